Source: an optimization exercise on an open RTL-to-GDS flow (aim: small area). Production flows keep margins and buffers that such runs may drop.
At most, simulation tests tie the RTL to the original design; equivalence was not proved.
Order is by start time. A run may have started before the one above it ended, and the first run may already hold edits.
The series may have gaps, and a smaller design here may also do less where the tests do not look.
Function not checked in runs 5 and 6: the RTL went through the layout flow alone.

## run.sh

```bash
#!/bin/bash
# synth_recipe.tcl (not shown) runs the flow's synth.tcl, then flattens the netlist and writes it again
# the make line also repeats each setting of config.mk as NAME=value (left out here)
make -C /OpenROAD-flow-scripts/flow DESIGN_CONFIG=/design/flow/config.mk WORK_HOME=/design/flow/orfs CLKGATE_MAP_FILE= SYNTH_SCRIPT=/design/flow/synth_recipe.tcl finish
```

## config.mk

```make
export PLATFORM = sky130hd
export DESIGN_NAME = top
export DESIGN_NICKNAME = top
export VERILOG_FILES = /design/flow/design.v
export SDC_FILE = /design/flow/constraint.sdc
export NUM_CORES = 4
export LEC_CHECK = 0
export CAP_MARGIN = 20
export CORE_MARGIN = 2
export CORE_UTILIZATION = 40
export SLEW_MARGIN = 20
```

## constraint.sdc

```tcl
create_clock -name core_clock -period 80.0 [get_ports {clk}]
set_input_delay 16.0000 -clock core_clock [delete_from_list [all_inputs] [get_ports {clk}]]
set_output_delay 16.0000 -clock core_clock [all_outputs]
set_load 0.01 [all_outputs]
```

## design.v

```verilog
module low_pass_filter
    #(parameter DATA_WIDTH = 16)
    (
        input rstn,
        input en,
        input clk,
        input signed [DATA_WIDTH - 1 : 0] xin,
        output signed [DATA_WIDTH - 1 : 0] yout
    );
    parameter NB_OF_X_REG = 13;
    parameter NB_OF_Y_REG = 2;  
    integer i;
    reg signed [DATA_WIDTH - 1 : 0] xn [NB_OF_X_REG - 1 : 0];
    reg signed [DATA_WIDTH - 1 : 0] yn [NB_OF_Y_REG - 1 : 0];
    wire signed [2 * DATA_WIDTH - 1 : 0] y;
    wire [DATA_WIDTH - 1 : 0] xn0 = xn[0];
    wire [DATA_WIDTH - 1 : 0] xn1 = xn[1];
    wire [DATA_WIDTH - 1 : 0] xn2 = xn[2];
    wire [DATA_WIDTH - 1 : 0] xn3 = xn[3];
    wire [DATA_WIDTH - 1 : 0] xn4 = xn[4];
    wire [DATA_WIDTH - 1 : 0] xn5 = xn[5];
    wire [DATA_WIDTH - 1 : 0] xn6 = xn[6];
    wire [DATA_WIDTH - 1 : 0] xn7 = xn[7];
    wire [DATA_WIDTH - 1 : 0] xn8 = xn[8];
    wire [DATA_WIDTH - 1 : 0] xn9 = xn[9];
    wire [DATA_WIDTH - 1 : 0] xn10 = xn[10];
    wire [DATA_WIDTH - 1 : 0] xn11 = xn[11];
    wire [DATA_WIDTH - 1 : 0] xn12 = xn[12];
    wire [DATA_WIDTH - 1 : 0] yn0 = yn[0];
    wire [DATA_WIDTH - 1 : 0] yn1 = yn[1];
    always @(posedge clk or negedge rstn)
    begin
        if (!rstn)
        begin
            for (i = 0; i < NB_OF_X_REG; i++)
                xn[i] <= 0;
            for (i = 0; i < NB_OF_Y_REG; i++)
                yn[i] <= 0;
        end
        else
            if (rstn && en)
            begin
                for (i = 0; i < NB_OF_X_REG - 1; i++)
                    xn[i + 1] <= xn[i];
                for (i = 0; i < NB_OF_Y_REG - 1; i++)
                    yn[i + 1] <= yn[i];
                xn[0] <= xin;
                yn[0] <= y[DATA_WIDTH - 1 + 5 : 5]; 
            end 
    end
    assign y = (2 * yn[0]) - yn[1] + xn[0] - (2 * xn[5]) + xn[11];
    assign yout = (rstn & en) ? y[DATA_WIDTH - 1 + 3 : 3] : {DATA_WIDTH{1'b0}};
endmodule
module high_pass_filter
    #(parameter DATA_WIDTH = 16)
    (
        input rstn,
        input en,
        input clk,
        input signed [DATA_WIDTH - 1 : 0] xin,
        output signed [DATA_WIDTH - 1 : 0] yout
    );
    parameter NB_OF_X_REG = 33;
    parameter NB_OF_Y_REG = 1;  
    integer i;
    reg signed [DATA_WIDTH - 1 : 0] xn [NB_OF_X_REG - 1 : 0];
    reg signed [DATA_WIDTH - 1 : 0] yn [NB_OF_Y_REG - 1 : 0];
    wire signed [2 * DATA_WIDTH - 1 : 0] y;
    wire [DATA_WIDTH - 1 : 0] xn0 = xn[0];
    wire [DATA_WIDTH - 1 : 0] xn1 = xn[1];
    wire [DATA_WIDTH - 1 : 0] xn2 = xn[2];
    wire [DATA_WIDTH - 1 : 0] xn3 = xn[3];
    wire [DATA_WIDTH - 1 : 0] xn4 = xn[4];
    wire [DATA_WIDTH - 1 : 0] xn5 = xn[5];
    wire [DATA_WIDTH - 1 : 0] xn6 = xn[6];
    wire [DATA_WIDTH - 1 : 0] xn7 = xn[7];
    wire [DATA_WIDTH - 1 : 0] xn8 = xn[8];
    wire [DATA_WIDTH - 1 : 0] xn9 = xn[9];
    wire [DATA_WIDTH - 1 : 0] xn10 = xn[10];
    wire [DATA_WIDTH - 1 : 0] xn11 = xn[11];
    wire [DATA_WIDTH - 1 : 0] xn12 = xn[12];
    wire [DATA_WIDTH - 1 : 0] xn13 = xn[13];
    wire [DATA_WIDTH - 1 : 0] xn14 = xn[14];
    wire [DATA_WIDTH - 1 : 0] xn15 = xn[15];
    wire [DATA_WIDTH - 1 : 0] xn16 = xn[16];
    wire [DATA_WIDTH - 1 : 0] xn17 = xn[17];
    wire [DATA_WIDTH - 1 : 0] xn18 = xn[18];
    wire [DATA_WIDTH - 1 : 0] xn19 = xn[19];
    wire [DATA_WIDTH - 1 : 0] xn20 = xn[20];
    wire [DATA_WIDTH - 1 : 0] xn21 = xn[21];
    wire [DATA_WIDTH - 1 : 0] xn22 = xn[22];
    wire [DATA_WIDTH - 1 : 0] xn23 = xn[23];
    wire [DATA_WIDTH - 1 : 0] xn24 = xn[24];
    wire [DATA_WIDTH - 1 : 0] xn25 = xn[25];
    wire [DATA_WIDTH - 1 : 0] xn26 = xn[26];
    wire [DATA_WIDTH - 1 : 0] xn27 = xn[27];
    wire [DATA_WIDTH - 1 : 0] xn28 = xn[28];
    wire [DATA_WIDTH - 1 : 0] xn29 = xn[29];
    wire [DATA_WIDTH - 1 : 0] xn30 = xn[30];
    wire [DATA_WIDTH - 1 : 0] xn31 = xn[31];
    wire [DATA_WIDTH - 1 : 0] xn32 = xn[32];
    wire [DATA_WIDTH - 1 : 0] yn0 = yn[0];
    always @(posedge clk or negedge rstn)
    begin
        if (!rstn)
        begin
            for (i = 0; i < NB_OF_X_REG; i++)
                xn[i] <= 0;
            for (i = 0; i < NB_OF_Y_REG; i++)
                yn[i] <= 0;
        end
        else
            if (rstn && en)
            begin
                for (i = 0; i < NB_OF_X_REG - 1; i++)
                    xn[i + 1] <= xn[i];
                for (i = 0; i < NB_OF_Y_REG - 1; i++)
                    yn[i + 1] <= yn[i];
                xn[0] <= xin;
                yn[0] <= y[DATA_WIDTH - 1 + 5 : 5];
            end 
    end
    assign y = (32 * xn[15]) - yn[0] - xn[0] + xn[31];
    assign yout = (rstn & en) ? y[DATA_WIDTH - 1 + 5 : 5] : {DATA_WIDTH{1'b0}};
endmodule
module derivative
    #(parameter DATA_WIDTH = 16)
    (
        input rstn,
        input en,
        input clk,
        input signed [DATA_WIDTH - 1 : 0] xin,
        output signed [DATA_WIDTH - 1 : 0] yout
    );
    parameter NB_OF_X_REG = 2;
    integer i;
    reg signed [DATA_WIDTH - 1 : 0] xn [NB_OF_X_REG - 1 : 0];
    wire signed [DATA_WIDTH - 1 : 0] yn;
    wire [DATA_WIDTH - 1 : 0] xn0 = xn[0];
    wire [DATA_WIDTH - 1 : 0] xn1 = xn[1];
    always @(posedge clk or negedge rstn)
    begin
        if (!rstn)
        begin
            for (i = 0; i < NB_OF_X_REG; i++)
                xn[i] <= 0;
        end
        else
            if (rstn && en)
            begin
                for (i = 0; i < NB_OF_X_REG - 1; i++)
                    xn[i + 1] <= xn[i];
                xn[0] <= xin;
            end 
    end
    assign yn = xn[0] - xn[1];
    assign yout = (rstn & en) ? yn : {DATA_WIDTH{1'b0}};
endmodule
module squared
    #(parameter DATA_WIDTH = 16)
    (
        input rstn,
        input en,
        input clk,
        input signed [DATA_WIDTH - 1 : 0] xin,
        output signed [DATA_WIDTH - 1 : 0] yout
    );
    integer i;
    reg signed [2 * DATA_WIDTH - 1 : 0] mul;
    always @(posedge clk or negedge rstn)
    begin
        if (!rstn)
            mul <= 0;
        else
            if (rstn  && en)
                mul <= xin * xin;
    end
    assign yout = (rstn & en) ? mul[DATA_WIDTH - 1 : 0] : {DATA_WIDTH{1'b0}};
endmodule
module integration
    #(parameter DATA_WIDTH = 16)
    (
        input rstn,
        input en,
        input clk,
        input [DATA_WIDTH - 1 : 0] xin,
        output [DATA_WIDTH - 1 : 0] yout
    );
    parameter WINDOW_SIZE = 30;
    reg signed [DATA_WIDTH - 1 : 0] xn [WINDOW_SIZE - 1 : 0];
    reg signed [2 * DATA_WIDTH - 1 : 0] sum;
    reg signed [2 * DATA_WIDTH - 1 : 0] s;
    integer i;
    wire [DATA_WIDTH - 1 : 0] xn0 = xn[0];
    wire [DATA_WIDTH - 1 : 0] xn1 = xn[1];
    wire [DATA_WIDTH - 1 : 0] xn2 = xn[2];
    wire [DATA_WIDTH - 1 : 0] xn3 = xn[3];
    wire [DATA_WIDTH - 1 : 0] xn4 = xn[4];
    wire [DATA_WIDTH - 1 : 0] xn5 = xn[5];
    wire [DATA_WIDTH - 1 : 0] xn6 = xn[6];
    wire [DATA_WIDTH - 1 : 0] xn7 = xn[7];
    wire [DATA_WIDTH - 1 : 0] xn8 = xn[8];
    wire [DATA_WIDTH - 1 : 0] xn9 = xn[9];
    wire [DATA_WIDTH - 1 : 0] xn10 = xn[10];
    wire [DATA_WIDTH - 1 : 0] xn11 = xn[11];
    wire [DATA_WIDTH - 1 : 0] xn12 = xn[12];
    wire [DATA_WIDTH - 1 : 0] xn13 = xn[13];
    wire [DATA_WIDTH - 1 : 0] xn14 = xn[14];
    wire [DATA_WIDTH - 1 : 0] xn15 = xn[15];
    wire [DATA_WIDTH - 1 : 0] xn16 = xn[16];
    wire [DATA_WIDTH - 1 : 0] xn17 = xn[17];
    wire [DATA_WIDTH - 1 : 0] xn18 = xn[18];
    wire [DATA_WIDTH - 1 : 0] xn19 = xn[19];
    wire [DATA_WIDTH - 1 : 0] xn20 = xn[20];
    wire [DATA_WIDTH - 1 : 0] xn21 = xn[21];
    wire [DATA_WIDTH - 1 : 0] xn22 = xn[22];
    wire [DATA_WIDTH - 1 : 0] xn23 = xn[23];
    wire [DATA_WIDTH - 1 : 0] xn24 = xn[24];
    wire [DATA_WIDTH - 1 : 0] xn25 = xn[25];
    wire [DATA_WIDTH - 1 : 0] xn26 = xn[26];
    wire [DATA_WIDTH - 1 : 0] xn27 = xn[27];
    wire [DATA_WIDTH - 1 : 0] xn28 = xn[28];
    wire [DATA_WIDTH - 1 : 0] xn29 = xn[29];
    always @(posedge clk or negedge rstn)
    begin
      if (!rstn)
      begin
        for (i = 0; i < WINDOW_SIZE; i++)
          xn[i] <= 0;
        sum <= 0;
      end
      else if (rstn && en)
      begin
        xn[0] <= xin;
        for (i = 0; i < WINDOW_SIZE; i++)
          xn[i + 1] <= xn[i];
        s = xin;
        for (i = 0; i < WINDOW_SIZE - 1; i++)
          s = s + xn[i];
        sum <= s / WINDOW_SIZE;
      end
    end
    assign yout = (rstn && en) ? sum[DATA_WIDTH - 1 : 0] : {DATA_WIDTH{1'b0}};
endmodule
module slope
  #(parameter DATA_WIDTH = 16)
  (
    input rstn,
    input en,
    input clk,
    input signed [DATA_WIDTH - 1 : 0] xin,
    output [DATA_WIDTH - 1 : 0] last_slope,
    output [DATA_WIDTH - 1 : 0] yout
  );
  parameter NB_OF_REGS = 10;
  reg [DATA_WIDTH - 1 : 0] sr [NB_OF_REGS - 1 : 0];
  reg [DATA_WIDTH - 1 : 0] max;
  reg [DATA_WIDTH - 1 : 0] result [1 : 0];
  integer i;
  always @(posedge clk or negedge rstn)
  begin
    if(!rstn)
    begin
      max = 0;
      for (i = 0; i <NB_OF_REGS; i++)
        sr[i] <= 0;
      for (i = 0; i < 2; i++)
        result[i] <= 0;
    end
    else if (rstn && en)
    begin
      sr[0] <= xin;
      for (i = 0; i < NB_OF_REGS - 1; i++)
        sr[i + 1] <= sr[i];
      max = xin;
      for (i = 0; i < NB_OF_REGS - 2; i++)
        if (sr[i] > max )
          max = sr[i];
      result[0] <= max;
      result[1] <= result[0];
    end
  end
  assign last_slope = (rstn && en) ? result[0] : {DATA_WIDTH{1'b0}};  
  assign yout = (rstn && en) ? result[0] : {DATA_WIDTH{1'b0}};
endmodule
module shift_register
  #(
    parameter DATA_WIDTH = 16,
    parameter NB_OF_REGS = 3
  )
  (
    input rstn,
    input en,
    input clk,
    input signed [DATA_WIDTH - 1 : 0] xin,
    output signed [DATA_WIDTH - 1 : 0] yout
  );
  reg signed [DATA_WIDTH - 1 : 0] sr [NB_OF_REGS - 1 : 0];
  integer i;
  always @(posedge clk or negedge rstn)
  begin
    if (!rstn)
    begin
      for (i = 0; i < NB_OF_REGS; i++)
        sr[i] <= 0;
    end
    else if (rstn && en)
    begin
      sr[0] <= xin;
      for (i = 0; i < NB_OF_REGS - 1; i++)
        sr[i + 1] <= sr[i];
    end
  end
  assign yout = (rstn && en) ? sr[NB_OF_REGS - 1] : {DATA_WIDTH{1'b0}};
endmodule
module peak_detector
  #(parameter DATA_WIDTH = 16)
  (
    input rstn,
    input en,
    input clk,
    input signed [DATA_WIDTH - 1 : 0] xin,
    input timer_activation,
    output signed [DATA_WIDTH - 1: 0] yout,
    output flag
  );
  parameter NB_OF_REGS = 3;
  reg signed [DATA_WIDTH - 1 : 0] sr [NB_OF_REGS - 1 : 0];
  reg signed [DATA_WIDTH - 1 : 0] peak;
  reg state;
  integer i;
  wire signed [DATA_WIDTH - 1 : 0] sr0 = sr[0];
  wire signed [DATA_WIDTH - 1 : 0] sr1 = sr[1];
  wire signed [DATA_WIDTH - 1 : 0] sr2 = sr[2];
  always @(posedge clk or negedge rstn)
  begin
    if (!rstn)
    begin
      for (i = 0; i < NB_OF_REGS; i++)
        sr[i] <= 0;
      peak <= 0;
      state <= 0;
    end
    else if (rstn && en)
    begin
      sr[0] <= xin;
      for (i= 0; i < NB_OF_REGS - 1; i++)
        sr[i + 1] <= sr[i];
      if (sr[1] > sr[2] && sr[1] >= sr[0])
      begin
        if (timer_activation == 0)
        begin
          peak <= sr[1];
          state <= 1;
        end
        else
        begin
          if (sr[1] > peak)
          begin
            peak <= sr[1];
            state <= 1;
          end
        end
      end
      else
        state <= 0;
    end
  end
  assign yout = (rstn && en) ? peak : {DATA_WIDTH{1'b0}};
  assign flag = (rstn && en) ? (state ? 1 : 0) : 0;
endmodule
module special_counter
  #(
    parameter PERIOD = 200
  )
  (
    input rstn,
    input en,
    input clk,
    input start,
    output reg flag,
    output active
  );
  reg signed [31 : 0] counter;
  always @(posedge clk or negedge rstn)
  begin
    if (!rstn)
    begin
      counter <= 0;
      flag <= 0;
    end
    else if (start)
    begin
      counter <= 1;
      flag <= 0;
    end
    else if (rstn && en)
    begin
      if (counter == 0)
        flag <= 0;
      else if (counter == PERIOD)
      begin
        counter <= 0;
        flag <= 1;
      end
      else  
        counter <= counter + 1;
    end
  end
  assign active = (rstn && en) ? ((counter != 0) ? 1 : 0) : 0;
endmodule
module special_counter_2
  #(
    parameter DATA_WIDTH = 16,
    parameter PERIOD = 16'hFFFF
  )
  (
    input rstn,
    input en,
    input clk,
    input start,
    input load,
    input [DATA_WIDTH - 1 : 0] value,
    output [DATA_WIDTH - 1 : 0] counter_val
  );
  reg signed [31 : 0] counter;
  always @(posedge clk or negedge rstn)
  begin
    if (!rstn)
    begin
      counter <= 0;
    end
    else if (start)
    begin
      counter <= 1;
    end
    else if (load)
    begin
      counter <= value;
    end
    else if (rstn && en)
    begin
      if (counter == PERIOD)
        counter <= 0;
      else  
        counter <= counter + 1;
    end
  end
  assign counter_val = (rstn && en) ? counter : {DATA_WIDTH{1'b0}};
endmodule
module control_unit
  #(
    parameter DATA_WIDTH = 16,
    parameter PT360MS = 350
  )
  (
    input rstn,
    input en,
    input clk,
    input signed [DATA_WIDTH - 1 : 0] peak_i,
    input signed [DATA_WIDTH - 1 : 0] peak_f,
    input signed [DATA_WIDTH - 1 : 0] thri_1,
    input signed [DATA_WIDTH - 1 : 0] thri_2,
    input signed [DATA_WIDTH - 1 : 0] thrf_1,
    input signed [DATA_WIDTH - 1 : 0] thrf_2,
    input signed [DATA_WIDTH - 1 : 0] rrmiss,
    input peak_i_flag,
    input peak_f_validation,
    input s200ms_flag,
    input s360ms_flag,
    input [DATA_WIDTH - 1 : 0] slope,
    input [DATA_WIDTH - 1 : 0] last_slope,
    input [DATA_WIDTH - 1 : 0] rr_interval,
    input timer_2s_update_flag,
    output reg timer_2s_trigger,
    output reg signed [DATA_WIDTH - 1 : 0] peak_i_max,
    output reg signed [DATA_WIDTH - 1 : 0] peak_i_mean,
    output reg signed [DATA_WIDTH - 1 : 0] peak_f_max,
    output reg signed [DATA_WIDTH - 1 : 0] peak_f_mean,
    output reg init_thrs,
    output reg load,
    output reg [DATA_WIDTH - 1 : 0] preset_value,
    output reg signed [DATA_WIDTH - 1 : 0] peak_i_sb,
    output reg signed [DATA_WIDTH - 1 : 0] peak_f_sb,
    output reg npu,
    output reg spu,
    output reg rru,
    output reg search_back,
    output reg t_wave
  );
  parameter STATE_START_UP          = 2'd0;
  parameter STATE_LEARNING_PHASE_1  = 2'd1;
  parameter STATE_LEARNING_PHASE_2  = 2'd2;
  parameter STATE_DETECTION         = 2'd3;
  reg [1 : 0] state;
  reg [1 : 0] rr_counter;
  reg [DATA_WIDTH - 1 : 0] last_rr_interval;
  reg signed [DATA_WIDTH - 1 : 0] peak_f_best;
  always @(posedge clk or negedge rstn)
  begin
    if (!rstn)
    begin
      init_thrs <= 0;
      load <= 0;
      preset_value <= 0;
      npu <= 0;
      spu <= 0;
      rru <= 0;
      search_back <= 0;
      t_wave <= 0;
      state <= STATE_START_UP;
      timer_2s_trigger <= 0;
      rr_counter <= 0;
      peak_i_max <= 0;
      peak_i_mean <= 0;
      peak_f_max <= 0;
      peak_f_mean <= 0;
      last_rr_interval <= 0;
      peak_f_best <= 0;
      peak_i_sb <= 0;
      peak_f_sb <= 0;
    end
    else if (rstn && en)
    begin
        if (peak_f_validation == 1)
          peak_f_best <= peak_f;
        case(state)
          STATE_START_UP:
          begin
            if (s200ms_flag == 1)
            begin
              peak_i_max <= peak_i;
              peak_i_mean <= peak_i;
              peak_f_max <= peak_f_best;
              peak_f_mean <= peak_f_best;
              state <= STATE_LEARNING_PHASE_1;
              timer_2s_trigger <= 1;
              rr_counter <= 0;
            end
          end
          STATE_LEARNING_PHASE_1:
          begin
            timer_2s_trigger <= 0;
            if (s200ms_flag == 1)
            begin
              if (peak_i > peak_i_max)
                  peak_i_max <= peak_i;
              if (peak_f_best > peak_f_max)
                  peak_f_max <= peak_f_best;
              peak_i_mean <= (peak_i_mean + peak_i) >> 1;
              peak_f_mean <= (peak_f_mean + peak_f_best) >> 1;
            end
            if (timer_2s_update_flag == 1)
            begin
              init_thrs <= 1;
              state <= STATE_LEARNING_PHASE_2;
            end
          end
          STATE_LEARNING_PHASE_2:
          begin
            init_thrs <= 0;
            if (s200ms_flag == 1)
            begin
              if (peak_i > thri_1 && peak_f_best > thrf_1)
              begin
                spu <= 1;
              end
              else
              begin
                npu <= 1;
                load <= 1;
              end
              rr_counter <= rr_counter + 1;
            end
            else
            begin
              if (spu == 1)
                spu <= 0;
              if (npu == 1)
                npu <= 0;
              if (load == 1)
                load <= 0;
            end
            if (rr_counter == 2)
            begin
              rr_counter <= 0;
              state <= STATE_DETECTION;
            end
          end
          STATE_DETECTION:
          begin
            if (s200ms_flag == 1)
            begin
              if (peak_i >= thri_1 && peak_f_best >= thrf_1)
              begin
                if (s200ms_flag == 1 && s360ms_flag == 0)
                begin
                  if (slope < last_slope / 2)
                  begin
                    npu <= 1;
                    spu <= 0;
                    rru <= 0;
                    t_wave <= 1;  
                  end
                  else
                  begin
                    npu <= 0;
                    spu <= 1;
                    rru <= 1;
                    search_back <= 0;
                    peak_i_sb <= 0;
                    peak_f_sb <= 0;
                  end
                end
                else if (s200ms_flag == 0 && s360ms_flag == 1)
                begin
                  npu <= 0;
                  spu <= 1;
                  rru <= 1;
                  search_back <= 0;
                end
              end
              else
              begin
                npu <= 1;
                spu <= 0;
                rru <= 0;
                if (peak_i > peak_i_sb && rr_interval >= PT360MS)
                begin
                  search_back <= 1;  
                  last_rr_interval <= rr_interval;
                  peak_i_sb <= peak_i;
                  peak_f_sb <= peak_f_best;
                end
              end
            end
            else
            begin
              if (spu == 1)
                spu <= 0;
              if (npu == 1)
                npu <= 0;
              if (rru == 1)
                rru <= 0;
              if (search_back == 1)
                search_back <= 0;
              if (t_wave == 1)
                t_wave <= 0;
              if (load == 1)
                load <= 0;
            end
            if (rr_interval > rrmiss)
            begin
              if (peak_i_sb >= thri_2 && peak_f_sb >= thrf_2)
              begin
                npu <= 0;
                spu <= 1;
                rru <= 1;
                load <= 1;
                preset_value <= last_rr_interval;
                peak_i_sb <= 0;
                peak_f_sb <= 0;
              end
            end
          end
        endcase
        if (load == 1)
          load <= 0;
    end
  end
endmodule
module correct_threshould
  #(parameter DATA_WIDTH = 16)
  (
    input rstn,
    input en,
    input clk,
    input signed [DATA_WIDTH - 1 : 0] peak_i,
    input signed [DATA_WIDTH - 1 : 0] peak_f,
    input signed [DATA_WIDTH - 1 : 0] peak_i_sb,
    input signed [DATA_WIDTH - 1 : 0] peak_f_sb,
    input signed [DATA_WIDTH - 1 : 0] peak_i_max,
    input signed [DATA_WIDTH - 1 : 0] peak_i_mean,
    input signed [DATA_WIDTH - 1 : 0] peak_f_max,
    input signed [DATA_WIDTH - 1 : 0] peak_f_mean,
    input init,
    input peak_selector,
    input npu,
    input spu,
    input flag,
    output reg signed [DATA_WIDTH - 1 : 0] thri_1,
    output reg signed [DATA_WIDTH - 1 : 0] thri_2,
    output reg signed [DATA_WIDTH - 1 : 0] thrf_1,
    output reg signed [DATA_WIDTH - 1 : 0] thrf_2,
    output reg qrs
  );
  reg signed [DATA_WIDTH - 1 : 0] peak_i_selected;
  reg signed [DATA_WIDTH - 1 : 0] peak_f_selected;
  reg signed [DATA_WIDTH - 1: 0] npk_i;
  reg signed [DATA_WIDTH - 1: 0] spk_i;
  reg signed [DATA_WIDTH - 1: 0] npk_f;
  reg signed [DATA_WIDTH - 1: 0] spk_f;
  integer t;
  reg signed [DATA_WIDTH - 1 : 0] thi1;
  reg signed [DATA_WIDTH - 1 : 0] thi2;
  reg signed [DATA_WIDTH - 1 : 0] thf1;
  reg signed [DATA_WIDTH - 1 : 0] thf2;
  reg signed [DATA_WIDTH - 1 : 0] d;
  always @(posedge clk or negedge rstn)
  begin
    if (!rstn)
    begin
      peak_i_selected = 0;
      peak_f_selected = 0;
      npk_i = 0;
      spk_i = 0;
      npk_f = 0;
      spk_f = 0;
      thi1 = 0;
      thi2 = 0;
      thf1 = 0;
      thf2 = 0;
      thri_1 <= 0;
      thri_2 <= 0;
      thrf_1 <= 0;
      thrf_2 <= 0;
      qrs <= 0;
    end
    else if (rstn && en)
    begin
      if (peak_selector == 1)
      begin
        peak_i_selected = peak_i_sb;
        peak_f_selected = peak_f_sb;
      end
      else
      begin
        peak_i_selected = peak_i;
        peak_f_selected = peak_f;
      end
      if (qrs == 1)
        qrs <= 0;
      if (init == 1)
      begin
        spk_i = (peak_i_max >> 1);
        npk_i = (peak_i_mean >> 3);
        thi1 = npk_i + ((spk_i - npk_i) >> 2);
        thi2 = thi1 >> 1;
        spk_f = (peak_f_max >> 1);
        npk_f = (peak_f_mean >> 3);
        thf1 = npk_f + ((spk_f - npk_f) >> 2);
        thf2 = thf1 >> 1;
      end
      if (npu == 1)
      begin
        t = peak_i_selected + 7 * npk_i;
        npk_i = (t >= 0) ? ((t + 4) >>> 3) : -((4 - t) >>> 3);
        t = peak_f_selected + 7 * npk_f;
        npk_f = (t >= 0) ? ((t + 4) >>> 3) : -((4 - t) >>> 3);
      end
      if (spu == 1)
      begin
        t = peak_i_selected + 7 * spk_i;
        spk_i = (t >= 0) ? ((t + 4) >>> 3) : -((4 - t) >>> 3);
        t = peak_f_selected + 7 * spk_f;
        spk_f = (t >= 0) ? ((t + 4) >>> 3) : -((4 - t) >>> 3);
        qrs <= 1;
      end
      if (spu == 1 || npu == 1)
      begin
        d = spk_i - npk_i;
        t = 4 * npk_i + d;
        thi1 = (t >= 0) ? ((t + 2) >>> 2) : -((2 - t) >>> 2);
        t = thi1;
        thi2 = (t >= 0) ? ((t + 1) >>> 1) : -((1 - t) >>> 1);
        d = spk_f - npk_f;
        t = 4 * npk_f + d;
        thf1 = (t >= 0) ? ((t + 2) >>> 2) : -((2 - t) >>> 2);
        t = thf1;
        thf2 = (t >= 0) ? ((t + 1) >>> 1) : -((1 - t) >>> 1);
      end
      if (flag == 1)
      begin
        thi1 = thi1 / 2;
        thf1 = thf1 / 2;
      end
      thri_1 <= thi1;
      thri_2 <= thi2;
      thrf_1 <= thf1;
      thrf_2 <= thf2;
    end
  end
endmodule
module rr_update
  #(parameter DATA_WIDTH = 16)
  (
    input rstn,
    input en,
    input clk,
    input rru,
    input signed [DATA_WIDTH - 1 : 0] rr_interval,
    output reg signed [DATA_WIDTH - 1 : 0] rrmiss,
    output reg regular
  );
  parameter PT1000MS = 200;
  parameter RR92PERCENT = 184;
  parameter RR116PERCENT = 232;
  parameter RR166PERCENT = 332;
  parameter REGULAR_HR = 0;
  parameter IRREGULAR_HR = 1;
  parameter NB_OF_REGS = 8;
  reg signed [DATA_WIDTH - 1 : 0] sr1 [NB_OF_REGS - 1 : 0];
  reg signed [DATA_WIDTH - 1 : 0] sr2 [NB_OF_REGS - 1 : 0];
  reg signed [2 * DATA_WIDTH - 1 : 0] rravg1;
  reg signed [2 * DATA_WIDTH - 1 : 0] rravg2;
  reg signed [DATA_WIDTH - 1 : 0] rrlow;
  reg signed [DATA_WIDTH - 1 : 0] rrhigh;
  integer i;
  integer t;
  reg signed [DATA_WIDTH - 1 : 0] rrmiss_v;
  reg regular_v;
  wire signed [DATA_WIDTH - 1 : 0] sr1_0 = sr1[0];
  wire signed [DATA_WIDTH - 1 : 0] sr1_1 = sr1[1];
  wire signed [DATA_WIDTH - 1 : 0] sr1_2 = sr1[2];
  wire signed [DATA_WIDTH - 1 : 0] sr1_3 = sr1[3];
  wire signed [DATA_WIDTH - 1 : 0] sr1_4 = sr1[4];
  wire signed [DATA_WIDTH - 1 : 0] sr1_5 = sr1[5];
  wire signed [DATA_WIDTH - 1 : 0] sr1_6 = sr1[6];
  wire signed [DATA_WIDTH - 1 : 0] sr1_7 = sr1[7];
  wire signed [DATA_WIDTH - 1 : 0] sr2_0 = sr2[0];
  wire signed [DATA_WIDTH - 1 : 0] sr2_1 = sr2[1];
  wire signed [DATA_WIDTH - 1 : 0] sr2_2 = sr2[2];
  wire signed [DATA_WIDTH - 1 : 0] sr2_3 = sr2[3];
  wire signed [DATA_WIDTH - 1 : 0] sr2_4 = sr2[4];
  wire signed [DATA_WIDTH - 1 : 0] sr2_5 = sr2[5];
  wire signed [DATA_WIDTH - 1 : 0] sr2_6 = sr2[6];
  wire signed [DATA_WIDTH - 1 : 0] sr2_7 = sr2[7];
  always @(posedge clk or negedge rstn)
  begin
    if(!rstn)
    begin
      for (i = 0; i < NB_OF_REGS; i++)
      begin
        sr1[i] <= PT1000MS;
        sr2[i] <= PT1000MS;
      end
      rravg1 = PT1000MS << 3;
      rravg2 = PT1000MS << 3;
      regular_v = REGULAR_HR;
      rrlow = RR92PERCENT;
      rrhigh = RR116PERCENT;
      rrmiss_v = RR166PERCENT;
      rrmiss <= RR166PERCENT;
      regular <= REGULAR_HR;
    end
    else if (rstn && en)
    begin
      if (rru == 1)
      begin
        sr1[0] <= rr_interval;
        for ( i = 0; i < NB_OF_REGS - 1; i++)
          sr1[i + 1] <= sr1[i];
        rravg1 = rr_interval;
        for (i = 1; i < NB_OF_REGS - 2; i++)
          rravg1 = rravg1 + sr1[i];
        rravg1 = rravg1 / NB_OF_REGS;
        if (rr_interval >= rrlow && rr_interval <= rrhigh)
        begin
          sr2[0] <= rr_interval;
          for ( i = 0; i < NB_OF_REGS - 2; i++)
            sr2[i + 1] <= sr2[i];
          rravg2 = rr_interval;
          for (i = 1; i < NB_OF_REGS - 2; i++)
            rravg2 = rravg2 + sr2[i];
          rravg2 = rravg2 / NB_OF_REGS;
          t = 92 * rravg1;
          rrlow = (t >= 0) ? ((t + 50) / 100) : -((50 - t) / 100);
          t = 116 * rravg1;
          rrhigh = (t >= 0) ? ((t + 50) / 100) : -((50 - t) / 100);
          t = 166 * rravg2;
          rrmiss_v = (t >= 0) ? ((t + 50) / 100) : -((50 - t) / 100);
          regular_v = REGULAR_HR;
        end
        else
        begin
          t = 166 * rravg1;
          rrmiss_v = (t >= 0) ? ((t + 50) / 100) : -((50 - t) / 100);
          regular_v = IRREGULAR_HR;
        end
      end
      else
      begin
        regular_v = REGULAR_HR;
      end
      rrmiss <= rrmiss_v;
      regular <= regular_v;
    end
  end
endmodule
module top
    #(parameter DATA_WIDTH = 16)
    (
        input clk,
        input rstn,
        input en,
        input [DATA_WIDTH - 1 : 0] xin,
        output y
    );
    parameter PT150MS = 30;
    parameter PT200MS = 40;
    parameter PT160MS = 32;
    parameter PT360MS = 72;
    parameter PT1000MS = 200;
    parameter PT2000MS = 400;
    parameter PT4000MS = 800;
    wire signed [DATA_WIDTH - 1 : 0] lpf_out;
    wire signed [DATA_WIDTH - 1 : 0] hpf_out;
    wire signed [DATA_WIDTH - 1 : 0] sr_out;
    wire signed [DATA_WIDTH - 1 : 0] deriv_out;
    wire signed [DATA_WIDTH - 1 : 0] squared_out;
     wire signed [DATA_WIDTH - 1 : 0] sr_out_2;
    wire signed [DATA_WIDTH - 1 : 0] integral_out;
    wire [DATA_WIDTH - 1 : 0] slope_out;
    wire [DATA_WIDTH - 1 : 0] last_slope;
    wire signed [DATA_WIDTH - 1 : 0] peak_i;
    wire signed [DATA_WIDTH - 1 : 0] peak_i_max;
    wire signed [DATA_WIDTH - 1 : 0] peak_i_mean;
    wire sc200_start;
    wire sc200_activation;
    wire sc200_flag;
    wire sc200_f_activation;
    wire sc200_f_flag;
    wire timer_360ms_update_flag;
    wire timer_360ms_activation;  
    wire timer_2s_update_flag;
    wire timer_2s_trigger;
    wire timer_2s_activation;
    wire init_thrs;
    wire signed [DATA_WIDTH - 1 : 0] peak_f;
    wire signed [DATA_WIDTH - 1 : 0] peak_f_max;
    wire signed [DATA_WIDTH - 1 : 0] peak_f_mean;
    wire peak_f_flag;
    wire [DATA_WIDTH - 1 : 0] rr_interval;
    wire qrs;
    wire signed [DATA_WIDTH - 1 : 0] rrmiss;
    wire signed [DATA_WIDTH - 1 : 0] thri_1;
    wire signed [DATA_WIDTH - 1 : 0] thrf_1;
    wire signed [DATA_WIDTH - 1 : 0] thri_2;
    wire signed [DATA_WIDTH - 1 : 0] thrf_2;
    wire npu;
    wire spu;
    wire rru;
    wire search_back;
    wire t_wave;
    wire load;
    wire [DATA_WIDTH - 1 : 0] preset_value;
    wire signed [DATA_WIDTH - 1 : 0] peak_i_sb;
    wire signed [DATA_WIDTH - 1 : 0] peak_f_sb;
    wire regular;
    low_pass_filter 
    #(
      .DATA_WIDTH(DATA_WIDTH)
    )
    LPF
    (
      .rstn(rstn),
      .en(en),
      .clk(clk),
      .xin(xin),
      .yout(lpf_out)
    );
    high_pass_filter
    #(
      .DATA_WIDTH(DATA_WIDTH)
    )
    HPF
    (
      .rstn(rstn),
      .en(en),
      .clk(clk),
      .xin(lpf_out),
      .yout(hpf_out)
    );
    shift_register
    #(
      .DATA_WIDTH(DATA_WIDTH),
      .NB_OF_REGS(3)
    )
    SR_1
    (
      .rstn(rstn),
      .en(en),
      .clk(clk),
      .xin(hpf_out),
      .yout(sr_out)
    );
    derivative
    #(
      .DATA_WIDTH(DATA_WIDTH)
    )
    DERIV
    (
      .rstn(rstn),
      .en(en),
      .clk(clk),
      .xin(hpf_out),
      .yout(deriv_out)
    );
    squared
    #(
      .DATA_WIDTH(DATA_WIDTH)
    )
    SQR
    (
      .rstn(rstn),
      .en(en),
      .clk(clk),
      .xin(deriv_out),
      .yout(squared_out)
    );
    shift_register
    #(
      .DATA_WIDTH(DATA_WIDTH),
      .NB_OF_REGS(1)
    )
    SR_2
    (
      .rstn(rstn),
      .en(en),
      .clk(clk),
      .xin(squared_out),
      .yout(sr_out_2)
    );
    integration
    #(
      .DATA_WIDTH(DATA_WIDTH)
    )
    MWI
    (
      .rstn(rstn),
      .en(en),
      .clk(clk),
      .xin(squared_out),
      .yout(integral_out)
    );
    slope
    #(
      .DATA_WIDTH(DATA_WIDTH)
    )
    SL
    (
      .rstn(rstn),
      .en(en),
      .clk(clk),
      .xin(sr_out_2),
      .last_slope(last_slope),
      .yout(slope_out)
    );
    peak_detector
    #(
      .DATA_WIDTH(DATA_WIDTH)
    )
    PDF
    (
      .rstn(rstn),
      .en(en),
      .clk(clk),
      .xin(sr_out),
      .timer_activation(sc200_f_activation),
      .yout(peak_f),
      .flag(peak_f_flag)
    );
    special_counter
    #(
      .PERIOD(PT200MS)
    )
    SC_200ms_f
    (
      .rstn(rstn),
      .en(en),
      .clk(clk),
      .start(peak_f_flag),
      .flag(sc200_f_flag),
      .active(sc200_f_activation)
    );
    peak_detector
    #(
      .DATA_WIDTH(DATA_WIDTH)
    )
    PDI
    (
      .rstn(rstn),
      .en(en),
      .clk(clk),
      .xin(integral_out),
      .timer_activation(sc200_activation),
      .yout(peak_i),
      .flag(sc200_start)
    );
    special_counter
    #(
      .PERIOD(PT200MS)
    )
    SC_200ms
    (
      .rstn(rstn),
      .en(en),
      .clk(clk),
      .start(sc200_start),
      .flag(sc200_flag),
      .active(sc200_activation)
    );
    control_unit
    #(
      .DATA_WIDTH(DATA_WIDTH),
      .PT360MS(PT360MS)
    )
    CU_1
    (
      .rstn(rstn),
      .en(en),
      .clk(clk),
      .peak_i(peak_i),
      .peak_f(peak_f),
      .thri_1(thri_1),
      .thri_2(thri_2),
      .thrf_1(thrf_1),
      .thrf_2(thrf_2),
      .rrmiss(rrmiss),
      .peak_i_flag(sc200_start),
      .peak_f_validation(sc200_f_flag),
      .s200ms_flag(sc200_flag),
      .s360ms_flag(timer_360ms_update_flag),
      .slope(slope_out),
      .last_slope(last_slope),
      .rr_interval(rr_interval),
      .timer_2s_update_flag(timer_2s_update_flag),
      .timer_2s_trigger(timer_2s_trigger),
      .peak_i_max(peak_i_max),
      .peak_i_mean(peak_i_mean),
      .peak_f_max(peak_f_max),
      .peak_f_mean(peak_f_mean),
      .init_thrs(init_thrs),
      .load(load),
      .preset_value(preset_value),
      .peak_i_sb(peak_i_sb),
      .peak_f_sb(peak_f_sb),
      .npu(npu),
      .spu(spu),
      .rru(rru),
      .search_back(search_back),
      .t_wave(t_wave)
    );
    special_counter
    #(
      .PERIOD(PT2000MS)
    )
    SC_2000s
    (
      .rstn(rstn),
      .en(en),
      .clk(clk),
      .start(timer_2s_trigger),
      .flag(timer_2s_update_flag),
      .active(timer_2s_activation)
    );
    special_counter
    #(
      .PERIOD(PT160MS)
    )
    SC_360ms
    (
      .rstn(rstn),
      .en(en),
      .clk(clk),
      .start(sc200_flag),
      .flag(timer_360ms_update_flag),
      .active(timer_360ms_activation)
    );
    special_counter_2
    #(
      .DATA_WIDTH(DATA_WIDTH),
      .PERIOD(16'hFFFF)
    )
    SC2_count_rr_interval
    (
      .rstn(rstn),
      .en(en),
      .clk(clk),
      .start(spu),
      .load(load),
      .value(preset_value),
      .counter_val(rr_interval)
    );
  correct_threshould
  #(
    .DATA_WIDTH(DATA_WIDTH)
  )
  UP
  (
    .rstn(rstn),
    .en(en),
    .clk(clk),
    .peak_i(peak_i),
    .peak_f(peak_f),
    .peak_i_sb(peak_i_sb),
    .peak_f_sb(peak_f_sb),
    .peak_i_max(peak_i_max),
    .peak_i_mean(peak_i_mean),
    .peak_f_max(peak_f_max),
    .peak_f_mean(peak_f_mean),
    .init(init_thrs),
    .peak_selector(load),
    .npu(npu),
    .spu(spu),
    .flag(regular),
    .thri_1(thri_1),
    .thri_2(thri_2),
    .thrf_1(thrf_1),
    .thrf_2(thrf_2),
    .qrs(qrs)
  );
  rr_update
  #(
    .DATA_WIDTH(DATA_WIDTH)
  )
  rr_u
  (
    .rstn(rstn),
    .en(en),
    .clk(clk),
    .rru(rru),
    .rr_interval(rr_interval),
    .rrmiss(rrmiss),
    .regular(regular)
  );
  assign y = (rstn | en) ? (load | spu) : 0;
endmodule
```

==> qor.csv, run 1 <==
metric,value,unit
outcome,timing/DRC/antenna clean,
Slowest cell on crit path,a21oi_1,
GPL Wtd Cong,0.933,
final wirelength,617000,um
Hold WC Path Type,flip-flop to flip-flop,
# H-tree levels,5,
CP Max Fanout,31,
Ys Warns,29,
die width,757,um
Finished Cell Area,243000,um2
Worst Skew,0.0863,ns
Tmin final,54.04,ns
cts bufs inserted,275,
most frequent cells in the layout,"nand2_1 (5568), inv_1 (2503), dfrtp_1 (2204)",
Core Area,565000,um2
Post-CTS Hold Fix Bufs,0,
largest net degree at the start of global routing,231,
maxcap violations,0,
Pins Over Slew Limit,0,
Main synth FF type,dfrtp_1,
via/cell ratio,5.55,
Worst Tran Pin Value,1.28,ns
Crit path largest cell delay,0.82,ns
first-pass GRT wire length,1020000,um
Synth async-reset ratio,100,%
post-synthesis register bit count,2256,
CTS max path bufs,4,
Final Cycle Share,67.5,%
share of cells above drive strength 1,6.83,%
global route hottest layer,met2,
routed len/inst,17.5,um
"Clk pin slew, worst setup/hold paths",0.06,ns
Critical Path Most Common Cell,a21oi_1,
f_max,0.0185,GHz
Worst Path Arrival,54.75,ns
CTS root buffer,clkbuf_16,
routed vias,196000,
RSZ-0062 raised after global routing,false,
Ports,20,
"commonest non-fill, non-tap cell in the layout",nand2_1,
clk sinks,2256,
fin nets,29900,
post-synthesis cell count,28100,
M3 GR Usage,1.62,%
total iterations of the first detailed-routing run,6,
Area growth syn-to-layout,7.17,%
hpwl dp,471000,um
initial antenna violation count,4,
Setup crit start kind,input pin,
crit path kind,input pin to flip-flop,
DRC violations left,0,
Cell variety after synth,210,
Crit. End Element,flip-flop,
die area,573000,um2
Syn Area/Cell,8.07,um2
Iteration-0 DRC Markers,15600,
I/O Buffers,19,
register area share after synthesis,24.9,%
vias in the first global route,189000,
cell area after placement,234000,um2
Core Rows,276,
CP required,80.71,ns
total track usage,21.0,%
TNS Setup,0,ns
met1 Use GR,31.2,%
final hold vios,0,
max_slew headroom,13.8,%
Worst-Skew Late Latency,0.93,ns
initial core utilization,40.2,%
Syn Std Cell Area,227000,um2
post_cts resized,0,
Post-synth EDFFs,0,
Die Y,757,um
"Remaining Overflow, GRT",0,
met2 Use GR,33.5,%
postcts setup bufs,0,
Setup-failing EPs final,0,
post-route ant nets,0,
CTS tree,built,
## final timing paths
| check | startpoint | to | slack (ns) | cells past startpoint |
|---|---|---|---|---|
| setup / recovery | rstn | rr_u.rrlow[14] | 25.96 | 130 |
| hold / removal | HPF.xn[25][5] | HPF.xn[26][5] | 0.45 | 2 |
| setup reg to reg | SC2_count_rr_interval.counter[1] | rr_u.rrlow[14] | 40.88 | 130 |
| hold reg to reg | HPF.xn[25][5] | HPF.xn[26][5] | 0.45 | 2 |
| max in group asynchronous | rstn | SC_200ms_f.counter[16] | 60.34 | 7 |
| min in group asynchronous | rstn | PDI.peak[15] | 15.01 | 1 |
## per-layer routing
| metal | up-vias | part of all wire (%) |
|---|---|---|
| met5 | - | 0 |
| met4 | 0 | 2.0 |
| met2 | 4282 | 45 |
| met1 | 94800 | 49 |
| li1 | 96400 | - |
| met3 | 661 | 4.2 |
## per-stage QoR
stage,utilization (%),cells,hold slack [ns],setup slack (ns)
after floorplan,-,28100,0.432,32.64
after global placement,41.4,34800,0.443,25.78
after detailed placement,41.4,34800,0.445,26.07
after CTS,43.0,35300,0.450,26.84
after global routing,43.0,35300,0.469,23.22
final,43.0,35300,0.447,25.96
## cell families (layout without fill, tap and decap cells)
group,count (synthesis),in the layout,synth area share (%)
AO/OA/AOI/OAI,6829,6829,20.6
XOR/XNOR,1990,1990,7.89
flip-flops,2256,2256,24.9
adder cells (fa/ha/maj),2386,2386,16.5
multiplexers,533,533,2.51
other,1,6,0.00165
buffers and inverters,3580,3270,6.34
AND/OR/NAND/NOR,10600,10600,21.3
## sequential cells by signal, summed over array words and instances, names as in the netlist, 32 cells and up
name and count:
rr_u.sr1 96, SC_360ms.counter 32, SC_200ms.counter 32, SC2_count_rr_interval.counter 32, SC_2000s.counter 32, DERIV.xn 32, HPF.xn 512, PDF.sr 48
PDI.sr 48, MWI.xn 464, LPF.yn 32, SC_200ms_f.counter 32, SL.sr 128, rr_u.sr2 96, LPF.xn 192
## worst max-delay path: cells and delay by family
kind / cells / cell delay [ns]
multiplexers: 3 / 1.17
AO/OA/AOI/OAI: 58 / 17.73
adder cells (fa/ha/maj): 18 / 6.81
XOR/XNOR: 8 / 3.18
buffers and inverters: 10 / 1.59
AND/OR/NAND/NOR: 33 / 8.15
## final cells by class
type | count | area (um2)
fillers | 56800 | 322000
flip-flops and latches | 2256 | 56500
repair buffers | 263 | 2120
well taps | 7506 | 9390
clock inverters | 100 | 1330
diodes | 4 | 10.0
inverters | 2514 | 9440
multi-input cells | 22300 | 156000
clock buffers | 393 | 7960
## Yosys cell counts, drive strengths merged, types with 79 or more instances
cell	instances	area, um2
o22ai	126	865
a21oi	1492	7740
nand2	5588	21000
and2	240	1550
o211ai	273	2170
nor2b	166	1050
nor4	217	1610
o21bai	193	1470
nor2	1641	6260
clkbuf	840	3540
or2	158	991
nor3	571	3040
or3	191	1250
xor2	580	5120
a211o	94	840
a21o	320	2440
a31oi	256	1770
o21ai	1970	10100
o21a	202	1530
nand3	595	3060
ha	1267	15900
mux2i	321	3280
nand4	283	1800
a21boi	83	657
nand2b	202	1260
a211oi	301	2450
maj3	88	886
fa	1031	20600
or4	86	693
a22oi	80	634
mux2	212	2400
xnor2	1394	12400
inv	2510	9420
and3	300	1910
nor3b	79	608
buf	223	1360
dfrtp	2208	55300
o31ai	174	1490
Power of run 1 is not shown: default switching activity piles up to over one toggle a cycle in this logic, so the estimate is an artifact.
==> run 2: changes to the inputs <==
==> design.v (replaced) <==
module top
  (
    input clk,
    input rstn,
    input en,
    input [15 : 0] xin,
    output y
  );
  integer i;
  function [23 : 0] add24;
    input [23 : 0] a;
    input [23 : 0] b;
    input ci;
    integer k;
    reg c;
    begin
      c = ci;
      for (k = 0; k < 24; k = k + 1)
      begin
        add24[k] = a[k] ^ b[k] ^ c;
        c = (a[k] & b[k]) | (c & (a[k] ^ b[k]));
      end
    end
  endfunction
  function geu16;
    input [15 : 0] a;
    input [15 : 0] b;
    integer k;
    reg c;
    begin
      c = 1'b1;
      for (k = 0; k < 16; k = k + 1)
        c = (a[k] & ~b[k]) | (c & (a[k] | ~b[k]));
      geu16 = c;
    end
  endfunction
  function ges16;
    input [15 : 0] a;
    input [15 : 0] b;
    begin
      ges16 = geu16({~a[15], a[14 : 0]}, {~b[15], b[14 : 0]});
    end
  endfunction
  function [23 : 0] sx16;
    input [15 : 0] a;
    begin
      sx16 = {{8{a[15]}}, a};
    end
  endfunction
  reg [5 : 0] vcnt;
  wire vld1 = |vcnt;
  wire vld6 = vcnt[5] | vcnt[4] | vcnt[3] | (vcnt[2] & vcnt[1]);
  wire vld12 = vcnt[5] | vcnt[4] | (vcnt[3] & vcnt[2]);
  wire vld16 = vcnt[5] | vcnt[4];
  wire vld29 = vcnt[5] | (vcnt[4] & vcnt[3] & vcnt[2] & (vcnt[1] | vcnt[0]));
  wire vld32 = vcnt[5];
  reg [15 : 0] lx [0 : 11];
  reg [15 : 0] ly0, ly1;
  wire [15 : 0] lx0 = vld1 ? lx[0] : 16'd0;
  wire [15 : 0] lx5 = vld6 ? lx[5] : 16'd0;
  wire [15 : 0] lx11 = vld12 ? lx[11] : 16'd0;
  wire [23 : 0] yl_a = add24({sx16(ly0), 1'b0}, ~sx16(ly1), 1'b1);
  wire [23 : 0] yl_b = add24(yl_a, sx16(lx0), 1'b0);
  wire [23 : 0] yl_c = add24(yl_b, ~{sx16(lx5), 1'b0}, 1'b1);
  wire [23 : 0] yl = add24(yl_c, sx16(lx11), 1'b0);
  reg [15 : 0] hx [1 : 31];
  reg [1 : 0] hx0_lo;
  wire [15 : 0] hx0 = {ly0[13 : 0], hx0_lo};
  wire [15 : 0] hx15 = vld16 ? hx[15] : 16'd0;
  wire [15 : 0] hx31 = vld32 ? hx[31] : 16'd0;
  reg [15 : 0] hy0;       
  wire [23 : 0] hz_a = add24(sx16(hx31), ~sx16(hy0), 1'b1);
  wire [23 : 0] hz = add24(hz_a, ~sx16(hx0), 1'b1);
  wire [23 : 0] hpf_w = add24({8'd0, hx15}, {8'd0, hz[20 : 5]}, 1'b0);
  wire [15 : 0] hpf_out = hpf_w[15 : 0];
  reg [15 : 0] s1, s2, p0, p1, p2;
  wire [23 : 0] dv_w = add24({8'd0, s1}, ~{8'd0, s2}, 1'b1);
  wire [14 : 0] e = dv_w[14 : 0];
  reg [23 : 0] sq_acc;
  reg [23 : 0] sq_row;
  integer si, sj;
  always @*
  begin
    sq_acc = 24'd0;
    for (si = 0; si < 8; si = si + 1)
      sq_acc[2 * si] = e[si];
    for (si = 0; si < 7; si = si + 1)
    begin
      sq_row = 24'd0;
      for (sj = si + 1; sj < 15; sj = sj + 1)
        if (si + sj + 1 < 16)
          sq_row[si + sj + 1] = e[si] & e[sj];
      sq_acc = add24(sq_acc, sq_row, 1'b0);
    end
  end
  wire [15 : 0] sq = sq_acc[15 : 0];
  wire [14 : 0] sq_c = {sq[15 : 2], sq[0]};    
  reg [14 : 0] ix [0 : 28];
  reg [20 : 0] racc;
  wire [15 : 0] ix28 = vld29 ? {ix[28][14 : 1], 1'b0, ix[28][0]} : 16'd0;
  wire [23 : 0] u0 = add24({3'd0, racc}, {8'd0, sq}, 1'b0);
  wire [4 : 0] w_hi = ix28[15] ? (sq[15] ? 5'h00 : 5'h1f) : (sq[15] ? 5'h01 : 5'h00);
  wire [23 : 0] racc_nx = add24(u0, ~{3'd0, w_hi, ix28}, 1'b1);
  wire sneg = ~(u0[20] | (&u0[19 : 16]));
  wire [23 : 0] u1 = add24(u0, sneg ? 24'd29 : 24'd0, 1'b0);
  reg [19 : 0] q15;
  reg [3 : 0] r15;
  reg [4 : 0] x15;
  integer di;
  always @*
  begin
    r15 = 4'd0;
    for (di = 20; di >= 1; di = di - 1)
    begin
      x15 = {r15, u1[di]};
      q15[di - 1] = x15[4] | (&x15[3 : 0]);
      if (q15[di - 1])
        r15 = x15[3 : 0] + 4'd1;
      else
        r15 = x15[3 : 0];
    end
  end
  wire [15 : 0] mwi = q15[15 : 0] ^ 16'h8000;
  reg [15 : 0] isum;
  reg [15 : 0] a0, a1, a2, peak_i;
  reg st_i;
  reg [15 : 0] peak_f;
  reg st_f;
  reg [5 : 0] c200i, c200f;
  reg fl200i, fl200f;
  reg [8 : 0] c2s;
  reg fl2s;
  reg [5 : 0] c160;
  reg fl160;
  reg [15 : 0] rrc;
  reg init_thrs, load, npu, spu, rru;
  reg [15 : 0] preset_value;
  reg [1 : 0] state;
  reg timer_2s_trigger;
  reg [1 : 0] rr_counter;
  reg [15 : 0] last_rr_interval;
  reg [15 : 0] peak_f_best, peak_i_sb, peak_f_sb;
  reg [15 : 0] spk_i, npk_i, spk_f, npk_f;
  reg [15 : 0] thri_1, thri_2, thrf_1, thrf_2;
  reg [15 : 0] sr1 [0 : 5];
  reg [15 : 0] sr2 [0 : 5];
  reg [15 : 0] avg_lim;    
  reg [15 : 0] avg_miss;   
  reg regular;
  wire [15 : 0] rr_interval = rrc;
  always @(posedge clk)
  begin
    if (en)
    begin
      lx[0] <= xin;
      for (i = 1; i < 12; i = i + 1)
        lx[i] <= lx[i - 1];
      hx[1] <= hx0;
      for (i = 2; i < 32; i = i + 1)
        hx[i] <= hx[i - 1];
      ix[0] <= sq_c;
      for (i = 1; i < 29; i = i + 1)
        ix[i] <= ix[i - 1];
    end
  end
  always @(posedge clk or negedge rstn)
  begin
    if (!rstn)
    begin
      vcnt <= 0;
      ly0 <= 0;
      ly1 <= 0;
      hx0_lo <= 0;
      hy0 <= 0;
      s1 <= 0;
      s2 <= 0;
      p0 <= 0;
      p1 <= 0;
      p2 <= 0;
      racc <= 21'h0F0000;
      isum <= 0;
      a0 <= 0;
      a1 <= 0;
      a2 <= 0;
    end
    else if (en)
    begin
      if (!vcnt[5])
        vcnt <= add24({18'd0, vcnt}, 24'd0, 1'b1);
      ly0 <= yl[20 : 5];
      ly1 <= ly0;
      hx0_lo <= yl[4 : 3];
      hy0 <= hpf_out;
      s1 <= hy0;
      s2 <= s1;
      p0 <= s2;
      p1 <= p0;
      p2 <= p1;
      racc <= racc_nx[20 : 0];
      isum <= mwi;
      a0 <= isum;
      a1 <= a0;
      a2 <= a1;
    end
  end
  wire a1_gt_a2 = ~ges16(a2, a1);
  wire a1_ge_a0 = ges16(a1, a0);
  wire a1_gt_pk = ~ges16(peak_i, a1);
  wire p1_gt_p2 = ~ges16(p2, p1);
  wire p1_ge_p0 = ges16(p1, p0);
  wire p1_gt_pk = ~ges16(peak_f, p1);
  always @(posedge clk or negedge rstn)
  begin
    if (!rstn)
    begin
      peak_i <= 0;
      st_i <= 0;
      peak_f <= 0;
      st_f <= 0;
    end
    else if (en)
    begin
      if (a1_gt_a2 && a1_ge_a0)
      begin
        if (c200i == 0 || a1_gt_pk)
        begin
          peak_i <= a1;
          st_i <= 1;
        end
      end
      else
        st_i <= 0;
      if (p1_gt_p2 && p1_ge_p0)
      begin
        if (c200f == 0 || p1_gt_pk)
        begin
          peak_f <= p1;
          st_f <= 1;
        end
      end
      else
        st_f <= 0;
    end
  end
  wire [23 : 0] c200i_inc = add24({18'd0, c200i}, 24'd0, 1'b1);
  wire [23 : 0] c200f_inc = add24({18'd0, c200f}, 24'd0, 1'b1);
  wire [23 : 0] c2s_inc = add24({15'd0, c2s}, 24'd0, 1'b1);
  wire [23 : 0] c160_inc = add24({18'd0, c160}, 24'd0, 1'b1);
  wire [23 : 0] rrc_inc = add24({8'd0, rrc}, 24'd0, 1'b1);
  always @(posedge clk or negedge rstn)
  begin
    if (!rstn)
    begin
      c200i <= 0;
      fl200i <= 0;
      c200f <= 0;
      fl200f <= 0;
      c2s <= 0;
      fl2s <= 0;
      c160 <= 0;
      fl160 <= 0;
      rrc <= 0;
    end
    else
    begin
      if (en && st_i)
      begin
        c200i <= 1;
        fl200i <= 0;
      end
      else if (en)
      begin
        if (c200i == 0)
          fl200i <= 0;
        else if (c200i == 40)
        begin
          c200i <= 0;
          fl200i <= 1;
        end
        else
          c200i <= c200i_inc[5 : 0];
      end
      if (en && st_f)
      begin
        c200f <= 1;
        fl200f <= 0;
      end
      else if (en)
      begin
        if (c200f == 0)
          fl200f <= 0;
        else if (c200f == 40)
        begin
          c200f <= 0;
          fl200f <= 1;
        end
        else
          c200f <= c200f_inc[5 : 0];
      end
      if (timer_2s_trigger)
      begin
        c2s <= 1;
        fl2s <= 0;
      end
      else if (en)
      begin
        if (c2s == 0)
          fl2s <= 0;
        else if (c2s == 400)
        begin
          c2s <= 0;
          fl2s <= 1;
        end
        else
          c2s <= c2s_inc[8 : 0];
      end
      if (fl200i)
      begin
        c160 <= 1;
        fl160 <= 0;
      end
      else if (en)
      begin
        if (c160 == 0)
          fl160 <= 0;
        else if (c160 == 32)
        begin
          c160 <= 0;
          fl160 <= 1;
        end
        else
          c160 <= c160_inc[5 : 0];
      end
      if (spu)
        rrc <= 1;
      else if (load)
        rrc <= preset_value;
      else if (en)
        rrc <= rrc_inc[15 : 0];
    end
  end
  function [17 : 0] div25;
    input [15 : 0] a;
    reg [23 : 0] n;
    reg [4 : 0] r;
    reg [5 : 0] x;
    reg [12 : 0] q;
    integer k;
    begin
      n = {a[15], a[15], a[15], a[15], a[15], a[15], a, 2'b00};
      n = add24(n, 24'd102400, 1'b0);
      r = 5'd0;
      for (k = 17; k >= 0; k = k - 1)
      begin
        x = {r, n[k]};
        if (k < 13)
          q[k] = (x >= 6'd25);
        if (x >= 6'd25)
          r = x - 6'd25;
        else
          r = x[4 : 0];
      end
      div25 = {q, r};
    end
  endfunction
  wire [17 : 0] dl = div25(avg_lim);
  wire [12 : 0] ql = dl[17 : 5];      
  wire [4 : 0] rl = dl[4 : 0];
  wire [17 : 0] dm = div25(avg_miss);
  wire [12 : 0] qm = dm[17 : 5];
  wire [4 : 0] rm = dm[4 : 0];
  wire [23 : 0] qsl = {{12{~ql[12]}}, ql[11 : 0]};
  wire [23 : 0] qsm = {{12{~qm[12]}}, qm[11 : 0]};
  wire [23 : 0] rrhigh_w = add24(sx16(avg_lim), qsl, rl >= 5'd13);
  wire [23 : 0] ql_p1 = add24(qsl, 24'd0, 1'b1);
  wire [23 : 0] rrlow_w = add24(sx16(avg_lim), ~{ql_p1[23], ql_p1[23 : 1]}, 1'b1);
  wire bonus_m = avg_miss[0] ? (avg_miss[15] ? (rm != 5'd0) : 1'b1) : (rm >= 5'd13);
  wire [23 : 0] rm_a = add24(sx16(avg_miss), {{9{avg_miss[15]}}, avg_miss[15 : 1]}, bonus_m);
  wire [23 : 0] rrmiss_w = add24(rm_a, qsm, 1'b0);
  wire [15 : 0] rrlow = rrlow_w[15 : 0];
  wire [15 : 0] rrhigh = rrhigh_w[15 : 0];
  wire [15 : 0] rrmiss = rrmiss_w[15 : 0];
  wire s200ms_flag = fl200i;
  wire s360ms_flag = fl160;
  wire pi_gt_t1 = ~ges16(thri_1, peak_i);
  wire pi_ge_t1 = ges16(peak_i, thri_1);
  wire pf_gt_t1 = ~ges16(thrf_1, peak_f_best);
  wire pf_ge_t1 = ges16(peak_f_best, thrf_1);
  wire pi_gt_max = ~ges16(spk_i, peak_i);
  wire pf_gt_max = ~ges16(spk_f, peak_f_best);
  wire pi_gt_sb = ~ges16(peak_i_sb, peak_i);
  wire rr_ge_72 = (|rrc[15 : 7]) | (rrc[6] & (rrc[5] | rrc[4] | rrc[3]));
  wire rr_gt_miss = ~geu16(rrmiss, rrc);
  wire sbi_ge_t2 = ges16(peak_i_sb, thri_2);
  wire sbf_ge_t2 = ges16(peak_f_sb, thrf_2);
  wire [23 : 0] mean_i = add24({8'd0, npk_i}, {8'd0, peak_i}, 1'b0);
  wire [23 : 0] mean_f = add24({8'd0, npk_f}, {8'd0, peak_f_best}, 1'b0);
  always @(posedge clk or negedge rstn)
  begin
    if (!rstn)
    begin
      init_thrs <= 0;
      load <= 0;
      preset_value <= 0;
      npu <= 0;
      spu <= 0;
      rru <= 0;
      state <= 0;
      timer_2s_trigger <= 0;
      rr_counter <= 0;
      last_rr_interval <= 0;
      peak_f_best <= 0;
      peak_i_sb <= 0;
      peak_f_sb <= 0;
    end
    else if (en)
    begin
      if (fl200f == 1)
        peak_f_best <= peak_f;
      case (state)
        2'd0:
        begin
          if (s200ms_flag == 1)
          begin
            state <= 2'd1;
            timer_2s_trigger <= 1;
            rr_counter <= 0;
          end
        end
        2'd1:
        begin
          timer_2s_trigger <= 0;
          if (fl2s == 1)
          begin
            init_thrs <= 1;
            state <= 2'd2;
          end
        end
        2'd2:
        begin
          init_thrs <= 0;
          if (s200ms_flag == 1)
          begin
            if (pi_gt_t1 && pf_gt_t1)
              spu <= 1;
            else
            begin
              npu <= 1;
              load <= 1;
            end
            rr_counter <= rr_counter + 1;
          end
          else
          begin
            spu <= 0;
            npu <= 0;
            load <= 0;
          end
          if (rr_counter == 2)
          begin
            rr_counter <= 0;
            state <= 2'd3;
          end
        end
        2'd3:
        begin
          if (s200ms_flag == 1)
          begin
            if (pi_ge_t1 && pf_ge_t1)
            begin
              if (s360ms_flag == 0)
              begin
                npu <= 0;
                spu <= 1;
                rru <= 1;
                peak_i_sb <= 0;
                peak_f_sb <= 0;
              end
            end
            else
            begin
              npu <= 1;
              spu <= 0;
              rru <= 0;
              if (pi_gt_sb && rr_ge_72)
              begin
                last_rr_interval <= rr_interval;
                peak_i_sb <= peak_i;
                peak_f_sb <= peak_f_best;
              end
            end
          end
          else
          begin
            spu <= 0;
            npu <= 0;
            rru <= 0;
            load <= 0;
          end
          if (rr_gt_miss)
          begin
            if (sbi_ge_t2 && sbf_ge_t2)
            begin
              npu <= 0;
              spu <= 1;
              rru <= 1;
              load <= 1;
              preset_value <= last_rr_interval;
              peak_i_sb <= 0;
              peak_f_sb <= 0;
            end
          end
        end
      endcase
      if (load == 1)
        load <= 0;
    end
  end
  wire [15 : 0] sel_i = load ? peak_i_sb : peak_i;
  wire [15 : 0] sel_f = load ? peak_f_sb : peak_f;
  function [15 : 0] upd8;
    input [15 : 0] p;
    input [15 : 0] k;
    reg [23 : 0] w;
    reg [23 : 0] b;
    reg c;
    begin
      w = add24(sx16(p), ~sx16(k), 1'b1);                  
      b = add24({{3{w[23]}}, w[23 : 3]}, sx16(k), 1'b0);    
      c = b[16] ? (w[2] & (w[1] | w[0])) : w[2];
      b = add24(b, 24'd0, c);
      upd8 = b[15 : 0];
    end
  endfunction
  wire [15 : 0] base_i = spu ? spk_i : npk_i;
  wire [15 : 0] base_f = spu ? spk_f : npk_f;
  wire [15 : 0] new_i = upd8(sel_i, base_i);
  wire [15 : 0] new_f = upd8(sel_f, base_f);
  wire [15 : 0] nspk_i = init_thrs ? (spk_i >> 1) : (spu ? new_i : spk_i);
  wire [15 : 0] nnpk_i = init_thrs ? (npk_i >> 3) : (npu ? new_i : npk_i);
  wire [15 : 0] nspk_f = init_thrs ? (spk_f >> 1) : (spu ? new_f : spk_f);
  wire [15 : 0] nnpk_f = init_thrs ? (npk_f >> 3) : (npu ? new_f : npk_f);
  function [31 : 0] thr;
    input [15 : 0] s;
    input [15 : 0] n;
    input init;
    reg [23 : 0] d;
    reg [23 : 0] a;
    reg [23 : 0] t1;
    reg [23 : 0] t2;
    reg c;
    begin
      d = add24({8'd0, s}, ~{8'd0, n}, 1'b1);
      a = add24(sx16(n), {{10{init ? 1'b0 : d[15]}}, d[15 : 2]}, 1'b0);
      c = a[16] ? (d[1] & d[0]) : d[1];
      t1 = add24(a, 24'd0, init ? 1'b0 : c);
      if (init)
        t2 = {9'd0, t1[15 : 1]};
      else
        t2 = add24({8'd0, t1[15], t1[15 : 1]}, 24'd0, t1[0] & ~t1[15]);
      thr = {t2[15 : 0], t1[15 : 0]};
    end
  endfunction
  function [15 : 0] half_t;
    input [15 : 0] t;
    reg [23 : 0] u;
    begin
      u = add24({8'd0, t[15], t[15 : 1]}, 24'd0, t[0] & t[15]);
      half_t = u[15 : 0];
    end
  endfunction
  wire [31 : 0] thr_i = thr(nspk_i, nnpk_i, init_thrs);
  wire [31 : 0] thr_f = thr(nspk_f, nnpk_f, init_thrs);
  wire upd = init_thrs | spu | npu;
  wire [15 : 0] thi1_p = upd ? thr_i[15 : 0] : thri_1;
  wire [15 : 0] thf1_p = upd ? thr_f[15 : 0] : thrf_1;
  wire [15 : 0] nthi1 = regular ? half_t(thi1_p) : thi1_p;
  wire [15 : 0] nthf1 = regular ? half_t(thf1_p) : thf1_p;
  always @(posedge clk or negedge rstn)
  begin
    if (!rstn)
    begin
      npk_i <= 0;
      spk_i <= 0;
      npk_f <= 0;
      spk_f <= 0;
      thri_1 <= 0;
      thri_2 <= 0;
      thrf_1 <= 0;
      thrf_2 <= 0;
    end
    else if (en)
    begin
      if (!state[1])
      begin
        if (s200ms_flag)
        begin
          if (!state[0])
          begin
            spk_i <= peak_i;
            npk_i <= peak_i;
            spk_f <= peak_f_best;
            npk_f <= peak_f_best;
          end
          else
          begin
            if (pi_gt_max)
              spk_i <= peak_i;
            if (pf_gt_max)
              spk_f <= peak_f_best;
            npk_i <= {1'b0, mean_i[15 : 1]};
            npk_f <= {1'b0, mean_f[15 : 1]};
          end
        end
      end
      else
      begin
        npk_i <= nnpk_i;
        spk_i <= nspk_i;
        npk_f <= nnpk_f;
        spk_f <= nspk_f;
      end
      thri_1 <= nthi1;
      thri_2 <= upd ? thr_i[31 : 16] : thri_2;
      thrf_1 <= nthf1;
      thrf_2 <= upd ? thr_f[31 : 16] : thrf_2;
    end
  end
  wire [23 : 0] sum1_a = add24(sx16(rrc), sx16(sr1[1]), 1'b0);
  wire [23 : 0] sum1_b = add24(sum1_a, sx16(sr1[2]), 1'b0);
  wire [23 : 0] sum1_c = add24(sum1_b, sx16(sr1[3]), 1'b0);
  wire [23 : 0] sum1_d = add24(sum1_c, sx16(sr1[4]), 1'b0);
  wire [23 : 0] sum1 = add24(sum1_d, sx16(sr1[5]), 1'b0);
  wire [23 : 0] sum2_a = add24(sx16(rrc), sx16(sr2[1]), 1'b0);
  wire [23 : 0] sum2_b = add24(sum2_a, sx16(sr2[2]), 1'b0);
  wire [23 : 0] sum2_c = add24(sum2_b, sx16(sr2[3]), 1'b0);
  wire [23 : 0] sum2_d = add24(sum2_c, sx16(sr2[4]), 1'b0);
  wire [23 : 0] sum2 = add24(sum2_d, sx16(sr2[5]), 1'b0);
  wire [23 : 0] avg1_w = add24({{3{sum1[23]}}, sum1[23 : 3]}, 24'd0, sum1[18] & (sum1[2 : 0] != 3'd0));
  wire [23 : 0] avg2_w = add24({{3{sum2[23]}}, sum2[23 : 3]}, 24'd0, sum2[18] & (sum2[2 : 0] != 3'd0));
  wire [15 : 0] avg1 = avg1_w[15 : 0];
  wire [15 : 0] avg2 = avg2_w[15 : 0];
  wire in_range = ges16(rrc, rrlow) && ges16(rrhigh, rrc);
  always @(posedge clk or negedge rstn)
  begin
    if (!rstn)
    begin
      for (i = 0; i < 6; i = i + 1)
      begin
        sr1[i] <= 200;
        sr2[i] <= 200;
      end
      avg_lim <= 200;
      avg_miss <= 200;
      regular <= 0;
    end
    else if (en)
    begin
      if (rru)
      begin
        sr1[0] <= rrc;
        for (i = 1; i < 6; i = i + 1)
          sr1[i] <= sr1[i - 1];
        if (in_range)
        begin
          sr2[0] <= rrc;
          for (i = 1; i < 6; i = i + 1)
            sr2[i] <= sr2[i - 1];
          avg_lim <= avg1;
          avg_miss <= avg2;
        end
        else
          avg_miss <= avg1;
        regular <= !in_range;
      end
      else
        regular <= 0;
    end
  end
  assign y = (rstn | en) ? (load | spu) : 1'b0;
endmodule
--- a/config.mk
+++ b/config.mk
@@ -7,5 +7,6 @@
 export LEC_CHECK = 0
+export ABC_AREA = 1
 export CAP_MARGIN = 20
 export CORE_MARGIN = 2
-export CORE_UTILIZATION = 40
+export CORE_UTILIZATION = 65
 export SLEW_MARGIN = 20
==> run 2 against run 1 <==
Compared with the run above: first-iteration DRC count shrank 70%; hold slack worse by 0.057 ns; setup slack better by 21 ns.
==> qor.csv, run 2 <==
metric,value,unit,change
M3 GR Usage,3.75,%,was 1.62%
Crit. End Element,primary output,,was flip-flop
first-pass GRT wire length,315000,um,was 1020000 um
most frequent cells in the layout,"nand2_1 (1576), edfxtp_1 (1123), inv_1 (1080)",,"was nand2_1 (5568), inv_1 (2503), dfrtp_1 (2204)"
Setup WS post-layout,46.60,ns,was 25.96 ns
RSZ-0062 raised after global routing,false,,unchanged
Synth async-reset ratio,39.9,%,was 100%
Main synth FF type,edfxtp_1,,was dfrtp_1
post-route ant nets,0,,unchanged
largest registers,"hx x496, ix x435, lx x192",,"was HPF.xn x512, MWI.xn x464, LPF.xn x192"
Worst Path Arrival,17.40,ns,was 54.75 ns
cts bufs inserted,183,,was 275
routed len/inst,19.1,um,was 17.5 um
DRC violations left,0,,unchanged
register area share after synthesis,55.7,%,was 24.9%
total track usage,27.3,%,was 21.0%
post-synthesis register bit count,1868,,was 2256
post-synth top area cell,edfxtp_1,,was dfrtp_1
Core Rows,139,,was 276
Largest register FFs,496,,was 512
Hold Path Depth,0,,was 2
Critical Path Most Common Cell,nor2_1,,was a21oi_1
CP Max Fanout,73,,was 31
CP top delay family,buffers and inverters,,was compound AO/OA/AOI/OAI gates
Cell variety after synth,75,,was 210
# H-tree levels,4,,was 5
GPL Wtd Cong,0.924,,was 0.933
Syn Std Cell Area,94200,um2,was 227000 um2
global route hottest layer,met2,,unchanged
share of Yosys cell area claimed by the top area cell type,35.8,%,was 24.4%
"commonest non-fill, non-tap cell in the layout",nand2_1,,unchanged
top-count cell post-synth,nand2_1,,unchanged
"worst slack, placed",46.60,ns,was 26.07 ns
Crit path largest cell delay,0.60,ns,was 0.82 ns
Post-CTS Hold Fix Bufs,0,,unchanged
met1 Use GR,37.8,%,was 31.2%
f_max,0.0299,GHz,was 0.0185 GHz
outcome,timing/DRC/antenna clean,,unchanged
Final Util,71.5,%,was 43.0%
hold endpoint,hx[25][3],,was HPF.xn[26][5]
Core Area,144000,um2,was 565000 um2
CP cell instances,buf_16 -> nor2_1 -> nor2_1 -> clkdlybuf4s50_1,,
CTS max path bufs,3,,was 4
total iterations of the first detailed-routing run,6,,unchanged
Syn Area/Cell,11.5,um2,was 8.07 um2
final hold vios,0,,unchanged
vias in the first global route,58300,,was 189k
Worst Tran Pin Value,1.08,ns,was 1.28 ns
crit path kind,input pin to primary output,,was input pin to flip-flop
CTS root buffer,clkbuf_16,,unchanged
Slowest cell on crit path,clkdlybuf4s50_1,,was a21oi_1
hpwl dp,133000,um,was 471000 um
die area,148000,um2,was 573000 um2
commonest cells in the netlist,"nand2_1 (1579), edfxtp_1 (1123), inv_1 (1084)",,"was nand2_1 (5570), inv_1 (2503), dfrtp_1 (2208)"
fin nets,9136,,was 29.9k
max_slew headroom,27.2,%,was 13.8%
via/cell ratio,5.67,,was 5.55
Post-synth EDFFs,1123,,was 0
Worst-Skew Late Latency,0.84,ns,was 0.93 ns
I/O Buffers,19,,unchanged
Tmin final,33.40,ns,was 54.04 ns
Reg with most FFs,hx,,was HPF.xn
Die Y,385,um,was 757 um
Critical R2R Launch,s1[0],,was SC2_count_rr_interval.counter[1]
largest net degree at the start of global routing,171,,was 231
R2R setup slack,52.04,ns,was 40.88 ns
clk sinks,1868,,was 2256
TNS Setup,0,ns,unchanged
"Clk pin slew, worst setup/hold paths",0.06,ns,about the same
die width,385,um,was 757 um
Setup-failing EPs final,0,,unchanged
Iteration-0 DRC Markers,4658,,was 15.6k
Hold WC Path Type,flip-flop to flip-flop,,unchanged
Ys Warns,6,,was 29
Inst Count DP,9897,,was 34.8k
Ports,20,,unchanged
post-synthesis cell count,8160,,was 28.1k
met2 Use GR,44.5,%,was 33.5%
crit path buf inv count,2,,was 10
fillers,10000,,was 56.8k
CTS tree,built,,unchanged
final cell count without fillers,10200,,was 35.3k
Area contributors post-synth,"edfxtp_1 (36%), dfrtp_1 (19%), fa_1 (12%)",,"was dfrtp_1 (24%), nand2_1 (9.2%), fa_1 (9.1%)"
postcts setup bufs,0,,unchanged
Crit Reg-Reg Endpoint,isum[0],,was rr_u.rrlow[14]
initial antenna violation count,1,,was 4
Setup crit start kind,input pin,,unchanged
post_cts resized,0,,unchanged
Area growth syn-to-layout,9.01,%,was 7.17%
final wirelength,196000,um,was 617000 um
routed vias,58000,,was 196k
maxcap violations,0,,unchanged
Hold Crit Start,hx[24][3],,was HPF.xn[25][5]
Worst path depth,4,,was 130
Worst Skew,0.0586,ns,was 0.0863 ns
cells on worst reg2reg path,154,,was 130
initial core utilization,65.6,%,was 40.2%
Pins Over Slew Limit,0,,unchanged
Final Cycle Share,41.7,%,was 67.5%
CP required,64.00,ns,was 80.71 ns
share of cells above drive strength 1,8.73,%,was 6.83%
"Remaining Overflow, GRT",0,,unchanged
n_diodes,0,,was 4
run 2: cell types whose count changed after synthesis, moves of 305 or more:
cell | before | now
fa_1 | 1031 | 584
nor3_1 | 541 | 15
ha_1 | 1267 | 354
xnor2_1 | 1370 | 40
edfxtp_1 | 0 | 1123
inv_1 | 2503 | 1084
o21ai_0 | 1769 | 808
nand2_1 | 5570 | 1579
nor2_1 | 1615 | 219
clkbuf_1 | 799 | 232
mux2i_1 | 305 | 0
a21oi_1 | 1439 | 136
dfrtp_1 | 2208 | 699
xor2_1 | 574 | 59
run 2: cell families (layout without fill, tap and decap cells):
| group | count (synthesis) | in the layout | share of synthesized area (%) |
|---|---|---|---|
| multiplexers | 2 | 2 | 0.0239 |
| flip-flops | 1868 | 1868 | 55.7 |
| AND/OR/NAND/NOR | 2424 | 2424 | 11.6 |
| adder cells (fa/ha/maj) | 940 | 940 | 17.1 |
| AO/OA/AOI/OAI | 1431 | 1431 | 8.83 |
| buffers and inverters | 1387 | 1566 | 5.56 |
| XOR/XNOR | 108 | 108 | 1.15 |
run 2: layout make-up:
class | instances | area [um2] | share of cell area, %
Sequential cell | 1868 | 52400 | 51.1
Multi-Input combinational cell | 4905 | 36600 | 35.6
Clock buffer | 242 | 5040 | 4.91
Inverter | 1131 | 4260 | 4.15
Tap cell | 1903 | 2380 | 2.32
Clock inverter | 103 | 1180 | 1.15
Timing Repair Buffer | 90 | 787 | 0.767
run 2: how the worst max path moves through the flow:
| stage | slack, ns | start | to |
|---|---|---|---|
| after floorplan | 47.23 | en | y |
| after global placement | 46.61 | en | y |
| after detailed placement | 46.60 | en | y |
| after CTS | 46.60 | en | y |
| after global routing | 46.55 | en | y |
| final | 46.60 | en | y |
run 2: metal layers:
layer | up-vias | routed length, um | part of all wire [%]
li1 | 27400 | - | -
met1 | 28800 | 84600 | 43
met2 | 1461 | 94900 | 48
met3 | 356 | 9440 | 4.8
met4 | 0 | 6840 | 3.5
met5 | - | 0 | 0
run 2: metrics by stage:
step | hold slack (ns) | area, um2
final | 0.390 | 103000
after global routing | 0.396 | 103000
after CTS | 0.390 | 103000
after detailed placement | 0.405 | 96400
after global placement | 0.400 | 96400
after floorplan | 0.400 | 94200
run 2: worst register-to-register path, delay by kind of cell (launching register included):
kind                       cells  cell delay [ns]
adders and majority gates     61            17.85
and+or+nand+nor               71             7.32
buffers and inverters         21             1.51
AOI/OAI and AO/OA              1             0.78
DFF                            1             0.36
Power of run 2 is left out for the same reason.
==> run 3: changes to the inputs <==
--- a/config.mk
+++ b/config.mk
@@ -11,2 +11,3 @@
 export CORE_UTILIZATION = 65
+export CTS_BUF_LIST = sky130_fd_sc_hd__clkbuf_8
 export SLEW_MARGIN = 20
==> run 3 against run 2 <==
Compared with the run above: non-clock buffer count is the same; clock skew up 0.055 ns; area after synthesis stayed put; critical path type unchanged; still clean on timing, DRC and antenna.
==> qor.csv, run 3 <==
metric,value,unit,change
outcome,timing/DRC/antenna clean,,unchanged
Synth async-reset ratio,39.9,%,unchanged
cts bufs inserted,318,,was 183
Syn Area/Cell,11.5,um2,unchanged
post-synthesis cell count,8160,,unchanged
Area growth syn-to-layout,8.66,%,was 9.01%
post_cts resized,0,,unchanged
Setup-failing EPs final,0,,unchanged
final hold vios,0,,unchanged
Ports,20,,unchanged
maxcap violations,0,,unchanged
Core Rows,139,,unchanged
Core Area,144000,um2,unchanged
Setup crit start kind,input pin,,unchanged
crit path kind,input pin to primary output,,unchanged
Main synth FF type,edfxtp_1,,unchanged
RSZ-0062 raised after global routing,false,,unchanged
Largest register FFs,496,,unchanged
share of cells above drive strength 1,9.83,%,was 8.73%
Synth Area in Compound Gates,8.83,%,unchanged
Syn Std Cell Area,94200,um2,unchanged
Pins Over Slew Limit,0,,unchanged
Worst-Skew Late Latency,1.03,ns,was 0.84 ns
Iteration-0 DRC Markers,4312,,was 4658
Hold WC Path Type,flip-flop to flip-flop,,unchanged
post-synthesis register bit count,1868,,unchanged
commonest cells in the netlist,"nand2_1 (1579), edfxtp_1 (1123), inv_1 (1084)",,unchanged
vias in the first global route,59000,,was 58.3k
f_max,0.0300,GHz,was 0.0299 GHz
largest net degree at the start of global routing,171,,unchanged
CTS tree,built,,unchanged
TNS Setup,0,ns,unchanged
Cell variety after synth,75,,unchanged
post-route ant nets,0,,unchanged
Area contributors post-synth,"edfxtp_1 (36%), dfrtp_1 (19%), fa_1 (12%)",,unchanged
total track usage,26.8,%,was 27.3%
final wirelength,193000,um,was 196000 um
Post-Synth XOR/XNOR Area,1.15,%,unchanged
post-synthesis mux area share,0.0239,%,unchanged
Reg with most FFs,hx,,unchanged
Worst Path Arrival,17.35,ns,was 17.40 ns
postcts setup bufs,0,,unchanged
# H-tree levels,5,,was 4
GPL Wtd Cong,0.924,,unchanged
Post-synth EDFFs,1123,,unchanged
largest family of logic cells by synthesized area,adder cells,,unchanged
Worst Tran Pin Value,1.08,ns,about the same
DRC violations left,0,,unchanged
Die Y,385,um,unchanged
Post-CTS Hold Fix Bufs,0,,unchanged
fin nets,9271,,was 9136
Ys Warns,6,,unchanged
CP Max Fanout,73,,unchanged
most frequent cells in the layout,"nand2_1 (1576), inv_1 (1208), edfxtp_1 (1123)",,"was nand2_1 (1576), edfxtp_1 (1123), inv_1 (1080)"
CTS max path bufs,4,,was 3
I/O Buffers,19,,unchanged
clk sinks,1868,,unchanged
fillers,10200,,was 10.0k
post-synth top area cell,edfxtp_1,,unchanged
"Clk pin slew, worst setup/hold paths",0.06,ns,about the same
initial core utilization,65.6,%,unchanged
die area,148000,um2,unchanged
multi-input logic area,36600,um2,unchanged
hpwl dp,133000,um,unchanged
register area share after synthesis,55.7,%,unchanged
total iterations of the first detailed-routing run,8,,was 6
share of Yosys cell area claimed by the top area cell type,35.8,%,unchanged
max_slew headroom,28.3,%,was 27.2%
Tmin final,33.35,ns,was 33.40 ns
largest registers,"hx x496, ix x435, lx x192",,unchanged
via/cell ratio,5.60,,was 5.67
Crit. End Element,primary output,,unchanged
Worst Skew,0.114,ns,was 0.0586 ns
Register Area,52400,um2,unchanged
routed vias,58500,,was 58.0k
top-count cell post-synth,nand2_1,,unchanged
first-pass GRT wire length,311000,um,was 315000 um
"Remaining Overflow, GRT",0,,unchanged
die width,385,um,unchanged
CTS root buffer,clkbuf_8,,was clkbuf_16
"commonest non-fill, non-tap cell in the layout",nand2_1,,unchanged
simple-gate share of the synthesized area,11.6,%,unchanged
Final Cycle Share,41.7,%,about the same
CP required,64.00,ns,about the same
Synth Area in Adders,17.1,%,unchanged
routed len/inst,18.5,um,was 19.1 um
initial antenna violation count,5,,was 1
-- run 3: layout make-up --
type	instances	area share [%]
antenna	4	0.00978
clock buffer	346	4.65
clock inverter	204	1.09
inverter	1131	4.16
multi-input combinational	4905	35.7
sequential	1868	51.2
tap	1903	2.33
timing repair buffer	90	0.769
-- run 3: final timing paths --
| path | startpoint | end | slack (ns) | depth (start not counted) |
|---|---|---|---|---|
| max | en | y | 46.65 | 4 |
| min | ix[8][8] | ix[9][8] | 0.33 | 0 |
| max reg2reg | s1[0] | isum[0] | 52.06 | 152 |
| min reg2reg | ix[8][8] | ix[9][8] | 0.33 | 0 |
| max in group asynchronous | rstn | ly1[6] | 62.95 | 3 |
| min in group asynchronous | rstn | npk_i[1] | 14.93 | 1 |
-- run 3: layer usage --
metal | vias to the layer above | global-route usage (%) | share of wire (%)
met5 | - | 0 | 0
met4 | 0 | 11.0 | 3.8
met3 | 432 | 4.35 | 5.1
met2 | 1540 | 43.0 | 48
met1 | 28800 | 37.0 | 43
li1 | 27700 | - | -
-- run 3: worst max-delay path: stages --
cell and delay, ns:
buf_16 0.26, nor2_1 0.12, nor2_1 0.25, clkdlybuf4s50_1 0.59
-- run 3: cell families after synthesis --
logic type,after synthesis
AOI/OAI and AO/OA,1431
muxes,2
adders and majority gates,940
xor gates and xnor gates,108
buffers and inverters,1387
DFF,1868
and+or+nand+nor,2424
-- run 3: through the flow --
step           worst slack, ns  utilization (%)  area (um2)  instances  hold slack (ns)
2_1_floorplan            47.23                -       94200       8160            0.400
3_3_place_gp             46.61             67.1       96400       9897            0.400
3_5_place_dp             46.60             67.1       96400       9897            0.405
4_1_cts                  46.60             71.2      102000      10400            0.305
5_1_grt                  46.56             71.2      102000      10500            0.328
6_report                 46.65             71.2      102000      10500            0.326
Power of run 3 is left out for the same reason.
==> run 4: changes to the inputs <==
--- a/config.mk
+++ b/config.mk
@@ -11,3 +11,3 @@
 export CORE_UTILIZATION = 65
-export CTS_BUF_LIST = sky130_fd_sc_hd__clkbuf_8
+export CTS_BUF_LIST = sky130_fd_sc_hd__clkbuf_4
 export SLEW_MARGIN = 20
==> run 4 against run 3 <==
Compared with the run above: non-clock buffer count did not move; clock-buffer cell count rose by 402; wire length rose by 0.56%; largest cell class unchanged; first-iteration DRC count rose by 5.0%; sequential share of layout area fell by 0.13 points; critical path depth did not move; cell area rose by 0.25%; register-to-register slack improved by 0.06 ns; critical endpoint unchanged; final cell count rose by 3.0%; via count rose by 2.0%; area after synthesis did not move.
==> qor.csv, run 4 <==
metric,value,unit,change
outcome,timing/DRC/antenna clean,,unchanged
Area contributors post-synth,"edfxtp_1 (36%), dfrtp_1 (19%), fa_1 (12%)",,unchanged
postcts setup bufs,0,,unchanged
largest net degree at the start of global routing,171,,unchanged
total track usage,27.0,%,was 26.8%
total iterations of the first detailed-routing run,8,,unchanged
Crit path largest cell delay,0.59,ns,about the same
Setup-failing EPs final,0,,unchanged
cts bufs inserted,475,,was 318
Slowest cell on crit path,clkdlybuf4s50_1,,unchanged
Critical Path Most Common Cell,nor2_1,,unchanged
max_slew headroom,29.4,%,was 28.3%
clk sinks,1868,,unchanged
Crit Reg-Reg Endpoint,isum[0],,unchanged
Crit. End Element,primary output,,unchanged
CP top delay family,buffers and inverters,,unchanged
Worst Skew,0.150,ns,was 0.114 ns
Worst Path Arrival,17.35,ns,about the same
die width,385,um,unchanged
initial core utilization,65.6,%,unchanged
Setup crit start kind,input pin,,unchanged
via/cell ratio,5.54,,was 5.60
final wirelength,194000,um,was 193000 um
CTS root buffer,clkbuf_4,,was clkbuf_8
post-route ant nets,0,,unchanged
Largest register FFs,496,,unchanged
Main synth FF type,edfxtp_1,,unchanged
Hold WC Path Type,flip-flop to flip-flop,,unchanged
Tmin final,33.35,ns,about the same
Worst-Skew Late Latency,1.31,ns,was 1.03 ns
register area share after synthesis,55.7,%,unchanged
CP required,64.00,ns,about the same
Post-CTS Hold Fix Bufs,0,,unchanged
CTS max path bufs,4,,unchanged
routed len/inst,18.0,um,was 18.5 um
# H-tree levels,5,,unchanged
Synth async-reset ratio,39.9,%,unchanged
Die Y,385,um,unchanged
R2R setup slack,52.12,ns,was 52.06 ns
Syn Std Cell Area,94200,um2,unchanged
CP cell instances,buf_16 -> nor2_1 -> nor2_1 -> clkdlybuf4s50_1,,unchanged
Setup WS post-layout,46.65,ns,about the same
TNS Setup,0,ns,unchanged
CP Max Fanout,73,,unchanged
crit path kind,input pin to primary output,,unchanged
post-synthesis register bit count,1868,,unchanged
post_cts resized,0,,unchanged
share of Yosys cell area claimed by the top area cell type,35.8,%,unchanged
Area growth syn-to-layout,8.93,%,was 8.66%
"worst slack, placed",46.60,ns,unchanged
Post-synth EDFFs,1123,,unchanged
RSZ-0062 raised after global routing,false,,unchanged
Core Rows,139,,unchanged
Iteration-0 DRC Markers,4529,,was 4312
Finished Cell Area,103000,um2,was 102000 um2
"Clk pin slew, worst setup/hold paths",0.07,ns,was 0.06 ns
post-synthesis cell count,8160,,unchanged
crit path buf inv count,2,,unchanged
CTS tree,built,,unchanged
Hold Crit Start,ix[8][8],,unchanged
routed vias,59700,,was 58.5k
"commonest non-fill, non-tap cell in the layout",nand2_1,,unchanged
final hold slack,0.322,ns,was 0.326 ns
Critical R2R Launch,s1[0],,unchanged
final hold vios,0,,unchanged
share of cells above drive strength 1,13.7,%,was 9.83%
maxcap violations,0,,unchanged
cell area after placement,96400,um2,unchanged
cells on worst reg2reg path,154,,was 152
hold endpoint,ix[9][8],,unchanged
commonest cells in the netlist,"nand2_1 (1579), edfxtp_1 (1123), inv_1 (1084)",,unchanged
post-synth top area cell,edfxtp_1,,unchanged
top-count cell post-synth,nand2_1,,unchanged
hpwl dp,133000,um,unchanged
Pins Over Slew Limit,0,,unchanged
initial antenna violation count,5,,unchanged
most frequent cells in the layout,"nand2_1 (1576), edfxtp_1 (1123), inv_1 (1080)",,"was nand2_1 (1576), inv_1 (1208), edfxtp_1 (1123)"
largest registers,"hx x496, ix x435, lx x192",,unchanged
Core Area,144000,um2,unchanged
Syn Area/Cell,11.5,um2,unchanged
Worst Tran Pin Value,1.06,ns,was 1.08 ns
die area,148000,um2,unchanged
f_max,0.0300,GHz,about the same
Reg with most FFs,hx,,unchanged
vias in the first global route,60500,,was 59.0k
GPL Wtd Cong,0.924,,unchanged
Hold Path Depth,0,,unchanged
Cell variety after synth,75,,unchanged
Ys Warns,6,,unchanged
fin nets,9428,,was 9271
Final Cycle Share,41.7,%,about the same
first-pass GRT wire length,314000,um,was 311000 um
Ports,20,,unchanged
I/O Buffers,19,,unchanged
DRC violations left,0,,unchanged
"Remaining Overflow, GRT",0,,unchanged
run 4: cell counts after synthesis:
Identical to the previous run, type by type.
run 4: layout make-up:
cell class	instances	area (um2)
Antenna cell	7	17.5
Sequential cell	1868	52400
Multi-Input combinational cell	4905	36600
Tap cell	1903	2380
Timing Repair Buffer	90	787
Clock inverter	114	518
Inverter	1131	4260
Fill cell	10400	41100
Clock buffer	748	5620
run 4: cell families after synthesis:
family          count (synthesis)  share of synthesized area, %
compound gates               1431                          8.83
xor+xnor                      108                          1.15
fa+ha+maj                     940                          17.1
buf+inv                      1387                          5.56
flops                        1868                          55.7
mux                             2                        0.0239
simple gates                 2424                          11.6
run 4: worst max path at each step:
stage / slack (ns) / from / endpoint / cells after the start
finish: 46.65 / en / y / 4
global route: 46.56 / en / y / 4
CTS: 46.61 / en / y / 4
detailed placement: 46.60 / en / y / 4
global placement: 46.61 / en / y / 4
floorplan: 47.23 / en / y / 5
run 4: worst register-to-register path: cells and delay by family, from the launching register on:
kind                       cells  cell delay (ns)
buffers and inverters         21             1.51
and+or+nand+nor               71             7.31
DFF                            1             0.36
adders and majority gates     61            17.85
AOI/OAI and AO/OA              1             0.76
run 4: metal layers:
| layer | GRT usage, % | wire length [um] | vias to the layer above |
|---|---|---|---|
| li1 | - | - | 28400 |
| met1 | 36.9 | 84100 | 29200 |
| met2 | 43.2 | 92600 | 1644 |
| met3 | 4.49 | 10200 | 449 |
| met4 | 11.7 | 7190 | 2 |
| met5 | 0 | 13 | - |
run 4: through the flow:
stage	util, %	cells
after floorplan	-	8160
after global placement	67.1	9897
after detailed placement	67.1	9897
after CTS	71.4	10800
after global routing	71.4	10800
final	71.4	10800
Power of run 4 is left out for the same reason.
==> run 5: changes to the inputs <==
--- a/design.v
+++ b/design.v
@@ -57,3 +57,5 @@
   reg [15 : 0] lx [0 : 11];
-  reg [15 : 0] ly0, ly1;
+  reg [15 : 0] ly0_r, ly1_r;
+  wire [15 : 0] ly0 = vld1 ? ly0_r : 16'd0;
+  wire [15 : 0] ly1 = vld1 ? ly1_r : 16'd0;
   wire [15 : 0] lx0 = vld1 ? lx[0] : 16'd0;
@@ -61,8 +63,9 @@
   wire [15 : 0] lx11 = vld12 ? lx[11] : 16'd0;
-  wire [23 : 0] yl_a = add24({sx16(ly0), 1'b0}, ~sx16(ly1), 1'b1);
-  wire [23 : 0] yl_b = add24(yl_a, sx16(lx0), 1'b0);
-  wire [23 : 0] yl_c = add24(yl_b, ~{sx16(lx5), 1'b0}, 1'b1);
-  wire [23 : 0] yl = add24(yl_c, sx16(lx11), 1'b0);
+  wire [23 : 0] yl_a = add24({sx16(ly0), 1'b0}, sx16(lx0), 1'b0);
+  wire [23 : 0] yl_b = add24(yl_a, sx16(lx11), 1'b0);
+  wire [23 : 0] yl_c = add24(sx16(ly1), {sx16(lx5), 1'b0}, 1'b0);
+  wire [23 : 0] yl = add24(yl_b, ~yl_c, 1'b1);
   reg [15 : 0] hx [1 : 31];
-  reg [1 : 0] hx0_lo;
+  reg [1 : 0] hx0_lo_r;
+  wire [1 : 0] hx0_lo = vld1 ? hx0_lo_r : 2'd0;
   wire [15 : 0] hx0 = {ly0[13 : 0], hx0_lo};
@@ -70,8 +73,14 @@
   wire [15 : 0] hx31 = vld32 ? hx[31] : 16'd0;
-  reg [15 : 0] hy0;       
-  wire [23 : 0] hz_a = add24(sx16(hx31), ~sx16(hy0), 1'b1);
-  wire [23 : 0] hz = add24(hz_a, ~sx16(hx0), 1'b1);
+  reg [15 : 0] hy0_r;       
+  wire [15 : 0] hy0 = vld1 ? hy0_r : 16'd0;
+  wire [23 : 0] hz_a = add24(sx16(hy0), sx16(hx0), 1'b0);
+  wire [23 : 0] hz = add24(sx16(hx31), ~hz_a, 1'b1);
   wire [23 : 0] hpf_w = add24({8'd0, hx15}, {8'd0, hz[20 : 5]}, 1'b0);
   wire [15 : 0] hpf_out = hpf_w[15 : 0];
-  reg [15 : 0] s1, s2, p0, p1, p2;
+  reg [15 : 0] s1_r, s2_r, p0_r, p1_r, p2_r;
+  wire [15 : 0] s1 = vld1 ? s1_r : 16'd0;
+  wire [15 : 0] s2 = vld1 ? s2_r : 16'd0;
+  wire [15 : 0] p0 = vld1 ? p0_r : 16'd0;
+  wire [15 : 0] p1 = vld1 ? p1_r : 16'd0;
+  wire [15 : 0] p2 = vld1 ? p2_r : 16'd0;
   wire [23 : 0] dv_w = add24({8'd0, s1}, ~{8'd0, s2}, 1'b1);
@@ -98,3 +107,4 @@
   reg [14 : 0] ix [0 : 28];
-  reg [20 : 0] racc;
+  reg [20 : 0] racc_r;
+  wire [20 : 0] racc = vld1 ? racc_r : 21'h0F0000;
   wire [15 : 0] ix28 = vld29 ? {ix[28][14 : 1], 1'b0, ix[28][0]} : 16'd0;
@@ -123,4 +133,8 @@
   wire [15 : 0] mwi = q15[15 : 0] ^ 16'h8000;
-  reg [15 : 0] isum;
-  reg [15 : 0] a0, a1, a2, peak_i;
+  reg [15 : 0] isum_r;
+  wire [15 : 0] isum = vld1 ? isum_r : 16'd0;
+  reg [15 : 0] a0_r, a1_r, a2_r, peak_i;
+  wire [15 : 0] a0 = vld1 ? a0_r : 16'd0;
+  wire [15 : 0] a1 = vld1 ? a1_r : 16'd0;
+  wire [15 : 0] a2 = vld1 ? a2_r : 16'd0;
   reg st_i;
@@ -132,7 +146,4 @@
   reg fl2s;
-  reg [5 : 0] c160;
-  reg fl160;
   reg [15 : 0] rrc;
-  reg init_thrs, load, npu, spu, rru;
-  reg [15 : 0] preset_value;
+  reg init_thrs, load, npu, spu;
   reg [1 : 0] state;
@@ -140,3 +151,2 @@
   reg [1 : 0] rr_counter;
-  reg [15 : 0] last_rr_interval;
   reg [15 : 0] peak_f_best, peak_i_sb, peak_f_sb;
@@ -163,2 +173,16 @@
         ix[i] <= ix[i - 1];
+      ly0_r <= yl[20 : 5];
+      ly1_r <= ly0;
+      hx0_lo_r <= yl[4 : 3];
+      hy0_r <= hpf_out;
+      s1_r <= hy0;
+      s2_r <= s1;
+      p0_r <= s2;
+      p1_r <= p0;
+      p2_r <= p1;
+      racc_r <= racc_nx[20 : 0];
+      isum_r <= mwi;
+      a0_r <= isum;
+      a1_r <= a0;
+      a2_r <= a1;
     end
@@ -170,16 +194,2 @@
       vcnt <= 0;
-      ly0 <= 0;
-      ly1 <= 0;
-      hx0_lo <= 0;
-      hy0 <= 0;
-      s1 <= 0;
-      s2 <= 0;
-      p0 <= 0;
-      p1 <= 0;
-      p2 <= 0;
-      racc <= 21'h0F0000;
-      isum <= 0;
-      a0 <= 0;
-      a1 <= 0;
-      a2 <= 0;
     end
@@ -189,16 +199,2 @@
         vcnt <= add24({18'd0, vcnt}, 24'd0, 1'b1);
-      ly0 <= yl[20 : 5];
-      ly1 <= ly0;
-      hx0_lo <= yl[4 : 3];
-      hy0 <= hpf_out;
-      s1 <= hy0;
-      s2 <= s1;
-      p0 <= s2;
-      p1 <= p0;
-      p2 <= p1;
-      racc <= racc_nx[20 : 0];
-      isum <= mwi;
-      a0 <= isum;
-      a1 <= a0;
-      a2 <= a1;
     end
@@ -247,3 +243,2 @@
   wire [23 : 0] c2s_inc = add24({15'd0, c2s}, 24'd0, 1'b1);
-  wire [23 : 0] c160_inc = add24({18'd0, c160}, 24'd0, 1'b1);
   wire [23 : 0] rrc_inc = add24({8'd0, rrc}, 24'd0, 1'b1);
@@ -259,4 +254,2 @@
       fl2s <= 0;
-      c160 <= 0;
-      fl160 <= 0;
       rrc <= 0;
@@ -316,19 +309,2 @@
       end
-      if (fl200i)
-      begin
-        c160 <= 1;
-        fl160 <= 0;
-      end
-      else if (en)
-      begin
-        if (c160 == 0)
-          fl160 <= 0;
-        else if (c160 == 32)
-        begin
-          c160 <= 0;
-          fl160 <= 1;
-        end
-        else
-          c160 <= c160_inc[5 : 0];
-      end
       if (spu)
@@ -336,3 +312,3 @@
       else if (load)
-        rrc <= preset_value;
+        rrc <= 0;
       else if (en)
@@ -383,3 +359,3 @@
   wire s200ms_flag = fl200i;
-  wire s360ms_flag = fl160;
+  wire rru = spu & (state == 2'd3);
   wire pi_gt_t1 = ~ges16(thri_1, peak_i);
@@ -403,6 +379,4 @@
       load <= 0;
-      preset_value <= 0;
       npu <= 0;
       spu <= 0;
-      rru <= 0;
       state <= 0;
@@ -410,3 +384,2 @@
       rr_counter <= 0;
-      last_rr_interval <= 0;
       peak_f_best <= 0;
@@ -470,10 +443,6 @@
             begin
-              if (s360ms_flag == 0)
-              begin
-                npu <= 0;
-                spu <= 1;
-                rru <= 1;
-                peak_i_sb <= 0;
-                peak_f_sb <= 0;
-              end
+              npu <= 0;
+              spu <= 1;
+              peak_i_sb <= 0;
+              peak_f_sb <= 0;
             end
@@ -483,6 +452,4 @@
               spu <= 0;
-              rru <= 0;
               if (pi_gt_sb && rr_ge_72)
               begin
-                last_rr_interval <= rr_interval;
                 peak_i_sb <= peak_i;
@@ -496,3 +463,2 @@
             npu <= 0;
-            rru <= 0;
             load <= 0;
@@ -505,5 +471,3 @@
               spu <= 1;
-              rru <= 1;
               load <= 1;
-              preset_value <= last_rr_interval;
               peak_i_sb <= 0;
@@ -518,4 +482,4 @@
   end
-  wire [15 : 0] sel_i = load ? peak_i_sb : peak_i;
-  wire [15 : 0] sel_f = load ? peak_f_sb : peak_f;
+  wire [15 : 0] sel_i = load ? 16'd0 : peak_i;
+  wire [15 : 0] sel_f = load ? 16'd0 : peak_f;
   function [15 : 0] upd8;
--- a/config.mk
+++ b/config.mk
@@ -11,3 +11,4 @@
 export CORE_UTILIZATION = 65
-export CTS_BUF_LIST = sky130_fd_sc_hd__clkbuf_4
+export CTS_CLUSTER_DIAMETER = 100
+export CTS_CLUSTER_SIZE = 20
 export SLEW_MARGIN = 20
==> run 5 against run 4 <==
Compared with the run above: first-iteration DRC count shrank 3.8%; clock-buffer cell count shrank 595; hold slack gained 0.075 ns; fmax grew 0.12%; utilization shrank 2.3 points; largest cell class unchanged; critical endpoint unchanged; area after synthesis shrank 2.2%; still clean.
==> qor.csv, run 5 <==
metric,value,unit,change
# H-tree levels,3,,was 5
Worst Skew,0.0440,ns,was 0.150 ns
largest net degree at the start of global routing,179,,was 171
total iterations of the first detailed-routing run,6,,was 8
post-synth top area cell,edfxtp_1,,unchanged
share of Yosys cell area claimed by the top area cell type,43.2,%,was 35.8%
Core Rows,138,,was 139
routed len/inst,18.3,um,was 18.0 um
Post-CTS Hold Fix Bufs,0,,unchanged
Syn Area/Cell,11.9,um2,was 11.5 um2
crit path kind,input pin to primary output,,unchanged
Post-synth EDFFs,1324,,was 1123
final wirelength,176000,um,was 194000 um
CTS tree,built,,unchanged
routed vias,53900,,was 59.7k
Largest register FFs,495,,was 496
first-pass GRT wire length,286000,um,was 314000 um
Reg with most FFs,hx,,unchanged
initial core utilization,65.3,%,was 65.6%
Synth async-reset ratio,27.0,%,was 39.9%
"Clk pin slew, worst setup/hold paths",0.08,ns,was 0.07 ns
Iteration-0 DRC Markers,4357,,was 4529
Crit. End Element,primary output,,unchanged
Area growth syn-to-layout,5.83,%,was 8.93%
CTS root buffer,clkbuf_16,,was clkbuf_4
Pins Over Slew Limit,0,,unchanged
vias in the first global route,53300,,was 60.5k
TNS Setup,0,ns,unchanged
max_slew headroom,29.9,%,was 29.4%
GPL Wtd Cong,0.874,,was 0.924
Tmin final,33.31,ns,was 33.35 ns
via/cell ratio,5.59,,was 5.54
Area contributors post-synth,"edfxtp_1 (43%), fa_1 (13%), dfrtp_1 (12%)",,"was edfxtp_1 (36%), dfrtp_1 (19%), fa_1 (12%)"
Syn Std Cell Area,92100,um2,was 94200 um2
Final Cycle Share,41.6,%,was 41.7%
cell area after placement,94400,um2,was 96400 um2
Ys Warns,6,,unchanged
total track usage,24.8,%,was 27.0%
top-count cell post-synth,nand2_1,,unchanged
register area share after synthesis,56.6,%,was 55.7%
Main synth FF type,edfxtp_1,,unchanged
outcome,timing/DRC/antenna clean,,unchanged
share of cells above drive strength 1,7.44,%,was 13.7%
"commonest non-fill, non-tap cell in the layout",nand2_1,,unchanged
final hold vios,0,,unchanged
Setup crit start kind,input pin,,unchanged
hpwl dp,125000,um,was 133000 um
Worst Tran Pin Value,1.05,ns,was 1.06 ns
f_max,0.0300,GHz,about the same
Die Y,380,um,was 385 um
Worst Path Arrival,17.31,ns,was 17.35 ns
DRC violations left,0,,unchanged
commonest cells in the netlist,"nand2_1 (1326), edfxtp_1 (1324), inv_1 (1146)",,"was nand2_1 (1579), edfxtp_1 (1123), inv_1 (1084)"
post_cts resized,0,,unchanged
post-route ant nets,0,,unchanged
Setup-failing EPs final,0,,unchanged
CP Max Fanout,68,,was 73
die width,380,um,was 385 um
post-synthesis register bit count,1814,,was 1868
initial antenna violation count,2,,was 5
RSZ-0062 raised after global routing,false,,unchanged
Hold WC Path Type,flip-flop to flip-flop,,unchanged
fin nets,8654,,was 9428
Finished Cell Area,97400,um2,was 103000 um2
clk sinks,1814,,was 1868
Core Area,141000,um2,was 144000 um2
die area,145000,um2,was 148000 um2
largest registers,"hx x495, ix x435, lx x192",,"was hx x496, ix x435, lx x192"
CP required,64.00,ns,about the same
CTS max path bufs,3,,was 4
Ports,20,,unchanged
Final Util,69.1,%,was 71.4%
cts bufs inserted,102,,was 475
most frequent cells in the layout,"nand2_1 (1326), edfxtp_1 (1324), inv_1 (1141)",,"was nand2_1 (1576), edfxtp_1 (1123), inv_1 (1080)"
Cell variety after synth,75,,unchanged
post-synthesis cell count,7730,,was 8160
Worst-Skew Late Latency,0.74,ns,was 1.31 ns
I/O Buffers,19,,unchanged
postcts setup bufs,0,,unchanged
"Remaining Overflow, GRT",0,,unchanged
n_diodes,0,,was 7
maxcap violations,0,,unchanged
## run 5: cell count changes after synthesis, sizes merged, moves of 12 or more
cell / delta
a21oi: -20
a22oi: +27
a31oi: -12
clkbuf: -33
dfrtp: -251
edfxtp: +201
inv: +55
nand2: -241
nor2: +26
o21ai: -119
o221ai: -17
o22ai: -39
## run 5: cells by family after synthesis
kind of cell / count (synthesis) / synth area share, %
AOI/OAI and AO/OA: 1256 / 8.02
xor gates and xnor gates: 111 / 1.22
adders and majority gates: 933 / 17.4
buffers and inverters: 1410 / 5.80
DFF: 1814 / 56.6
muxes: 3 / 0.0367
and+or+nand+nor: 2203 / 11.0
## run 5: through the flow
step	worst slack (ns)	cells	hold WS [ns]
6_report	46.69	9657	0.397
5_1_grt	46.60	9657	0.404
4_1_cts	46.69	9656	0.397
3_5_place_dp	46.70	9490	0.405
3_3_place_gp	46.70	9490	0.400
2_1_floorplan	47.00	7730	0.400
## run 5: final cells by class
cell class / count / area (um2)
Sequential cell: 1814 / 52100
Fill cell: 10200 / 43600
Multi-Input combinational cell: 4506 / 34700
Inverter: 1188 / 4470
Clock buffer: 153 / 2750
Tap cell: 1890 / 2360
Timing Repair Buffer: 93 / 821
Clock inverter: 13 / 231
## run 5: worst max-delay path, cell delays in order
cell	delay [ns]
buf_8	0.37
nor2_1	0.08
nor2_1	0.20
clkdlybuf4s50_1	0.58
## run 5: routing by layer
metal	GRT usage, %	up-vias	wire length (um)
li1	-	25800	-
met5	0	-	0
met4	7.55	0	4990
met1	36.4	26600	79700
met2	39.1	1312	82200
met3	3.78	244	9440
## run 5: worst paths after layout
| kind | from | endpoint | slack [ns] | depth (start not counted) |
|---|---|---|---|---|
| min in group asynchronous | rstn | c2s[7] | 15.19 | 1 |
| min reg2reg | ix[25][13] | ix[26][13] | 0.40 | 0 |
| min | ix[25][13] | ix[26][13] | 0.40 | 0 |
| max reg2reg | vcnt[5] | isum_r[0] | 50.76 | 145 |
| max | rstn | y | 46.69 | 4 |
| max in group asynchronous | rstn | avg_lim[13] | 61.87 | 4 |
Power of run 5 is left out for the same reason.
==> run 6: changes to the inputs <==
--- a/config.mk
+++ b/config.mk
@@ -11,4 +11,4 @@
 export CORE_UTILIZATION = 65
-export CTS_CLUSTER_DIAMETER = 100
-export CTS_CLUSTER_SIZE = 20
+export CTS_CLUSTER_DIAMETER = 70
+export CTS_CLUSTER_SIZE = 26
 export SLEW_MARGIN = 20
==> run 6 against run 5 <==
Compared with the run above: still clean on timing, DRC and antenna; wire length about the same; global-route usage barely moved; register-to-register slack better by 0.05 ns; sequential share of layout area shrank 0.34 points; die area did not move; critical endpoint unchanged.
==> qor.csv, run 6 <==
metric,value,unit,change
largest family of logic cells by synthesized area,adder cells,,unchanged
DRC violations left,0,,unchanged
post_cts resized,0,,unchanged
Post-synth EDFFs,1324,,unchanged
RSZ-0062 raised after global routing,false,,unchanged
Cell variety after synth,75,,unchanged
Final Cycle Share,41.6,%,about the same
register area share after synthesis,56.6,%,unchanged
CP Max Fanout,68,,unchanged
share of Yosys cell area claimed by the top area cell type,43.2,%,unchanged
GPL Wtd Cong,0.874,,unchanged
Register Area,52100,um2,unchanged
Die Y,380,um,unchanged
top-count cell post-synth,nand2_1,,unchanged
largest net degree at the start of global routing,179,,unchanged
Synth Area in Adders,17.4,%,unchanged
fin nets,8660,,was 8654
total track usage,24.8,%,about the same
Worst Skew,0.0648,ns,was 0.0440 ns
Reg with most FFs,hx,,unchanged
postcts setup bufs,0,,unchanged
Crit. End Element,primary output,,unchanged
Ys Warns,6,,unchanged
simple-gate share of the synthesized area,11.0,%,unchanged
Post-CTS Hold Fix Bufs,0,,unchanged
via/cell ratio,5.58,,was 5.59
first-pass GRT wire length,286000,um,about the same
share of cells above drive strength 1,8.17,%,was 7.44%
routed len/inst,18.2,um,was 18.3 um
Worst Path Arrival,17.31,ns,about the same
Hold WC Path Type,flip-flop to flip-flop,,unchanged
# H-tree levels,3,,unchanged
Setup-failing EPs final,0,,unchanged
CTS root buffer,clkbuf_16,,unchanged
Iteration-0 DRC Markers,4270,,was 4357
CTS max path bufs,3,,unchanged
die width,380,um,unchanged
"Clk pin slew, worst setup/hold paths",0.09,ns,was 0.08 ns
Syn Area/Cell,11.9,um2,unchanged
Synth async-reset ratio,27.0,%,unchanged
I/O Buffers,19,,unchanged
maxcap violations,0,,unchanged
Pins Over Slew Limit,0,,unchanged
Worst Tran Pin Value,1.06,ns,was 1.05 ns
Final Util,69.5,%,was 69.1%
Worst-Skew Late Latency,0.76,ns,was 0.74 ns
total iterations of the first detailed-routing run,6,,unchanged
largest registers,"hx x495, ix x435, lx x192",,unchanged
Core Rows,138,,unchanged
Largest register FFs,495,,unchanged
cts bufs inserted,108,,was 102
hpwl dp,125000,um,unchanged
max_slew headroom,29.2,%,was 29.9%
TNS Setup,0,ns,unchanged
post-synthesis cell count,7730,,unchanged
final hold vios,0,,unchanged
clk sinks,1814,,unchanged
"Remaining Overflow, GRT",0,,unchanged
initial antenna violation count,3,,was 2
Area growth syn-to-layout,6.50,%,was 5.83%
post-synthesis register bit count,1814,,unchanged
post-route ant nets,0,,unchanged
Syn Std Cell Area,92100,um2,unchanged
Main synth FF type,edfxtp_1,,unchanged
Setup crit start kind,input pin,,unchanged
"commonest non-fill, non-tap cell in the layout",nand2_1,,unchanged
commonest cells in the netlist,"nand2_1 (1326), edfxtp_1 (1324), inv_1 (1146)",,unchanged
most frequent cells in the layout,"nand2_1 (1326), edfxtp_1 (1324), inv_1 (1141)",,unchanged
crit path kind,input pin to primary output,,unchanged
Post-Synth XOR/XNOR Area,1.22,%,unchanged
Synth Area in Compound Gates,8.02,%,unchanged
Ports,20,,unchanged
post-synthesis mux area share,0.0367,%,unchanged
Tmin final,33.31,ns,about the same
CP required,64.00,ns,about the same
fillers,10100,,was 10.2k
Setup WS post-layout,46.69,ns,about the same
final wirelength,176000,um,about the same
Core Area,141000,um2,unchanged
Area contributors post-synth,"edfxtp_1 (43%), fa_1 (13%), dfrtp_1 (12%)",,unchanged
die area,145000,um2,unchanged
"worst slack, placed",46.70,ns,unchanged
f_max,0.0300,GHz,about the same
initial core utilization,65.3,%,unchanged
outcome,timing/DRC/antenna clean,,unchanged
multi-input logic area,34700,um2,unchanged
CTS tree,built,,unchanged
vias in the first global route,53300,,about the same
routed vias,54000,,was 53.9k
post-synth top area cell,edfxtp_1,,unchanged
final hold slack,0.412,ns,was 0.397 ns
[run 6: layer usage]
| layer | track usage, % | vias to the layer above | wire [um] |
|---|---|---|---|
| li1 | - | 25900 | - |
| met1 | 36.6 | 26600 | 79700 |
| met2 | 39.3 | 1271 | 82400 |
| met3 | 3.28 | 257 | 9080 |
| met4 | 7.28 | 2 | 4970 |
| met5 | 0 | - | 13 |
[run 6: worst max-delay path, cell delays in order]
cell and delay, ns:
buf_8 0.37, nor2_1 0.08, nor2_1 0.20, clkdlybuf4s50_1 0.57
[run 6: kinds of logic after synthesis]
kind of cell | Yosys count
buf+inv | 1410
xor+xnor | 111
compound gates | 1256
fa+ha+maj | 933
mux | 3
simple gates | 2203
flops | 1814
[run 6: final cells by class]
cell class / instances / share of cell area (%)
diodes: 1 / 0.00255
clock buffers: 117 / 2.79
clock inverters: 68 / 0.879
inverters: 1188 / 4.56
multi-input cells: 4506 / 35.4
flip-flops and latches: 1814 / 53.1
well taps: 1890 / 2.41
repair buffers: 93 / 0.837
[run 6: path summary, 6_finish.rpt]
path	from	to	slack (ns)	depth (start not counted)
max reg2reg	vcnt[5]	isum_r[0]	50.81	145
min reg2reg	ix[6][8]	ix[7][8]	0.41	0
min in group asynchronous	rstn	c2s[7]	15.16	1
max	rstn	y	46.69	4
min	ix[6][8]	ix[7][8]	0.41	0
max in group asynchronous	rstn	sr2[3][11]	61.85	4
[run 6: through the flow]
step           cells  cell area, um2
5_1_grt         9676           98100
3_3_place_gp    9490           94400
3_5_place_dp    9490           94400
6_report        9677           98100
2_1_floorplan   7730           92100
4_1_cts         9675           98000
Power of run 6 is left out for the same reason.
==> run 7: changes to the inputs <==
--- a/design.v
+++ b/design.v
@@ -79,3 +79,3 @@
   wire [15 : 0] hpf_out = hpf_w[15 : 0];
-  reg [15 : 0] s1_r, s2_r, p0_r, p1_r, p2_r;
+  reg [15 : 0] s1_r, s2_r, p0_r, p1_r;
   wire [15 : 0] s1 = vld1 ? s1_r : 16'd0;
@@ -84,3 +84,2 @@
   wire [15 : 0] p1 = vld1 ? p1_r : 16'd0;
-  wire [15 : 0] p2 = vld1 ? p2_r : 16'd0;
   wire [23 : 0] dv_w = add24({8'd0, s1}, ~{8'd0, s2}, 1'b1);
@@ -135,6 +134,9 @@
   wire [15 : 0] isum = vld1 ? isum_r : 16'd0;
-  reg [15 : 0] a0_r, a1_r, a2_r, peak_i;
+  reg [15 : 0] a0_r, a1_r, peak_i;
+  reg [1 : 0] gi_r;
+  reg [2 : 0] gs_r;
+  wire [1 : 0] gi = vld1 ? gi_r : 2'd0;
+  wire [2 : 0] gs = vld1 ? gs_r : 3'd0;
   wire [15 : 0] a0 = vld1 ? a0_r : 16'd0;
   wire [15 : 0] a1 = vld1 ? a1_r : 16'd0;
-  wire [15 : 0] a2 = vld1 ? a2_r : 16'd0;
   reg st_i;
@@ -160,2 +162,4 @@
   wire [15 : 0] rr_interval = rrc;
+  wire s1_gt_s2 = ~ges16(s2, s1);
+  wire isum_gt_a0 = ~ges16(a0, isum);
   always @(posedge clk)
@@ -181,3 +185,3 @@
       p1_r <= p0;
-      p2_r <= p1;
+      gs_r <= {gs[1 : 0], s1_gt_s2};
       racc_r <= racc_nx[20 : 0];
@@ -186,3 +190,3 @@
       a1_r <= a0;
-      a2_r <= a1;
+      gi_r <= {gi[0], isum_gt_a0};
     end
@@ -201,7 +205,7 @@
   end
-  wire a1_gt_a2 = ~ges16(a2, a1);
-  wire a1_ge_a0 = ges16(a1, a0);
+  wire a1_gt_a2 = gi[1];
+  wire a1_ge_a0 = ~gi[0];
   wire a1_gt_pk = ~ges16(peak_i, a1);
-  wire p1_gt_p2 = ~ges16(p2, p1);
-  wire p1_ge_p0 = ges16(p1, p0);
+  wire p1_gt_p2 = gs[2];
+  wire p1_ge_p0 = ~gs[1];
   wire p1_gt_pk = ~ges16(peak_f, p1);
@@ -211,3 +215,2 @@
     begin
-      peak_i <= 0;
       st_i <= 0;
@@ -221,6 +224,3 @@
         if (c200i == 0 || a1_gt_pk)
-        begin
-          peak_i <= a1;
           st_i <= 1;
-        end
       end
@@ -240,2 +240,7 @@
   end
+  always @(posedge clk)
+  begin
+    if (en && a1_gt_a2 && a1_ge_a0 && (c200i == 0 || a1_gt_pk))
+      peak_i <= a1;
+  end
   wire [23 : 0] c200i_inc = add24({18'd0, c200i}, 24'd0, 1'b1);
@@ -385,4 +390,2 @@
       peak_f_best <= 0;
-      peak_i_sb <= 0;
-      peak_f_sb <= 0;
     end
@@ -445,4 +448,2 @@
               spu <= 1;
-              peak_i_sb <= 0;
-              peak_f_sb <= 0;
             end
@@ -452,7 +453,2 @@
               spu <= 0;
-              if (pi_gt_sb && rr_ge_72)
-              begin
-                peak_i_sb <= peak_i;
-                peak_f_sb <= peak_f_best;
-              end
             end
@@ -472,4 +468,2 @@
               load <= 1;
-              peak_i_sb <= 0;
-              peak_f_sb <= 0;
             end
@@ -542,16 +536,5 @@
   wire [15 : 0] nthf1 = regular ? half_t(thf1_p) : thf1_p;
-  always @(posedge clk or negedge rstn)
+  always @(posedge clk)
   begin
-    if (!rstn)
-    begin
-      npk_i <= 0;
-      spk_i <= 0;
-      npk_f <= 0;
-      spk_f <= 0;
-      thri_1 <= 0;
-      thri_2 <= 0;
-      thrf_1 <= 0;
-      thrf_2 <= 0;
-    end
-    else if (en)
+    if (en)
     begin
@@ -586,5 +569,5 @@
       end
-      thri_1 <= nthi1;
+      thri_1 <= state[1] ? nthi1 : 16'd0;
       thri_2 <= upd ? thr_i[31 : 16] : thri_2;
-      thrf_1 <= nthf1;
+      thrf_1 <= state[1] ? nthf1 : 16'd0;
       thrf_2 <= upd ? thr_f[31 : 16] : thrf_2;
@@ -607,18 +590,17 @@
   wire in_range = ges16(rrc, rrlow) && ges16(rrhigh, rrc);
-  always @(posedge clk or negedge rstn)
+  always @(posedge clk)
   begin
-    if (!rstn)
+    if (en)
     begin
-      for (i = 0; i < 6; i = i + 1)
+      if (state != 2'd3)
       begin
-        sr1[i] <= 200;
-        sr2[i] <= 200;
+        for (i = 0; i < 6; i = i + 1)
+        begin
+          sr1[i] <= 200;
+          sr2[i] <= 200;
+        end
+        avg_lim <= 200;
+        avg_miss <= 200;
       end
-      avg_lim <= 200;
-      avg_miss <= 200;
-      regular <= 0;
-    end
-    else if (en)
-    begin
-      if (rru)
+      else if (spu)
       begin
@@ -637,6 +619,42 @@
           avg_miss <= avg1;
-        regular <= !in_range;
+      end
+    end
+  end
+  always @(posedge clk or negedge rstn)
+  begin
+    if (!rstn)
+      regular <= 0;
+    else if (en)
+      regular <= rru & !in_range;
+  end
+  always @(posedge clk)
+  begin
+    if (en)
+    begin
+      if (state != 2'd3)
+      begin
+        peak_i_sb <= 0;
+        peak_f_sb <= 0;
       end
       else
-        regular <= 0;
+      begin
+        if (s200ms_flag)
+        begin
+          if (pi_ge_t1 && pf_ge_t1)
+          begin
+            peak_i_sb <= 0;
+            peak_f_sb <= 0;
+          end
+          else if (pi_gt_sb && rr_ge_72)
+          begin
+            peak_i_sb <= peak_i;
+            peak_f_sb <= peak_f_best;
+          end
+        end
+        if (rr_gt_miss && sbi_ge_t2 && sbf_ge_t2)
+        begin
+          peak_i_sb <= 0;
+          peak_f_sb <= 0;
+        end
+      end
     end
--- a/config.mk
+++ b/config.mk
@@ -11,4 +11,4 @@
 export CORE_UTILIZATION = 65
-export CTS_CLUSTER_DIAMETER = 70
-export CTS_CLUSTER_SIZE = 26
+export CTS_CLUSTER_DIAMETER = 100
+export CTS_CLUSTER_SIZE = 20
 export SLEW_MARGIN = 20
==> run 7 against run 6 <==
Compared with the run above: still clean on timing, DRC and antenna; global-route usage is 0.41 points lower; clock-buffer cell count grew 28; area after synthesis decreased by 1.6%.
==> qor.csv, run 7 <==
metric,value,unit,change
Worst Path Arrival,17.31,ns,about the same
Inst Count DP,8915,,was 9490
"commonest non-fill, non-tap cell in the layout",edfxtp_1,,was nand2_1
CTS root buffer,clkbuf_16,,unchanged
die width,377,um,was 380 um
largest registers,"hx x495, ix x435, lx x192",,unchanged
post-synthesis cell count,7197,,was 7730
top-count cell post-synth,edfxtp_1,,was nand2_1
maxcap violations,0,,unchanged
Worst-Skew Late Latency,0.75,ns,was 0.76 ns
most frequent cells in the layout,"edfxtp_1 (1697), nand2_1 (1266), inv_1 (1212)",,"was nand2_1 (1326), edfxtp_1 (1324), inv_1 (1141)"
Core Rows,136,,was 138
RSZ-0062 raised after global routing,false,,unchanged
Worst Tran Pin Value,1.06,ns,about the same
share of Yosys cell area claimed by the top area cell type,56.2,%,was 43.2%
CP required,64.00,ns,about the same
Setup WS post-layout,46.69,ns,about the same
max_slew headroom,29.5,%,was 29.2%
via/cell ratio,5.50,,was 5.58
Area growth syn-to-layout,5.82,%,was 6.50%
"Clk pin slew, worst setup/hold paths",0.08,ns,was 0.09 ns
Iteration-0 DRC Markers,3796,,was 4270
fin nets,8201,,was 8660
Ys Warns,6,,unchanged
final cell count without fillers,9073,,was 9677
post-synthesis register bit count,1787,,was 1814
final hold slack,0.396,ns,was 0.412 ns
CP Max Fanout,21,,was 68
routed vias,49900,,was 54.0k
Die Y,377,um,was 380 um
GPL Wtd Cong,0.899,,was 0.874
cells on worst reg2reg path,146,,was 145
TNS Setup,0,ns,unchanged
"worst slack, placed",46.67,ns,was 46.70 ns
Main synth FF type,edfxtp_1,,unchanged
Crit. End Element,primary output,,unchanged
Syn Std Cell Area,90600,um2,was 92100 um2
f_max,0.0300,GHz,about the same
commonest cells in the netlist,"edfxtp_1 (1697), nand2_1 (1266), inv_1 (1214)",,"was nand2_1 (1326), edfxtp_1 (1324), inv_1 (1146)"
Reg with most FFs,hx,,unchanged
CTS tree,built,,unchanged
Hold Path Depth,0,,unchanged
Worst Skew,0.0506,ns,was 0.0648 ns
share of cells above drive strength 1,7.46,%,was 8.17%
Setup crit start kind,input pin,,unchanged
DRC violations left,0,,unchanged
post-route ant nets,0,,unchanged
Syn Area/Cell,12.6,um2,was 11.9 um2
postcts setup bufs,0,,unchanged
largest net degree at the start of global routing,191,,was 179
"Remaining Overflow, GRT",0,,unchanged
clk sinks,1787,,was 1814
final hold vios,0,,unchanged
crit path kind,input pin to primary output,,unchanged
CTS max path bufs,3,,unchanged
Pins Over Slew Limit,0,,unchanged
Hold WC Path Type,flip-flop to flip-flop,,unchanged
total iterations of the first detailed-routing run,6,,unchanged
Slowest cell on crit path,clkdlybuf4s50_1,,unchanged
initial core utilization,65.7,%,was 65.3%
Setup-failing EPs final,0,,unchanged
outcome,timing/DRC/antenna clean,,unchanged
I/O Buffers,19,,unchanged
Core Area,138000,um2,was 141000 um2
vias in the first global route,50400,,was 53.3k
Tmin final,33.31,ns,about the same
Critical Path Most Common Cell,nor2_1,,unchanged
Largest register FFs,495,,unchanged
die area,142000,um2,was 145000 um2
Ports,20,,unchanged
Post-CTS Hold Fix Bufs,0,,unchanged
routed len/inst,18.6,um,was 18.2 um
Cell variety after synth,70,,was 75
Crit path largest cell delay,0.59,ns,was 0.57 ns
Area contributors post-synth,"edfxtp_1 (56%), fa_1 (13%), nand2_1 (5.2%)",,"was edfxtp_1 (43%), fa_1 (13%), dfrtp_1 (12%)"
# H-tree levels,3,,unchanged
total track usage,24.4,%,was 24.8%
Synth async-reset ratio,5.04,%,was 27.0%
hpwl dp,119000,um,was 125000 um
register area share after synthesis,58.7,%,was 56.6%
cts bufs inserted,100,,was 108
Post-synth EDFFs,1697,,was 1324
post_cts resized,0,,unchanged
CP cell instances,buf_4 -> nor2_1 -> nor2_1 -> clkdlybuf4s50_1,,was buf_8 -> nor2_1 -> nor2_1 -> clkdlybuf4s50_1
first-pass GRT wire length,271000,um,was 286000 um
final wirelength,168000,um,was 176000 um
initial antenna violation count,2,,was 3
post-synth top area cell,edfxtp_1,,unchanged
Final Cycle Share,41.6,%,about the same
run 7: cell count changes after synthesis, moves of 68 or more:
cell	change
dfrtp_1	-358
o21ai_0	-335
clkbuf_1	-73
edfxtp_1	+373
inv_1	+68
nor2_1	+75
run 7: metal layers:
| layer | routed length, um | track usage [%] | vias up |
|---|---|---|---|
| li1 | - | - | 23900 |
| met1 | 70400 | 32.4 | 24800 |
| met4 | 5480 | 8.23 | 0 |
| met5 | 0 | 0 | - |
| met3 | 6840 | 2.57 | 246 |
| met2 | 85700 | 42.5 | 1010 |
run 7: final cells by class:
| cell class | count | area [um2] |
|---|---|---|
| sequential | 1787 | 53200 |
| fill | 9692 | 42000 |
| multi-input combinational | 3998 | 32100 |
| inverter | 1262 | 4740 |
| clock buffer | 145 | 2670 |
| tap | 1794 | 2240 |
| timing repair buffer | 74 | 643 |
| clock inverter | 12 | 229 |
| antenna | 1 | 2.50 |
run 7: cells by family (layout without fill, tap and decap cells):
group                    Yosys count  after routing  synth area share [%]
XOR/XNOR                         118            118                  1.27
flip-flops                      1787           1787                  58.7
adder cells (fa/ha/maj)          963            963                  18.1
buffers and inverters           1412           1493                  5.87
AO/OA/AOI/OAI                    699            699                  4.71
other                              0              1                     0
AND/OR/NAND/NOR                 2215           2215                  11.3
multiplexers                       3              3                0.0373
run 7: final timing paths:
path	to	start	slack, ns
setup / recovery	y	rstn	46.69
hold / removal	hx[26][0]	hx[25][0]	0.40
min in group asynchronous	timer_2s_trigger	rstn	15.20
setup reg to reg	isum_r[0]	vcnt[5]	51.49
hold reg to reg	hx[26][0]	hx[25][0]	0.40
max in group asynchronous	peak_f_best[7]	rstn	63.81
run 7: stage by stage:
step                      util (%)  instance area [um2]
final                         69.6                95900
after global routing          69.6                95900
after CTS                     69.6                95900
after detailed placement      67.4                93000
after global placement        67.4                93000
after floorplan                  -                90600
run 7: worst max-delay path: cells and delay by family:
kind	cells	cell delay (ns)
buf+inv	2	0.94
simple gates	2	0.36
Power of run 7 is left out for the same reason.
==> run 8: changes to the inputs <==
==> flow/run.sh (new file) <==
#!/bin/bash
# Standard layout, except that synthesis maps the logic with an area-oriented
# ABC script (flow/abc_area.script).  Yosys, its register handling and every
# later step are the standard ones: synthesis runs with a copy of the ORFS
# scripts folder that differs only in abc_area.script, and the remaining
# steps run with the stock scripts.
set -euo pipefail
here=$(pwd)
rm -rf "$here/synth_scripts"
cp -r "$FLOW_HOME/scripts" "$here/synth_scripts"
cp "$here/flow/abc_area.script" "$here/synth_scripts/abc_area.script"
SCRIPTS_DIR="$here/synth_scripts" bash standard.sh synth > "$here/synth.log" 2>&1
bash standard.sh > "$here/layout.log" 2>&1
==> flow/abc_area.script (new file) <==
strash
dc2
dch -f
amap
topo
stime -c
buffer -c
upsize -c
dnsize -c
==> standard.sh (new file) <==
#!/bin/bash
# synth_recipe.tcl (not shown) runs the flow's synth.tcl, then flattens the netlist and writes it again
# the make line also repeats each setting of config.mk as NAME=value (left out here)
make -C /OpenROAD-flow-scripts/flow DESIGN_CONFIG=/design/flow/config.mk WORK_HOME=/design/flow/orfs CLKGATE_MAP_FILE= SYNTH_SCRIPT=/design/flow/synth_recipe.tcl "${@:-finish}"
removed: run.sh
==> run 8 against run 7 <==
Compared with the run above: first-iteration DRC count up 7.9%; critical endpoint is now isum_r[0]; register-to-register slack lost 4.9 ns; via count decreased by 7.8%; final cell count decreased by 12%; cell area fell by 4.1%; highest routed layer unchanged; wire length shrank 5.2%; largest cell class unchanged; sequential cell count stayed put; utilization shrank 0.38 points; non-clock buffer count unchanged; sequential share of layout area rose by 2.3 points.
==> qor.csv, run 8 <==
metric,value,unit,change
outcome,timing/DRC/antenna clean,,unchanged
Ports,20,,unchanged
Critical R2R Launch,vcnt[4],,was vcnt[5]
Core Area,133000,um2,was 138000 um2
largest net degree at the start of global routing,168,,was 191
commonest cells in the netlist,"edfxtp_1 (1697), inv_1 (933), fa_1 (580)",,"was edfxtp_1 (1697), nand2_1 (1266), inv_1 (1214)"
routed len/inst,19.9,um,was 18.6 um
Finished Cell Area,92000,um2,was 95900 um2
most frequent cells in the layout,"edfxtp_1 (1697), inv_1 (930), fa_1 (580)",,"was edfxtp_1 (1697), nand2_1 (1266), inv_1 (1212)"
die area,136000,um2,was 142000 um2
share of cells above drive strength 1,6.13,%,was 7.46%
cell area after placement,89100,um2,was 93000 um2
Post-CTS Hold Fix Bufs,0,,unchanged
CP Max Fanout,70,,was 21
Main synth FF type,edfxtp_1,,unchanged
Largest register FFs,495,,unchanged
"commonest non-fill, non-tap cell in the layout",edfxtp_1,,unchanged
CP required,80.49,ns,was 64.00 ns
via/cell ratio,5.75,,was 5.50
crit path kind,flip-flop to flip-flop,,was input pin to primary output
postcts setup bufs,0,,unchanged
Final Cycle Share,41.7,%,was 41.6%
"Clk pin slew, worst setup/hold paths",0.09,ns,was 0.08 ns
"Remaining Overflow, GRT",0,,unchanged
DRC violations left,0,,unchanged
post-route ant nets,0,,unchanged
f_max,0.0299,GHz,was 0.0300 GHz
die width,369,um,was 377 um
Setup-failing EPs final,0,,unchanged
Worst Skew,0.0598,ns,was 0.0506 ns
Worst-Skew Late Latency,0.76,ns,was 0.75 ns
post-synthesis cell count,6168,,was 7197
total iterations of the first detailed-routing run,6,,unchanged
Area contributors post-synth,"edfxtp_1 (59%), fa_1 (13%), ha_1 (5.5%)",,"was edfxtp_1 (56%), fa_1 (13%), nand2_1 (5.2%)"
initial core utilization,65.2,%,was 65.7%
Cell variety after synth,82,,was 70
top-count cell post-synth,edfxtp_1,,unchanged
total track usage,23.9,%,was 24.4%
Hold WC Path Type,flip-flop to flip-flop,,unchanged
Final Util,69.2,%,was 69.6%
post-synth top area cell,edfxtp_1,,unchanged
Setup crit start kind,flip-flop,,was input pin
Critical Path Most Common Cell,ha_1,,was nor2_1
Worst Tran Pin Value,1.13,ns,was 1.06 ns
# H-tree levels,3,,unchanged
hpwl dp,112000,um,was 119000 um
final hold vios,0,,unchanged
n_diodes,0,,was 1
I/O Buffers,19,,unchanged
Reg with most FFs,hx,,unchanged
clk sinks,1787,,unchanged
post-synthesis register bit count,1787,,unchanged
largest registers,"hx x495, ix x435, lx x192",,unchanged
first-pass GRT wire length,254000,um,was 271000 um
initial antenna violation count,0,,was 2
Slowest cell on crit path,dfrtp_1,,was clkdlybuf4s50_1
post_cts resized,0,,unchanged
CTS root buffer,clkbuf_16,,unchanged
Worst Path Arrival,33.88,ns,was 17.31 ns
Area growth syn-to-layout,6.03,%,was 5.82%
Die Y,369,um,was 377 um
vias in the first global route,46600,,was 50.4k
Syn Area/Cell,14.1,um2,was 12.6 um2
Post-synth EDFFs,1697,,unchanged
crit path launch,vcnt[4],,was rstn
Syn Std Cell Area,86800,um2,was 90600 um2
CTS max path bufs,3,,unchanged
RSZ-0062 raised after global routing,false,,unchanged
fin nets,7173,,was 8201
final hold slack,0.400,ns,was 0.396 ns
final wirelength,160000,um,was 168000 um
share of Yosys cell area claimed by the top area cell type,58.7,%,was 56.2%
maxcap violations,0,,unchanged
Pins Over Slew Limit,0,,unchanged
Iteration-0 DRC Markers,4097,,was 3796
cts bufs inserted,100,,unchanged
Ys Warns,6,,unchanged
Tmin final,33.40,ns,was 33.31 ns
max_slew headroom,24.7,%,was 29.5%
Hold Crit Start,lx[10][0],,was hx[25][0]
TNS Setup,0,ns,unchanged
Crit. End Element,flip-flop,,was primary output
routed vias,46000,,was 49.9k
register area share after synthesis,61.3,%,was 58.7%
Core Rows,134,,was 136
Crit path largest cell delay,0.83,ns,was 0.59 ns
CTS tree,built,,unchanged
GPL Wtd Cong,0.882,,was 0.899
Synth async-reset ratio,5.04,%,unchanged
-- run 8: cell count changes after synthesis, moves of 45 or more --
cell	before	now
o22ai_1	69	273
nand2_2	124	1
nand4_1	48	3
inv_1	1214	933
xor2_1	67	7
nand2_4	69	0
o21ai_0	342	216
nor2_1	325	503
nand2_1	1266	334
nand3_1	262	5
a21oi_1	90	205
nor2b_1	1	192
-- run 8: layer usage --
metal	vias up	GRT usage [%]	share of wire (%)
met4	0	6.54	2.4
met3	235	2.71	4.5
met2	1103	39.1	48
met1	23100	34.8	45
met5	-	0	0
li1	21600	-	-
-- run 8: path summary, 6_finish.rpt --
kind	slack (ns)	depth (start not counted)	to
max	46.60	164	isum_r[0]
min	0.40	0	lx[11][0]
max reg2reg	46.60	164	isum_r[0]
min reg2reg	0.40	0	lx[11][0]
max in group asynchronous	63.39	2	state[1]
min in group asynchronous	15.24	1	peak_f_best[0]
-- run 8: critical path: cells and delay by family (launching register included) --
kind	cells	cell delay [ns]
buffers and inverters	38	4.36
flip-flops	1	0.83
adder cells (fa/ha/maj)	55	15.52
AO/OA/AOI/OAI	36	7.00
AND/OR/NAND/NOR	31	4.55
XOR/XNOR	4	0.82
-- run 8: area by class of cell --
cell class	count	area, um2
sequential	1787	53200
fill	9083	41000
multi-input combinational	3262	29400
inverter	970	3660
clock buffer	132	2640
tap	1768	2210
timing repair buffer	74	628
clock inverter	11	245
-- run 8: logic make-up after synthesis --
family	count (synthesis)	synth area share [%]
AND/OR/NAND/NOR	1184	6.19
buffers and inverters	1119	4.86
AO/OA/AOI/OAI	1111	8.68
adder cells (fa/ha/maj)	959	18.9
XOR/XNOR	8	0.0808
flip-flops	1787	61.3
-- run 8: stage by stage --
stage          setup WS (ns)  cells
4_1_cts                46.57   8003
6_report               46.60   8004
3_5_place_dp           46.57   7860
3_3_place_gp           46.56   7860
5_1_grt                44.24   8004
2_1_floorplan          47.28   6168
Power of run 8 is left out for the same reason.
==> run 9: changes to the inputs <==
==> flow/abc_area.script (replaced) <==
strash
dc2
dch -f
amap -m -F 2 -A 8
topo
stime -c
buffer -c
upsize -c
dnsize -c
==> run 9 against run 8 <==
Compared with the run above: global-route usage is 0.34 points higher; utilization increased by 0.48 points; final cell count fell by 0.47%; wire length rose by 1.2%; fmax down 0.78%; area after synthesis down 0.33%; clock-buffer cell count grew 22; via count rose by 0.89%; sequential cell count stayed put; critical path depth fell by 160; highest routed layer is now met5; non-clock buffer count rose by 7; critical path type is now input pin to primary output.
==> qor.csv, run 9 <==
metric,value,unit,change
Inst Count DP,7801,,was 7860
Post-Synth XOR/XNOR Area,0.0810,%,was 0.0808%
CP Max Fanout,52,,was 70
post-synth top area cell,edfxtp_1,,unchanged
GPL Wtd Cong,0.896,,was 0.882
hpwl dp,113000,um,was 112000 um
post-synthesis register bit count,1787,,unchanged
post-synthesis mux area share,0,%,unchanged
maxcap violations,0,,unchanged
Syn Area/Cell,14.1,um2,about the same
post-synthesis cell count,6114,,was 6168
M3 GR Usage,3.47,%,was 2.71%
CTS root buffer,clkbuf_16,,unchanged
Area contributors post-synth,"edfxtp_1 (59%), fa_1 (13%), ha_1 (5.5%)",,unchanged
Worst Path Arrival,17.66,ns,was 33.88 ns
final wirelength,161000,um,was 160000 um
initial core utilization,65.6,%,was 65.2%
clk sinks,1787,,unchanged
Post-CTS Hold Fix Bufs,0,,unchanged
Core Area,132000,um2,was 133000 um2
I/O Buffers,19,,unchanged
CTS max path bufs,3,,unchanged
Synth Area in Compound Gates,9.02,%,was 8.68%
# H-tree levels,3,,unchanged
outcome,timing/DRC/antenna clean,,unchanged
Worst-Skew Late Latency,0.75,ns,was 0.76 ns
met1 Use GR,37.1,%,was 34.8%
TNS Setup,0,ns,unchanged
fin nets,7126,,was 7173
first-pass GRT wire length,257000,um,was 254000 um
f_max,0.0297,GHz,was 0.0299 GHz
Post-synth EDFFs,1697,,unchanged
Largest register FFs,495,,unchanged
Setup-failing EPs final,0,,unchanged
final hold vios,0,,unchanged
"Clk pin slew, worst setup/hold paths",0.08,ns,was 0.09 ns
register area share after synthesis,61.5,%,was 61.3%
Setup crit start kind,input pin,,was flip-flop
Area growth syn-to-layout,6.18,%,was 6.03%
Crit. End Element,primary output,,was flip-flop
fillers,9037,,was 9083
met2 Use GR,37.3,%,was 39.1%
post-route ant nets,0,,unchanged
Synth Area in Adders,18.9,%,about the same
Tmin final,33.66,ns,was 33.40 ns
Ys Warns,6,,unchanged
crit path kind,input pin to primary output,,was flip-flop to flip-flop
Pins Over Slew Limit,0,,unchanged
vias in the first global route,46000,,was 46.6k
Cell variety after synth,83,,was 82
Finished Cell Area,91800,um2,was 92000 um2
RSZ-0062 raised after global routing,false,,unchanged
"worst slack, placed",46.25,ns,was 46.57 ns
cell area after placement,88900,um2,was 89100 um2
max_slew headroom,22.4,%,was 24.7%
routed len/inst,20.3,um,was 19.9 um
CP required,64.00,ns,was 80.49 ns
Syn Std Cell Area,86500,um2,was 86800 um2
total iterations of the first detailed-routing run,10,,was 6
"Remaining Overflow, GRT",0,,unchanged
post_cts resized,0,,unchanged
Synth async-reset ratio,5.04,%,unchanged
Main synth FF type,edfxtp_1,,unchanged
Worst Skew,0.0418,ns,was 0.0598 ns
largest registers,"hx x495, ix x435, lx x192",,unchanged
Final Cycle Share,42.1,%,was 41.7%
Iteration-0 DRC Markers,4883,,was 4097
simple-gate share of the synthesized area,5.61,%,was 6.19%
die area,136000,um2,about the same
initial antenna violation count,4,,was 0
cts bufs inserted,100,,unchanged
via/cell ratio,5.82,,was 5.75
Core Rows,133,,was 134
"commonest non-fill, non-tap cell in the layout",edfxtp_1,,unchanged
Ports,20,,unchanged
global route hottest layer,met2,,unchanged
routed vias,46400,,was 46.0k
total track usage,24.3,%,was 23.9%
top-count cell post-synth,edfxtp_1,,unchanged
Hold WC Path Type,flip-flop to flip-flop,,unchanged
commonest cells in the netlist,"edfxtp_1 (1697), inv_1 (909), fa_1 (580)",,"was edfxtp_1 (1697), inv_1 (933), fa_1 (580)"
postcts setup bufs,0,,unchanged
share of cells above drive strength 1,6.09,%,was 6.13%
largest net degree at the start of global routing,210,,was 168
Die Y,369,um,about the same
most frequent cells in the layout,"edfxtp_1 (1697), inv_1 (906), fa_1 (580)",,"was edfxtp_1 (1697), inv_1 (930), fa_1 (580)"
share of Yosys cell area claimed by the top area cell type,58.9,%,was 58.7%
CTS tree,built,,unchanged
Setup WS post-layout,46.34,ns,was 46.60 ns
largest family of logic cells by synthesized area,adder cells,,unchanged
Reg with most FFs,hx,,unchanged
Worst Tran Pin Value,1.16,ns,was 1.13 ns
final cell count without fillers,7966,,was 8004
die width,369,um,about the same
DRC violations left,0,,unchanged
## run 9: logic make-up after synthesis
logic type,after synthesis
DFF,1787
AOI/OAI and AO/OA,1172
buffers and inverters,1112
and+or+nand+nor,1076
adders and majority gates,959
xor gates and xnor gates,8
## run 9: area by class of cell
cell class | count | area (um2) | share of cell area (%)
multi-input cells | 3215 | 29100 | 31.7
clock buffers | 154 | 2740 | 2.98
clock inverters | 10 | 178 | 0.194
inverters | 963 | 3620 | 3.95
flip-flops and latches | 1787 | 53200 | 58.0
well taps | 1755 | 2200 | 2.39
repair buffers | 81 | 721 | 0.785
diodes | 1 | 2.50 | 0.00273
## run 9: per-layer routing
layer	up-vias	wire [um]	part of all wire [%]
met3	202	9930	6.1
met1	23200	73400	45
met4	6	3790	2.3
met5	-	46	0.028
met2	1392	74300	46
li1	21600	-	-
## run 9: final timing paths
kind,start,to,slack [ns],cells after the start
min in group asynchronous,rstn,fl200f,15.37,1
worst min-delay path,ix[17][3],ix[18][3],0.41,0
worst min register to register,ix[17][3],ix[18][3],0.41,0
worst max-delay path,rstn,y,46.34,4
worst max register to register,vcnt[5],isum_r[0],46.58,169
max in group asynchronous,rstn,peak_f[15],63.52,2
## run 9: critical path, cell delays in order
cell	delay, ns
buf_4	0.52
nor2_1	0.08
nor2_1	0.29
clkdlybuf4s50_1	0.60
## run 9: through the flow
stage / utilization, % / hold WS, ns
after global routing: 69.7 / 0.412
after floorplan: - / 0.400
after global placement: 67.4 / 0.400
after detailed placement: 67.4 / 0.405
after CTS: 69.7 / 0.404
final: 69.7 / 0.407
Power of run 9 is left out for the same reason.
==> run 10: changes to the inputs <==
==> flow/abc_area.script (replaced) <==
strash
dc2
dch -f
amap -m -F 2 -A 8
topo
stime -c
==> run 10 against run 9 <==
Compared with the run above: largest cell class unchanged; global-route usage grew 0.11 points; setup slack got worse by 4.2 ns; hold slack improved by 0.0025 ns; wire length is 0.68% lower; sequential share of layout area increased by 0.32 points.
==> qor.csv, run 10 <==
metric,value,unit,change
cells on worst reg2reg path,166,,was 169
Tmin final,37.85,ns,was 33.66 ns
Worst Skew,0.0379,ns,was 0.0418 ns
largest net degree at the start of global routing,208,,was 210
Hold Path Depth,0,,unchanged
Crit Reg-Reg Endpoint,isum_r[0],,unchanged
crit path kind,flip-flop to flip-flop,,was input pin to primary output
Hold Crit Start,ix[26][10],,was ix[17][3]
DRC violations left,0,,unchanged
post-route ant nets,0,,unchanged
Crit. End Element,flip-flop,,was primary output
via/cell ratio,5.83,,was 5.82
postcts setup bufs,0,,unchanged
die area,134000,um2,was 136000 um2
post_cts resized,0,,unchanged
I/O Buffers,19,,unchanged
register area share after synthesis,62.2,%,was 61.5%
multi-input logic area,28800,um2,was 29100 um2
Setup-failing EPs final,0,,unchanged
total iterations of the first detailed-routing run,9,,was 10
share of Yosys cell area claimed by the top area cell type,59.6,%,was 58.9%
Critical Path Most Common Cell,clkinv_1,,was nor2_1
vias in the first global route,46100,,was 46.0k
Ports,20,,unchanged
cts bufs inserted,100,,unchanged
Register Area,53200,um2,about the same
Critical R2R Launch,vcnt[1],,was vcnt[5]
Core Rows,133,,unchanged
"Remaining Overflow, GRT",0,,unchanged
Largest register FFs,495,,unchanged
maxcap violations,0,,unchanged
outcome,timing/DRC/antenna clean,,unchanged
fin nets,7121,,was 7126
routed vias,46200,,was 46.4k
Syn Std Cell Area,85500,um2,was 86500 um2
CP required,80.50,ns,was 64.00 ns
CTS root buffer,clkbuf_16,,unchanged
Pins Over Slew Limit,0,,unchanged
Post-CTS Hold Fix Bufs,0,,unchanged
TNS Setup,0,ns,unchanged
clk sinks,1787,,unchanged
Core Area,131000,um2,was 132000 um2
# H-tree levels,3,,unchanged
CTS tree,built,,unchanged
"commonest non-fill, non-tap cell in the layout",edfxtp_1,,unchanged
Syn Area/Cell,14.3,um2,was 14.1 um2
post-synthesis register bit count,1787,,unchanged
Slowest cell on crit path,fa_1,,was clkdlybuf4s50_1
"Clk pin slew, worst setup/hold paths",0.09,ns,was 0.08 ns
die width,367,um,was 369 um
final wirelength,160000,um,was 161000 um
Worst Path Arrival,38.35,ns,was 17.66 ns
post-synth top area cell,edfxtp_1,,unchanged
total track usage,24.4,%,was 24.3%
CTS max path bufs,3,,unchanged
Die Y,367,um,was 369 um
Iteration-0 DRC Markers,4653,,was 4883
Ys Warns,6,,unchanged
most frequent cells in the layout,"edfxtp_1 (1697), clkinv_1 (961), fa_1 (580)",,"was edfxtp_1 (1697), inv_1 (906), fa_1 (580)"
Final Cycle Share,47.3,%,was 42.1%
Area growth syn-to-layout,6.76,%,was 6.18%
final hold vios,0,,unchanged
Cell variety after synth,53,,was 83
R2R setup slack,42.15,ns,was 46.58 ns
Area contributors post-synth,"edfxtp_1 (60%), fa_1 (14%), ha_1 (5.5%)",,"was edfxtp_1 (59%), fa_1 (13%), ha_1 (5.5%)"
Worst Tran Pin Value,1.18,ns,was 1.16 ns
Worst-Skew Late Latency,0.74,ns,was 0.75 ns
Crit path largest cell delay,0.65,ns,was 0.60 ns
hold endpoint,ix[27][10],,was ix[18][3]
Hold WC Path Type,flip-flop to flip-flop,,unchanged
Main synth FF type,edfxtp_1,,unchanged
first-pass GRT wire length,256000,um,was 257000 um
commonest cells in the netlist,"edfxtp_1 (1697), clkinv_1 (963), fa_1 (580)",,"was edfxtp_1 (1697), inv_1 (909), fa_1 (580)"
share of cells above drive strength 1,3.05,%,was 6.09%
Post-synth EDFFs,1697,,unchanged
max_slew headroom,21.2,%,was 22.4%
initial antenna violation count,3,,was 4
f_max,0.0264,GHz,was 0.0297 GHz
Synth async-reset ratio,5.04,%,unchanged
RSZ-0062 raised after global routing,false,,unchanged
Reg with most FFs,hx,,unchanged
fillers,8954,,was 9037
routed len/inst,20.2,um,was 20.3 um
Setup crit start kind,flip-flop,,was input pin
top-count cell post-synth,edfxtp_1,,unchanged
largest registers,"hx x495, ix x435, lx x192",,unchanged
post-synthesis cell count,5965,,was 6114
hpwl dp,111000,um,was 113000 um
GPL Wtd Cong,0.883,,was 0.896
CP Max Fanout,63,,was 52
initial core utilization,65.3,%,was 65.6%
run 10: cell types whose count changed after synthesis, sizes merged:
cell,change
clkbuf,-133
or2b,-1
inv,-952
clkinv,+952
buf,-16
nand2b,+1
run 10: metrics by stage:
stage,hold slack (ns),std cells,utilization [%],cell area (um2),setup slack (ns)
2_1_floorplan,0.400,5965,-,85500,44.73
3_3_place_gp,0.400,7794,67.6,88500,44.77
3_5_place_dp,0.405,7794,67.6,88500,42.81
4_1_cts,0.403,7925,69.7,91300,42.76
5_1_grt,0.411,7927,69.7,91300,39.34
6_report,0.409,7929,69.7,91300,42.15
run 10: cell families after synthesis:
logic type      share of synthesized area, %
compound gates                          8.76
buf+inv                                 4.23
simple gates                            5.59
flops                                   62.2
xor+xnor                              0.0819
fa+ha+maj                               19.1
run 10: cell type report:
type	instances	share of cell area, %
clock inverter	12	0.221
clock buffer	119	2.83
tap	1755	2.40
inverter	963	3.96
antenna	2	0.00548
multi-input combinational	3215	31.5
timing repair buffer	76	0.778
sequential	1787	58.3
run 10: worst max path at each step:
stage,start,endpoint,slack [ns]
finish,vcnt[1],isum_r[0],42.15
detailed placement,vcnt[1],isum_r[0],42.81
floorplan,vcnt[5],isum_r[0],44.73
CTS,vcnt[1],isum_r[0],42.76
global route,vcnt[1],isum_r[0],39.34
global placement,vcnt[1],isum_r[0],44.77
run 10: routing by layer:
metal | global-route usage, % | part of all wire [%] | vias to the layer above
met2 | 38.0 | 46 | 1298
li1 | - | - | 21600
met1 | 37.3 | 46 | 23100
met3 | 3.33 | 5.6 | 196
met5 | 0 | 0.0056 | -
met4 | 5.62 | 1.9 | 2
run 10: worst max-delay path, delay by kind of cell, from the launching register on:
family	cells	cell delay, ns
fa+ha+maj	59	16.38
xor+xnor	3	0.64
simple gates	25	4.24
buf+inv	43	6.11
flops	1	0.40
compound gates	36	9.81
Power of run 10 is left out for the same reason.
==> run 11: changes to the inputs <==
--- a/design.v
+++ b/design.v
@@ -146,4 +146,2 @@
   reg fl200i, fl200f;
-  reg [8 : 0] c2s;
-  reg fl2s;
   reg [15 : 0] rrc;
@@ -151,3 +149,2 @@
   reg [1 : 0] state;
-  reg timer_2s_trigger;
   reg [1 : 0] rr_counter;
@@ -247,3 +244,2 @@
   wire [23 : 0] c200f_inc = add24({18'd0, c200f}, 24'd0, 1'b1);
-  wire [23 : 0] c2s_inc = add24({15'd0, c2s}, 24'd0, 1'b1);
   wire [23 : 0] rrc_inc = add24({8'd0, rrc}, 24'd0, 1'b1);
@@ -257,4 +253,2 @@
       fl200f <= 0;
-      c2s <= 0;
-      fl2s <= 0;
       rrc <= 0;
@@ -297,22 +291,5 @@
       end
-      if (timer_2s_trigger)
-      begin
-        c2s <= 1;
-        fl2s <= 0;
-      end
-      else if (en)
-      begin
-        if (c2s == 0)
-          fl2s <= 0;
-        else if (c2s == 400)
-        begin
-          c2s <= 0;
-          fl2s <= 1;
-        end
-        else
-          c2s <= c2s_inc[8 : 0];
-      end
       if (spu)
         rrc <= 1;
-      else if (load)
+      else if (load || (en && state == 2'd0 && fl200i))
         rrc <= 0;
@@ -387,3 +364,2 @@
       state <= 0;
-      timer_2s_trigger <= 0;
       rr_counter <= 0;
@@ -401,3 +377,2 @@
             state <= 2'd1;
-            timer_2s_trigger <= 1;
             rr_counter <= 0;
@@ -407,4 +382,3 @@
         begin
-          timer_2s_trigger <= 0;
-          if (fl2s == 1)
+          if (rrc == 16'd401)
           begin
@@ -575,12 +549,17 @@
   end
-  wire [23 : 0] sum1_a = add24(sx16(rrc), sx16(sr1[1]), 1'b0);
-  wire [23 : 0] sum1_b = add24(sum1_a, sx16(sr1[2]), 1'b0);
-  wire [23 : 0] sum1_c = add24(sum1_b, sx16(sr1[3]), 1'b0);
-  wire [23 : 0] sum1_d = add24(sum1_c, sx16(sr1[4]), 1'b0);
-  wire [23 : 0] sum1 = add24(sum1_d, sx16(sr1[5]), 1'b0);
-  wire [23 : 0] sum2_a = add24(sx16(rrc), sx16(sr2[1]), 1'b0);
-  wire [23 : 0] sum2_b = add24(sum2_a, sx16(sr2[2]), 1'b0);
-  wire [23 : 0] sum2_c = add24(sum2_b, sx16(sr2[3]), 1'b0);
-  wire [23 : 0] sum2_d = add24(sum2_c, sx16(sr2[4]), 1'b0);
-  wire [23 : 0] sum2 = add24(sum2_d, sx16(sr2[5]), 1'b0);
+  wire [15 : 0] rrc_b = {~rrc[15], rrc[14 : 0]};
+  wire [23 : 0] sum1_a = add24({8'd0, rrc_b}, {8'd0, sr1[1]}, 1'b0);
+  wire [23 : 0] sum1_b = add24(sum1_a, {8'd0, sr1[2]}, 1'b0);
+  wire [23 : 0] sum1_c = add24(sum1_b, {8'd0, sr1[3]}, 1'b0);
+  wire [23 : 0] sum1_d = add24(sum1_c, {8'd0, sr1[4]}, 1'b0);
+  wire [23 : 0] sum1_e = add24(sum1_d, {8'd0, sr1[5]}, 1'b0);
+  wire [23 : 0] sum2_a = add24({8'd0, rrc_b}, {8'd0, sr2[1]}, 1'b0);
+  wire [23 : 0] sum2_b = add24(sum2_a, {8'd0, sr2[2]}, 1'b0);
+  wire [23 : 0] sum2_c = add24(sum2_b, {8'd0, sr2[3]}, 1'b0);
+  wire [23 : 0] sum2_d = add24(sum2_c, {8'd0, sr2[4]}, 1'b0);
+  wire [23 : 0] sum2_e = add24(sum2_d, {8'd0, sr2[5]}, 1'b0);
+  wire [23 : 0] sum1_f = add24({5'd0, sum1_e[18 : 0]}, 24'h050000, 1'b0);
+  wire [23 : 0] sum2_f = add24({5'd0, sum2_e[18 : 0]}, 24'h050000, 1'b0);
+  wire [23 : 0] sum1 = {{5{sum1_f[18]}}, sum1_f[18 : 0]};
+  wire [23 : 0] sum2 = {{5{sum2_f[18]}}, sum2_f[18 : 0]};
   wire [23 : 0] avg1_w = add24({{3{sum1[23]}}, sum1[23 : 3]}, 24'd0, sum1[18] & (sum1[2 : 0] != 3'd0));
@@ -598,4 +577,4 @@
         begin
-          sr1[i] <= 200;
-          sr2[i] <= 200;
+          sr1[i] <= 16'h80c8;    
+          sr2[i] <= 16'h80c8;
         end
@@ -606,3 +585,3 @@
       begin
-        sr1[0] <= rrc;
+        sr1[0] <= rrc_b;
         for (i = 1; i < 6; i = i + 1)
@@ -611,3 +590,3 @@
         begin
-          sr2[0] <= rrc;
+          sr2[0] <= rrc_b;
           for (i = 1; i < 6; i = i + 1)
==> run 11 against run 10 <==
Compared with the run above: still clean on timing, DRC and antenna; critical path depth is 2 higher; cell area down 0.77%; area after synthesis down 1.0%; hold slack worse by 0.0014 ns; first-iteration DRC count decreased by 13%; highest routed layer is now met4; clock skew decreased by 0.0038 ns; fmax rose by 0.66%; wire length grew 0.59%.
==> qor.csv, run 11 <==
metric,value,unit,change
outcome,timing/DRC/antenna clean,,unchanged
Iteration-0 DRC Markers,4064,,was 4653
DRC violations left,0,,unchanged
share of Yosys cell area claimed by the top area cell type,60.2,%,was 59.6%
hpwl dp,114000,um,was 111000 um
routed len/inst,20.5,um,was 20.2 um
fin nets,7040,,was 7121
cts bufs inserted,100,,unchanged
Post-synth EDFFs,1697,,unchanged
Syn Std Cell Area,84700,um2,was 85500 um2
die area,133000,um2,was 134000 um2
Setup-failing EPs final,0,,unchanged
Cell variety after synth,53,,unchanged
Die Y,365,um,was 367 um
Final Cycle Share,47.0,%,was 47.3%
register area share after synthesis,62.5,%,was 62.2%
Core Rows,132,,was 133
final wirelength,161000,um,was 160000 um
Worst Path Arrival,38.09,ns,was 38.35 ns
Hold WC Path Type,flip-flop to flip-flop,,unchanged
Worst Skew,0.0341,ns,was 0.0379 ns
CTS max path bufs,3,,unchanged
multi-input logic area,28200,um2,was 28800 um2
post-synthesis cell count,5879,,was 5965
Tmin final,37.61,ns,was 37.85 ns
initial core utilization,65.5,%,was 65.3%
first-pass GRT wire length,255000,um,was 256000 um
Register Area,52900,um2,was 53200 um2
Critical Path Most Common Cell,clkinv_1,,unchanged
routed vias,46200,,about the same
Area growth syn-to-layout,7.04,%,was 6.76%
"Remaining Overflow, GRT",0,,unchanged
f_max,0.0266,GHz,was 0.0264 GHz
final hold vios,0,,unchanged
clk sinks,1776,,was 1787
Post-CTS Hold Fix Bufs,0,,unchanged
postcts setup bufs,0,,unchanged
# H-tree levels,3,,unchanged
Core Area,129000,um2,was 131000 um2
Area contributors post-synth,"edfxtp_1 (60%), fa_1 (13%), ha_1 (5.7%)",,"was edfxtp_1 (60%), fa_1 (14%), ha_1 (5.5%)"
post-synthesis register bit count,1776,,was 1787
crit path kind,flip-flop to flip-flop,,unchanged
Worst Tran Pin Value,1.09,ns,was 1.18 ns
post-route ant nets,0,,unchanged
CTS root buffer,clkbuf_16,,unchanged
Crit. End Element,flip-flop,,unchanged
I/O Buffers,19,,unchanged
via/cell ratio,5.87,,was 5.83
Main synth FF type,edfxtp_1,,unchanged
Setup crit start kind,flip-flop,,unchanged
"commonest non-fill, non-tap cell in the layout",edfxtp_1,,unchanged
final hold slack,0.408,ns,was 0.409 ns
largest registers,"hx x495, ix x435, lx x192",,unchanged
top-count cell post-synth,edfxtp_1,,unchanged
Ports,20,,unchanged
TNS Setup,0,ns,unchanged
post_cts resized,0,,unchanged
CP required,80.49,ns,was 80.50 ns
most frequent cells in the layout,"edfxtp_1 (1697), clkinv_1 (955), fa_1 (560)",,"was edfxtp_1 (1697), clkinv_1 (961), fa_1 (580)"
post-synth top area cell,edfxtp_1,,unchanged
Ys Warns,6,,unchanged
Largest register FFs,495,,unchanged
vias in the first global route,46300,,was 46.1k
largest net degree at the start of global routing,194,,was 208
total iterations of the first detailed-routing run,10,,was 9
max_slew headroom,27.3,%,was 21.2%
n_diodes,0,,was 2
total track usage,24.9,%,was 24.4%
Reg with most FFs,hx,,unchanged
Synth async-reset ratio,4.45,%,was 5.04%
CP Max Fanout,19,,was 63
"Clk pin slew, worst setup/hold paths",0.09,ns,about the same
maxcap violations,0,,unchanged
share of cells above drive strength 1,3.49,%,was 3.05%
Crit path largest cell delay,0.56,ns,was 0.65 ns
CTS tree,built,,unchanged
Syn Area/Cell,14.4,um2,was 14.3 um2
Pins Over Slew Limit,0,,unchanged
commonest cells in the netlist,"edfxtp_1 (1697), clkinv_1 (959), fa_1 (560)",,"was edfxtp_1 (1697), clkinv_1 (963), fa_1 (580)"
die width,365,um,was 367 um
RSZ-0062 raised after global routing,false,,unchanged
Slowest cell on crit path,a221oi_1,,was fa_1
initial antenna violation count,3,,unchanged
GPL Wtd Cong,0.888,,was 0.883
fillers,8847,,was 8954
Worst-Skew Late Latency,0.75,ns,was 0.74 ns
-- run 11: stage by stage --
stage | instance area, um2 | worst slack [ns] | std cells | util, %
global placement | 87700 | 45.23 | 7716 | 67.8
CTS | 90600 | 43.14 | 7866 | 70.0
floorplan | 84700 | 44.76 | 5879 | -
finish | 90600 | 42.39 | 7867 | 70.1
detailed placement | 87700 | 43.20 | 7716 | 67.8
global route | 90600 | 39.35 | 7867 | 70.1
-- run 11: logic make-up after synthesis --
family | count (synthesis) | share of synthesized area [%]
compound gates | 1157 | 8.74
simple gates | 1040 | 5.52
fa+ha+maj | 944 | 18.9
buf+inv | 959 | 4.25
xor+xnor | 3 | 0.0310
flops | 1776 | 62.5
-- run 11: worst paths after layout --
check / from / to / slack [ns] / depth (start not counted)
worst max-delay path: vcnt[0] / isum_r[0] / 42.39 / 168
worst min-delay path: ix[8][2] / ix[9][2] / 0.41 / 0
worst max register to register: vcnt[0] / isum_r[0] / 42.39 / 168
worst min register to register: ix[8][2] / ix[9][2] / 0.41 / 0
max in group asynchronous: rstn / vcnt[5] / 63.65 / 2
min in group asynchronous: rstn / rrc[4] / 15.13 / 1
-- run 11: metal layers --
layer / share of wire (%) / vias up / global-route usage (%)
met2: 49 / 1302 / 40.6
li1: - / 21400 / -
met4: 2.9 / 0 / 7.68
met3: 5.5 / 251 / 3.47
met5: 0 / - / 0
met1: 43 / 23200 / 35.3
-- run 11: worst max-delay path, delay by kind of cell (launching register included) --
kind | cells | cell delay [ns]
AOI/OAI and AO/OA | 38 | 10.39
DFF | 1 | 0.38
buffers and inverters | 47 | 6.09
adders and majority gates | 61 | 17.02
and+or+nand+nor | 22 | 3.37
-- run 11: layout make-up --
cell class / instances / area share (%)
tap: 1742 / 2.41
clock inverter: 12 / 0.247
multi-input combinational: 3144 / 31.1
inverter: 959 / 3.98
clock buffer: 138 / 2.94
timing repair buffer: 96 / 0.882
sequential: 1776 / 58.4
Power of run 11 is left out for the same reason.
==> run 12: changes to the inputs <==
--- a/config.mk
+++ b/config.mk
@@ -11,4 +11,4 @@
 export CORE_UTILIZATION = 65
-export CTS_CLUSTER_DIAMETER = 100
-export CTS_CLUSTER_SIZE = 20
+export CTS_CLUSTER_DIAMETER = 90
+export CTS_CLUSTER_SIZE = 24
 export SLEW_MARGIN = 20
==> run 12 against run 11 <==
Compared with the run above: synthesized cell count did not move; sequential cell count did not move; still clean; critical endpoint unchanged; highest routed layer unchanged; critical path depth did not move.
==> qor.csv, run 12 <==
metric,value,unit,change
crit path buf inv count,46,,was 47
Area contributors post-synth,"edfxtp_1 (60%), fa_1 (13%), ha_1 (5.7%)",,unchanged
top-count cell post-synth,edfxtp_1,,unchanged
# H-tree levels,3,,unchanged
Cell variety after synth,53,,unchanged
Ys Warns,6,,unchanged
total iterations of the first detailed-routing run,7,,was 10
Slowest cell on crit path,a221oi_1,,unchanged
cell area after placement,87700,um2,unchanged
Hold Crit Start,hx[2][1],,was ix[8][2]
Inst Count DP,7716,,unchanged
Hold Path Depth,0,,unchanged
final hold vios,0,,unchanged
CTS max path bufs,3,,unchanged
hold endpoint,hx[3][1],,was ix[9][2]
most frequent cells in the layout,"edfxtp_1 (1697), clkinv_1 (957), fa_1 (560)",,"was edfxtp_1 (1697), clkinv_1 (955), fa_1 (560)"
Main synth FF type,edfxtp_1,,unchanged
largest registers,"hx x495, ix x435, lx x192",,unchanged
"commonest non-fill, non-tap cell in the layout",edfxtp_1,,unchanged
CP top delay family,adder cells,,unchanged
Setup crit start kind,flip-flop,,unchanged
Crit Reg-Reg Endpoint,isum_r[0],,unchanged
Crit. End Element,flip-flop,,unchanged
share of cells above drive strength 1,3.34,%,was 3.49%
crit path launch,vcnt[0],,unchanged
initial antenna violation count,2,,was 3
Critical Path Most Common Cell,clkinv_1,,unchanged
Finished Cell Area,90200,um2,was 90600 um2
Critical R2R Launch,vcnt[0],,unchanged
CTS tree,built,,unchanged
Worst Skew,0.0557,ns,was 0.0341 ns
"Clk pin slew, worst setup/hold paths",0.10,ns,was 0.09 ns
Final Util,69.8,%,was 70.1%
outcome,timing/DRC/antenna clean,,unchanged
final cell count without fillers,7848,,was 7867
Final Cycle Share,47.0,%,about the same
R2R setup slack,42.42,ns,was 42.39 ns
Pins Over Slew Limit,0,,unchanged
postcts setup bufs,0,,unchanged
Post-synth EDFFs,1697,,unchanged
Core Rows,132,,unchanged
die width,365,um,unchanged
post-route ant nets,0,,unchanged
maxcap violations,0,,unchanged
first-pass GRT wire length,254000,um,was 255000 um
CP Max Fanout,19,,unchanged
Worst-Skew Late Latency,0.74,ns,was 0.75 ns
TNS Setup,0,ns,unchanged
total track usage,24.7,%,was 24.9%
n_diodes,0,,unchanged
commonest cells in the netlist,"edfxtp_1 (1697), clkinv_1 (959), fa_1 (560)",,unchanged
"Remaining Overflow, GRT",0,,unchanged
RSZ-0062 raised after global routing,false,,unchanged
Die Y,365,um,unchanged
Post-CTS Hold Fix Bufs,0,,unchanged
I/O Buffers,19,,unchanged
Setup-failing EPs final,0,,unchanged
GPL Wtd Cong,0.888,,unchanged
post-synthesis cell count,5879,,unchanged
Worst Path Arrival,38.04,ns,was 38.09 ns
f_max,0.0266,GHz,about the same
initial core utilization,65.5,%,unchanged
crit path kind,flip-flop to flip-flop,,unchanged
Crit path largest cell delay,0.54,ns,was 0.56 ns
Largest register FFs,495,,unchanged
cts bufs inserted,86,,was 100
CP required,80.46,ns,was 80.49 ns
Reg with most FFs,hx,,unchanged
post-synthesis register bit count,1776,,unchanged
share of Yosys cell area claimed by the top area cell type,60.2,%,unchanged
Area growth syn-to-layout,6.61,%,was 7.04%
Worst Tran Pin Value,1.04,ns,was 1.09 ns
Tmin final,37.58,ns,was 37.61 ns
final wirelength,161000,um,about the same
fin nets,7027,,was 7040
Syn Area/Cell,14.4,um2,unchanged
hpwl dp,114000,um,unchanged
clk sinks,1776,,unchanged
max_slew headroom,30.3,%,was 27.3%
post_cts resized,0,,unchanged
Syn Std Cell Area,84700,um2,unchanged
Synth async-reset ratio,4.45,%,unchanged
fillers,8879,,was 8847
Iteration-0 DRC Markers,4010,,was 4064
die area,133000,um2,unchanged
routed vias,46100,,was 46.2k
CTS root buffer,clkbuf_16,,unchanged
post-synth top area cell,edfxtp_1,,unchanged
via/cell ratio,5.87,,about the same
vias in the first global route,46100,,was 46.3k
Core Area,129000,um2,unchanged
register area share after synthesis,62.5,%,unchanged
routed len/inst,20.5,um,about the same
Hold WC Path Type,flip-flop to flip-flop,,unchanged
largest net degree at the start of global routing,194,,unchanged
cells on worst reg2reg path,168,,unchanged
DRC violations left,0,,unchanged
Ports,20,,unchanged
[run 12: cell counts after synthesis]
No cell type changed its count.
[run 12: per-layer routing]
layer / routed length (um) / vias up / track usage [%]
met1: 69300 / 23200 / 35.0
li1: - / 21400 / -
met5: 0 / - / 0
met3: 8590 / 253 / 3.13
met2: 78100 / 1286 / 40.7
met4: 4790 / 0 / 7.61
[run 12: cell families after synthesis]
| kind of cell | count (synthesis) | share of synthesized area (%) |
|---|---|---|
| buffers and inverters | 959 | 4.25 |
| adder cells (fa/ha/maj) | 944 | 18.9 |
| flip-flops | 1776 | 62.5 |
| AND/OR/NAND/NOR | 1040 | 5.52 |
| XOR/XNOR | 3 | 0.0310 |
| AO/OA/AOI/OAI | 1157 | 8.74 |
[run 12: area by class of cell]
class / count / area [um2] / share of cell area (%)
inverter: 959 / 3600 / 3.99
timing repair buffer: 97 / 827 / 0.916
clock buffer: 114 / 2280 / 2.52
tap: 1742 / 2180 / 2.42
sequential: 1776 / 52900 / 58.7
clock inverter: 16 / 225 / 0.250
multi-input combinational: 3144 / 28200 / 31.2
[run 12: through the flow]
step	hold WS [ns]	setup slack, ns
after floorplan	0.400	44.76
after global placement	0.400	45.23
after detailed placement	0.405	43.20
after CTS	0.403	43.15
after global routing	0.419	39.39
final	0.408	42.42
[run 12: worst max-delay path by stage]
stage / depth (start not counted) / end
finish: 168 / isum_r[0]
detailed placement: 165 / isum_r[0]
floorplan: 164 / isum_r[0]
CTS: 168 / isum_r[0]
global route: 169 / isum_r[0]
global placement: 170 / isum_r[0]
Power of run 12 is left out for the same reason.
==> run 13: changes to the inputs <==
--- a/design.v
+++ b/design.v
@@ -63,5 +63,5 @@
   wire [15 : 0] lx11 = vld12 ? lx[11] : 16'd0;
-  wire [23 : 0] yl_a = add24({sx16(ly0), 1'b0}, sx16(lx0), 1'b0);
-  wire [23 : 0] yl_b = add24(yl_a, sx16(lx11), 1'b0);
-  wire [23 : 0] yl_c = add24(sx16(ly1), {sx16(lx5), 1'b0}, 1'b0);
+  wire [23 : 0] yl_a = add24({7'd0, ~ly0[15], ly0[14 : 0], 1'b0}, {8'd0, ~lx0[15], lx0[14 : 0]}, 1'b0);
+  wire [23 : 0] yl_b = add24(yl_a, {8'd0, ~lx11[15], lx11[14 : 0]}, 1'b0);
+  wire [23 : 0] yl_c = add24({7'd0, ~ly1[15], ly1}, {7'd0, ~lx5[15], lx5[14 : 0], 1'b0}, 1'b0);
   wire [23 : 0] yl = add24(yl_b, ~yl_c, 1'b1);
@@ -75,4 +75,4 @@
   wire [15 : 0] hy0 = vld1 ? hy0_r : 16'd0;
-  wire [23 : 0] hz_a = add24(sx16(hy0), sx16(hx0), 1'b0);
-  wire [23 : 0] hz = add24(sx16(hx31), ~hz_a, 1'b1);
+  wire [23 : 0] hz_a = add24({8'd0, ~hy0[15], hy0[14 : 0]}, {8'd0, ~hx0[15], hx0[14 : 0]}, 1'b0);
+  wire [23 : 0] hz = add24({7'd0, ~hx31[15], hx31}, ~hz_a, 1'b1);
   wire [23 : 0] hpf_w = add24({8'd0, hx15}, {8'd0, hz[20 : 5]}, 1'b0);
--- a/config.mk
+++ b/config.mk
@@ -11,4 +11,4 @@
 export CORE_UTILIZATION = 65
-export CTS_CLUSTER_DIAMETER = 90
-export CTS_CLUSTER_SIZE = 24
+export CTS_CLUSTER_DIAMETER = 80
+export CTS_CLUSTER_SIZE = 28
 export SLEW_MARGIN = 20
==> run 13 against run 12 <==
Compared with the run above: setup slack got worse by 1.8 ns; via count fell by 1.5%; sequential share of layout area rose by 0.071 points; hold slack improved by 0.0068 ns; critical path depth fell by 2; register-to-register slack got worse by 1.8 ns; synthesized cell count fell by 0.78%; first-iteration DRC count rose by 6.2%; fmax fell by 4.7%; largest cell class unchanged; highest routed layer unchanged.
==> qor.csv, run 13 <==
metric,value,unit,change
CP top delay family,adder cells,,unchanged
share of Yosys cell area claimed by the top area cell type,60.3,%,was 60.2%
"Remaining Overflow, GRT",0,,unchanged
RSZ-0062 raised after global routing,false,,unchanged
CTS tree,built,,unchanged
Iteration-0 DRC Markers,4257,,was 4010
n_diodes,0,,unchanged
Area growth syn-to-layout,6.73,%,was 6.61%
Synth Area in Compound Gates,8.74,%,about the same
post-synthesis cell count,5833,,was 5879
Core Rows,132,,unchanged
post-synthesis register bit count,1774,,was 1776
Setup crit start kind,flip-flop,,unchanged
Synth Area in Adders,18.8,%,was 18.9%
TNS Setup,0,ns,unchanged
Worst Skew,0.0376,ns,was 0.0557 ns
cts bufs inserted,86,,unchanged
crit path kind,flip-flop to flip-flop,,unchanged
post_cts resized,0,,unchanged
outcome,timing/DRC/antenna clean,,unchanged
clk sinks,1774,,was 1776
Hold WC Path Type,flip-flop to flip-flop,,unchanged
routed vias,45400,,was 46.1k
max_slew headroom,25.9,%,was 30.3%
first-pass GRT wire length,250000,um,was 254000 um
Slowest cell on crit path,o311ai_0,,was a221oi_1
Area contributors post-synth,"edfxtp_1 (60%), fa_1 (13%), ha_1 (5.8%)",,"was edfxtp_1 (60%), fa_1 (13%), ha_1 (5.7%)"
Synth async-reset ratio,4.45,%,about the same
cell area after placement,87300,um2,was 87700 um2
Pins Over Slew Limit,0,,unchanged
"commonest non-fill, non-tap cell in the layout",edfxtp_1,,unchanged
crit path buf inv count,45,,was 46
Syn Area/Cell,14.5,um2,was 14.4 um2
maxcap violations,0,,unchanged
# H-tree levels,3,,unchanged
CTS max path bufs,3,,unchanged
die width,364,um,was 365 um
total iterations of the first detailed-routing run,7,,unchanged
Post-Synth XOR/XNOR Area,0.0311,%,was 0.0310%
CTS root buffer,clkbuf_16,,unchanged
Crit path largest cell delay,0.83,ns,was 0.54 ns
post-route ant nets,0,,unchanged
top-count cell post-synth,edfxtp_1,,unchanged
final hold vios,0,,unchanged
post-synthesis mux area share,0,%,unchanged
"Clk pin slew, worst setup/hold paths",0.10,ns,about the same
I/O Buffers,19,,unchanged
largest net degree at the start of global routing,184,,was 194
GPL Wtd Cong,0.892,,was 0.888
fin nets,6956,,was 7027
Cell variety after synth,51,,was 53
largest family of logic cells by synthesized area,adder cells,,unchanged
Crit. End Element,flip-flop,,unchanged
CP Max Fanout,47,,was 19
Setup-failing EPs final,0,,unchanged
most frequent cells in the layout,"edfxtp_1 (1695), clkinv_1 (933), fa_1 (551)",,"was edfxtp_1 (1697), clkinv_1 (957), fa_1 (560)"
total track usage,24.4,%,was 24.7%
Largest register FFs,495,,unchanged
Tmin final,39.42,ns,was 37.58 ns
f_max,0.0254,GHz,was 0.0266 GHz
largest registers,"hx x495, ix x435, lx x192",,unchanged
final wirelength,158000,um,was 161000 um
Ys Warns,6,,unchanged
commonest cells in the netlist,"edfxtp_1 (1695), clkinv_1 (935), fa_1 (551)",,"was edfxtp_1 (1697), clkinv_1 (959), fa_1 (560)"
Post-synth EDFFs,1695,,was 1697
initial antenna violation count,1,,was 2
routed len/inst,20.3,um,was 20.5 um
initial core utilization,65.3,%,was 65.5%
register area share after synthesis,62.7,%,was 62.5%
Finished Cell Area,90000,um2,was 90200 um2
Reg with most FFs,hx,,unchanged
Worst-Skew Late Latency,0.75,ns,was 0.74 ns
simple-gate share of the synthesized area,5.56,%,was 5.52%
vias in the first global route,45200,,was 46.1k
Critical Path Most Common Cell,clkinv_1,,unchanged
post-synth top area cell,edfxtp_1,,unchanged
Worst Tran Pin Value,1.11,ns,was 1.04 ns
Final Util,69.7,%,was 69.8%
Final Cycle Share,49.3,%,was 47.0%
die area,133000,um2,about the same
Post-CTS Hold Fix Bufs,0,,unchanged
hpwl dp,110000,um,was 114000 um
Core Area,129000,um2,about the same
share of cells above drive strength 1,3.43,%,was 3.34%
Worst Path Arrival,39.91,ns,was 38.04 ns
postcts setup bufs,0,,unchanged
Main synth FF type,edfxtp_1,,unchanged
Ports,20,,unchanged
via/cell ratio,5.83,,was 5.87
Die Y,364,um,was 365 um
DRC violations left,0,,unchanged
Syn Std Cell Area,84400,um2,was 84700 um2
CP required,80.49,ns,was 80.46 ns
run 13: stage by stage:
stage	setup WS [ns]	cells	hold slack, ns
detailed placement	41.28	7652	0.405
CTS	41.15	7785	0.411
floorplan	43.94	5833	0.400
finish	40.58	7785	0.415
global placement	43.41	7652	0.400
global route	37.57	7785	0.417
run 13: area by class of cell:
class	count	area [um2]
clock buffers	90	2170
inverters	935	3510
clock inverters	43	579
well taps	1742	2180
flip-flops and latches	1774	52900
repair buffers	77	661
fillers	8837	39100
multi-input cells	3124	28100
run 13: layer usage:
| metal | up-vias | GRT usage [%] | routed length [um] |
|---|---|---|---|
| li1 | 21200 | - | - |
| met1 | 22800 | 34.6 | 68700 |
| met2 | 1121 | 40.3 | 77300 |
| met3 | 213 | 3.04 | 7650 |
| met4 | 0 | 7.73 | 4610 |
| met5 | - | 0 | 0 |
run 13: final timing paths:
kind	cells past startpoint	slack, ns	end	from
max	166	40.58	isum_r[0]	vcnt[5]
min	0	0.42	hx[24][5]	hx[23][5]
max reg2reg	166	40.58	isum_r[0]	vcnt[5]
min reg2reg	0	0.42	hx[24][5]	hx[23][5]
max in group asynchronous	2	63.67	peak_f[14]	rstn
min in group asynchronous	1	15.16	fl200i	rstn
run 13: cell families after synthesis:
family,Yosys count
AO/OA/AOI/OAI,1142
XOR/XNOR,3
adder cells (fa/ha/maj),939
buffers and inverters,935
flip-flops,1774
AND/OR/NAND/NOR,1040
Power of run 13 is left out for the same reason.
==> run 14: changes to the inputs <==
--- a/config.mk
+++ b/config.mk
@@ -11,4 +11,4 @@
 export CORE_UTILIZATION = 65
-export CTS_CLUSTER_DIAMETER = 80
-export CTS_CLUSTER_SIZE = 28
+export CTS_CLUSTER_DIAMETER = 70
+export CTS_CLUSTER_SIZE = 32
 export SLEW_MARGIN = 20
==> run 14 against run 13 <==
Compared with the run above: still clean; area after synthesis did not move; via count rose by 0.84%; utilization rose by 1.1 points; critical path depth unchanged; final cell count grew 0.85%; highest routed layer unchanged.
==> qor.csv, run 14 <==
metric,value,unit,change
outcome,timing/DRC/antenna clean,,unchanged
fin nets,6976,,was 6956
Crit path largest cell delay,0.83,ns,about the same
CP required,80.48,ns,was 80.49 ns
Register Area,52900,um2,unchanged
Worst Skew,0.0732,ns,was 0.0376 ns
Worst-Skew Late Latency,0.77,ns,was 0.75 ns
Post-Synth XOR/XNOR Area,0.0311,%,unchanged
initial antenna violation count,0,,was 1
first-pass GRT wire length,252000,um,was 250000 um
Final Cycle Share,49.2,%,was 49.3%
Setup WS post-layout,40.67,ns,was 40.58 ns
Core Area,129000,um2,unchanged
clk sinks,1774,,unchanged
f_max,0.0254,GHz,about the same
CTS max path bufs,3,,unchanged
post_cts resized,0,,unchanged
Hold WC Path Type,flip-flop to flip-flop,,unchanged
"commonest non-fill, non-tap cell in the layout",edfxtp_1,,unchanged
largest family of logic cells by synthesized area,adder cells,,unchanged
Finished Cell Area,91500,um2,was 90000 um2
Syn Area/Cell,14.5,um2,unchanged
cell area after placement,87300,um2,unchanged
total track usage,24.7,%,was 24.4%
# H-tree levels,3,,unchanged
final hold vios,0,,unchanged
Core Rows,132,,unchanged
post-synthesis cell count,5833,,unchanged
largest net degree at the start of global routing,184,,unchanged
Die Y,364,um,unchanged
CTS tree,built,,unchanged
via/cell ratio,5.83,,about the same
top-count cell post-synth,edfxtp_1,,unchanged
post-synthesis mux area share,0,%,unchanged
register area share after synthesis,62.7,%,unchanged
total iterations of the first detailed-routing run,9,,was 7
Syn Std Cell Area,84400,um2,unchanged
Critical Path Most Common Cell,clkinv_1,,unchanged
Setup crit start kind,flip-flop,,unchanged
Slowest cell on crit path,o311ai_0,,unchanged
Post-CTS Hold Fix Bufs,0,,unchanged
Worst Path Arrival,39.82,ns,was 39.91 ns
post-route ant nets,0,,unchanged
CP top delay family,adder cells,,unchanged
simple-gate share of the synthesized area,5.56,%,unchanged
Area contributors post-synth,"edfxtp_1 (60%), fa_1 (13%), ha_1 (5.8%)",,unchanged
die width,364,um,unchanged
maxcap violations,0,,unchanged
fillers,8666,,was 8837
Post-synth EDFFs,1695,,unchanged
Iteration-0 DRC Markers,4286,,was 4257
cts bufs inserted,105,,was 86
routed vias,45800,,was 45.4k
vias in the first global route,45500,,was 45.2k
Setup-failing EPs final,0,,unchanged
crit path buf inv count,45,,unchanged
Cell variety after synth,51,,unchanged
GPL Wtd Cong,0.892,,unchanged
TNS Setup,0,ns,unchanged
CP Max Fanout,47,,unchanged
Largest register FFs,495,,unchanged
multi-input logic area,28100,um2,unchanged
Synth Area in Compound Gates,8.74,%,unchanged
routed len/inst,20.4,um,was 20.3 um
Reg with most FFs,hx,,unchanged
share of cells above drive strength 1,4.44,%,was 3.43%
Synth Area in Adders,18.8,%,unchanged
post-synth top area cell,edfxtp_1,,unchanged
Synth async-reset ratio,4.45,%,unchanged
I/O Buffers,19,,unchanged
"Remaining Overflow, GRT",0,,unchanged
final cell count without fillers,7851,,was 7785
postcts setup bufs,0,,unchanged
initial core utilization,65.3,%,unchanged
final wirelength,160000,um,was 158000 um
Crit. End Element,flip-flop,,unchanged
Tmin final,39.33,ns,was 39.42 ns
"worst slack, placed",41.28,ns,unchanged
Area growth syn-to-layout,8.41,%,was 6.73%
post-synthesis register bit count,1774,,unchanged
Ys Warns,6,,unchanged
CTS root buffer,clkbuf_16,,unchanged
RSZ-0062 raised after global routing,false,,unchanged
die area,133000,um2,unchanged
largest registers,"hx x495, ix x435, lx x192",,unchanged
Worst Tran Pin Value,1.11,ns,about the same
Main synth FF type,edfxtp_1,,unchanged
most frequent cells in the layout,"edfxtp_1 (1695), clkinv_1 (937), fa_1 (551)",,"was edfxtp_1 (1695), clkinv_1 (933), fa_1 (551)"
"Clk pin slew, worst setup/hold paths",0.11,ns,was 0.10 ns
Inst Count DP,7652,,unchanged
max_slew headroom,25.8,%,was 25.9%
DRC violations left,0,,unchanged
share of Yosys cell area claimed by the top area cell type,60.3,%,unchanged
commonest cells in the netlist,"edfxtp_1 (1695), clkinv_1 (935), fa_1 (551)",,unchanged
crit path kind,flip-flop to flip-flop,,unchanged
Pins Over Slew Limit,0,,unchanged
hpwl dp,110000,um,unchanged
Ports,20,,unchanged
run 14: metal layers:
metal / up-vias / wire length (um) / track usage, %
li1: 21300 / - / -
met5: - / 0 / 0
met1: 22900 / 68300 / 34.8
met4: 0 / 5280 / 7.79
met2: 1313 / 78100 / 40.5
met3: 257 / 8420 / 3.52
run 14: final cells by class:
cell class / count / share of cell area, %
Antenna cell: 1 / 0.00274
Tap cell: 1742 / 2.38
Multi-Input combinational cell: 3124 / 30.7
Clock inverter: 91 / 1.64
Inverter: 935 / 3.84
Sequential cell: 1774 / 57.8
Clock buffer: 106 / 2.88
Timing Repair Buffer: 78 / 0.752
run 14: path summary, 6_finish.rpt:
kind,from,endpoint,slack (ns),depth (start not counted)
setup / recovery,vcnt[5],isum_r[0],40.67,166
hold / removal,ix[27][7],ix[28][7],0.39,0
setup reg to reg,vcnt[5],isum_r[0],40.67,166
hold reg to reg,ix[27][7],ix[28][7],0.39,0
max in group asynchronous,rstn,rrc[11],63.68,2
min in group asynchronous,rstn,load,15.14,1
run 14: worst reg2reg max path: cells and delay by family, from the launching register on:
family	cells	cell delay, ns
buffers and inverters	45	6.43
DFF	1	0.37
xor gates and xnor gates	3	0.64
and+or+nand+nor	23	4.24
adders and majority gates	59	16.46
AOI/OAI and AO/OA	36	10.90
run 14: per-stage QoR:
step	hold slack [ns]	utilization, %
floorplan	0.400	-
finish	0.389	70.8
CTS	0.392	70.8
global route	0.396	70.8
global placement	0.400	67.6
detailed placement	0.405	67.6
run 14: kinds of logic after synthesis:
logic type | count (synthesis)
DFF | 1774
AOI/OAI and AO/OA | 1142
adders and majority gates | 939
buffers and inverters | 935
xor gates and xnor gates | 3
and+or+nand+nor | 1040
Power of run 14 is left out for the same reason.
==> run 15: changes to the inputs <==
--- a/config.mk
+++ b/config.mk
@@ -11,4 +11,4 @@
 export CORE_UTILIZATION = 65
-export CTS_CLUSTER_DIAMETER = 70
-export CTS_CLUSTER_SIZE = 32
+export CTS_CLUSTER_DIAMETER = 90
+export CTS_CLUSTER_SIZE = 24
 export SLEW_MARGIN = 20
==> run 15 against run 14 <==
Compared with the run above: sequential cell count stayed put; fmax is 0.12% higher; utilization decreased by 1.2 points; global-route usage shrank 0.27 points; clock-buffer cell count increased by 3; synthesized cell count is the same; final cell count fell by 0.89%; die area unchanged; critical endpoint unchanged; largest cell class unchanged.
==> qor.csv, run 15 <==
metric,value,unit,change
Critical R2R Launch,vcnt[5],,unchanged
TNS Setup,0,ns,unchanged
Area contributors post-synth,"edfxtp_1 (60%), fa_1 (13%), ha_1 (5.8%)",,unchanged
Hold WC Path Type,flip-flop to flip-flop,,unchanged
Slowest cell on crit path,o311ai_0,,unchanged
Main synth FF type,edfxtp_1,,unchanged
largest registers,"hx x495, ix x435, lx x192",,unchanged
initial antenna violation count,2,,was 0
commonest cells in the netlist,"edfxtp_1 (1695), clkinv_1 (935), fa_1 (551)",,unchanged
f_max,0.0255,GHz,was 0.0254 GHz
postcts setup bufs,0,,unchanged
Worst Tran Pin Value,1.12,ns,was 1.11 ns
Worst Path Arrival,39.76,ns,was 39.82 ns
largest net degree at the start of global routing,184,,unchanged
die width,364,um,unchanged
initial core utilization,65.3,%,unchanged
vias in the first global route,45300,,was 45.5k
Setup crit start kind,flip-flop,,unchanged
post-route ant nets,0,,unchanged
post-synthesis cell count,5833,,unchanged
CP Max Fanout,47,,unchanged
cts bufs inserted,88,,was 105
Largest register FFs,495,,unchanged
fin nets,6959,,was 6976
crit path kind,flip-flop to flip-flop,,unchanged
total track usage,24.4,%,was 24.7%
crit path launch,vcnt[5],,unchanged
Register Area,52900,um2,unchanged
CTS root buffer,clkbuf_16,,unchanged
Setup-failing EPs final,0,,unchanged
post-synth top area cell,edfxtp_1,,unchanged
GPL Wtd Cong,0.892,,unchanged
final hold vios,0,,unchanged
Tmin final,39.29,ns,was 39.33 ns
CP top delay family,adder cells,,unchanged
Syn Area/Cell,14.5,um2,unchanged
I/O Buffers,19,,unchanged
Critical Path Most Common Cell,clkinv_1,,unchanged
share of Yosys cell area claimed by the top area cell type,60.3,%,unchanged
Worst-Skew Late Latency,0.74,ns,was 0.77 ns
Post-synth EDFFs,1695,,unchanged
clk sinks,1774,,unchanged
Worst path depth,164,,was 166
Syn Std Cell Area,84400,um2,unchanged
Final Cycle Share,49.1,%,was 49.2%
"commonest non-fill, non-tap cell in the layout",edfxtp_1,,unchanged
CP required,80.48,ns,about the same
Crit path largest cell delay,0.81,ns,was 0.83 ns
max_slew headroom,25.5,%,was 25.8%
Die Y,364,um,unchanged
final wirelength,158000,um,was 160000 um
routed vias,45500,,was 45.8k
Ports,20,,unchanged
Crit Reg-Reg Endpoint,isum_r[0],,unchanged
share of cells above drive strength 1,3.06,%,was 4.44%
via/cell ratio,5.85,,was 5.83
CTS max path bufs,3,,unchanged
die area,133000,um2,unchanged
n_diodes,0,,was 1
Ys Warns,6,,unchanged
post_cts resized,0,,unchanged
hpwl dp,110000,um,unchanged
most frequent cells in the layout,"edfxtp_1 (1695), clkinv_1 (934), fa_1 (551)",,"was edfxtp_1 (1695), clkinv_1 (937), fa_1 (551)"
cells on worst reg2reg path,164,,was 166
Hold Path Depth,0,,unchanged
hold endpoint,ix[28][13],,was ix[28][7]
Iteration-0 DRC Markers,4174,,was 4286
register area share after synthesis,62.7,%,unchanged
Reg with most FFs,hx,,unchanged
outcome,timing/DRC/antenna clean,,unchanged
"Remaining Overflow, GRT",0,,unchanged
total iterations of the first detailed-routing run,7,,was 9
Hold Crit Start,ix[27][13],,was ix[27][7]
maxcap violations,0,,unchanged
Core Area,129000,um2,unchanged
CTS tree,built,,unchanged
fillers,8862,,was 8666
"Clk pin slew, worst setup/hold paths",0.10,ns,was 0.11 ns
final hold slack,0.396,ns,was 0.389 ns
Worst Skew,0.0409,ns,was 0.0732 ns
RSZ-0062 raised after global routing,false,,unchanged
routed len/inst,20.4,um,about the same
Area growth syn-to-layout,6.50,%,was 8.41%
R2R setup slack,40.71,ns,was 40.67 ns
top-count cell post-synth,edfxtp_1,,unchanged
first-pass GRT wire length,250000,um,was 252000 um
Core Rows,132,,unchanged
Crit. End Element,flip-flop,,unchanged
multi-input logic area,28100,um2,unchanged
crit path buf inv count,43,,was 45
Pins Over Slew Limit,0,,unchanged
Post-CTS Hold Fix Bufs,0,,unchanged
DRC violations left,0,,unchanged
# H-tree levels,3,,unchanged
post-synthesis register bit count,1774,,unchanged
Cell variety after synth,51,,unchanged
Synth async-reset ratio,4.45,%,unchanged
run 15: cell counts after synthesis:
No cell type changed its count.
run 15: through the flow:
step | utilization [%] | std cells | setup WS, ns | area [um2]
5_1_grt | 69.6 | 7781 | 37.62 | 89800
4_1_cts | 69.5 | 7780 | 41.21 | 89800
3_5_place_dp | 67.6 | 7652 | 41.28 | 87300
6_report | 69.6 | 7781 | 40.71 | 89800
3_3_place_gp | 67.6 | 7652 | 43.41 | 87300
2_1_floorplan | - | 5833 | 43.94 | 84400
run 15: final cells by class:
type / count / area share, %
Sequential cell: 1774 / 58.9
Multi-Input combinational cell: 3124 / 31.2
Inverter: 935 / 3.91
Clock buffer: 109 / 2.54
Tap cell: 1742 / 2.43
Timing Repair Buffer: 78 / 0.766
Clock inverter: 19 / 0.276
run 15: metal layers:
layer,GRT usage [%],share of wire (%),up-vias,wire [um]
met5,0,0,-,0
met4,7.85,3.0,0,4720
met3,3.25,5.0,228,7920
met2,40.2,49,1167,77300
met1,34.4,43,22800,68500
li1,-,-,21300,-
run 15: cell families (layout without fill, tap and decap cells):
logic type | Yosys count | in the layout | share of synthesized area, %
compound gates | 1142 | 1142 | 8.74
xor+xnor | 3 | 3 | 0.0312
fa+ha+maj | 939 | 939 | 18.8
buf+inv | 935 | 1141 | 4.16
flops | 1774 | 1774 | 62.7
simple gates | 1040 | 1040 | 5.56
run 15: worst max-delay path by stage:
stage / to / slack (ns)
floorplan: isum_r[0] / 43.94
global placement: isum_r[0] / 43.41
detailed placement: isum_r[0] / 41.28
CTS: isum_r[0] / 41.21
global route: isum_r[0] / 37.62
finish: isum_r[0] / 40.71
Power of run 15 is left out for the same reason.
==> run 16: changes to the inputs <==
--- a/design.v
+++ b/design.v
@@ -43,2 +43,19 @@
   endfunction
+  function gec16;
+    input [15 : 0] a;
+    input [15 : 0] b;
+    input ci;
+    integer k;
+    reg c;
+    reg [15 : 0] x;
+    reg [15 : 0] z;
+    begin
+      x = {~a[15], a[14 : 0]};
+      z = {~b[15], b[14 : 0]};
+      c = ci;
+      for (k = 0; k < 16; k = k + 1)
+        c = (x[k] & ~z[k]) | (c & (x[k] | ~z[k]));
+      gec16 = c;
+    end
+  endfunction
   function [23 : 0] sx16;
@@ -342,6 +359,4 @@
   wire rru = spu & (state == 2'd3);
-  wire pi_gt_t1 = ~ges16(thri_1, peak_i);
-  wire pi_ge_t1 = ges16(peak_i, thri_1);
-  wire pf_gt_t1 = ~ges16(thrf_1, peak_f_best);
-  wire pf_ge_t1 = ges16(peak_f_best, thrf_1);
+  wire pi_t1 = gec16(peak_i, thri_1, state[0]);
+  wire pf_t1 = gec16(peak_f_best, thrf_1, state[0]);
   wire pi_gt_max = ~ges16(spk_i, peak_i);
@@ -393,3 +408,3 @@
           begin
-            if (pi_gt_t1 && pf_gt_t1)
+            if (pi_t1 && pf_t1)
               spu <= 1;
@@ -418,3 +433,3 @@
           begin
-            if (pi_ge_t1 && pf_ge_t1)
+            if (pi_t1 && pf_t1)
             begin
@@ -621,3 +636,3 @@
         begin
-          if (pi_ge_t1 && pf_ge_t1)
+          if (pi_t1 && pf_t1)
           begin
==> run 16 against run 15 <==
Compared with the run above: utilization barely moved; fmax up 3.6%; highest routed layer unchanged; synthesized cell count down 0.41%; final cell count down 0.41%; critical path type unchanged; area after synthesis is 0.15% lower.
==> qor.csv, run 16 <==
metric,value,unit,change
max_slew headroom,26.3,%,was 25.5%
Crit Reg-Reg Endpoint,isum_r[0],,unchanged
Hold WC Path Type,flip-flop to flip-flop,,unchanged
Crit path largest cell delay,0.70,ns,was 0.81 ns
largest registers,"hx x495, ix x435, lx x192",,unchanged
Cell variety after synth,50,,was 51
share of Yosys cell area claimed by the top area cell type,60.4,%,was 60.3%
total track usage,24.8,%,was 24.4%
R2R setup slack,42.07,ns,was 40.71 ns
postcts setup bufs,0,,unchanged
Worst Path Arrival,38.39,ns,was 39.76 ns
Pins Over Slew Limit,0,,unchanged
DRC violations left,0,,unchanged
"Clk pin slew, worst setup/hold paths",0.10,ns,about the same
post_cts resized,0,,unchanged
Register Area,52900,um2,about the same
via/cell ratio,5.83,,was 5.85
first-pass GRT wire length,253000,um,was 250000 um
final cell count without fillers,7749,,was 7781
post-synthesis register bit count,1774,,unchanged
routed vias,45200,,was 45.5k
Worst Skew,0.0836,ns,was 0.0409 ns
die width,364,um,about the same
Core Area,129000,um2,about the same
fin nets,6934,,was 6959
Slowest cell on crit path,dfrtp_1,,was o311ai_0
Iteration-0 DRC Markers,4099,,was 4174
CP required,80.46,ns,was 80.48 ns
multi-input logic area,27900,um2,was 28100 um2
Critical Path Most Common Cell,clkinv_1,,unchanged
RSZ-0062 raised after global routing,false,,unchanged
largest net degree at the start of global routing,208,,was 184
Crit. End Element,flip-flop,,unchanged
crit path kind,flip-flop to flip-flop,,unchanged
Hold Crit Start,hx[16][9],,was ix[27][13]
Setup crit start kind,flip-flop,,unchanged
# H-tree levels,3,,unchanged
Largest register FFs,495,,unchanged
maxcap violations,0,,unchanged
cells on worst reg2reg path,173,,was 164
Post-CTS Hold Fix Bufs,0,,unchanged
Worst Tran Pin Value,1.11,ns,was 1.12 ns
crit path launch,vcnt[4],,was vcnt[5]
post-synth top area cell,edfxtp_1,,unchanged
routed len/inst,20.7,um,was 20.4 um
Final Util,69.6,%,about the same
"Remaining Overflow, GRT",0,,unchanged
vias in the first global route,45400,,was 45.3k
TNS Setup,0,ns,unchanged
final hold vios,0,,unchanged
CP Capture Point,isum_r[0],,unchanged
Final Cycle Share,47.4,%,was 49.1%
most frequent cells in the layout,"edfxtp_1 (1695), clkinv_1 (931), fa_1 (551)",,"was edfxtp_1 (1695), clkinv_1 (934), fa_1 (551)"
Main synth FF type,edfxtp_1,,unchanged
GPL Wtd Cong,0.867,,was 0.892
fillers,8824,,was 8862
cts bufs inserted,87,,was 88
Ports,20,,unchanged
initial core utilization,65.3,%,about the same
Critical R2R Launch,vcnt[4],,was vcnt[5]
final wirelength,160000,um,was 158000 um
commonest cells in the netlist,"edfxtp_1 (1695), clkinv_1 (933), fa_1 (551)",,"was edfxtp_1 (1695), clkinv_1 (935), fa_1 (551)"
I/O Buffers,19,,unchanged
register area share after synthesis,62.8,%,was 62.7%
Core Rows,132,,unchanged
Syn Area/Cell,14.5,um2,about the same
share of cells above drive strength 1,3.10,%,was 3.06%
CTS root buffer,clkbuf_16,,unchanged
total iterations of the first detailed-routing run,7,,unchanged
Setup-failing EPs final,0,,unchanged
Reg with most FFs,hx,,unchanged
"commonest non-fill, non-tap cell in the layout",edfxtp_1,,unchanged
clk sinks,1774,,unchanged
Area contributors post-synth,"edfxtp_1 (60%), fa_1 (13%), ha_1 (5.8%)",,unchanged
initial antenna violation count,5,,was 2
top-count cell post-synth,edfxtp_1,,unchanged
post-synthesis cell count,5809,,was 5833
outcome,timing/DRC/antenna clean,,unchanged
CTS tree,built,,unchanged
Tmin final,37.93,ns,was 39.29 ns
Post-synth EDFFs,1695,,unchanged
Ys Warns,6,,unchanged
die area,132000,um2,was 133000 um2
Syn Std Cell Area,84200,um2,was 84400 um2
hpwl dp,111000,um,was 110000 um
Inst Count DP,7628,,was 7652
Die Y,364,um,about the same
Synth async-reset ratio,4.45,%,unchanged
f_max,0.0264,GHz,was 0.0255 GHz
n_diodes,0,,unchanged
CP Max Fanout,24,,was 47
Worst-Skew Late Latency,0.77,ns,was 0.74 ns
CTS max path bufs,3,,unchanged
Area growth syn-to-layout,6.58,%,was 6.50%
post-route ant nets,0,,unchanged
[run 16: cell count changes in the layout (fill, tap and decap cells not counted), moves of 11 or more]
| cell | before | now |
|---|---|---|
| a21oi_1 | 200 | 233 |
| clkbuf_1 | 21 | 10 |
| nand2_1 | 288 | 272 |
| nor2_1 | 417 | 398 |
| o21ai_0 | 245 | 266 |
| o22ai_1 | 292 | 280 |
[run 16: critical path: cells and delay by family, from the launching register on]
kind                     cells  cell delay, ns
AND/OR/NAND/NOR             26            4.36
flip-flops                   1            0.70
buffers and inverters       48            6.01
AO/OA/AOI/OAI               39            9.74
adder cells (fa/ha/maj)     60           16.79
[run 16: worst min-delay path by stage]
stage               cells past startpoint  slack [ns]         to
CTS                                     0        0.41  hx[17][9]
finish                                  0        0.40  hx[17][9]
floorplan                               0        0.40  hx[10][0]
detailed placement                      0        0.40  hx[10][9]
global route                            0        0.42  hx[26][4]
global placement                        0        0.40  ix[20][7]
[run 16: cell families (layout without fill, tap and decap cells)]
group,Yosys count,count (layout),synth area share (%)
compound gates,1165,1165,8.83
xor+xnor,1,1,0.0104
fa+ha+maj,939,939,18.9
buf+inv,933,1131,4.16
flops,1774,1774,62.8
simple gates,997,997,5.37
[run 16: area by class of cell]
type | count | area share [%]
clock buffers | 98 | 2.49
clock inverters | 22 | 0.376
multi-input cells | 3102 | 31.1
well taps | 1742 | 2.43
flip-flops and latches | 1774 | 58.9
inverters | 933 | 3.91
repair buffers | 78 | 0.789
[run 16: per-stage QoR]
| stage | instance area (um2) | hold slack [ns] | setup slack [ns] |
|---|---|---|---|
| 2_1_floorplan | 84200 | 0.400 | 44.80 |
| 6_report | 89800 | 0.399 | 42.07 |
| 4_1_cts | 89800 | 0.409 | 42.50 |
| 3_5_place_dp | 87200 | 0.405 | 42.68 |
| 3_3_place_gp | 87200 | 0.400 | 44.73 |
| 5_1_grt | 89800 | 0.415 | 38.91 |
[run 16: routing by layer]
layer  track usage, %  share of wire [%]  vias up  routed length, um
li1                 -                  -    21100                  -
met1             35.4                 44    22700              70200
met2             40.7                 48     1105              77500
met3             3.03                4.6      260               7320
met4             7.73                3.1        0               4990
met5                0                  0        -                  0
Power of run 16 is left out for the same reason.
==> run 17: changes to the inputs <==
--- a/config.mk
+++ b/config.mk
@@ -10,3 +10,3 @@
 export CORE_MARGIN = 2
-export CORE_UTILIZATION = 65
+export CORE_UTILIZATION = 80
 export CTS_CLUSTER_DIAMETER = 90
==> run 17 against run 16 <==
Compared with the run above: wire length is 22% higher; highest routed layer is now met5; via count increased by 10%; critical endpoint unchanged; critical path type unchanged; synthesized cell count did not move; still clean on timing, DRC and antenna; setup slack worse by 2.5 ns.
==> qor.csv, run 17 <==
metric,value,unit,change
CTS root buffer,clkbuf_16,,unchanged
post-synthesis cell count,5809,,unchanged
via/cell ratio,6.73,,was 5.83
crit path kind,flip-flop to flip-flop,,unchanged
Iteration-0 DRC Markers,7305,,was 4099
TNS Setup,0,ns,unchanged
total track usage,36.9,%,was 24.8%
fin nets,6929,,was 6934
post_cts resized,0,,unchanged
"Clk pin slew, worst setup/hold paths",0.11,ns,was 0.10 ns
total iterations of the first detailed-routing run,9,,was 7
Worst Tran Pin Value,1.22,ns,was 1.11 ns
share of cells above drive strength 1,2.93,%,was 3.10%
largest family of logic cells by synthesized area,adder cells,,unchanged
# H-tree levels,3,,unchanged
Inst Count DP,7274,,was 7628
initial antenna violation count,10,,was 5
cell area after placement,86700,um2,was 87200 um2
GPL Wtd Cong,0.911,,was 0.867
die width,328,um,was 364 um
crit path buf inv count,49,,was 48
initial core utilization,80.4,%,was 65.3%
Syn Std Cell Area,84200,um2,unchanged
Main synth FF type,edfxtp_1,,unchanged
Area growth syn-to-layout,5.89,%,was 6.58%
Finished Cell Area,89200,um2,was 89800 um2
share of Yosys cell area claimed by the top area cell type,60.4,%,unchanged
CP required,80.49,ns,was 80.46 ns
cts bufs inserted,86,,was 87
Setup-failing EPs final,0,,unchanged
Reg with most FFs,hx,,unchanged
commonest cells in the netlist,"edfxtp_1 (1695), clkinv_1 (933), fa_1 (551)",,unchanged
f_max,0.0247,GHz,was 0.0264 GHz
Ports,20,,unchanged
register area share after synthesis,62.8,%,unchanged
post-route ant nets,0,,unchanged
Worst-Skew Late Latency,0.74,ns,was 0.77 ns
post-synth top area cell,edfxtp_1,,unchanged
crit path launch,vcnt[4],,unchanged
Syn Area/Cell,14.5,um2,unchanged
hpwl dp,123000,um,was 111000 um
Worst Path Arrival,40.93,ns,was 38.39 ns
Worst Skew,0.0493,ns,was 0.0836 ns
post-synthesis register bit count,1774,,unchanged
Cell variety after synth,50,,unchanged
Critical Path Most Common Cell,clkinv_1,,unchanged
Hold Crit Start,hx[7][11],,was hx[16][9]
Post-synth EDFFs,1695,,unchanged
Critical R2R Launch,vcnt[4],,unchanged
Area contributors post-synth,"edfxtp_1 (60%), fa_1 (13%), ha_1 (5.8%)",,unchanged
Core Rows,119,,was 132
CTS tree,built,,unchanged
DRC violations left,0,,unchanged
final wirelength,195000,um,was 160000 um
final hold vios,0,,unchanged
Pins Over Slew Limit,0,,unchanged
Crit. End Element,flip-flop,,unchanged
outcome,timing/DRC/antenna clean,,unchanged
Hold WC Path Type,flip-flop to flip-flop,,unchanged
Core Area,105000,um2,was 129000 um2
Post-Synth XOR/XNOR Area,0.0104,%,unchanged
largest registers,"hx x495, ix x435, lx x192",,unchanged
Crit path largest cell delay,0.62,ns,was 0.70 ns
Tmin final,40.43,ns,was 37.93 ns
postcts setup bufs,0,,unchanged
post-synthesis mux area share,0,%,unchanged
maxcap violations,0,,unchanged
Ys Warns,6,,unchanged
Slowest cell on crit path,dfrtp_1,,unchanged
Die Y,328,um,was 364 um
die area,108000,um2,was 132000 um2
I/O Buffers,19,,unchanged
Synth Area in Compound Gates,8.83,%,unchanged
Setup crit start kind,flip-flop,,unchanged
routed len/inst,26.3,um,was 20.7 um
routed vias,49800,,was 45.2k
vias in the first global route,50300,,was 45.4k
CP Max Fanout,49,,was 24
CP top delay family,adder cells,,unchanged
final cell count without fillers,7404,,was 7749
CTS max path bufs,3,,unchanged
Synth async-reset ratio,4.45,%,unchanged
Synth Area in Adders,18.9,%,unchanged
Largest register FFs,495,,unchanged
most frequent cells in the layout,"edfxtp_1 (1695), clkinv_1 (931), fa_1 (551)",,unchanged
"commonest non-fill, non-tap cell in the layout",edfxtp_1,,unchanged
simple-gate share of the synthesized area,5.37,%,unchanged
largest net degree at the start of global routing,214,,was 208
first-pass GRT wire length,295000,um,was 253000 um
Final Util,85.1,%,was 69.6%
"Remaining Overflow, GRT",0,,unchanged
Final Cycle Share,50.5,%,was 47.4%
max_slew headroom,18.7,%,was 26.3%
Post-CTS Hold Fix Bufs,0,,unchanged
RSZ-0062 raised after global routing,false,,unchanged
top-count cell post-synth,edfxtp_1,,unchanged
clk sinks,1774,,unchanged
-- run 17: final cells by class --
cell class | count | area (um2)
Antenna cell | 6 | 15.0
Clock buffer | 108 | 2260
Clock inverter | 16 | 221
Fill cell | 4702 | 15600
Inverter | 933 | 3500
Multi-Input combinational cell | 3102 | 27900
Sequential cell | 1774 | 52900
Tap cell | 1391 | 1740
Timing Repair Buffer | 74 | 656
-- run 17: worst reg2reg max path, delay by kind of cell, from the launching register on --
family | cells | cell delay [ns]
AO/OA/AOI/OAI | 39 | 10.20
adder cells (fa/ha/maj) | 58 | 16.43
buffers and inverters | 49 | 7.18
flip-flops | 1 | 0.62
AND/OR/NAND/NOR | 27 | 5.74
-- run 17: worst paths after layout --
check	endpoint	slack [ns]	cells past startpoint
min	hx[8][11]	0.41	0
max reg2reg	isum_r[0]	39.57	173
max in group asynchronous	peak_f[10]	63.65	2
max	isum_r[0]	39.57	173
min reg2reg	hx[8][11]	0.41	0
min in group asynchronous	c200i[4]	15.20	1
-- run 17: routing by layer --
metal  track usage (%)  wire length, um  vias to the layer above
met3              8.01            20200                      874
li1                  -                -                    21100
met2              60.5            95800                     3465
met1              47.1            66100                    24400
met5             0.177               76                        -
met4              19.3            12400                        8
-- run 17: kinds of logic (layout without fill, tap and decap cells) --
| family | Yosys count | count (layout) |
|---|---|---|
| simple gates | 997 | 997 |
| xor+xnor | 1 | 1 |
| flops | 1774 | 1774 |
| buf+inv | 933 | 1131 |
| fa+ha+maj | 939 | 939 |
| other cells | 0 | 6 |
| compound gates | 1165 | 1165 |
-- run 17: through the flow --
step / setup slack [ns] / hold WS (ns)
detailed placement: 41.93 / 0.405
floorplan: 44.80 / 0.400
global placement: 44.72 / 0.400
global route: 37.04 / 0.408
CTS: 40.91 / 0.411
finish: 39.57 / 0.411
Power of run 17 is left out for the same reason.
==> run 18: changes to the inputs <==
--- a/design.v
+++ b/design.v
@@ -368,4 +368,2 @@
   wire sbf_ge_t2 = ges16(peak_f_sb, thrf_2);
-  wire [23 : 0] mean_i = add24({8'd0, npk_i}, {8'd0, peak_i}, 1'b0);
-  wire [23 : 0] mean_f = add24({8'd0, npk_f}, {8'd0, peak_f_best}, 1'b0);
   always @(posedge clk or negedge rstn)
@@ -467,20 +465,17 @@
   wire [15 : 0] sel_f = load ? 16'd0 : peak_f;
-  function [15 : 0] upd8;
-    input [15 : 0] p;
-    input [15 : 0] k;
-    reg [23 : 0] w;
-    reg [23 : 0] b;
-    reg c;
-    begin
-      w = add24(sx16(p), ~sx16(k), 1'b1);                  
-      b = add24({{3{w[23]}}, w[23 : 3]}, sx16(k), 1'b0);    
-      c = b[16] ? (w[2] & (w[1] | w[0])) : w[2];
-      b = add24(b, 24'd0, c);
-      upd8 = b[15 : 0];
-    end
-  endfunction
   wire [15 : 0] base_i = spu ? spk_i : npk_i;
   wire [15 : 0] base_f = spu ? spk_f : npk_f;
-  wire [15 : 0] new_i = upd8(sel_i, base_i);
-  wire [15 : 0] new_f = upd8(sel_f, base_f);
+  wire learn = ~state[1];
+  wire [23 : 0] w_i = add24(sx16(sel_i), ~sx16(base_i), 1'b1);
+  wire [23 : 0] w_f = add24(sx16(sel_f), ~sx16(base_f), 1'b1);
+  wire [23 : 0] b_i = add24(learn ? {8'd0, peak_i} : {{3{w_i[23]}}, w_i[23 : 3]}, sx16(base_i), 1'b0);
+  wire [23 : 0] b_f = add24(learn ? {8'd0, peak_f_best} : {{3{w_f[23]}}, w_f[23 : 3]}, sx16(base_f), 1'b0);
+  wire c_i = b_i[16] ? (w_i[2] & (w_i[1] | w_i[0])) : w_i[2];
+  wire c_f = b_f[16] ? (w_f[2] & (w_f[1] | w_f[0])) : w_f[2];
+  wire [23 : 0] n_i = add24(b_i, 24'd0, c_i);
+  wire [23 : 0] n_f = add24(b_f, 24'd0, c_f);
+  wire [15 : 0] new_i = n_i[15 : 0];
+  wire [15 : 0] new_f = n_f[15 : 0];
+  wire [23 : 0] mean_i = b_i;
+  wire [23 : 0] mean_f = b_f;
   wire [15 : 0] nspk_i = init_thrs ? (spk_i >> 1) : (spu ? new_i : spk_i);
--- a/config.mk
+++ b/config.mk
@@ -10,3 +10,3 @@
 export CORE_MARGIN = 2
-export CORE_UTILIZATION = 80
+export CORE_UTILIZATION = 65
 export CTS_CLUSTER_DIAMETER = 90
==> run 18 against run 17 <==
Compared with the run above: die area rose by 22%; cell area grew 0.28%; sequential cell count unchanged; first-iteration DRC count decreased by 44%; register-to-register slack better by 2.4 ns; non-clock buffer count is 11 higher; clock-buffer cell count down 3; critical path type unchanged; critical endpoint unchanged; largest cell class unchanged.
==> qor.csv, run 18 <==
metric,value,unit,change
CP Max Fanout,41,,was 49
Hold WC Path Type,flip-flop to flip-flop,,unchanged
commonest cells in the netlist,"edfxtp_1 (1695), clkinv_1 (925), fa_1 (523)",,"was edfxtp_1 (1695), clkinv_1 (933), fa_1 (551)"
f_max,0.0263,GHz,was 0.0247 GHz
R2R setup slack,41.92,ns,was 39.57 ns
Crit. End Element,flip-flop,,unchanged
final hold slack,0.411,ns,about the same
CTS max path bufs,3,,unchanged
die area,132000,um2,was 108000 um2
Main synth FF type,edfxtp_1,,unchanged
CP required,80.48,ns,was 80.49 ns
Crit path largest cell delay,0.72,ns,was 0.62 ns
Final Cycle Share,47.6,%,was 50.5%
Largest register FFs,495,,unchanged
register area share after synthesis,63.0,%,was 62.8%
Tmin final,38.08,ns,was 40.43 ns
post-synthesis register bit count,1774,,unchanged
Area growth syn-to-layout,6.56,%,was 5.89%
Area contributors post-synth,"edfxtp_1 (61%), fa_1 (12%), ha_1 (5.8%)",,"was edfxtp_1 (60%), fa_1 (13%), ha_1 (5.8%)"
hold endpoint,lx[3][6],,was hx[8][11]
post-synthesis cell count,5842,,was 5809
hpwl dp,111000,um,was 123000 um
vias in the first global route,45200,,was 50.3k
routed vias,45500,,was 49.8k
Worst Skew,0.0276,ns,was 0.0493 ns
# H-tree levels,3,,unchanged
Post-synth EDFFs,1695,,unchanged
total iterations of the first detailed-routing run,6,,was 9
Ys Warns,6,,unchanged
GPL Wtd Cong,0.875,,was 0.911
"commonest non-fill, non-tap cell in the layout",edfxtp_1,,unchanged
Setup crit start kind,flip-flop,,unchanged
post-synth top area cell,edfxtp_1,,unchanged
initial antenna violation count,2,,was 10
post-route ant nets,0,,unchanged
RSZ-0062 raised after global routing,false,,unchanged
Worst Path Arrival,38.56,ns,was 40.93 ns
Core Rows,131,,was 119
Synth async-reset ratio,4.45,%,unchanged
I/O Buffers,19,,unchanged
die width,363,um,was 328 um
Reg with most FFs,hx,,unchanged
TNS Setup,0,ns,unchanged
Critical R2R Launch,vcnt[4],,unchanged
cells on worst reg2reg path,173,,unchanged
most frequent cells in the layout,"edfxtp_1 (1695), clkinv_1 (921), fa_1 (523)",,"was edfxtp_1 (1695), clkinv_1 (931), fa_1 (551)"
final wirelength,159000,um,was 195000 um
Setup WS post-layout,41.92,ns,was 39.57 ns
Syn Std Cell Area,83900,um2,was 84200 um2
top-count cell post-synth,edfxtp_1,,unchanged
outcome,timing/DRC/antenna clean,,unchanged
Slowest cell on crit path,fa_1,,was dfrtp_1
Post-CTS Hold Fix Bufs,0,,unchanged
Critical Path Most Common Cell,clkinv_1,,unchanged
"Remaining Overflow, GRT",0,,unchanged
maxcap violations,0,,unchanged
total track usage,24.6,%,was 36.9%
DRC violations left,0,,unchanged
share of cells above drive strength 1,3.24,%,was 2.93%
cts bufs inserted,87,,was 86
Core Area,128000,um2,was 105000 um2
CTS tree,built,,unchanged
"worst slack, placed",42.76,ns,was 41.93 ns
largest registers,"hx x495, ix x435, lx x192",,unchanged
n_diodes,0,,was 6
"Clk pin slew, worst setup/hold paths",0.10,ns,was 0.11 ns
initial core utilization,65.7,%,was 80.4%
Pins Over Slew Limit,0,,unchanged
Setup-failing EPs final,0,,unchanged
Worst Tran Pin Value,1.07,ns,was 1.22 ns
fin nets,6946,,was 6929
clk sinks,1774,,unchanged
post_cts resized,0,,unchanged
max_slew headroom,28.6,%,was 18.7%
Crit Reg-Reg Endpoint,isum_r[0],,unchanged
Cell variety after synth,53,,was 50
crit path kind,flip-flop to flip-flop,,unchanged
via/cell ratio,5.90,,was 6.73
Hold Path Depth,0,,unchanged
Hold Crit Start,lx[2][6],,was hx[7][11]
first-pass GRT wire length,250000,um,was 295000 um
Worst-Skew Late Latency,0.72,ns,was 0.74 ns
Ports,20,,unchanged
Iteration-0 DRC Markers,4078,,was 7305
postcts setup bufs,0,,unchanged
routed len/inst,20.6,um,was 26.3 um
Syn Area/Cell,14.4,um2,was 14.5 um2
final hold vios,0,,unchanged
CTS root buffer,clkbuf_16,,unchanged
largest net degree at the start of global routing,185,,was 214
Die Y,363,um,was 328 um
share of Yosys cell area claimed by the top area cell type,60.6,%,was 60.4%
[run 18: worst max-delay path, delay by kind of cell, from the launching register on]
| family | cells | cell delay (ns) |
|---|---|---|
| AOI/OAI and AO/OA | 38 | 9.66 |
| and+or+nand+nor | 25 | 4.37 |
| buffers and inverters | 51 | 6.65 |
| DFF | 1 | 0.71 |
| adders and majority gates | 59 | 16.42 |
[run 18: stage by stage]
step                instance area, um2  utilization [%]  instances
floorplan                        83900                -       5842
global placement                 86800             67.9       7587
detailed placement               86800             67.9       7587
CTS                              89400             69.9       7710
global route                     89400             70.0       7712
finish                           89400             70.0       7712
[run 18: layer usage]
metal / track usage, % / vias up / routed length (um)
met5: 0 / - / 0
met4: 7.86 / 0 / 4830
met2: 41.2 / 1146 / 78900
met3: 2.71 / 243 / 7590
li1: - / 21200 / -
met1: 34.5 / 22900 / 67700
[run 18: worst max-delay path by stage]
stage / start / endpoint / slack (ns)
2_1_floorplan: vcnt[5] / isum_r[0] / 44.85
5_1_grt: vcnt[4] / isum_r[0] / 38.79
3_3_place_gp: vcnt[4] / isum_r[0] / 44.64
4_1_cts: vcnt[4] / isum_r[0] / 42.62
3_5_place_dp: vcnt[4] / isum_r[0] / 42.76
6_report: vcnt[4] / isum_r[0] / 41.92
[run 18: cell type report]
type                            count  area [um2]
Clock buffer                      105        2300
Clock inverter                     18         302
Fill cell                        8693       38400
Inverter                          925        3480
Multi-Input combinational cell   3143       27700
Sequential cell                  1774       52900
Tap cell                         1662        2080
Timing Repair Buffer               85         743
[run 18: logic make-up after synthesis]
family                   after synthesis  synth area share (%)
AO/OA/AOI/OAI                       1177                  8.94
XOR/XNOR                               2                0.0209
adder cells (fa/ha/maj)              911                  18.3
buffers and inverters                925                  4.14
flip-flops                          1774                  63.0
AND/OR/NAND/NOR                     1053                  5.65
Power of run 18 is left out for the same reason.
==> run 19: changes to the inputs <==
--- a/design.v
+++ b/design.v
@@ -230,3 +230,2 @@
       st_i <= 0;
-      peak_f <= 0;
       st_f <= 0;
@@ -245,6 +244,3 @@
         if (c200f == 0 || p1_gt_pk)
-        begin
-          peak_f <= p1;
           st_f <= 1;
-        end
       end
@@ -270,3 +266,2 @@
       fl200f <= 0;
-      rrc <= 0;
     end
@@ -308,8 +303,29 @@
       end
-      if (spu)
-        rrc <= 1;
-      else if (load || (en && state == 2'd0 && fl200i))
-        rrc <= 0;
-      else if (en)
-        rrc <= rrc_inc[15 : 0];
+    end
+  end
+  always @(posedge clk)
+  begin
+    if (spu)
+      rrc <= 1;
+    else if (load || (en && state == 2'd0 && fl200i))
+      rrc <= 0;
+    else if (en)
+      rrc <= rrc_inc[15 : 0];
+  end
+  always @(posedge clk)
+  begin
+    if (en)
+    begin
+      if (!vld1)
+      begin
+        peak_f <= 0;
+        peak_f_best <= 0;
+      end
+      else
+      begin
+        if (p1_gt_p2 && p1_ge_p0 && (c200f == 0 || p1_gt_pk))
+          peak_f <= p1;
+        if (fl200f)
+          peak_f_best <= peak_f;
+      end
     end
@@ -378,3 +394,2 @@
       rr_counter <= 0;
-      peak_f_best <= 0;
     end
@@ -382,4 +397,2 @@
     begin
-      if (fl200f == 1)
-        peak_f_best <= peak_f;
       case (state)
==> run 19 against run 18 <==
Compared with the run above: still clean on timing, DRC and antenna; cell area is 0.12% lower; setup slack worse by 0.53 ns; synthesized cell count shrank 0.36%; highest routed layer unchanged; wire length decreased by 2.0%; global-route usage down 0.43 points; clock-buffer cell count rose by 9; largest cell class unchanged; via count fell by 0.61%; hold slack lost 0.0095 ns; non-clock buffer count shrank 7; die area is essentially flat; critical path type unchanged; sequential cell count unchanged.
==> qor.csv, run 19 <==
metric,value,unit,change
Ys Warns,6,,unchanged
"worst slack, placed",41.80,ns,was 42.76 ns
routed vias,45200,,was 45.5k
Setup WS post-layout,41.39,ns,was 41.92 ns
most frequent cells in the layout,"edfxtp_1 (1727), clkinv_1 (910), fa_1 (523)",,"was edfxtp_1 (1695), clkinv_1 (921), fa_1 (523)"
CP Max Fanout,37,,was 41
Iteration-0 DRC Markers,4111,,was 4078
Finished Cell Area,89300,um2,was 89400 um2
post-synth top area cell,edfxtp_1,,unchanged
DRC violations left,0,,unchanged
"Clk pin slew, worst setup/hold paths",0.09,ns,was 0.10 ns
crit path kind,flip-flop to flip-flop,,unchanged
Worst Skew,0.0425,ns,was 0.0276 ns
Slowest cell on crit path,dfrtp_1,,was fa_1
Setup crit start kind,flip-flop,,unchanged
Area growth syn-to-layout,6.47,%,was 6.56%
cts bufs inserted,87,,unchanged
RSZ-0062 raised after global routing,false,,unchanged
die width,363,um,about the same
post-synthesis register bit count,1774,,unchanged
largest net degree at the start of global routing,140,,was 185
initial antenna violation count,0,,was 2
final wirelength,156000,um,was 159000 um
Core Area,128000,um2,unchanged
Worst-Skew Late Latency,0.73,ns,was 0.72 ns
f_max,0.0259,GHz,was 0.0263 GHz
post-route ant nets,0,,unchanged
Syn Area/Cell,14.4,um2,about the same
CP required,80.48,ns,about the same
Crit. End Element,flip-flop,,unchanged
Syn Std Cell Area,83900,um2,about the same
post_cts resized,0,,unchanged
# H-tree levels,3,,unchanged
I/O Buffers,19,,unchanged
outcome,timing/DRC/antenna clean,,unchanged
top-count cell post-synth,edfxtp_1,,unchanged
CTS root buffer,clkbuf_16,,unchanged
final hold slack,0.401,ns,was 0.411 ns
CTS tree,built,,unchanged
register area share after synthesis,63.1,%,was 63.0%
Final Cycle Share,48.3,%,was 47.6%
Worst Path Arrival,39.08,ns,was 38.56 ns
post-synthesis cell count,5821,,was 5842
Core Rows,131,,unchanged
"Remaining Overflow, GRT",0,,unchanged
vias in the first global route,44600,,was 45.2k
via/cell ratio,5.88,,was 5.90
maxcap violations,0,,unchanged
largest registers,"hx x495, ix x435, lx x192",,unchanged
share of cells above drive strength 1,3.07,%,was 3.24%
CP top delay family,adder cells,,unchanged
Post-synth EDFFs,1727,,was 1695
"commonest non-fill, non-tap cell in the layout",edfxtp_1,,unchanged
Main synth FF type,edfxtp_1,,unchanged
initial core utilization,65.6,%,was 65.7%
total iterations of the first detailed-routing run,7,,was 6
fin nets,6918,,was 6946
Cell variety after synth,48,,was 53
Critical Path Most Common Cell,clkinv_1,,unchanged
Hold WC Path Type,flip-flop to flip-flop,,unchanged
first-pass GRT wire length,247000,um,was 250000 um
total track usage,24.2,%,was 24.6%
TNS Setup,0,ns,unchanged
postcts setup bufs,0,,unchanged
Pins Over Slew Limit,0,,unchanged
Largest register FFs,495,,unchanged
crit path buf inv count,45,,was 51
Area contributors post-synth,"edfxtp_1 (62%), fa_1 (12%), ha_1 (5.8%)",,"was edfxtp_1 (61%), fa_1 (12%), ha_1 (5.8%)"
commonest cells in the netlist,"edfxtp_1 (1727), clkinv_1 (912), fa_1 (523)",,"was edfxtp_1 (1695), clkinv_1 (925), fa_1 (523)"
Ports,20,,unchanged
Synth async-reset ratio,1.75,%,was 4.45%
hpwl dp,108000,um,was 111000 um
CTS max path bufs,3,,unchanged
share of Yosys cell area claimed by the top area cell type,61.8,%,was 60.6%
Post-CTS Hold Fix Bufs,0,,unchanged
Crit path largest cell delay,0.72,ns,about the same
final hold vios,0,,unchanged
max_slew headroom,24.4,%,was 28.6%
Reg with most FFs,hx,,unchanged
clk sinks,1774,,unchanged
Tmin final,38.61,ns,was 38.08 ns
GPL Wtd Cong,0.883,,was 0.875
cell area after placement,86700,um2,was 86800 um2
routed len/inst,20.2,um,was 20.6 um
Die Y,363,um,about the same
die area,132000,um2,about the same
Worst Tran Pin Value,1.12,ns,was 1.07 ns
Setup-failing EPs final,0,,unchanged
[run 19: routing by layer]
| layer | vias up | routed length (um) | track usage, % |
|---|---|---|---|
| met5 | - | 0 | 0 |
| met4 | 0 | 3410 | 6.08 |
| met3 | 215 | 8500 | 3.11 |
| met2 | 1213 | 72300 | 38.0 |
| met1 | 22600 | 71600 | 36.7 |
| li1 | 21200 | - | - |
[run 19: area by class of cell]
class	instances	area (um2)
diodes	1	2.50
well taps	1662	2080
repair buffers	78	672
clock inverters	20	304
inverters	912	3430
clock buffers	114	2280
multi-input cells	3135	27600
fillers	8660	38500
flip-flops and latches	1774	53000
[run 19: through the flow]
stage               cells  util (%)
CTS                  7694      69.9
detailed placement   7560      67.8
global placement     7560      67.8
floorplan            5821         -
finish               7696      69.9
global route         7695      69.9
[run 19: path summary, 6_finish.rpt]
kind,from,to,cells past startpoint,slack [ns]
max,vcnt[5],isum_r[0],165,41.39
min,lx[2][7],lx[3][7],0,0.40
max reg2reg,vcnt[5],isum_r[0],165,41.39
min reg2reg,lx[2][7],lx[3][7],0,0.40
max in group asynchronous,rstn,state[1],2,64.18
min in group asynchronous,rstn,fl200f,2,15.36
[run 19: kinds of logic (layout without fill, tap and decap cells)]
family | count (synthesis) | count (layout) | share of synthesized area [%]
and+or+nand+nor | 1101 | 1101 | 5.90
buffers and inverters | 912 | 1124 | 4.08
adders and majority gates | 911 | 911 | 18.3
other | 0 | 1 | 0
AOI/OAI and AO/OA | 1123 | 1123 | 8.64
DFF | 1774 | 1774 | 63.1
[run 19: worst reg2reg max path, delay by kind of cell, from the launching register on]
kind                     cells  cell delay (ns)
adder cells (fa/ha/maj)     58            16.40
AND/OR/NAND/NOR             24             4.39
flip-flops                   1             0.72
buffers and inverters       45             6.22
AO/OA/AOI/OAI               38            10.67
Power of run 19 is left out for the same reason.
==> run 20: changes to the inputs <==
--- a/design.v
+++ b/design.v
@@ -255,4 +255,4 @@
   end
-  wire [23 : 0] c200i_inc = add24({18'd0, c200i}, 24'd0, 1'b1);
-  wire [23 : 0] c200f_inc = add24({18'd0, c200f}, 24'd0, 1'b1);
+  wire [5 : 0] c200i_inc = {c200i[4 : 0], c200i[5] ^ c200i[4]};
+  wire [5 : 0] c200f_inc = {c200f[4 : 0], c200f[5] ^ c200f[4]};
   wire [23 : 0] rrc_inc = add24({8'd0, rrc}, 24'd0, 1'b1);
@@ -278,3 +278,3 @@
           fl200i <= 0;
-        else if (c200i == 40)
+        else if (c200i == 6'h37)
         begin
@@ -295,3 +295,3 @@
           fl200f <= 0;
-        else if (c200f == 40)
+        else if (c200f == 6'h37)
         begin
==> run 20 against run 19 <==
Compared with the run above: register-to-register slack improved by 1.3 ns; critical endpoint unchanged; die area shrank 0.12%; area after synthesis fell by 0.12%; synthesized cell count shrank 0.36%; final cell count is 0.44% lower; non-clock buffer count rose by 1; still clean; via count fell by 0.79%.
==> qor.csv, run 20 <==
metric,value,unit,change
Cell variety after synth,50,,was 48
Worst Tran Pin Value,1.14,ns,was 1.12 ns
# H-tree levels,3,,unchanged
postcts setup bufs,0,,unchanged
met2 Use GR,39.1,%,was 38.0%
vias in the first global route,45000,,was 44.6k
outcome,timing/DRC/antenna clean,,unchanged
max_slew headroom,23.7,%,was 24.4%
Final Util,69.9,%,about the same
cells on worst reg2reg path,165,,unchanged
Setup-failing EPs final,0,,unchanged
Setup crit start kind,flip-flop,,unchanged
Hold WC Path Type,flip-flop to flip-flop,,unchanged
cts bufs inserted,87,,unchanged
Crit Reg-Reg Endpoint,isum_r[0],,unchanged
final hold vios,0,,unchanged
post-route ant nets,0,,unchanged
most frequent cells in the layout,"edfxtp_1 (1727), clkinv_1 (884), fa_1 (523)",,"was edfxtp_1 (1727), clkinv_1 (910), fa_1 (523)"
Synth async-reset ratio,1.75,%,unchanged
Crit path largest cell delay,0.68,ns,was 0.72 ns
Hold Crit Start,hx[26][0],,was lx[2][7]
I/O Buffers,19,,unchanged
CTS root buffer,clkbuf_16,,unchanged
maxcap violations,0,,unchanged
post-synth top area cell,edfxtp_1,,unchanged
CP Max Fanout,43,,was 37
largest registers,"hx x495, ix x435, lx x192",,unchanged
Post-CTS Hold Fix Bufs,0,,unchanged
Iteration-0 DRC Markers,4293,,was 4111
TNS Setup,0,ns,unchanged
Post-synth EDFFs,1727,,unchanged
Ys Warns,6,,unchanged
global route hottest layer,met2,,unchanged
Critical R2R Launch,vcnt[5],,unchanged
largest net degree at the start of global routing,205,,was 140
Crit. End Element,flip-flop,,unchanged
Worst Skew,0.0452,ns,was 0.0425 ns
GPL Wtd Cong,0.897,,was 0.883
routed vias,44900,,was 45.2k
Final Cycle Share,46.6,%,was 48.3%
post-synthesis register bit count,1774,,unchanged
Largest register FFs,495,,unchanged
first-pass GRT wire length,250000,um,was 247000 um
routed len/inst,20.4,um,was 20.2 um
CP required,80.48,ns,about the same
register area share after synthesis,63.2,%,was 63.1%
"commonest non-fill, non-tap cell in the layout",edfxtp_1,,unchanged
clk sinks,1774,,unchanged
Critical Path Most Common Cell,clkinv_1,,unchanged
Core Rows,131,,unchanged
crit path kind,flip-flop to flip-flop,,unchanged
die width,363,um,about the same
share of cells above drive strength 1,3.13,%,was 3.07%
Main synth FF type,edfxtp_1,,unchanged
Syn Area/Cell,14.4,um2,about the same
Die Y,363,um,about the same
RSZ-0062 raised after global routing,false,,unchanged
initial antenna violation count,2,,was 0
post-synthesis cell count,5800,,was 5821
hpwl dp,109000,um,was 108000 um
final wirelength,157000,um,was 156000 um
R2R setup slack,42.69,ns,was 41.39 ns
Reg with most FFs,hx,,unchanged
Worst Path Arrival,37.80,ns,was 39.08 ns
share of Yosys cell area claimed by the top area cell type,61.9,%,was 61.8%
Slowest cell on crit path,dfrtp_2,,was dfrtp_1
DRC violations left,0,,unchanged
Pins Over Slew Limit,0,,unchanged
Syn Std Cell Area,83800,um2,was 83900 um2
die area,132000,um2,about the same
"Clk pin slew, worst setup/hold paths",0.10,ns,was 0.09 ns
top-count cell post-synth,edfxtp_1,,unchanged
Area contributors post-synth,"edfxtp_1 (62%), fa_1 (12%), ha_1 (5.7%)",,"was edfxtp_1 (62%), fa_1 (12%), ha_1 (5.8%)"
post_cts resized,0,,unchanged
CTS max path bufs,3,,unchanged
Core Area,128000,um2,about the same
Area growth syn-to-layout,6.47,%,about the same
hold endpoint,hx[27][0],,was lx[3][7]
Worst-Skew Late Latency,0.74,ns,was 0.73 ns
n_diodes,0,,was 1
total track usage,24.4,%,was 24.2%
via/cell ratio,5.86,,was 5.88
initial core utilization,65.6,%,about the same
total iterations of the first detailed-routing run,6,,was 7
M3 GR Usage,2.89,%,was 3.11%
Ports,20,,unchanged
Tmin final,37.31,ns,was 38.61 ns
met1 Use GR,36.1,%,was 36.7%
"Remaining Overflow, GRT",0,,unchanged
Hold Path Depth,0,,unchanged
commonest cells in the netlist,"edfxtp_1 (1727), clkinv_1 (888), fa_1 (523)",,"was edfxtp_1 (1727), clkinv_1 (912), fa_1 (523)"
f_max,0.0268,GHz,was 0.0259 GHz
CTS tree,built,,unchanged
fin nets,6892,,was 6918
-- run 20: cell types whose count changed after synthesis, sizes merged, moves of 11 or more --
cell,change
nand2b,-12
clkinv,-24
o21ai,+35
nor2,+11
a222oi,-19
nand2,-53
a21oi,+21
-- run 20: how the worst max path moves through the flow --
stage / from / endpoint / slack, ns / cells past startpoint
detailed placement: vcnt[5] / isum_r[0] / 43.15 / 165
global route: vcnt[5] / isum_r[0] / 39.17 / 168
floorplan: vcnt[5] / isum_r[0] / 45.22 / 161
global placement: vcnt[5] / isum_r[0] / 45.20 / 165
CTS: vcnt[5] / isum_r[0] / 43.09 / 165
finish: vcnt[5] / isum_r[0] / 42.69 / 165
-- run 20: kinds of logic after synthesis --
| logic type | synth area share (%) |
|---|---|
| buf+inv | 3.98 |
| xor+xnor | 0.0209 |
| simple gates | 5.64 |
| compound gates | 8.97 |
| fa+ha+maj | 18.2 |
| flops | 63.2 |
-- run 20: worst max-delay path, delay by kind of cell (launching register included) --
kind                     cells  cell delay [ns]
buffers and inverters       46             5.61
AND/OR/NAND/NOR             21             4.09
adder cells (fa/ha/maj)     59            16.39
XOR/XNOR                     1             0.22
AO/OA/AOI/OAI               38            10.01
flip-flops                   1             0.68
-- run 20: through the flow --
step	hold WS, ns	setup slack, ns	cell area (um2)	std cells
4_1_cts	0.408	43.09	89200	7661
6_report	0.406	42.69	89200	7662
5_1_grt	0.414	39.17	89200	7662
2_1_floorplan	0.400	45.22	83800	5800
3_5_place_dp	0.405	43.15	86700	7540
3_3_place_gp	0.400	45.20	86700	7540
-- run 20: cell type report --
type | instances | area (um2)
Timing Repair Buffer | 79 | 727
Clock inverter | 17 | 269
Sequential cell | 1774 | 53000
Fill cell | 8658 | 38500
Multi-Input combinational cell | 3138 | 27600
Clock buffer | 104 | 2260
Tap cell | 1662 | 2080
Inverter | 888 | 3340
-- run 20: metal layers --
| metal | vias to the layer above | part of all wire [%] |
|---|---|---|
| li1 | 21100 | - |
| met1 | 22400 | 45 |
| met2 | 1185 | 48 |
| met3 | 214 | 5.3 |
| met4 | 0 | 2.1 |
| met5 | - | 0 |
Power of run 20 is left out for the same reason.
==> run 21: changes to the inputs <==
--- a/config.mk
+++ b/config.mk
@@ -10,3 +10,3 @@
 export CORE_MARGIN = 2
-export CORE_UTILIZATION = 65
+export CORE_UTILIZATION = 80
 export CTS_CLUSTER_DIAMETER = 90
==> run 21 against run 20 <==
Compared with the run above: still clean on timing, DRC and antenna; clock-buffer cell count is 17 higher; utilization rose by 16 points; register-to-register slack got worse by 5.2 ns; first-iteration DRC count grew 110%; critical endpoint unchanged; highest routed layer is now met5.
==> qor.csv, run 21 <==
metric,value,unit,change
Largest register FFs,495,,unchanged
most frequent cells in the layout,"edfxtp_1 (1727), clkinv_1 (884), fa_1 (523)",,unchanged
Ys Warns,6,,unchanged
CTS root buffer,clkbuf_16,,unchanged
Setup-failing EPs final,0,,unchanged
final cell count without fillers,7406,,was 7662
Main synth FF type,edfxtp_1,,unchanged
Pins Over Slew Limit,0,,unchanged
cts bufs inserted,86,,was 87
Critical Path Most Common Cell,clkinv_1,,unchanged
CP required,80.48,ns,about the same
maxcap violations,0,,unchanged
CP Max Fanout,58,,was 43
Core Area,104000,um2,was 128000 um2
total track usage,40.5,%,was 24.4%
Hold WC Path Type,flip-flop to flip-flop,,unchanged
Worst Path Arrival,43.04,ns,was 37.80 ns
commonest cells in the netlist,"edfxtp_1 (1727), clkinv_1 (888), fa_1 (523)",,unchanged
Die Y,328,um,was 363 um
Syn Area/Cell,14.4,um2,unchanged
crit path kind,flip-flop to flip-flop,,unchanged
Setup crit start kind,flip-flop,,unchanged
total iterations of the first detailed-routing run,9,,was 6
final wirelength,219000,um,was 157000 um
initial antenna violation count,15,,was 2
Crit path largest cell delay,0.87,ns,was 0.68 ns
post_cts resized,0,,unchanged
R2R setup slack,37.44,ns,was 42.69 ns
Worst Skew,0.0442,ns,was 0.0452 ns
"Clk pin slew, worst setup/hold paths",0.12,ns,was 0.10 ns
Worst Tran Pin Value,1.17,ns,was 1.14 ns
max_slew headroom,21.0,%,was 23.7%
Worst-Skew Late Latency,0.73,ns,was 0.74 ns
"Remaining Overflow, GRT",0,,unchanged
RSZ-0062 raised after global routing,false,,unchanged
share of Yosys cell area claimed by the top area cell type,61.9,%,unchanged
die width,328,um,was 363 um
Post-synth EDFFs,1727,,unchanged
Tmin final,42.56,ns,was 37.31 ns
Area growth syn-to-layout,6.05,%,was 6.47%
Reg with most FFs,hx,,unchanged
post-route ant nets,0,,unchanged
register area share after synthesis,63.2,%,unchanged
vias in the first global route,51900,,was 45.0k
outcome,timing/DRC/antenna clean,,unchanged
largest registers,"hx x495, ix x435, lx x192",,unchanged
post-synth top area cell,edfxtp_1,,unchanged
routed vias,52300,,was 44.9k
Syn Std Cell Area,83800,um2,unchanged
cells on worst reg2reg path,165,,unchanged
hpwl dp,128000,um,was 109000 um
post-synthesis register bit count,1774,,unchanged
cell area after placement,86300,um2,was 86700 um2
top-count cell post-synth,edfxtp_1,,unchanged
postcts setup bufs,0,,unchanged
Crit. End Element,flip-flop,,unchanged
final hold vios,0,,unchanged
Critical R2R Launch,vcnt[4],,was vcnt[5]
Post-CTS Hold Fix Bufs,0,,unchanged
largest net degree at the start of global routing,224,,was 205
Ports,20,,unchanged
Crit Reg-Reg Endpoint,isum_r[0],,unchanged
share of cells above drive strength 1,2.98,%,was 3.13%
routed len/inst,29.6,um,was 20.4 um
crit path launch,vcnt[4],,was vcnt[5]
first-pass GRT wire length,320000,um,was 250000 um
via/cell ratio,7.06,,was 5.86
Cell variety after synth,50,,unchanged
TNS Setup,0,ns,unchanged
Slowest cell on crit path,dfrtp_1,,was dfrtp_2
I/O Buffers,19,,unchanged
# H-tree levels,3,,unchanged
CTS tree,built,,unchanged
Synth async-reset ratio,1.75,%,unchanged
Finished Cell Area,88900,um2,was 89200 um2
CTS max path bufs,3,,unchanged
f_max,0.0235,GHz,was 0.0268 GHz
DRC violations left,0,,unchanged
die area,107000,um2,was 132000 um2
"commonest non-fill, non-tap cell in the layout",edfxtp_1,,unchanged
fin nets,6890,,was 6892
Final Cycle Share,53.2,%,was 46.6%
Core Rows,118,,was 131
Iteration-0 DRC Markers,8832,,was 4293
Inst Count DP,7256,,was 7540
initial core utilization,80.9,%,was 65.6%
clk sinks,1774,,unchanged
GPL Wtd Cong,0.959,,was 0.897
Area contributors post-synth,"edfxtp_1 (62%), fa_1 (12%), ha_1 (5.7%)",,unchanged
post-synthesis cell count,5800,,unchanged
CP Capture Point,isum_r[0],,unchanged
run 21: how the worst min path moves through the flow:
| stage | slack (ns) | from | cells after the start | end |
|---|---|---|---|---|
| after global placement | 0.40 | hx[17][9] | 0 | hx[18][9] |
| after floorplan | 0.40 | hx[9][0] | 0 | hx[10][0] |
| final | 0.41 | ix[22][7] | 0 | ix[23][7] |
| after detailed placement | 0.40 | hx[20][4] | 0 | hx[21][4] |
| after global routing | 0.42 | lx[3][8] | 0 | lx[4][8] |
| after CTS | 0.41 | lx[8][8] | 0 | lx[9][8] |
run 21: cell families after synthesis:
family / Yosys count / synth area share (%)
DFF: 1774 / 63.2
AOI/OAI and AO/OA: 1182 / 8.97
xor gates and xnor gates: 2 / 0.0209
adders and majority gates: 905 / 18.2
buffers and inverters: 888 / 3.98
and+or+nand+nor: 1049 / 5.64
run 21: worst max-delay path, delay by kind of cell (launching register included):
family	cells	cell delay, ns
fa+ha+maj	56	16.86
flops	1	0.87
simple gates	24	5.51
xor+xnor	1	0.29
compound gates	39	11.41
buf+inv	45	7.26
run 21: routing by layer:
layer	vias up	part of all wire (%)	global-route usage [%]
met4	14	8.0	23.2
met3	1324	13	10.9
li1	21100	-	-
met5	-	0.041	0
met1	25100	33	52.2
met2	4720	46	63.5
run 21: final cells by class:
class                   instances  area [um2]
clock buffers                 121        2330
multi-input cells            3138       27600
diodes                         14        35.0
repair buffers                 78         712
clock inverters                13         198
well taps                    1380        1730
fillers                      4345       14800
flip-flops and latches       1774       53000
inverters                     888        3340
run 21: stage by stage:
step                      hold slack [ns]  worst slack, ns  util [%]
final                               0.409            37.44      85.7
after global placement              0.400            45.81      83.2
after global routing                0.422            36.58      85.7
after detailed placement            0.405            42.90      83.2
after floorplan                     0.400            45.22         -
after CTS                           0.408            40.41      85.7
Power of run 21 is left out for the same reason.

[port drivers added, routing unchanged]
The results above use ideal ports. As a check the final layouts listed here were re-extracted and re-timed, cells and wires unchanged.
Step 1 assumes that a clkbuf_16 drives the clock port and a buf_2 every other input.
Step 2 also shifts input and output timing later by t, the mid clock arrival at the registers, as if the neighbouring blocks saw the same clock.
a / b / c = no drivers / after step 1 / after step 2; a / b = the first two.
run	t (ns)	slack for setup (ns)	worst hold slack (ns)	worst setup path after step 2	worst data-port slew with drivers (ns)
run 1	0.984	25.962 / 25.998 / 25.014	0.447 / 0.447 / 0.447	input to register	0.09
run 2	0.895	46.601 / 46.514 / 46.514	0.390 / 0.390 / 0.390	input to output	0.08
run 3	1.031	46.645 / 46.559 / 46.559	0.326 / 0.326 / 0.326	input to output	0.08
run 4	1.323	46.650 / 46.564 / 46.564	0.322 / 0.322 / 0.322	input to output	0.08
run 5	0.795	46.691 / 46.640 / 46.640	0.397 / 0.397 / 0.397	input to output	0.08
run 6	0.801	46.693 / 46.642 / 46.642	0.412 / 0.412 / 0.412	input to output	0.08
run 7	0.800	46.687 / 46.664 / 46.664	0.396 / 0.396 / 0.396	input to output	0.08
run 8	0.807	46.604 / 46.525 / 46.525	0.400 / 0.400 / 0.400	input to output	0.08
run 9	0.793	46.343 / 46.307 / 46.307	0.407 / 0.407 / 0.407	input to output	0.12
run 10	0.795	42.147 / 42.147 / 42.147	0.409 / 0.409 / 0.409	register to register	0.08
run 11	0.811	42.394 / 42.394 / 42.394	0.408 / 0.408 / 0.408	register to register	0.08
run 12	0.782	42.425 / 42.425 / 42.425	0.408 / 0.408 / 0.408	register to register	0.08
run 13	0.802	40.582 / 40.582 / 40.582	0.415 / 0.415 / 0.415	register to register	0.08
run 14	0.806	40.665 / 40.665 / 40.665	0.389 / 0.389 / 0.389	register to register	0.08
run 15	0.783	40.711 / 40.711 / 40.711	0.396 / 0.396 / 0.396	register to register	0.08
run 16	0.807	42.066 / 42.066 / 42.066	0.399 / 0.399 / 0.399	register to register	0.08
run 17	0.794	39.565 / 39.565 / 39.565	0.411 / 0.411 / 0.411	register to register	0.10
run 18	0.784	41.922 / 41.922 / 41.922	0.411 / 0.411 / 0.411	register to register	0.11
run 19	0.781	41.392 / 41.392 / 41.392	0.401 / 0.401 / 0.401	register to register	0.08
run 20	0.794	42.687 / 42.687 / 42.687	0.406 / 0.406 / 0.406	register to register	0.08
run 21	0.781	37.442 / 37.442 / 37.442	0.409 / 0.409 / 0.409	register to register	0.13
After both steps setup and hold are still met in every run listed. The setup slack of run 1, which loses most, moves by +0.036 ns with the drivers and by -0.948 ns with both steps.
